Background: an optimization exercise with open tools, aiming at small area. Do not read the settings as production practice.
Only simulation tests tie the RTL to the original design; equivalence was not proved.
Runs are listed by start time; runs that overlapped did not see each other's results, and the first one shown may already differ from the original design.
The series may have gaps, and a smaller design here may also do less where the tests do not look.
Power figures rest on the tool's default switching activity, not on a simulated workload.

### flow/config.mk
export PLATFORM = sky130hd
export DESIGN_NAME = vga_top
export DESIGN_NICKNAME = vga_top
export VERILOG_FILES = /design/flow/design.v
export SDC_FILE = /design/flow/constraint.sdc
export NUM_CORES = 4
export LEC_CHECK = 0
export CAP_MARGIN = 20
export CORE_MARGIN = 2
export CORE_UTILIZATION = 40
export SLEW_MARGIN = 20
### flow/constraint.sdc
create_clock -name core_clock -period 12.0 [get_ports {ClkPort}]
set_input_delay 2.4000 -clock core_clock [delete_from_list [all_inputs] [get_ports {ClkPort}]]
set_output_delay 2.4000 -clock core_clock [all_outputs]
set_load 0.01 [all_outputs]
### flow/design.v
`timescale 1ns / 1ps
module display_controller(
	input clk,
	input rst,
	output hSync, vSync,
	output reg bright,
	output reg[9:0] hCount, 
	output reg [9:0] vCount  
	);
	always @ (posedge clk)
		begin
		if (rst)
			begin
			hCount <= 0;
			vCount <= 0;
			end
		else if (hCount < 10'd799)  
			begin
			hCount <= hCount + 1;
			end
		else if (vCount < 10'd524)  
			begin
			hCount <= 0;
			vCount <= vCount + 1;
			end
		else
			begin
			hCount <= 0;
			vCount <= 0;
			end
		end
	assign hSync = (hCount < 96) ? 0:1;
	assign vSync = (vCount < 2) ? 0:1;
	always @(posedge clk)
		begin
		if (rst)
			bright <= 0;
		else if(hCount > 10'd143 && hCount < 10'd784 && vCount > 10'd34 && vCount < 10'd516)
			bright <= 1;
		else
			bright <= 0;
		end	
endmodule
`timescale 1ns / 1ps
module block_controller(
	input clk,   
	input tick,  
	input bright,
	input rst,
	input up, input down, input left, input right,
	input [9:0] hCount, vCount,
	output reg [11:0] rgb,
	output reg [11:0] background,
	output reg [11:0] health,
	output reg [15:0] score
   );
	reg [3:0] state; 
	localparam
    	START		    =   4'b0001,
	    GAME	        =   4'b0010,
	    WIN	            =   4'b0100,
	    LOSE 	        =   4'b1000;
	wire block_fill;
	wire pipe_fill;
	wire pipe_fill_long;
	wire pipe_fill_3;
	wire coin_fill;
	wire coin2_fill;
	wire coin3_fill;
	wire coin4_fill;
	wire coin5_fill;
	wire coin6_fill;
	wire coin7_fill;
	wire coin8_fill;
	wire coin9_fill;
	wire coin10_fill;
	wire coin11_fill;
	wire coin12_fill;
	wire coin13_fill;
	wire coin14_fill;
	wire coin15_fill;
	wire coin16_fill;
	wire coin17_fill;
	wire coin18_fill;
	wire coin19_fill;
	wire coin20_fill;
	wire coin21_fill;
	wire coin22_fill;
	wire coin23_fill;
	wire coin24_fill;
	wire coin25_fill;
	wire coin26_fill;
	wire coin27_fill;
	wire coin28_fill;
	wire ground_fill;
	wire floating_block_fill;
	wire cloud_fill2;
	wire cloud_fill3;
	wire cloud_fill4;
	wire brick_fill;
	wire brick2_fill;
	wire brick3_fill;
	wire brick4_fill;
	wire brick5_fill;
	wire brick6_fill;
	wire goomba_fill;
	wire flag_fill;
	wire goal_fill;
	reg jump_flag;
	reg [9:0] counter;
	reg [9:0] prevcounter;
    reg count;
	reg [6:0] coin_count;
	reg coin_flag;
	reg coin_flag2;
	reg coin_flag3;
	reg coin_flag4;
	reg coin_flag5;
	reg coin_flag6;
	reg coin_flag7;
	reg coin_flag8;
	reg coin_flag9;
	reg coin_flag10;
	reg score_flag;
	reg fall_flag;
	reg [9:0] xpos, ypos;
    reg [10:0] pipe_xpos, pipe_ypos;
	reg [9:0] cloud_xpos, cloud_ypos;
	reg [10:0] brick_xpos, brick_ypos;
	reg [10:0] coin_xpos, coin_ypos;
	reg [10:0] goomba_xpos, goomba_ypos;
	reg goomba_flag;
	reg [10:0] goal_xpos, goal_ypos; 
	reg [10:0] flag_xpos, flag_ypos;
    parameter SPRITE_WIDTH = 50;
    parameter SPRITE_HEIGHT = 100;
	parameter FLAG_WIDTH = 5;
	parameter FLAG_HEIGHT = 100;
    parameter GOAL_WIDTH = 80;
    parameter GOAL_HEIGHT = 60;
	parameter GROUND_WIDTH = 800;
	parameter GROUND_HEIGHT = 50;
	parameter BRICK_WIDTH = 50;
	parameter BRICK_HEIGHT = 20;
	parameter COIN_WIDTH = 6;
	parameter COIN_HEIGHT = 6;
	parameter GOOMBA_WIDTH = 10;
	parameter GOOMBA_HEIGHT = 10;
	parameter RED   = 12'b1111_0000_0000;
	parameter GREEN = 12'b0000_1111_0000;
	parameter WHITE = 12'b1111_1111_1111;
	parameter BROWN = 12'b1100_0010_0000;
	parameter YELLOW = 12'b1111_1111_0000;
	parameter SKYBLUE = 12'b0000_1111_1111;
	always@ (*) begin
    	if(~bright )	 
			rgb = 12'b0000_0000_0000;
		else if (block_fill) 
			rgb = RED;  
		else if (pipe_fill)
			rgb = 12'b0000_1111_0000;  
		else if (pipe_fill_long)
			rgb = GREEN;  
		else if (pipe_fill_3)
			rgb = GREEN;  
		else if (floating_block_fill)
			rgb = WHITE;
		else if (cloud_fill2)
			rgb = WHITE;
		else if (cloud_fill3)
			rgb = WHITE;
		else if (cloud_fill4)
			rgb = WHITE;
		else if (brick_fill)
			rgb = BROWN;
		else if (brick2_fill)
			rgb = BROWN;
		else if (brick3_fill)
			rgb = BROWN;
		else if (brick4_fill)
			rgb = BROWN;
		else if (brick5_fill)
			rgb = BROWN;
		else if (brick6_fill)
			rgb = BROWN;
		else if (goal_fill)
			rgb = BROWN;
		else if (flag_fill)
			rgb = WHITE;  
		else if (coin_fill)
			begin
				if(coin_flag == 1)
					rgb = 12'b0000_1111_1111;
				else  
					rgb = YELLOW;
			end
		else if (coin2_fill) 
			begin
				if(coin_flag == 1)
					rgb = 12'b0000_1111_1111;
				else  
					rgb = YELLOW;
			end
		else if (coin3_fill) 
			begin
				if(coin_flag == 1)
					rgb = 12'b0000_1111_1111;
				else  
					rgb = YELLOW;
			end
		else if (coin4_fill) 
			begin
				if(coin_flag2 == 1)
					rgb = 12'b0000_1111_1111;
				else  
					rgb = YELLOW;
			end
		else if (coin5_fill) 
			begin
				if(coin_flag2 == 1)
					rgb = 12'b0000_1111_1111;
				else  
					rgb = YELLOW;
			end
		else if (coin6_fill) 
			begin
				if(coin_flag2 == 1)
					rgb = 12'b0000_1111_1111;
				else  
					rgb = YELLOW;
			end
		else if (coin7_fill) 
			begin
				if(coin_flag3 == 1)
					rgb = 12'b0000_1111_1111;
				else  
					rgb = YELLOW;
			end
		else if (coin8_fill) 
			begin
				if(coin_flag3 == 1)
					rgb = 12'b0000_1111_1111;
				else  
					rgb = YELLOW;
			end
		else if (coin9_fill) 
			begin
				if(coin_flag3 == 1)
					rgb = 12'b0000_1111_1111;
				else  
					rgb = YELLOW;
			end
		else if (coin10_fill) 
			begin
				if(coin_flag4 == 1)
					rgb = 12'b0000_1111_1111;
				else  
					rgb = YELLOW;
			end
		else if (coin11_fill) 
			begin
				if(coin_flag4 == 1)
					rgb = 12'b0000_1111_1111;
				else  
					rgb = YELLOW;
			end
		else if (coin12_fill) 
			begin
				if(coin_flag4 == 1)
					rgb = 12'b0000_1111_1111;
				else  
					rgb = YELLOW;
			end
		else if (coin13_fill) 
			begin
				if(coin_flag5 == 1)
					rgb = 12'b0000_1111_1111;
				else  
					rgb = YELLOW;
			end
		else if (coin14_fill) 
			begin
				if(coin_flag5 == 1)
					rgb = 12'b0000_1111_1111;
				else  
					rgb = YELLOW;
			end
		else if (coin15_fill) 
			begin
				if(coin_flag5 == 1)
					rgb = 12'b0000_1111_1111;
				else  
					rgb = YELLOW;
			end
		else if (coin16_fill) 
			begin
				if(coin_flag6 == 1)
					rgb = 12'b0000_1111_1111;
				else  
					rgb = YELLOW;
			end
		else if (coin17_fill) 
			begin
				if(coin_flag6 == 1)
					rgb = 12'b0000_1111_1111;
				else  
					rgb = YELLOW;
			end
		else if (coin18_fill) 
			begin
				if(coin_flag6 == 1)
					rgb = 12'b0000_1111_1111;
				else  
					rgb = YELLOW;
			end
		else if (coin19_fill) 
			begin
				if(coin_flag7 == 1)
					rgb = 12'b0000_1111_1111;
				else  
					rgb = YELLOW;
			end
		else if (coin20_fill) 
			begin
				if(coin_flag7 == 1)
					rgb = 12'b0000_1111_1111;
				else  
					rgb = YELLOW;
			end
		else if (coin21_fill) 
			begin
				if(coin_flag8 == 1)
					rgb = 12'b0000_1111_1111;
				else  
					rgb = YELLOW;
			end
		else if (coin22_fill) 
			begin
				if(coin_flag8 == 1)
					rgb = 12'b0000_1111_1111;
				else  
					rgb = YELLOW;
			end
		else if (coin23_fill) 
			begin
				if(coin_flag9 == 1)
					rgb = 12'b0000_1111_1111;
				else  
					rgb = YELLOW;
			end
		else if (coin24_fill) 
			begin
				if(coin_flag9 == 1)
					rgb = 12'b0000_1111_1111;
				else  
					rgb = YELLOW;
			end
		else if (coin25_fill) 
			begin
				if(coin_flag9 == 1)
					rgb = 12'b0000_1111_1111;
				else  
					rgb = YELLOW;
			end
		else if (coin26_fill) 
			begin
				if(coin_flag10 == 1)
					rgb = 12'b0000_1111_1111;
				else  
					rgb = YELLOW;
			end
		else if (coin27_fill) 
			begin
				if(coin_flag10 == 1)
					rgb = 12'b0000_1111_1111;
				else  
					rgb = YELLOW;
			end
		else if (coin28_fill) 
			begin
				if(coin_flag10 == 1)
					rgb = 12'b0000_1111_1111;
				else  
					rgb = YELLOW;
			end
		else if (goomba_fill)
			rgb = BROWN;
		else if (vCount >= 450)
			rgb = BROWN;
		else	
			rgb=background;
	end
	assign block_fill = vCount>=(ypos-5) && vCount<=(ypos+5) && hCount>=(xpos-5) && hCount<=(xpos+5);
	assign coin_fill  = (vCount >= (coin_ypos + 60)) && (vCount <= (coin_ypos + 60) + COIN_HEIGHT) && (hCount >= (515 - coin_xpos)) && (hCount <= ((515 - coin_xpos) + COIN_WIDTH));
	assign coin2_fill = (vCount >= (coin_ypos + 60)) && (vCount <= ((coin_ypos + 60) + COIN_HEIGHT)) && (hCount >= (525 - coin_xpos)) && (hCount <= (525 - coin_xpos) + COIN_WIDTH);
	assign coin3_fill = (vCount >= (coin_ypos + 60)) && (vCount <= ((coin_ypos + 60) + COIN_HEIGHT)) && (hCount >= (535 - coin_xpos)) && (hCount <= (535 - coin_xpos) + COIN_WIDTH);
	assign coin4_fill = (vCount >= (coin_ypos + 50)) && (vCount <= ((coin_ypos + 50) + COIN_HEIGHT)) && (hCount >= (625 - coin_xpos)) && (hCount <= ((625 - coin_xpos) + COIN_WIDTH));
	assign coin5_fill = (vCount >= (coin_ypos + 50)) && (vCount <= ((coin_ypos + 50) + COIN_HEIGHT)) && (hCount >= (635 - coin_xpos)) && (hCount <= ((635 - coin_xpos) + COIN_WIDTH));
	assign coin6_fill = (vCount >= (coin_ypos + 50)) && (vCount <= ((coin_ypos + 50) + COIN_HEIGHT)) && (hCount >= (645 - coin_xpos)) && (hCount <= ((645 - coin_xpos) + COIN_WIDTH));
	assign coin7_fill = (vCount >= (coin_ypos + 130)) && (vCount <= ((coin_ypos + 130) + COIN_HEIGHT)) && (hCount >= (695 - coin_xpos)) && (hCount <= ((695 - coin_xpos) + COIN_WIDTH));
	assign coin8_fill = (vCount >= (coin_ypos + 130)) && (vCount <= ((coin_ypos + 130) + COIN_HEIGHT)) && (hCount >= (705 - coin_xpos)) && (hCount <= ((705 - coin_xpos) + COIN_WIDTH));
	assign coin9_fill = (vCount >= (coin_ypos + 130)) && (vCount <= ((coin_ypos + 130) + COIN_HEIGHT)) && (hCount >= (715 - coin_xpos)) && (hCount <= ((715 - coin_xpos) + COIN_WIDTH));
	assign coin10_fill = (vCount >= (coin_ypos + 50)) && (vCount <= ((coin_ypos + 50) + COIN_HEIGHT)) && (hCount >= (775 - coin_xpos)) && (hCount <= ((775 - coin_xpos) + COIN_WIDTH));
	assign coin11_fill = (vCount >= (coin_ypos + 50)) && (vCount <= ((coin_ypos + 50) + COIN_HEIGHT)) && (hCount >= (785 - coin_xpos)) && (hCount <= ((785 - coin_xpos) + COIN_WIDTH));
	assign coin12_fill = (vCount >= (coin_ypos + 50)) && (vCount <= ((coin_ypos + 50) + COIN_HEIGHT)) && (hCount >= (795 - coin_xpos)) && (hCount <= ((795 - coin_xpos) + COIN_WIDTH));
	assign coin13_fill = (vCount >= (coin_ypos - 50)) && (vCount <= ((coin_ypos - 50) + COIN_HEIGHT)) && (hCount >= (875 - coin_xpos)) && (hCount <= ((875 - coin_xpos) + COIN_WIDTH));
	assign coin14_fill = (vCount >= (coin_ypos - 50)) && (vCount <= ((coin_ypos - 50) + COIN_HEIGHT)) && (hCount >= (885 - coin_xpos)) && (hCount <= ((885 - coin_xpos) + COIN_WIDTH));
	assign coin15_fill = (vCount >= (coin_ypos - 50)) && (vCount <= ((coin_ypos - 50) + COIN_HEIGHT)) && (hCount >= (895 - coin_xpos)) && (hCount <= ((895 - coin_xpos) + COIN_WIDTH));
	assign coin16_fill = (vCount >= (coin_ypos + 110)) && (vCount <= ((coin_ypos + 110) + COIN_HEIGHT)) && (hCount >= (865 - coin_xpos)) && (hCount <= ((865 - coin_xpos) + COIN_WIDTH));
	assign coin17_fill = (vCount >= (coin_ypos + 110)) && (vCount <= ((coin_ypos + 110) + COIN_HEIGHT)) && (hCount >= (885 - coin_xpos)) && (hCount <= ((885 - coin_xpos) + COIN_WIDTH));
	assign coin18_fill = (vCount >= (coin_ypos + 110)) && (vCount <= ((coin_ypos + 110) + COIN_HEIGHT)) && (hCount >= (905 - coin_xpos)) && (hCount <= ((905 - coin_xpos) + COIN_WIDTH));
	assign coin19_fill = (vCount >= (coin_ypos - 10)) && (vCount <= ((coin_ypos - 10) + COIN_HEIGHT)) && (hCount >= (965 - coin_xpos)) && (hCount <= ((965 - coin_xpos) + COIN_WIDTH));
	assign coin20_fill = (vCount >= (coin_ypos - 10)) && (vCount <= ((coin_ypos - 10) + COIN_HEIGHT)) && (hCount >= (975 - coin_xpos)) && (hCount <= ((975 - coin_xpos) + COIN_WIDTH));
	assign coin21_fill = (vCount >= (coin_ypos - 60)) && (vCount <= ((coin_ypos - 60) + COIN_HEIGHT)) && (hCount >= (1035 - coin_xpos)) && (hCount <= ((1035 - coin_xpos) + COIN_WIDTH));
	assign coin22_fill = (vCount >= (coin_ypos - 60)) && (vCount <= ((coin_ypos - 60) + COIN_HEIGHT)) && (hCount >= (1045 - coin_xpos)) && (hCount <= ((1045 - coin_xpos) + COIN_WIDTH));
	assign coin23_fill = (vCount >= (coin_ypos - 10)) && (vCount <= ((coin_ypos - 10) + COIN_HEIGHT)) && (hCount >= (715 - coin_xpos)) && (hCount <= ((715 - coin_xpos) + COIN_WIDTH));
	assign coin24_fill = (vCount >= (coin_ypos - 10)) && (vCount <= ((coin_ypos - 10) + COIN_HEIGHT)) && (hCount >= (725 - coin_xpos)) && (hCount <= ((725 - coin_xpos) + COIN_WIDTH));
	assign coin25_fill = (vCount >= (coin_ypos - 10)) && (vCount <= ((coin_ypos - 10) + COIN_HEIGHT)) && (hCount >= (735 - coin_xpos)) && (hCount <= ((735 - coin_xpos) + COIN_WIDTH));
	assign coin26_fill = (vCount >= (coin_ypos + 40)) && (vCount <= ((coin_ypos + 40) + COIN_HEIGHT)) && (hCount >= (365 - coin_xpos)) && (hCount <= ((365 - coin_xpos) + COIN_WIDTH));
	assign coin27_fill = (vCount >= (coin_ypos + 40)) && (vCount <= ((coin_ypos + 40) + COIN_HEIGHT)) && (hCount >= (375 - coin_xpos)) && (hCount <= ((375 - coin_xpos) + COIN_WIDTH));
	assign coin28_fill = (vCount >= (coin_ypos + 40)) && (vCount <= ((coin_ypos + 40) + COIN_HEIGHT)) && (hCount >= (385 - coin_xpos)) && (hCount <= ((385 - coin_xpos) + COIN_WIDTH));
	assign pipe_fill = (vCount >= pipe_ypos) && (vCount <= (pipe_ypos + SPRITE_HEIGHT)) && (hCount >= (610 - pipe_xpos)) && (hCount <= ((610 - pipe_xpos) + SPRITE_WIDTH));
	assign pipe_fill_long = (vCount >= pipe_ypos) && (vCount <= (pipe_ypos + SPRITE_HEIGHT)) && (hCount >= (760 - pipe_xpos)) && (hCount <= ((760 - pipe_xpos) + SPRITE_WIDTH));
	assign pipe_fill_3 = (vCount >= pipe_ypos) && (vCount <= (pipe_ypos + SPRITE_HEIGHT)) && (hCount >= (960 - pipe_xpos)) && (hCount <= ((960 - pipe_xpos) + SPRITE_WIDTH));
	assign floating_block_fill = (vCount >= cloud_ypos-5) && (vCount <= cloud_ypos+5) && (hCount >= cloud_xpos - 20) && (hCount <= cloud_xpos + 20);
	assign cloud_fill2 = (vCount >= (cloud_ypos - 80)) && (vCount <= (cloud_ypos - 80) + 10) && (hCount >= (cloud_xpos + 120) - 25) && (hCount <= (cloud_xpos + 120) + 25);
	assign cloud_fill3 = (vCount >= (cloud_ypos - 5)) && (vCount <= (cloud_ypos - 5) + 10) && (hCount >= (cloud_xpos + 200) - 15) && (hCount <= (cloud_xpos + 200) + 15);
	assign cloud_fill4 = (vCount >= (cloud_ypos + 40)) && (vCount <= (cloud_ypos + 40) + 10) && (hCount >= (cloud_xpos + 100) - 15) && (hCount <= (cloud_xpos + 100) + 15);
	assign brick_fill  = (vCount >= (brick_ypos + 60)) && (vCount <= ((brick_ypos + 60) + BRICK_HEIGHT)) && (hCount >= (500 - brick_xpos)) && (hCount <= ((500 - brick_xpos) + BRICK_WIDTH));
	assign brick2_fill = (vCount >= (brick_ypos - 10)) && (vCount <= ((brick_ypos - 10) + BRICK_HEIGHT)) && (hCount >= (700 - brick_xpos)) && (hCount <= ((700 - brick_xpos) + BRICK_WIDTH));
	assign brick3_fill = (vCount >= (brick_ypos - 40)) && (vCount <= ((brick_ypos - 40) + BRICK_HEIGHT)) && (hCount >= (820 - brick_xpos)) && (hCount <= ((820 - brick_xpos) + (BRICK_WIDTH + 80)));
	assign brick4_fill = (vCount >= brick_ypos) && (vCount <= (brick_ypos + BRICK_HEIGHT)) && (hCount >= (950 - brick_xpos)) && (hCount <= ((950 - brick_xpos) + BRICK_WIDTH));
	assign brick5_fill = (vCount >= (brick_ypos - 50)) && (vCount <= ((brick_ypos - 50) + BRICK_HEIGHT)) && (hCount >= (1050 - brick_xpos)) && (hCount <= ((1050 - brick_xpos) + (BRICK_WIDTH - 20)));
	assign brick6_fill  = (vCount >= (brick_ypos + 40)) && (vCount <= ((brick_ypos + 40) + BRICK_HEIGHT)) && (hCount >= (350 - brick_xpos)) && (hCount <= ((350 - brick_xpos) + (BRICK_WIDTH + 60)));
	assign goomba_fill = (vCount >= (goomba_ypos-10)) && (vCount <= (goomba_ypos + 10)) && (hCount >= (780 - goomba_xpos) - 10) && (hCount <= ((780 - goomba_xpos) + 10));
	assign goal_fill = (vCount >= goal_ypos) && (vCount <= (goal_ypos + GOAL_HEIGHT)) && (hCount >= (1250 - goal_xpos)) && (hCount <= ((1250 - goal_xpos) + GOAL_WIDTH));
	assign flag_fill = (vCount >= flag_ypos) && (vCount <= (flag_ypos + FLAG_HEIGHT)) && (hCount >= (1290 - flag_xpos)) && (hCount <= ((1290 - flag_xpos) + FLAG_WIDTH));
	always@(posedge clk) 
	begin
		if(rst)
		begin 
			state <= START;
						xpos <= 400;  
						ypos <= 450;  
						cloud_xpos <= 450;
						cloud_ypos <= 150;
						brick_xpos <= 0;
						brick_ypos <= 300;
						pipe_xpos <= 0;
						pipe_ypos <= 350; 
						coin_xpos <= 0;
						coin_ypos <= 290; 
						coin_flag <= 0;
						coin_flag2 <= 0;
						coin_flag3 <= 0;
						coin_flag4 <= 0;
						coin_flag5 <= 0;
						coin_flag6 <= 0;
						coin_flag7 <= 0;
						coin_flag8 <= 0;
						coin_flag9 <= 0;
						coin_flag10 <= 0;
						score <= 0;
						goomba_xpos <= 820;
						goomba_ypos <= 440;
						goomba_flag <= 0;
						health <= 4'b0001;
						goal_xpos <= 0;
						goal_ypos <= 390;
						flag_xpos <= 0;
						flag_ypos <= 290;
						counter <= 0;
						jump_flag <= 0;
						prevcounter <= 0;
						score_flag <= 0;
						coin_count <= 0;
		end
		else if (tick) begin
			case (state)
				START:
					begin
						state <= GAME;
						xpos <= 400;  
						ypos <= 450;  
						cloud_xpos <= 450;
						cloud_ypos <= 150;
						brick_xpos <= 0;
						brick_ypos <= 300;
						pipe_xpos <= 0;
						pipe_ypos <= 350; 
						coin_xpos <= 0;
						coin_ypos <= 290; 
						coin_flag <= 0;
						coin_flag2 <= 0;
						coin_flag3 <= 0;
						coin_flag4 <= 0;
						coin_flag5 <= 0;
						coin_flag6 <= 0;
						coin_flag7 <= 0;
						coin_flag8 <= 0;
						coin_flag9 <= 0;
						coin_flag10 <= 0;
						score <= 0;
						goomba_xpos <= 820;
						goomba_ypos <= 440;
						goomba_flag <= 0;
						health <= 4'b0001;
						goal_xpos <= 0;
						goal_ypos <= 390;
						flag_xpos <= 0;
						flag_ypos <= 290;
						counter <= 0;
						jump_flag <= 0;
						prevcounter <= 0;
						score_flag <= 0;
						coin_count <= 0;
					end
				GAME:
					begin
						if(health == 0)
							state <= LOSE;
						if(xpos == (1290 - flag_xpos))
							state <= WIN;
						cloud_xpos <= cloud_xpos - 1;
						if(right) begin
							pipe_xpos <= pipe_xpos + 2;
							brick_xpos <= brick_xpos + 2; 
							coin_xpos <= coin_xpos + 2;
							goal_xpos <= goal_xpos + 2;
							flag_xpos <= flag_xpos + 2;
							goomba_xpos <= goomba_xpos + 2;
							if((xpos == (610 - pipe_xpos)) && (ypos > pipe_ypos))  
								begin
									pipe_xpos <= pipe_xpos;
									brick_xpos <= brick_xpos;
									coin_xpos <= coin_xpos;
									goal_xpos <= goal_xpos;
									flag_xpos <= flag_xpos;
								end 
							if((xpos == (760 - pipe_xpos)) && (ypos > pipe_ypos))
								begin
									pipe_xpos <= pipe_xpos;
									brick_xpos <= brick_xpos;
									coin_xpos <= coin_xpos;
									goal_xpos <= goal_xpos;
									flag_xpos <= flag_xpos;
								end 
							if((xpos == (960 - pipe_xpos)) && (ypos > pipe_ypos))
								begin
									pipe_xpos <= pipe_xpos;
									brick_xpos <= brick_xpos;
									coin_xpos <= coin_xpos;
									goal_xpos <= goal_xpos;
									flag_xpos <= flag_xpos;
								end 
							if((xpos == (1250 - goal_xpos)) && (ypos > goal_ypos))
								begin
									pipe_xpos <= pipe_xpos;
									brick_xpos <= brick_xpos;
									coin_xpos <= coin_xpos;
									goal_xpos <= goal_xpos;
									flag_xpos <= flag_xpos;
								end 
							if((xpos == (350 - brick_xpos)) && ((ypos >= (brick_ypos + 40)) && (ypos <= ((brick_ypos + 40) + BRICK_HEIGHT))))  
								begin
									pipe_xpos <= pipe_xpos;
									brick_xpos <= brick_xpos;
									coin_xpos <= coin_xpos;
									goal_xpos <= goal_xpos;
									flag_xpos <= flag_xpos;
								end
							if((xpos == (500 - brick_xpos)) && ((ypos >= (brick_ypos + 60)) && (ypos <= ((brick_ypos + 60) + BRICK_HEIGHT))))  
								begin
									pipe_xpos <= pipe_xpos;
									brick_xpos <= brick_xpos;
									coin_xpos <= coin_xpos;
									goal_xpos <= goal_xpos;
									flag_xpos <= flag_xpos;
								end 
							if((xpos == (700 - brick_xpos)) && ((ypos >= (brick_ypos - 10)) && (ypos <= ((brick_ypos - 10) + BRICK_HEIGHT))))  
								begin
									pipe_xpos <= pipe_xpos;
									brick_xpos <= brick_xpos;
									coin_xpos <= coin_xpos;
									goal_xpos <= goal_xpos;
									flag_xpos <= flag_xpos;
								end
							if((xpos == (820 - brick_xpos)) && ((ypos >= (brick_ypos - 40)) && (ypos <= ((brick_ypos - 40) + BRICK_HEIGHT))))  
								begin
									pipe_xpos <= pipe_xpos;
									brick_xpos <= brick_xpos;
									coin_xpos <= coin_xpos;
									goal_xpos <= goal_xpos;
									flag_xpos <= flag_xpos;
								end 
							if((xpos == (950 - brick_xpos)) && ((ypos >= (brick_ypos)) && (ypos <= ((brick_ypos) + BRICK_HEIGHT))))  
								begin
									pipe_xpos <= pipe_xpos;
									brick_xpos <= brick_xpos;
									coin_xpos <= coin_xpos;
									goal_xpos <= goal_xpos;
									flag_xpos <= flag_xpos;
								end 
							if((xpos == (1050 - brick_xpos)) && ((ypos >= (brick_ypos - 50)) && (ypos <= ((brick_ypos - 50) + BRICK_HEIGHT))))  
								begin
									pipe_xpos <= pipe_xpos;
									brick_xpos <= brick_xpos;
									coin_xpos <= coin_xpos;
									goal_xpos <= goal_xpos;
									flag_xpos <= flag_xpos;
								end				
						end
						else if(left) begin
						    if (pipe_xpos >= 2)
							    pipe_xpos <= pipe_xpos - 2;
							if (brick_xpos >= 2)
    							brick_xpos <= brick_xpos - 2; 
    						if (coin_xpos >= 2)
						        coin_xpos <= coin_xpos - 2;
							if (goal_xpos >= 2)
						        goal_xpos <= goal_xpos - 2;
							if (flag_xpos >= 2)
						        flag_xpos <= flag_xpos - 2;
							if(goomba_xpos >= 2)
								goomba_xpos <= goomba_xpos - 2;
							if((xpos == ((610 - pipe_xpos) + SPRITE_WIDTH)) && (ypos > pipe_ypos))
								begin
									pipe_xpos <= pipe_xpos;
									brick_xpos <= brick_xpos;
									coin_xpos <= coin_xpos;
									goal_xpos <= goal_xpos;
									flag_xpos <= flag_xpos;
								end 
							if((xpos == ((760 - pipe_xpos) + SPRITE_WIDTH)) && (ypos > pipe_ypos))
								begin
									pipe_xpos <= pipe_xpos;
									brick_xpos <= brick_xpos;
									coin_xpos <= coin_xpos;
									goal_xpos <= goal_xpos;
									flag_xpos <= flag_xpos;
								end 
							if((xpos == ((960 - pipe_xpos) + SPRITE_WIDTH)) && (ypos > pipe_ypos))
								begin
									pipe_xpos <= pipe_xpos;
									brick_xpos <= brick_xpos;
									coin_xpos <= coin_xpos;
									goal_xpos <= goal_xpos;
									flag_xpos <= flag_xpos;
								end 
							if((xpos == ((1250 - goal_xpos) + GOAL_WIDTH)) && (ypos > goal_ypos))
								begin
									pipe_xpos <= pipe_xpos;
									brick_xpos <= brick_xpos;
									coin_xpos <= coin_xpos;
									goal_xpos <= goal_xpos;
									flag_xpos <= flag_xpos;
								end 
							if((xpos == ((350 - brick_xpos)  + BRICK_WIDTH)) && ((ypos >= (brick_ypos + 40)) && (ypos <= ((brick_ypos + 40) + BRICK_HEIGHT))))  
								begin
									pipe_xpos <= pipe_xpos;
									brick_xpos <= brick_xpos;
									coin_xpos <= coin_xpos;
									goal_xpos <= goal_xpos;
									flag_xpos <= flag_xpos;
								end
							if((xpos == ((500 - brick_xpos) + BRICK_WIDTH)) && ((ypos >= (brick_ypos + 60)) && (ypos <= ((brick_ypos + 60) + BRICK_HEIGHT))))  
								begin
									pipe_xpos <= pipe_xpos;
									brick_xpos <= brick_xpos;
									coin_xpos <= coin_xpos;
									goal_xpos <= goal_xpos;
									flag_xpos <= flag_xpos;
								end 
							if((xpos == ((700 - brick_xpos) + BRICK_WIDTH)) && ((ypos >= (brick_ypos - 10)) && (ypos <= ((brick_ypos - 10) + BRICK_HEIGHT))))  
								begin
									pipe_xpos <= pipe_xpos;
									brick_xpos <= brick_xpos;
									coin_xpos <= coin_xpos;
									goal_xpos <= goal_xpos;
									flag_xpos <= flag_xpos;
								end
							if((xpos == ((820 - brick_xpos) + BRICK_WIDTH)) && ((ypos >= (brick_ypos - 40)) && (ypos <= ((brick_ypos - 40) + BRICK_HEIGHT))))  
								begin
									pipe_xpos <= pipe_xpos;
									brick_xpos <= brick_xpos;
									coin_xpos <= coin_xpos;
									goal_xpos <= goal_xpos;
									flag_xpos <= flag_xpos;
								end 
							if((xpos == ((950 - brick_xpos) + BRICK_WIDTH)) && ((ypos >= (brick_ypos)) && (ypos <= ((brick_ypos) + BRICK_HEIGHT))))  
								begin
									pipe_xpos <= pipe_xpos;
									brick_xpos <= brick_xpos;
									coin_xpos <= coin_xpos;
									goal_xpos <= goal_xpos;
									flag_xpos <= flag_xpos;
								end 
							if((xpos == ((1050 - brick_xpos) + BRICK_WIDTH)) && ((ypos >= (brick_ypos - 50)) && (ypos <= ((brick_ypos - 50) + (BRICK_HEIGHT - 20)))))  
								begin
									pipe_xpos <= pipe_xpos;
									brick_xpos <= brick_xpos;
									coin_xpos <= coin_xpos;
									goal_xpos <= goal_xpos;
									flag_xpos <= flag_xpos;
								end
						end
						else if(up) begin
							jump_flag = 1;
							if(ypos==34)
								ypos<=514;	
						end
						else if(down) begin
							ypos <= ypos + 2;
							jump_flag = 0;
							if(((xpos > (610 - pipe_xpos)) && (xpos < ((610 - pipe_xpos) + SPRITE_WIDTH))) && (ypos == pipe_ypos))
								ypos <= ypos;
							if(((xpos > (760 - pipe_xpos)) && (xpos < ((760 - pipe_xpos) + SPRITE_WIDTH))) && (ypos == pipe_ypos))
								ypos <= ypos;
							if(((xpos > (960 - pipe_xpos)) && (xpos < ((960 - pipe_xpos) + SPRITE_WIDTH))) && (ypos == pipe_ypos))
								ypos <= ypos;
							if(((xpos > (1250 - goal_xpos)) && (xpos < ((1250 - goal_xpos) + GOAL_WIDTH))) && (ypos == goal_ypos))
								ypos <= ypos;
							if(((xpos > (350 - brick_xpos)) && (xpos < ((350 - brick_xpos)  + (BRICK_WIDTH + 60)))) && (ypos == (brick_ypos + 40)))
								ypos <= ypos;
							if(((xpos > (500 - brick_xpos)) && (xpos < ((500 - brick_xpos) + BRICK_WIDTH))) && (ypos == (brick_ypos + 60)))
								ypos <= ypos;
							if(((xpos > (700 - brick_xpos)) && (xpos < ((700 - brick_xpos) + BRICK_WIDTH))) && (ypos == (brick_ypos - 10)))
								ypos <= ypos;
							if(((xpos > (820 - brick_xpos)) && (xpos < ((820 - brick_xpos)  + (BRICK_WIDTH + 80)))) && (ypos == (brick_ypos - 40)))
								ypos <= ypos;
							if(((xpos > (950 - brick_xpos)) && (xpos < ((950 - brick_xpos)  + BRICK_WIDTH))) && (ypos == brick_ypos))
								ypos <= ypos;
							if(((xpos > (1050 - brick_xpos)) && (xpos < ((1050 - brick_xpos) + BRICK_WIDTH))) && (ypos == (brick_ypos - 50)))
								ypos <= ypos;
							if(ypos > 450)
								ypos <= ypos;
							if(ypos==514)
								ypos<=34;		
						end
			if (jump_flag == 1 && counter < prevcounter + 128)
                begin 
                    ypos <= ypos - 1;
                    counter = counter + 1;
					if(((xpos > (350 - brick_xpos))  && (xpos < ((350 - brick_xpos)  + (BRICK_WIDTH + 60)))) && (ypos == ((brick_ypos + 40) + BRICK_HEIGHT)))
								ypos <= ypos;
                    if(((xpos > (500 - brick_xpos))  && (xpos < ((500 - brick_xpos)  + BRICK_WIDTH))) && (ypos == ((brick_ypos + 60) + BRICK_HEIGHT)))
								ypos <= ypos;
					if(((xpos > (700 - brick_xpos))  && (xpos < ((700 - brick_xpos)  + BRICK_WIDTH))) && (ypos == ((brick_ypos - 10) + BRICK_HEIGHT)))
								ypos <= ypos;
					if(((xpos > (820 - brick_xpos))  && (xpos < ((820 - brick_xpos)  + (BRICK_WIDTH + 80)))) && (ypos == ((brick_ypos - 40) + BRICK_HEIGHT)))
								ypos <= ypos;
					if(((xpos > (950 - brick_xpos))  && (xpos < ((950 - brick_xpos)  + BRICK_WIDTH))) && (ypos == (brick_ypos + BRICK_HEIGHT)))
								ypos <= ypos;
					if(((xpos > (1050 - brick_xpos)) && (xpos < ((1050 - brick_xpos) + BRICK_WIDTH))) && (ypos == ((brick_ypos - 50) + BRICK_HEIGHT)))
								ypos <= ypos;
                end
            if (counter == prevcounter + 127)
                begin 
                    jump_flag <= 0;
                end
            if (jump_flag == 0 && counter >= 1)
                begin 
                    ypos <= ypos + 1;
                    if(((xpos > (610 - pipe_xpos)) && (xpos < ((610 - pipe_xpos) + SPRITE_WIDTH))) && (ypos == pipe_ypos))
								begin
									ypos <= ypos;
									prevcounter<= counter;
								end
					else if(((xpos > (760 - pipe_xpos)) && (xpos < ((760 - pipe_xpos) + SPRITE_WIDTH))) && (ypos == pipe_ypos))
								begin
									ypos <= ypos;
									prevcounter<= counter;
								end
					else if(((xpos > (960 - pipe_xpos)) && (xpos < ((960 - pipe_xpos) + SPRITE_WIDTH))) && (ypos == pipe_ypos))
								begin
									ypos <= ypos;
									prevcounter<= counter;
								end
					else if(((xpos > (1250 - goal_xpos)) && (xpos < ((1250 - goal_xpos) + GOAL_WIDTH))) && (ypos <= (goal_ypos + GOAL_HEIGHT)))
								begin
									ypos <= ypos;
									prevcounter<= counter;
								end
					else if(((xpos > (350 - brick_xpos)) && (xpos < ((350 - brick_xpos)  + (BRICK_WIDTH + 60)))) && (ypos == (brick_ypos + 40)))
								begin
									ypos <= ypos;
									prevcounter<= counter;
								end		
					else if(((xpos > (500 - brick_xpos)) && (xpos < ((500 - brick_xpos) + BRICK_WIDTH))) && (ypos == (brick_ypos + 60)))
								begin
									ypos <= ypos;
									prevcounter<= counter;
								end
					else if(((xpos > (700 - brick_xpos)) && (xpos < ((700 - brick_xpos) + BRICK_WIDTH))) && (ypos == (brick_ypos - 10)))
								begin
									ypos <= ypos;
									prevcounter<= counter;
								end
					else if(((xpos > (820 - brick_xpos)) && (xpos < ((820 - brick_xpos)  + (BRICK_WIDTH + 80)))) && (ypos == (brick_ypos - 40)))
								begin
									ypos <= ypos;
									prevcounter<= counter;
								end
					else if(((xpos > (950 - brick_xpos))  && (xpos < ((950 - brick_xpos)  + BRICK_WIDTH))) && (ypos == brick_ypos))
								begin
									ypos <= ypos;
									prevcounter<= counter;
								end
					else if(((xpos > (1050 - brick_xpos)) && (xpos < ((1050 - brick_xpos) + BRICK_WIDTH))) && (ypos == (brick_ypos - 50)))
								begin
									ypos <= ypos;
									prevcounter <= counter;
								end
					else 
						counter = counter - 1;
						prevcounter <= counter;
					if(ypos > 450)
					begin 
						ypos <= ypos;
						prevcounter <= 0;
					end 
                end
						if(goomba_xpos == (960 - pipe_xpos))
							goomba_flag <= 1;
						if((xpos == goomba_xpos) && (ypos > goomba_ypos))
								health <= health - 1;
						if(goomba_flag == 0)
							goomba_xpos <= goomba_xpos + 1;
						else begin
							goomba_xpos <= goomba_xpos - 1;
							if(goomba_xpos == ((760 - pipe_xpos) + SPRITE_WIDTH))
								goomba_flag <= 0;
						end
						if(((xpos > (350 - brick_xpos)) && (xpos < ((350 - brick_xpos)  + (BRICK_WIDTH + 60)))) && (ypos == (brick_ypos + 40)))
							begin
								coin_flag10 <= 1;
								score_flag <= 1;
							end
						if(((xpos > (500 - brick_xpos)) && (xpos < ((500 - brick_xpos) + BRICK_WIDTH))) && (ypos == (brick_ypos + 60)))
							begin
								coin_flag <= 1;
								score_flag <= 1;
							end
						if(((xpos > (610 - pipe_xpos)) && (xpos < ((610 - pipe_xpos) + SPRITE_WIDTH))) && (ypos == pipe_ypos))
							begin
								coin_flag2 <= 1;
								score_flag <= 1;
							end
						if((xpos == (760 - pipe_xpos)) && (ypos > pipe_ypos))
							begin
								coin_flag3 <= 1;
								score_flag <= 1;
							end
						if(((xpos > (760 - pipe_xpos)) && (xpos < ((760 - pipe_xpos) + SPRITE_WIDTH))) && (ypos == pipe_ypos))
							begin
								coin_flag4 <= 1;
								score_flag <= 1;
							end
						if(((xpos > (820 - brick_xpos)) && (xpos < ((820 - brick_xpos)  + (BRICK_WIDTH + 80)))) && (ypos == (brick_ypos - 40)))
							begin
								coin_flag5 <= 1;
								score_flag <= 1;
							end
						if((xpos == (960 - pipe_xpos)) && (ypos > pipe_ypos))
							begin
								coin_flag6 <= 1;
								score_flag <= 1;
							end
						if(((xpos > (950 - brick_xpos))  && (xpos < ((950 - brick_xpos)  + BRICK_WIDTH))) && (ypos == brick_ypos))
							begin
								coin_flag7 <= 1;
								score_flag <= 1;
							end
						if(((xpos > (1050 - brick_xpos)) && (xpos < ((1050 - brick_xpos) + BRICK_WIDTH))) && (ypos == (brick_ypos - 50)))
							begin
								coin_flag8 <= 1;
								score_flag <= 1;
							end
						if(((xpos > (700 - brick_xpos)) && (xpos < ((700 - brick_xpos) + BRICK_WIDTH))) && (ypos == (brick_ypos - 10)))
							begin
								coin_flag9 <= 1;
								score_flag <= 1;
							end
						if(score_flag == 1)
							begin
								coin_count <= coin_count + 1;
								if(coin_count == 15)
									begin
										score <= score + 10;
										score_flag <= 0;
										coin_count <= 0;
									end
							end
					end
				LOSE:
					begin 
						state <= START;
					end
				WIN:
					begin 
						state <= START;
					end
			endcase
		end
	end
	always@(posedge clk) begin
		if(rst)
			background <= 12'b0000_1111_1111;
		else if (tick)
			if(right)
				background <= 12'b0000_1111_1111;
			else if(left)
				background <= 12'b0000_1111_1111;
			else if(down)
				background <= 12'b0000_1111_1111;
			else if(up)
				background <= 12'b0000_1111_1111;
	end
endmodule
`timescale 1ns / 1ps
module vga_top(
	input ClkPort,  
	input BtnC,     
	input BtnU,
	input BtnR,
	input BtnL,
	input BtnD,
	output hSync, vSync,
	output [3:0] vgaR, vgaG, vgaB,
	output An0, An1, An2, An3, An4, An5, An6, An7,
	output Ca, Cb, Cc, Cd, Ce, Cf, Cg, Dp,
	output MemOE, MemWR, RamCS, QuadSpiFlashCS
	);
	wire Reset;
	assign Reset=BtnC;
	wire bright;
	wire[9:0] hc, vc;
	wire[15:0] score;
	wire[11:0] health;
	wire up,down,left,right;
	wire [3:0] anode;
	wire [11:0] rgb;
	wire rst;
	reg [3:0]	SSD;
	wire [3:0] SSD7, SSD6, SSD5, SSD4, SSD3, SSD2, SSD1, SSD0;
	reg [7:0]  	SSD_CATHODES;
	wire [2:0] 	ssdscan_clk;
	reg [11:0]	DIV_CLK;
	always @ (posedge ClkPort)  
	begin : CLOCK_DIVIDER
      if (Reset)
			DIV_CLK <= 0;
	  else
			DIV_CLK <= DIV_CLK + 1'b1;
	end
	wire move_tick;
	assign move_tick = (DIV_CLK == 12'h7FF);  
	wire [11:0] background;
	display_controller dc(.clk(ClkPort), .rst(Reset), .hSync(hSync), .vSync(vSync), .bright(bright), .hCount(hc), .vCount(vc));
	block_controller sc(.clk(ClkPort), .tick(move_tick), .bright(bright), .rst(BtnC), .up(BtnU), .down(BtnD),.left(BtnL),.right(BtnR),.hCount(hc), .vCount(vc), .rgb(rgb), .background(background), .health(health), .score(score));
	assign vgaR = rgb[11 : 8];
	assign vgaG = rgb[7  : 4];
	assign vgaB = rgb[3  : 0];
	assign {MemOE, MemWR, RamCS, QuadSpiFlashCS} = 4'b1111;
	assign SSD0 = health[3:0];
	assign SSD1 = 4'b0000;
	assign SSD2 = 4'b0000;
	assign SSD3 = 4'b0000;
	assign SSD4 = score[3:0];
	assign SSD5 = score[7:4];
	assign SSD6 = score[11:8];
	assign SSD7 = score[15:12];
	assign ssdscan_clk = DIV_CLK[11:9];
	assign An0	= ~(~(ssdscan_clk[2]) && ~(ssdscan_clk[1]) && ~(ssdscan_clk[0]));   
	assign An1	= ~(~(ssdscan_clk[2]) && ~(ssdscan_clk[1]) &&  (ssdscan_clk[0]));   
	assign An2	= ~(~(ssdscan_clk[2]) &&  (ssdscan_clk[1]) && ~(ssdscan_clk[0]));   
	assign An3	= ~(~(ssdscan_clk[2]) &&  (ssdscan_clk[1]) &&  (ssdscan_clk[0]));
	assign An4	= ~( (ssdscan_clk[2]) && ~(ssdscan_clk[1]) && ~(ssdscan_clk[0]));   
	assign An5	= ~( (ssdscan_clk[2]) && ~(ssdscan_clk[1]) &&  (ssdscan_clk[0]));   
	assign An6	= ~( (ssdscan_clk[2]) &&  (ssdscan_clk[1]) && ~(ssdscan_clk[0]));   
	assign An7	= ~( (ssdscan_clk[2]) &&  (ssdscan_clk[1]) &&  (ssdscan_clk[0]));   
	always @ (ssdscan_clk, SSD0, SSD1, SSD2, SSD3, SSD4, SSD5, SSD6, SSD7)
	begin : SSD_SCAN_OUT
		case (ssdscan_clk) 
				  3'b000: SSD = SSD0;
				  3'b001: SSD = SSD1;
				  3'b010: SSD = SSD2;
				  3'b011: SSD = SSD3;
				  3'b100: SSD = SSD4;
				  3'b101: SSD = SSD5;
				  3'b110: SSD = SSD6;
				  3'b111: SSD = SSD7;
		endcase 
	end
	always @ (SSD) 
	begin : HEX_TO_SSD
		case (SSD)  
			4'b0000: SSD_CATHODES = 8'b00000011;  
			4'b0001: SSD_CATHODES = 8'b10011111;  
			4'b0010: SSD_CATHODES = 8'b00100101;  
			4'b0011: SSD_CATHODES = 8'b00001101;  
			4'b0100: SSD_CATHODES = 8'b10011001;  
			4'b0101: SSD_CATHODES = 8'b01001001;  
			4'b0110: SSD_CATHODES = 8'b01000001;  
			4'b0111: SSD_CATHODES = 8'b00011111;  
			4'b1000: SSD_CATHODES = 8'b00000001;  
			4'b1001: SSD_CATHODES = 8'b00001001;  
			4'b1010: SSD_CATHODES = 8'b00010001;  
			4'b1011: SSD_CATHODES = 8'b11000001;  
			4'b1100: SSD_CATHODES = 8'b01100011;  
			4'b1101: SSD_CATHODES = 8'b10000101;  
			4'b1110: SSD_CATHODES = 8'b01100001;  
			4'b1111: SSD_CATHODES = 8'b01110001;  
			default: SSD_CATHODES = 8'b11111111;  
		endcase
	end	
	assign {Ca, Cb, Cc, Cd, Ce, Cf, Cg, Dp} = {SSD_CATHODES};
endmodule
### flow/run.sh
#!/bin/bash
# synth_recipe.tcl (not shown) runs the flow's synth.tcl, then flattens the netlist and writes it again
# the make line also repeats each setting of config.mk as NAME=value (left out here)
make -C /OpenROAD-flow-scripts/flow DESIGN_CONFIG=/design/flow/config.mk WORK_HOME=/design/flow/orfs CLKGATE_MAP_FILE= SYNTH_SCRIPT=/design/flow/synth_recipe.tcl finish
==> summary.txt, run 1 <==
Status = finished clean
Worst endpoint required time = 9600 ps
Synth Area in Adders = 0.2447
DR DRC count = 0
Synthesized cell area = 46800 um2
DIE WIDTH = 346.1 um
Ranking of synthesized cells by area = ha_1, xnor2_1, dfxtp_1
Syn Inst Count = 6338
Commonest cells in the netlist = ha_1, nor2_1, nand2_1
DR WL/cell = 22.50 um
Worst-margin pin slew = 1290 ps
Worst Path Arrival = 9000 ps
Die area = 119800 um2
GRT overflow = 0
Clk sinks = 185
CTS Hold Buffers Added = 0
Post-CTS Resized = 0
Area growth syn-to-layout = 4.991%
Vias in the first global route = 45052
Ys Warns = 3
CTS tree = built
CTS Buffer Depth = 2
Row count = 125
Compound-Gate Fraction of Synth Area = 0.2239
Clock latency (worst-skew pair) = 530 ps
CP Capture Type = output port
Post-synth ARST share = 0
Post-synthesis register bit count = 185
Slew margin rel. = 0.1328
Final HPWL DP = 131600 um
Largest net degree at the start of global routing = 81
Layout Nets = 7089
Peak VDD IR = 0.09714 mV
Post-route clock period utilization = 0.9500
Count leader, synth = ha_1
RSZ-0062 raised after global routing = no
Routed via count = 48441
Mux contribution to synthesized area = 0.01436
Routed wire length = 173400 um
Setup Viol. Count Final = 0
Post-CTS setup repair buffer count = 0
Core Area = 116000 um2
Max_cap viols = 0
DRT iter0 DRCs = 4923
Initial antenna violation count = 3
Vias/cell = 6.285
GRT Util Overall = 0.2794
FF+latch area = 3740 um2
Post-synth EDFFs = 0
# IOs = 40
Synth Area in XOR/XNOR = 0.1186
Setup TNS = 0 ps
Hold slack final = 450.4 ps
Power Density = 28.29 nW/um2
Register area share after synthesis = 0.07914
Initial core utilization = 0.4033
First-pass GRT wire length = 266900 um
Skew final = 25.84 ps
Worst Hold Class = flop to flop
Clk Tree Root Cell = clkbuf_16
CP Max Fanout = 19
Maximum achievable frequency = 0.08772 GHz
Synth top area share = 0.2441
Antenna-violating nets left = 0
Synth Flop Type = dfxtp_1
Multi-input gate area = 40740 um2
Synth area leader = ha_1
Simple-Gate Fraction of Synth Area = 0.2677
CTS HTree Levels = 4
Main combinational cell family by area after synthesis = simple AND/OR/NAND/NOR gates
Final hold violations = 0
CTS clock-pin slew for the worst setup and hold paths = 90 ps
Input/output buffers = 34
Fin. max-slew vios = 0
Total power = 0.001390 W
Leakage power = 21.25 nW
RD Place Congestion = 1.006
Min cycle time layout = 11400 ps
Setup slack, reg-to-reg = 4000 ps
Initial DRT Pass Iterations = 6
FILL cells = 11973
Share of cells above drive strength 1 = 0.04756
Die Ht = 346.1 um
WS Path Type = flop to output port
CTS Buf Count = 17
Average cell area after synthesis = 7.384 um2
Unique cell type count in the Yosys netlist = 114
Setup crit start kind = flop
[per-layer routing]
layer	wire length [um]	vias to the layer above	GRT usage
met1	76600	22937	0.3780
met4	8377	0	0.1200
met2	74310	2000	0.4380
li1	-	23084	-
met3	14120	420	0.04329
met5	0	-	0
[worst paths after layout]
| kind | startpoint | endpoint | depth (start not counted) |
|---|---|---|---|
| worst min-delay path | sc.prevcounter[4] | sc.prevcounter[4] | 2 |
| worst min register to register | sc.prevcounter[4] | sc.prevcounter[4] | 2 |
| worst max register to register | sc.pipe_xpos[1] | sc.pipe_xpos[9] | 22 |
| worst max-delay path | sc.brick_xpos[1] | vgaB[0] | 19 |
[state kept, by name (all words and copies together) (netlist names), 11 cells and up]
signal,flops
sc.health,12
DIV_CLK,12
sc.score,15
sc.goomba_xpos,11
[metrics by stage]
step	setup slack [ps]	cells	instance area, um2	utilization
after detailed placement	1344	7674	48520	0.4181
final	600.0	7707	49140	0.4234
after floorplan	3521	6342	46810	-
after CTS	760.9	7706	49130	0.4234
after global routing	366.0	7707	49140	0.4234
after global placement	1478	7674	48520	0.4181
[power by group]
part | leakage (nW) | internal (W) | switching (W)
Combinational | 19.5 | 0.0000434 | 0.0000916
Sequential | 1.50 | 0.000613 | 0.00000391
Clock | 0.301 | 0.000311 | 0.000327
[cell usage in the layout, fill, tap and decap left out, types with 27 or more instances in the layout]
| cell | instances |
|---|---|
| o21ai_0 | 301 |
| or2_2 | 44 |
| nand3_1 | 274 |
| nand4_1 | 157 |
| xor2_1 | 178 |
| or3_1 | 105 |
| nand2b_1 | 100 |
| nor3b_1 | 27 |
| nand3b_1 | 45 |
| ha_1 | 913 |
| nor2_1 | 533 |
| clkdlybuf4s50_1 | 32 |
| nor4_1 | 86 |
| and3_1 | 45 |
| o21bai_1 | 27 |
| nand2_1 | 479 |
| dfxtp_1 | 170 |
| o21a_1 | 120 |
| a2111oi_0 | 29 |
| inv_1 | 257 |
| or4_1 | 32 |
| mux2i_1 | 39 |
| a21o_1 | 154 |
| o2111ai_1 | 37 |
| xnor2_1 | 450 |
| nor4b_1 | 30 |
| and2_1 | 56 |
| a21oi_1 | 315 |
| nand4b_1 | 27 |
| nor3_1 | 207 |
| o211ai_1 | 60 |
| a211oi_1 | 48 |
| buf_4 | 96 |
| o31ai_1 | 30 |
| a31oi_1 | 63 |
| nor2b_1 | 82 |
[critical path: stages, from the launching register on]
cell	delay [ps]
dfxtp_1	790
clkinv_1	660
ha_1	710
inv_1	210
ha_1	300
nand2_1	130
and2_1	240
a21oi_1	490
nand3_1	150
ha_1	310
or4b_2	570
or4_1	540
a311o_1	360
o2111ai_1	130
o221ai_1	170
nor4_1	930
and3b_1	350
nand3_1	80
o21ai_0	640
clkdlybuf4s50_1	680
[cells by family after synthesis]
logic type      Yosys count
simple gates           2415
compound gates         1532
fa+ha+maj               915
xor+xnor                631
buf+inv                 597
flops                   185
mux                      62
other cells               1
[cell type report]
class                   instances  area share
clock inverters                14    0.003361
well taps                    1524     0.03881
repair buffers                133     0.02261
diodes                          1  0.00005093
multi-input cells            5560      0.8291
clock buffers                  18    0.009167
flip-flops and latches        185     0.07611
inverters                     272     0.02078
==> run 2: changes to the inputs <==
==> flow/design.v (replaced) <==
`timescale 1ns / 1ps
module display_controller(
	input clk,
	input rst,
	output hSync, vSync,
	output bright,
	output reg [9:0] hCount,
	output reg [9:0] vCount
	);
	wire h_end = (hCount == 10'd799);
	wire v_end = (vCount == 10'd524);
	always @ (posedge clk)
		begin
		if (rst)
			begin
			hCount <= 0;
			vCount <= 0;
			end
		else if (!h_end)
			hCount <= hCount + 1'b1;
		else
			begin
			hCount <= 0;
			vCount <= v_end ? 10'd0 : vCount + 1'b1;
			end
		end
	assign hSync = (hCount >= 10'd96);
	assign vSync = (vCount >= 10'd2);
	assign bright = (hCount >= 10'd145) && (hCount <= 10'd784) &&
	                (vCount >= 10'd35) && (vCount <= 10'd515);
endmodule
`timescale 1ns / 1ps
module block_controller(
	input clk,   
	input tick,  
	input bright,
	input rst,
	input up, input down, input left, input right,
	input [9:0] hCount, vCount,
	output reg [11:0] rgb,
	output health0,
	output [15:0] score
   );
	reg        st_game, st_end;    
	reg [9:0]  ypos;
	reg [9:0]  cloud_xpos;
	reg [10:1] xs;                 
	reg [10:0] goomba_xpos;
	reg        goomba_flag;
	reg        health;
	reg [15:1] sc;
	reg [3:0]  coin_count;
	reg        score_flag;
	reg [10:1] coin_flag;          
	reg [9:0]  counter, prevcounter;
	reg        jump_flag;
	wire [10:0] X = {xs, 1'b0};
	assign score = {sc, 1'b0};
	assign health0 = health;
	wire y_gt350 = (ypos > 10'd350);
	wire y_gt390 = (ypos > 10'd390);
	wire y_gt440 = (ypos > 10'd440);
	wire y_gt450 = (ypos > 10'd450);
	wire xb6 = (X <= 11'd59);
	wire xb1 = (X >= 11'd101) && (X <= 11'd149);
	wire xp1 = (X >= 11'd211) && (X <= 11'd259);
	wire xb2 = (X >= 11'd301) && (X <= 11'd349);
	wire xp2 = (X >= 11'd361) && (X <= 11'd409);
	wire xb3 = (X >= 11'd421) && (X <= 11'd549);
	wire xb4 = (X >= 11'd551) && (X <= 11'd599);
	wire xp3 = (X >= 11'd561) && (X <= 11'd609);
	wire xb5 = (X >= 11'd651) && (X <= 11'd699);
	wire xgl = (X >= 11'd851) && (X <= 11'd929);
	wire on_b6 = xb6 && (ypos == 10'd340);
	wire on_b1 = xb1 && (ypos == 10'd360);
	wire on_p1 = xp1 && (ypos == 10'd350);
	wire on_b2 = xb2 && (ypos == 10'd290);
	wire on_p2 = xp2 && (ypos == 10'd350);
	wire on_b3 = xb3 && (ypos == 10'd260);
	wire on_b4 = xb4 && (ypos == 10'd300);
	wire on_p3 = xp3 && (ypos == 10'd350);
	wire on_b5 = xb5 && (ypos == 10'd250);
	wire on_bricks = on_b6 | on_b1 | on_b2 | on_b3 | on_b4 | on_b5;
	wire on_pipes  = on_p1 | on_p2 | on_p3;
	wire hit_below = (xb6 && (ypos == 10'd360)) | (xb1 && (ypos == 10'd380)) |
	                 (xb2 && (ypos == 10'd310)) | (xb3 && (ypos == 10'd280)) |
	                 (xb4 && (ypos == 10'd320)) | (xb5 && (ypos == 10'd270));
	wire col_down = on_pipes | on_bricks | (xgl && (ypos == 10'd390));
	wire col_fall = on_pipes | on_bricks | (xgl && !y_gt450);
	wire y_in_b1 = (ypos >= 10'd360) && (ypos <= 10'd380);
	wire y_in_b2 = (ypos >= 10'd290) && (ypos <= 10'd310);
	wire y_in_b3 = (ypos >= 10'd260) && (ypos <= 10'd280);
	wire y_in_b4 = (ypos >= 10'd300) && (ypos <= 10'd320);
	wire y_in_b5 = (ypos >= 10'd250) && (ypos <= 10'd270);
	wire x360 = (X == 11'd360);
	wire x560 = (X == 11'd560);
	wire col_right = ((X == 11'd210) | x360 | x560) & y_gt350 |
	                 (X == 11'd850) & y_gt390 |
	                 (X == 11'd100) & y_in_b1 |
	                 (X == 11'd300) & y_in_b2 |
	                 (X == 11'd420) & y_in_b3 |
	                 (X == 11'd550) & y_in_b4 |
	                 (X == 11'd650) & y_in_b5;
	wire col_left  = ((X == 11'd260) | (X == 11'd410) | (X == 11'd610)) & y_gt350 |
	                 (X == 11'd930) & y_gt390 |
	                 (X == 11'd150) & y_in_b1 |
	                 (X == 11'd350) & y_in_b2 |
	                 (X == 11'd470) & y_in_b3 |
	                 (X == 11'd600) & y_in_b4 |
	                 (X == 11'd700) & (ypos == 10'd250);
	wire [10:1] coin_hit;
	assign coin_hit[1]  = on_b1;
	assign coin_hit[2]  = on_p1;
	assign coin_hit[3]  = x360 & y_gt350;
	assign coin_hit[4]  = on_p2;
	assign coin_hit[5]  = on_b3;
	assign coin_hit[6]  = x560 & y_gt350;
	assign coin_hit[7]  = on_b4;
	assign coin_hit[8]  = on_b5;
	assign coin_hit[9]  = on_b2;
	assign coin_hit[10] = on_b6;
	wire [11:0] gx = {1'b0, goomba_xpos} + {1'b0, X};
	reg        jf;
	reg        rise, fall;
	reg [9:0]  cnt;
	reg [9:0]  ynext;
	always @(*) begin
		jf = jump_flag;
		ynext = ypos;
		if (right || left) begin
		end
		else if (up) begin
			jf = 1'b1;
			if (ypos == 10'd34)
				ynext = 10'd514;
		end
		else if (down) begin
			jf = 1'b0;
			if (!(col_down || y_gt450))
				ynext = ypos + 10'd2;
			if (ypos == 10'd514)
				ynext = 10'd34;
		end
		rise = jf && ({1'b0, counter} < ({1'b0, prevcounter} + 11'd128));
		cnt = counter;
		if (rise) begin
			cnt = counter + 1'b1;
			ynext = hit_below ? ypos : ypos - 1'b1;
		end
		fall = !jf && (cnt != 10'd0);
		if (fall) begin
			ynext = (col_fall || y_gt450) ? ypos : ypos + 1'b1;
			if (!col_fall)
				cnt = cnt - 1'b1;
		end
	end
	wire jf_clear = ({1'b0, cnt} == ({1'b0, prevcounter} + 11'd127));
	wire st_start = !st_game && !st_end;
	wire load = rst || (tick && st_start);
	always @(posedge clk) begin
		if (load) begin
			st_game <= !rst;
			st_end <= 1'b0;
			ypos <= 10'd450;
			cloud_xpos <= 10'd450;
			xs <= 0;
			goomba_xpos <= 11'd820;
			goomba_flag <= 1'b0;
			health <= 1'b1;
			sc <= 0;
			coin_count <= 0;
			score_flag <= 1'b0;
			coin_flag <= 0;
			counter <= 0;
			prevcounter <= 0;
			jump_flag <= 1'b0;
		end
		else if (tick) begin
			if (st_end)
				st_end <= 1'b0;
			if (st_game) begin
				if (!health || (X == 11'd890)) begin
					st_game <= 1'b0;
					st_end <= 1'b1;
				end
				cloud_xpos <= cloud_xpos - 1'b1;
				if (right) begin
					if (!col_right)
						xs <= xs + 1'b1;
				end
				else if (left) begin
					if (!col_left && (xs != 0))
						xs <= xs - 1'b1;
				end
				ypos <= ynext;
				counter <= cnt;
				jump_flag <= jf_clear ? 1'b0 : jf;
				if (fall)
					prevcounter <= y_gt450 ? 10'd0 : cnt;
				if (gx == 12'd960)
					goomba_flag <= 1'b1;
				else if (goomba_flag && (gx == 12'd810))
					goomba_flag <= 1'b0;
				goomba_xpos <= goomba_flag ? goomba_xpos - 1'b1 : goomba_xpos + 1'b1;
				if ((goomba_xpos == 11'd400) && y_gt440)
					health <= 1'b0;
				coin_flag <= coin_flag | coin_hit;
				if (score_flag)
					coin_count <= coin_count + 1'b1;
				if (score_flag && (coin_count == 4'd15)) begin
					sc <= sc + 15'd5;
					score_flag <= 1'b0;
				end
				else if (|coin_hit)
					score_flag <= 1'b1;
			end
		end
	end
	wire [11:0] S  = {2'b0, hCount} + {1'b0, X};            
	wire [11:0] SG = {2'b0, hCount} + {1'b0, goomba_xpos};  
	wire [10:0] DC = {1'b0, hCount} - {1'b0, cloud_xpos};   
	wire [10:0] DY = {1'b0, vCount} - {1'b0, ypos};         
	wire sDC = DC[10];
	wire sDY = DY[10];
	wire player = !sDY ? (DY <= 11'd5) : (DY >= 11'h7FB) ;
	wire player_fill = player && (hCount >= 10'd395) && (hCount <= 10'd405);
	wire pipe_fill = ((vCount >= 350) && (vCount <= 450)) && (((S >= 610) && (S <= 660)) || ((S >= 760) && (S <= 810)) || ((S >= 960) && (S <= 1010)));
	wire cloud_fill =
		(((vCount >= 145) && (vCount <= 155)) && ((!sDC && DC <= 11'd20) || (sDC && DC >= 11'h7EC))) ||
		(((vCount >= 70) && (vCount <= 80))   && !sDC && DC >= 11'd95  && DC <= 11'd145) ||
		(((vCount >= 145) && (vCount <= 155)) && !sDC && DC >= 11'd185 && DC <= 11'd215) ||
		(((vCount >= 190) && (vCount <= 200)) && !sDC && DC >= 11'd85  && DC <= 11'd115);
	wire brick_fill =
		(((vCount >= 360) && (vCount <= 380)) && ((S >= 500) && (S <= 550))) ||
		(((vCount >= 290) && (vCount <= 310)) && ((S >= 700) && (S <= 750))) ||
		(((vCount >= 260) && (vCount <= 280)) && ((S >= 820) && (S <= 950))) ||
		(((vCount >= 300) && (vCount <= 320)) && ((S >= 950) && (S <= 1000))) ||
		(((vCount >= 250) && (vCount <= 270)) && ((S >= 1050) && (S <= 1080))) ||
		(((vCount >= 340) && (vCount <= 360)) && ((S >= 350) && (S <= 460))) ||
		(((vCount >= 390) && (vCount <= 450)) && ((S >= 1250) && (S <= 1330)));
	wire flag_fill = ((vCount >= 290) && (vCount <= 390)) && ((S >= 1290) && (S <= 1295));
	wire coin_y =
		(((vCount >= 350) && (vCount <= 356)) && !coin_flag[1]  && (((S >= 515) && (S <= 521)) || ((S >= 525) && (S <= 531)) || ((S >= 535) && (S <= 541)))) ||
		(((vCount >= 340) && (vCount <= 346)) && !coin_flag[2]  && (((S >= 625) && (S <= 631)) || ((S >= 635) && (S <= 641)) || ((S >= 645) && (S <= 651)))) ||
		(((vCount >= 420) && (vCount <= 426)) && !coin_flag[3]  && (((S >= 695) && (S <= 701)) || ((S >= 705) && (S <= 711)) || ((S >= 715) && (S <= 721)))) ||
		(((vCount >= 340) && (vCount <= 346)) && !coin_flag[4]  && (((S >= 775) && (S <= 781)) || ((S >= 785) && (S <= 791)) || ((S >= 795) && (S <= 801)))) ||
		(((vCount >= 240) && (vCount <= 246)) && !coin_flag[5]  && (((S >= 875) && (S <= 881)) || ((S >= 885) && (S <= 891)) || ((S >= 895) && (S <= 901)))) ||
		(((vCount >= 400) && (vCount <= 406)) && !coin_flag[6]  && (((S >= 865) && (S <= 871)) || ((S >= 885) && (S <= 891)) || ((S >= 905) && (S <= 911)))) ||
		(((vCount >= 280) && (vCount <= 286)) && !coin_flag[7]  && (((S >= 965) && (S <= 971)) || ((S >= 975) && (S <= 981)))) ||
		(((vCount >= 230) && (vCount <= 236)) && !coin_flag[8]  && (((S >= 1035) && (S <= 1041)) || ((S >= 1045) && (S <= 1051)))) ||
		(((vCount >= 280) && (vCount <= 286)) && !coin_flag[9]  && (((S >= 715) && (S <= 721)) || ((S >= 725) && (S <= 731)) || ((S >= 735) && (S <= 741)))) ||
		(((vCount >= 330) && (vCount <= 336)) && !coin_flag[10] && (((S >= 365) && (S <= 371)) || ((S >= 375) && (S <= 381)) || ((S >= 385) && (S <= 391))));
	wire ground_fill = (((vCount >= 430) && (vCount <= 450)) && (SG >= 12'd770) && (SG <= 12'd790)) || (vCount >= 10'd450);
	localparam RED    = 12'hF00;
	localparam GREEN  = 12'h0F0;
	localparam WHITE  = 12'hFFF;
	localparam BROWN  = 12'hC20;
	localparam YELLOW = 12'hFF0;
	localparam SKY    = 12'h0FF;
	always @(*) begin
		if (!bright)           rgb = 12'h000;
		else if (player_fill)  rgb = RED;
		else if (pipe_fill)    rgb = GREEN;
		else if (cloud_fill)   rgb = WHITE;
		else if (brick_fill)   rgb = BROWN;
		else if (flag_fill)    rgb = WHITE;
		else if (coin_y)       rgb = YELLOW;
		else if (ground_fill)  rgb = BROWN;
		else                   rgb = SKY;
	end
endmodule
`timescale 1ns / 1ps
module vga_top(
	input ClkPort,  
	input BtnC,     
	input BtnU,
	input BtnR,
	input BtnL,
	input BtnD,
	output hSync, vSync,
	output [3:0] vgaR, vgaG, vgaB,
	output An0, An1, An2, An3, An4, An5, An6, An7,
	output Ca, Cb, Cc, Cd, Ce, Cf, Cg, Dp,
	output MemOE, MemWR, RamCS, QuadSpiFlashCS
	);
	wire Reset = BtnC;
	wire bright;
	wire [9:0] hc, vc;
	wire [15:0] score;
	wire health0;
	wire [11:0] rgb;
	reg [11:0] DIV_CLK;
	always @ (posedge ClkPort)
	begin : CLOCK_DIVIDER
		if (Reset)
			DIV_CLK <= 0;
		else
			DIV_CLK <= DIV_CLK + 1'b1;
	end
	wire move_tick = (DIV_CLK == 12'h7FF);
	display_controller dc(.clk(ClkPort), .rst(Reset), .hSync(hSync), .vSync(vSync), .bright(bright), .hCount(hc), .vCount(vc));
	block_controller sc(.clk(ClkPort), .tick(move_tick), .bright(bright), .rst(Reset), .up(BtnU), .down(BtnD), .left(BtnL), .right(BtnR),
		.hCount(hc), .vCount(vc), .rgb(rgb), .health0(health0), .score(score));
	assign vgaR = rgb[11 : 8];
	assign vgaG = rgb[7  : 4];
	assign vgaB = rgb[3  : 0];
	assign {MemOE, MemWR, RamCS, QuadSpiFlashCS} = 4'b1111;
	wire [2:0] ssdscan_clk = DIV_CLK[11:9];
	assign An0 = ~(ssdscan_clk == 3'd0);
	assign An1 = ~(ssdscan_clk == 3'd1);
	assign An2 = ~(ssdscan_clk == 3'd2);
	assign An3 = ~(ssdscan_clk == 3'd3);
	assign An4 = ~(ssdscan_clk == 3'd4);
	assign An5 = ~(ssdscan_clk == 3'd5);
	assign An6 = ~(ssdscan_clk == 3'd6);
	assign An7 = ~(ssdscan_clk == 3'd7);
	reg [3:0] SSD;
	always @(*) begin
		case (ssdscan_clk)
			3'd0: SSD = {3'b000, health0};
			3'd4: SSD = score[3:0];
			3'd5: SSD = score[7:4];
			3'd6: SSD = score[11:8];
			3'd7: SSD = score[15:12];
			default: SSD = 4'b0000;
		endcase
	end
	reg [7:0] SSD_CATHODES;
	always @(*) begin
		case (SSD)  
			4'b0000: SSD_CATHODES = 8'b00000011;
			4'b0001: SSD_CATHODES = 8'b10011111;
			4'b0010: SSD_CATHODES = 8'b00100101;
			4'b0011: SSD_CATHODES = 8'b00001101;
			4'b0100: SSD_CATHODES = 8'b10011001;
			4'b0101: SSD_CATHODES = 8'b01001001;
			4'b0110: SSD_CATHODES = 8'b01000001;
			4'b0111: SSD_CATHODES = 8'b00011111;
			4'b1000: SSD_CATHODES = 8'b00000001;
			4'b1001: SSD_CATHODES = 8'b00001001;
			4'b1010: SSD_CATHODES = 8'b00010001;
			4'b1011: SSD_CATHODES = 8'b11000001;
			4'b1100: SSD_CATHODES = 8'b01100011;
			4'b1101: SSD_CATHODES = 8'b10000101;
			4'b1110: SSD_CATHODES = 8'b01100001;
			default: SSD_CATHODES = 8'b01110001;
		endcase
	end
	assign {Ca, Cb, Cc, Cd, Ce, Cf, Cg, Dp} = SSD_CATHODES;
endmodule
==> summary.txt, run 2 <==
Status = finished clean
Max_cap viols = 0 (unchanged)
RD Place Congestion = 0.9953 (-1.1%)
Worst Hold Class = flop to flop
Most frequent cells in the layout = nor2_1, nand2_1, a21oi_1
Row count = 68 (-46%)
CTS Hold Buffers Added = 0 (unchanged)
Final HPWL DP = 35770 um (-73%)
Setup TNS = 0 ps (unchanged)
Area growth syn-to-layout = 8.541%
Place WS = 4020 ps (+2676 ps)
DIE WIDTH = 191.7 um (-45%)
CP Capture Type = output port
CTS HTree Levels = 4 (unchanged)
Fin. max-slew vios = 0 (unchanged)
Initial DRT Pass Iterations = 6 (unchanged)
Clk sinks = 128 (-31%)
Synthesized cell area = 14090 um2 (-70%)
Die Ht = 191.7 um (-45%)
Layout Nets = 2066 (-71%)
CP Max Fanout = 23 (+4)
Ranking of synthesized cells by area = dfxtp_1, ha_1, nor2_1
Synth area leader = dfxtp_1
Die area = 36750 um2 (-69%)
Count leader, synth = nor2_1
RSZ-0062 raised after global routing = no
Comb pwr share = 0.076 (-0.021)
Maximum achievable frequency = 0.1184 GHz (+35%)
Setup crit start kind = flop
Initial core utilization = 0.4070 (+0.003718)
CTS tree = built
Worst Path Arrival = 6040 ps (-2960 ps)
Final hold violations = 0 (unchanged)
Post-synthesis register bit count = 128 (-31%)
Switching power = 0.0002544 W (-40%)
Largest register by flop count = sc.sc
Slew margin rel. = 0.2421 (+0.1093)
Clock latency (worst-skew pair) = 450 ps (-80 ps)
Most common cell after layout, fill and taps aside = nor2_1
Register area share after synthesis = 0.1825 (+0.1034)
Syn Inst Count = 1986 (-69%)
Largest register FFs = 15 (unchanged)
DR WL/cell = 19.89 um (-12%)
Core Area = 34630 um2 (-70%)
Ys Warns = 3 (unchanged)
Average cell area after synthesis = 7.096 um2 (-3.9%)
Clock Power Share = 0.511 (+0.052)
Slowest Stage Delay on Critical Path = 810 ps (-120 ps)
Unique cell type count in the Yosys netlist = 95 (-17%)
Post-route clock period utilization = 0.7036 (-0.2464)
Ant diodes = 0 (-1)
Peak VDD IR = 0.09922 mV (+2.1%)
Setup Viol. Count Final = 0 (unchanged)
CP max stage cell = dfxtp_1
Sw Ratio = 0.2434 (-0.06050)
Cell mode on critical path = a211oi_1
Register share of total power = 0.413 (-0.031)
Total power = 0.001045 W (-25%)
Skew final = 13.78 ps (-12.06 ps)
CTS Buf Count = 17 (unchanged)
Worst path cell trace = inv_1 -> fa_1 -> nor2b_1 -> o21a_1 -> o21ai_1 -> a211oi_1 -> or2_2 -> nor3_1 -> nor4_1 -> o32ai_1 -> a221oi_1 -> nand3_1 -> a211oi_1 -> clkdlybuf4s50_1
First-pass GRT wire length = 75920 um (-72%)
Post-synth EDFFs = 1 (+1)
Clk Tree Root Cell = clkbuf_16
Routed wire length = 48020 um (-72%)
Initial antenna violation count = 0 (-3)
# IOs = 40 (unchanged)
Worst setup margin = 3556 ps (+2956 ps)
GRT overflow = 0 (unchanged)
Power Density = 68.32 nW/um2 (+140%)
DRT iter0 DRCs = 1735 (-65%)
Post-CTS Resized = 0 (unchanged)
Vias/cell = 6.195 (-1.4%)
Share of cells above drive strength 1 = 0.04798 (+0.0004262)
Worst endpoint required time = 9600 ps (about the same)
Commonest cells in the netlist = nor2_1, nand2_1, a21oi_1
Min cycle time layout = 8444 ps (-2956 ps)
Biggest regs = sc.sc: 15 flops, DIV_CLK: 12 flops, sc.goomba_xpos: 11 flops
Post-CTS setup repair buffer count = 0 (unchanged)
Routed via count = 14955 (-69%)
Synth top area share = 0.1804 (-0.06369)
Leakage power = 5.825 nW (-73%)
Hold slack final = 435.1 ps (-15.30 ps)
Pint = 0.0007907 W (-18%)
Post-synth ARST share = 0 (unchanged)
GRT Util Overall = 0.2609 (-0.01858)
Vias in the first global route = 13679 (-70%)
Input/output buffers = 34 (unchanged)
Worst-margin pin slew = 1129 ps (-161.4 ps)
CTS clock-pin slew for the worst setup and hold paths = 60 ps (-30 ps)
Setup slack, reg-to-reg = 6650 ps (+2650 ps)
Synth Flop Type = dfxtp_1
CTS Buffer Depth = 2 (unchanged)
Antenna-violating nets left = 0 (unchanged)
DR DRC count = 0 (unchanged)
Largest net degree at the start of global routing = 61 (-25%)
WS Path Type = flop to output port
run 2: changes by cell type in the layout (fill, tap and decap cells not counted), moves of 134 or more:
cell	previous run	this run
inv_1	257	104
a21oi_1	315	157
a21o_1	154	20
nor2_1	533	225
xnor2_1	450	75
ha_1	913	105
nand3_1	274	72
nand2_1	479	171
o21ai_0	301	102
run 2: worst paths after layout:
path,from,endpoint,cells past startpoint
setup / recovery,sc.xs[2],vgaG[0],14
hold / removal,DIV_CLK[0],DIV_CLK[0],1
setup reg to reg,sc.prevcounter[7],sc.ypos[6],15
hold reg to reg,DIV_CLK[0],DIV_CLK[0],1
run 2: cells by family after synthesis:
kind of cell,synth area share
simple gates,0.2908
compound gates,0.2591
buf+inv,0.06445
xor+xnor,0.08008
flops,0.1825
fa+ha+maj,0.1039
mux,0.01882
other cells,0.0002661
run 2: area by class of cell:
type / count / area, um2
multi-input cells: 1638 / 10650
repair buffers: 59 / 525.5
clock buffers: 26 / 519.2
inverters: 104 / 390.4
flip-flops and latches: 128 / 2572
fillers: 3525 / 19330
well taps: 455 / 569.3
clock inverters: 4 / 73.82
run 2: through the flow:
stage          utilization  area (um2)  instances
2_1_floorplan            -       14110       1990
3_3_place_gp        0.4240       14680       2383
3_5_place_dp        0.4240       14680       2383
4_1_cts             0.4411       15280       2413
5_1_grt             0.4418       15300       2414
6_report            0.4418       15300       2414
run 2: layer usage:
layer  vias up  wire length, um  part of all wire  global-route usage
li1       7184                -                 -                   -
met1      7022            21600              0.45              0.3594
met2       645            21420              0.45              0.4070
met3       104             3393             0.071             0.04221
met4         0             1600             0.033             0.09882
met5         -                0                 0                   0
run 2: worst max-delay path, delay by kind of cell, from the launching register on:
family                   cells  cell delay [ps]
adder cells (fa/ha/maj)      1              540
AND/OR/NAND/NOR              5             1600
flip-flops                   1              810
buffers and inverters        2              880
AO/OA/AOI/OAI                6             1760
run 2: power by group through the flow:
stage	registers, W	clock network [W]	logic (W)
final	0.000432	0.000534	0.0000790
after global routing	0.000432	0.000567	0.0000875
after CTS	0.000432	0.000546	0.0000776
after detailed placement	0.000441	0	0.0000772
after global placement	0.000441	0	0.0000771
after floorplan	0.000439	0	0.0000592
==> run 3: changes to the inputs <==
==> flow/design.v (replaced) <==
`timescale 1ns / 1ps
module display_controller(
	input clk,
	input rst,
	output hSync, vSync,
	output bright,
	output reg [9:0] hCount,
	output reg [9:0] vCount
	);
	function ge10;
		input [9:0] x; input [9:0] k;
		integer i; reg r;
		begin
			r = 1'b1;
			for (i = 0; i < 10; i = i + 1) r = k[i] ? (x[i] & r) : (x[i] | r);
			ge10 = r;
		end
	endfunction
	function le10;
		input [9:0] x; input [9:0] k;
		integer i; reg r;
		begin
			r = 1'b1;
			for (i = 0; i < 10; i = i + 1) r = k[i] ? (~x[i] | r) : (~x[i] & r);
			le10 = r;
		end
	endfunction
	wire h_end = hCount[9] & hCount[8] & (&hCount[4:0]);    
	wire v_end = vCount[9] & vCount[3] & vCount[2];           
	always @ (posedge clk)
		begin
		if (rst)
			begin
			hCount <= 0;
			vCount <= 0;
			end
		else if (!h_end)
			hCount <= hCount + 1'b1;
		else
			begin
			hCount <= 0;
			vCount <= v_end ? 10'd0 : vCount + 1'b1;
			end
		end
	assign hSync = ge10(hCount, 10'd96);
	assign vSync = |vCount[9:1];
	assign bright = ge10(hCount, 10'd145) && le10(hCount, 10'd784) &&
	                ge10(vCount, 10'd35) && le10(vCount, 10'd515);
endmodule
`timescale 1ns / 1ps
module block_controller(
	input clk,   
	input tick,  
	input bright,
	input rst,
	input up, input down, input left, input right,
	input [9:0] hCount, vCount,
	output reg [11:0] rgb,
	output health0,
	output [15:0] score
   );
	function ge;
		input [11:0] x; input [11:0] k;
		integer i; reg r;
		begin
			r = 1'b1;
			for (i = 0; i < 12; i = i + 1) r = k[i] ? (x[i] & r) : (x[i] | r);
			ge = r;
		end
	endfunction
	function le;
		input [11:0] x; input [11:0] k;
		integer i; reg r;
		begin
			r = 1'b1;
			for (i = 0; i < 12; i = i + 1) r = k[i] ? (~x[i] | r) : (~x[i] & r);
			le = r;
		end
	endfunction
	function inr;
		input [11:0] x; input [11:0] lo; input [11:0] hi;
		inr = ge(x, lo) & le(x, hi);
	endfunction
	reg        st_game, st_end;    
	reg [9:0]  ypos;
	reg [9:0]  cloud_xpos;
	reg [10:1] xs;                 
	reg [10:0] goomba_xpos;
	reg        goomba_flag;
	reg        health;
	reg [15:1] sc;
	reg [3:0]  coin_count;
	reg        score_flag;
	reg [10:1] coin_flag;          
	reg [9:0]  counter, prevcounter;
	reg        jump_flag;
	wire [11:0] X = {1'b0, xs, 1'b0};
	wire [11:0] Y = {2'b0, ypos};
	assign score = {sc, 1'b0};
	assign health0 = health;
	wire y_gt350 = ge(Y, 351);
	wire y_gt390 = ge(Y, 391);
	wire y_gt440 = ge(Y, 441);
	wire y_gt450 = ge(Y, 451);
	wire xb6 = le(X, 59);
	wire xb1 = inr(X, 101, 149);
	wire xp1 = inr(X, 211, 259);
	wire xb2 = inr(X, 301, 349);
	wire xp2 = inr(X, 361, 409);
	wire xb3 = inr(X, 421, 549);
	wire xb4 = inr(X, 551, 599);
	wire xp3 = inr(X, 561, 609);
	wire xb5 = inr(X, 651, 699);
	wire xgl = inr(X, 851, 929);
	wire on_b6 = xb6 && (ypos == 10'd340);
	wire on_b1 = xb1 && (ypos == 10'd360);
	wire on_p1 = xp1 && (ypos == 10'd350);
	wire on_b2 = xb2 && (ypos == 10'd290);
	wire on_p2 = xp2 && (ypos == 10'd350);
	wire on_b3 = xb3 && (ypos == 10'd260);
	wire on_b4 = xb4 && (ypos == 10'd300);
	wire on_p3 = xp3 && (ypos == 10'd350);
	wire on_b5 = xb5 && (ypos == 10'd250);
	wire on_bricks = on_b6 | on_b1 | on_b2 | on_b3 | on_b4 | on_b5;
	wire on_pipes  = on_p1 | on_p2 | on_p3;
	wire hit_below = (xb6 && (ypos == 10'd360)) | (xb1 && (ypos == 10'd380)) |
	                 (xb2 && (ypos == 10'd310)) | (xb3 && (ypos == 10'd280)) |
	                 (xb4 && (ypos == 10'd320)) | (xb5 && (ypos == 10'd270));
	wire col_down = on_pipes | on_bricks | (xgl && (ypos == 10'd390));
	wire col_fall = on_pipes | on_bricks | (xgl && !y_gt450);
	wire y_in_b1 = inr(Y, 360, 380);
	wire y_in_b2 = inr(Y, 290, 310);
	wire y_in_b3 = inr(Y, 260, 280);
	wire y_in_b4 = inr(Y, 300, 320);
	wire y_in_b5 = inr(Y, 250, 270);
	wire x360 = (xs == 10'd180);
	wire x560 = (xs == 10'd280);
	wire col_right = ((xs == 10'd105) | x360 | x560) & y_gt350 |
	                 (xs == 10'd425) & y_gt390 |
	                 (xs == 10'd50)  & y_in_b1 |
	                 (xs == 10'd150) & y_in_b2 |
	                 (xs == 10'd210) & y_in_b3 |
	                 (xs == 10'd275) & y_in_b4 |
	                 (xs == 10'd325) & y_in_b5;
	wire col_left  = ((xs == 10'd130) | (xs == 10'd205) | (xs == 10'd305)) & y_gt350 |
	                 (xs == 10'd465) & y_gt390 |
	                 (xs == 10'd75)  & y_in_b1 |
	                 (xs == 10'd175) & y_in_b2 |
	                 (xs == 10'd235) & y_in_b3 |
	                 (xs == 10'd300) & y_in_b4 |
	                 (xs == 10'd350) & (ypos == 10'd250);
	wire [10:1] coin_hit;
	assign coin_hit[1]  = on_b1;
	assign coin_hit[2]  = on_p1;
	assign coin_hit[3]  = x360 & y_gt350;
	assign coin_hit[4]  = on_p2;
	assign coin_hit[5]  = on_b3;
	assign coin_hit[6]  = x560 & y_gt350;
	assign coin_hit[7]  = on_b4;
	assign coin_hit[8]  = on_b5;
	assign coin_hit[9]  = on_b2;
	assign coin_hit[10] = on_b6;
	wire [11:0] gx = {1'b0, goomba_xpos} + X;
	wire [10:0] d = {1'b0, counter} - {1'b0, prevcounter};
	wire d_lt128 = d[10] | ~(|d[9:7]);
	wire d_is126 = (d == 11'd126);
	wire no_lr = !right && !left;
	wire jf = no_lr ? (up ? 1'b1 : (down ? 1'b0 : jump_flag)) : jump_flag;
	wire rise = jf && d_lt128;
	wire fall = !jf && (counter != 10'd0);
	wire cnt_dec = fall && !col_fall;
	wire [9:0] cnt = counter + {{9{cnt_dec}}, rise | cnt_dec};
	wire jf_clear = rise && d_is126 && !(&counter);
	wire y_is34  = (ypos == 10'd34);
	wire y_is514 = (ypos == 10'd514);
	reg  [1:0] ydel;    
	reg        yset;
	reg  [9:0] yval;
	always @(*) begin
		ydel = 2'b00;
		yset = 1'b0;
		yval = 10'd514;
		if (rise) begin
			if (!hit_below) ydel = 2'b11;
		end
		else if (fall) begin
			if (!(col_fall || y_gt450)) ydel = 2'b01;
		end
		else if (no_lr && up) begin
			yset = y_is34;
			yval = 10'd514;
		end
		else if (no_lr && down) begin
			if (!(col_down || y_gt450)) ydel = 2'b10;
			yset = y_is514;
			yval = 10'd34;
		end
	end
	wire [9:0] yadd  = ypos + {{8{ydel[0] & ydel[1]}}, ydel};
	wire [9:0] ynext = yset ? yval : yadd;
	wire xs_inc = right && !col_right;
	wire xs_dec = !right && left && !col_left && (xs != 10'd0);
	wire [9:0] xs_next = xs + {{9{xs_dec}}, xs_inc | xs_dec};
	wire st_start = !st_game && !st_end;
	wire load = rst || (tick && st_start);
	wire step = tick && st_game;
	always @(posedge clk) begin
		if (load) begin
			st_game <= !rst;
			st_end <= 1'b0;
			ypos <= 10'd450;
			cloud_xpos <= 10'd450;
			xs <= 0;
			goomba_xpos <= 11'd820;
			goomba_flag <= 1'b0;
			health <= 1'b1;
			sc <= 0;
			coin_count <= 0;
			score_flag <= 1'b0;
			coin_flag <= 0;
			counter <= 0;
			prevcounter <= 0;
			jump_flag <= 1'b0;
		end
		else begin
			if (tick && st_end)
				st_end <= 1'b0;
			if (step) begin
				if (!health || (xs == 10'd445)) begin
					st_game <= 1'b0;
					st_end <= 1'b1;
				end
				cloud_xpos <= cloud_xpos - 1'b1;
				xs <= xs_next;
				ypos <= ynext;
				counter <= cnt;
				jump_flag <= jf && !jf_clear;
				if (fall)
					prevcounter <= y_gt450 ? 10'd0 : cnt;
				if (gx == 12'd960)
					goomba_flag <= 1'b1;
				else if (goomba_flag && (gx == 12'd810))
					goomba_flag <= 1'b0;
				goomba_xpos <= goomba_xpos + {{10{goomba_flag}}, 1'b1};
				if ((goomba_xpos == 11'd400) && y_gt440)
					health <= 1'b0;
				coin_flag <= coin_flag | coin_hit;
				if (score_flag)
					coin_count <= coin_count + 1'b1;
				if (score_flag && (&coin_count)) begin
					sc <= sc + 15'd5;
					score_flag <= 1'b0;
				end
				else if (|coin_hit)
					score_flag <= 1'b1;
			end
		end
	end
	wire [11:0] H  = {2'b0, hCount};
	wire [11:0] V  = {2'b0, vCount};
	wire [11:0] S  = H + X;                                 
	wire [11:0] SG = H + {1'b0, goomba_xpos};               
	wire [10:0] DC = {1'b0, hCount} - {1'b0, cloud_xpos};   
	wire [10:0] DY = {1'b0, vCount} - {1'b0, ypos};         
	wire [11:0] DCu = {1'b0, DC};
	wire [11:0] DYu = {1'b0, DY};
	wire player = DY[10] ? ge(DYu, 12'h7FB) : le(DYu, 5);
	wire player_fill = player && inr(H, 395, 405);
	wire pipe_fill = inr(V, 350, 450) && (inr(S, 610, 660) || inr(S, 760, 810) || inr(S, 960, 1010));
	wire cloud_fill =
		(inr(V, 145, 155) && (DC[10] ? ge(DCu, 12'h7EC) : le(DCu, 20))) ||
		(inr(V, 70, 80)   && !DC[10] && inr(DCu, 95, 145)) ||
		(inr(V, 145, 155) && !DC[10] && inr(DCu, 185, 215)) ||
		(inr(V, 190, 200) && !DC[10] && inr(DCu, 85, 115));
	wire brick_fill =
		(inr(V, 360, 380) && inr(S, 500, 550)) ||
		(inr(V, 290, 310) && inr(S, 700, 750)) ||
		(inr(V, 260, 280) && inr(S, 820, 950)) ||
		(inr(V, 300, 320) && inr(S, 950, 1000)) ||
		(inr(V, 250, 270) && inr(S, 1050, 1080)) ||
		(inr(V, 340, 360) && inr(S, 350, 460)) ||
		(inr(V, 390, 450) && inr(S, 1250, 1330));
	wire flag_fill = inr(V, 290, 390) && inr(S, 1290, 1295);
	wire coin_y =
		(inr(V, 350, 356) && !coin_flag[1]  && (inr(S, 515, 521) || inr(S, 525, 531) || inr(S, 535, 541))) ||
		(inr(V, 340, 346) && !coin_flag[2]  && (inr(S, 625, 631) || inr(S, 635, 641) || inr(S, 645, 651))) ||
		(inr(V, 420, 426) && !coin_flag[3]  && (inr(S, 695, 701) || inr(S, 705, 711) || inr(S, 715, 721))) ||
		(inr(V, 340, 346) && !coin_flag[4]  && (inr(S, 775, 781) || inr(S, 785, 791) || inr(S, 795, 801))) ||
		(inr(V, 240, 246) && !coin_flag[5]  && (inr(S, 875, 881) || inr(S, 885, 891) || inr(S, 895, 901))) ||
		(inr(V, 400, 406) && !coin_flag[6]  && (inr(S, 865, 871) || inr(S, 885, 891) || inr(S, 905, 911))) ||
		(inr(V, 280, 286) && !coin_flag[7]  && (inr(S, 965, 971) || inr(S, 975, 981))) ||
		(inr(V, 230, 236) && !coin_flag[8]  && (inr(S, 1035, 1041) || inr(S, 1045, 1051))) ||
		(inr(V, 280, 286) && !coin_flag[9]  && (inr(S, 715, 721) || inr(S, 725, 731) || inr(S, 735, 741))) ||
		(inr(V, 330, 336) && !coin_flag[10] && (inr(S, 365, 371) || inr(S, 375, 381) || inr(S, 385, 391)));
	wire ground_fill = (inr(V, 430, 450) && inr(SG, 770, 790)) || ge(V, 450);
	localparam RED    = 12'hF00;
	localparam GREEN  = 12'h0F0;
	localparam WHITE  = 12'hFFF;
	localparam BROWN  = 12'hC20;
	localparam YELLOW = 12'hFF0;
	localparam SKY    = 12'h0FF;
	always @(*) begin
		if (!bright)           rgb = 12'h000;
		else if (player_fill)  rgb = RED;
		else if (pipe_fill)    rgb = GREEN;
		else if (cloud_fill)   rgb = WHITE;
		else if (brick_fill)   rgb = BROWN;
		else if (flag_fill)    rgb = WHITE;
		else if (coin_y)       rgb = YELLOW;
		else if (ground_fill)  rgb = BROWN;
		else                   rgb = SKY;
	end
endmodule
`timescale 1ns / 1ps
module vga_top(
	input ClkPort,  
	input BtnC,     
	input BtnU,
	input BtnR,
	input BtnL,
	input BtnD,
	output hSync, vSync,
	output [3:0] vgaR, vgaG, vgaB,
	output An0, An1, An2, An3, An4, An5, An6, An7,
	output Ca, Cb, Cc, Cd, Ce, Cf, Cg, Dp,
	output MemOE, MemWR, RamCS, QuadSpiFlashCS
	);
	wire Reset = BtnC;
	wire bright;
	wire [9:0] hc, vc;
	wire [15:0] score;
	wire health0;
	wire [11:0] rgb;
	reg [11:0] DIV_CLK;
	always @ (posedge ClkPort)
	begin : CLOCK_DIVIDER
		if (Reset)
			DIV_CLK <= 0;
		else
			DIV_CLK <= DIV_CLK + 1'b1;
	end
	wire move_tick = (DIV_CLK == 12'h7FF);
	display_controller dc(.clk(ClkPort), .rst(Reset), .hSync(hSync), .vSync(vSync), .bright(bright), .hCount(hc), .vCount(vc));
	block_controller sc(.clk(ClkPort), .tick(move_tick), .bright(bright), .rst(Reset), .up(BtnU), .down(BtnD), .left(BtnL), .right(BtnR),
		.hCount(hc), .vCount(vc), .rgb(rgb), .health0(health0), .score(score));
	assign vgaR = rgb[11 : 8];
	assign vgaG = rgb[7  : 4];
	assign vgaB = rgb[3  : 0];
	assign {MemOE, MemWR, RamCS, QuadSpiFlashCS} = 4'b1111;
	wire [2:0] ssdscan_clk = DIV_CLK[11:9];
	assign An0 = ~(ssdscan_clk == 3'd0);
	assign An1 = ~(ssdscan_clk == 3'd1);
	assign An2 = ~(ssdscan_clk == 3'd2);
	assign An3 = ~(ssdscan_clk == 3'd3);
	assign An4 = ~(ssdscan_clk == 3'd4);
	assign An5 = ~(ssdscan_clk == 3'd5);
	assign An6 = ~(ssdscan_clk == 3'd6);
	assign An7 = ~(ssdscan_clk == 3'd7);
	reg [3:0] SSD;
	always @(*) begin
		case (ssdscan_clk)
			3'd0: SSD = {3'b000, health0};
			3'd4: SSD = score[3:0];
			3'd5: SSD = score[7:4];
			3'd6: SSD = score[11:8];
			3'd7: SSD = score[15:12];
			default: SSD = 4'b0000;
		endcase
	end
	reg [7:0] SSD_CATHODES;
	always @(*) begin
		case (SSD)  
			4'b0000: SSD_CATHODES = 8'b00000011;
			4'b0001: SSD_CATHODES = 8'b10011111;
			4'b0010: SSD_CATHODES = 8'b00100101;
			4'b0011: SSD_CATHODES = 8'b00001101;
			4'b0100: SSD_CATHODES = 8'b10011001;
			4'b0101: SSD_CATHODES = 8'b01001001;
			4'b0110: SSD_CATHODES = 8'b01000001;
			4'b0111: SSD_CATHODES = 8'b00011111;
			4'b1000: SSD_CATHODES = 8'b00000001;
			4'b1001: SSD_CATHODES = 8'b00001001;
			4'b1010: SSD_CATHODES = 8'b00010001;
			4'b1011: SSD_CATHODES = 8'b11000001;
			4'b1100: SSD_CATHODES = 8'b01100011;
			4'b1101: SSD_CATHODES = 8'b10000101;
			4'b1110: SSD_CATHODES = 8'b01100001;
			default: SSD_CATHODES = 8'b01110001;
		endcase
	end
	assign {Ca, Cb, Cc, Cd, Ce, Cf, Cg, Dp} = SSD_CATHODES;
endmodule
--- a/flow/config.mk
+++ b/flow/config.mk
@@ -5,6 +5,7 @@
 export SDC_FILE = /design/flow/constraint.sdc
 export NUM_CORES = 4
 export LEC_CHECK = 0
+export ABC_AREA = 1
 export CAP_MARGIN = 20
 export CORE_MARGIN = 2
 export CORE_UTILIZATION = 40
==> summary.txt, run 3 <==
Routed wire length = 40230 um (-16%)
Die area = 33460 um2 (-9.0%)
Die Ht = 182.9 um (-4.6%)
CTS Buffer Depth = 2 (unchanged)
Share of cells above drive strength 1 = 0.03475 (-0.01324)
Skew final = 10.51 ps (-3.266 ps)
GRT Util Overall = 0.2438 (-0.01710)
Most common cell after layout, fill and taps aside = nand2_1
CP Capture Type = output port
Synth Flop Type = dfxtp_1
CTS Hold Buffers Added = 0 (unchanged)
Status = finished clean
Ranking of synthesized cells by area = dfxtp_1, nand2_1, ha_1
FILL cells = 3361 (-4.7%)
Area growth syn-to-layout = 9.371%
Syn Inst Count = 2082 (+4.8%)
Fin. max-slew vios = 0 (unchanged)
Post-layout util = 0.4438 (+0.002020)
Setup TNS = 0 ps (unchanged)
Post-synthesis register bit count = 128 (unchanged)
CTS tree = built
Worst Hold Class = flop to flop
CP Max Fanout = 12 (-48%)
CP max stage cell = clkdlybuf4s50_1
Post-CTS Resized = 0 (unchanged)
Register area share after synthesis = 0.2009 (+0.01839)
Antenna-violating nets left = 0 (unchanged)
DR WL/cell = 16.07 um (-19%)
Post-CTS setup repair buffer count = 0 (unchanged)
Input/output buffers = 34 (unchanged)
Setup crit start kind = flop
Max_cap viols = 0 (unchanged)
# IOs = 40 (unchanged)
Worst Path Arrival = 4460 ps (-1580 ps)
CTS clock-pin slew for the worst setup and hold paths = 60 ps (about the same)
Slew margin rel. = 0.4564 (+0.2143)
Min cycle time layout = 6863 ps (-1580 ps)
Total power = 0.001011 W (-3.3%)
Clock latency (worst-skew pair) = 440 ps (about the same)
Leakage power = 6.511 nW (+12%)
Ant diodes = 0 (unchanged)
Maximum achievable frequency = 0.1457 GHz (+23%)
GRT overflow = 0 (unchanged)
Peak VDD IR = 0.1002 mV (+0.99%)
Largest register by flop count = sc.sc
Core Area = 31560 um2 (-8.9%)
Multi-input gate area = 8911 um2 (-16%)
Initial DRT Pass Iterations = 7 (+1)
Place WS = 5534 ps (+1514 ps)
Row count = 65 (-4.4%)
Clk Tree Root Cell = clkbuf_16
Post-route clock period utilization = 0.5720 (-0.1317)
DRT iter0 DRCs = 979 (-44%)
Power Density = 72.17 nW/um2 (+5.6%)
Setup Viol. Count Final = 0 (unchanged)
CTS HTree Levels = 4 (unchanged)
Worst setup margin = 5137 ps (+1580 ps)
Largest register FFs = 15 (unchanged)
Final hold violations = 0 (unchanged)
DIE WIDTH = 182.9 um (-4.6%)
Initial antenna violation count = 0 (unchanged)
First-pass GRT wire length = 65810 um (-13%)
Synthesized cell area = 12800 um2 (-9.2%)
Largest net degree at the start of global routing = 59 (-3.3%)
Ys Warns = 3 (unchanged)
Post-synth EDFFs = 1 (unchanged)
FF+latch area = 2572 um2 (unchanged)
Most frequent cells in the layout = nand2_1, inv_1, nor2_1
RSZ-0062 raised after global routing = no
Slowest Stage Delay on Critical Path = 590 ps (-220 ps)
Layout Nets = 2217 (+7.3%)
Buffer and inverter count on the worst path = 2 (unchanged)
Post-route cell area = 14000 um2 (-8.5%)
DR DRC count = 0 (unchanged)
Vias/cell = 5.530 (-11%)
Worst path cell trace = ha_1 -> fa_1 -> inv_1 -> nand2_1 -> nand2_1 -> o21ai_0 -> nand3_1 -> nor2_1 -> nand3_1 -> nand3_1 -> nand3_1 -> nand2_1 -> nand2_1 -> nand2_1 -> nor2_1 -> nand4_1 -> or2_1 -> nor2_1 -> clkdlybuf4s50_1
Routed via count = 13841 (-7.4%)
Post-synth ARST share = 0 (unchanged)
Synth area leader = dfxtp_1
RD Place Congestion = 0.9806 (-1.5%)
Placed cell areas = 13430 um2 (-8.6%)
Count leader, synth = nand2_1
WS Path Type = flop to output port
Commonest cells in the netlist = nand2_1, inv_1, nor2_1
CTS Buf Count = 17 (unchanged)
Cell mode on critical path = nand2_1
Clk sinks = 128 (unchanged)
Synth top area share = 0.1986 (+0.01818)
Worst endpoint required time = 9600 ps (about the same)
Average cell area after synthesis = 6.150 um2 (-13%)
Worst-margin pin slew = 812.3 ps (-316.4 ps)
Initial core utilization = 0.4057 (-0.001246)
Unique cell type count in the Yosys netlist = 60 (-37%)
Biggest regs = sc.sc: 15 flops, DIV_CLK: 12 flops, sc.goomba_xpos: 11 flops
Final HPWL DP = 31300 um (-12%)
Largest delay share family, worst path = simple AND/OR/NAND/NOR gates
Vias in the first global route = 13062 (-4.5%)
[run 3: final cells by class]
cell class,count,area share
clock buffers,17,0.03038
clock inverters,15,0.01054
inverters,288,0.07720
multi-input cells,1616,0.6363
flip-flops and latches,128,0.1837
well taps,402,0.03592
repair buffers,37,0.02591
[run 3: routing by layer]
metal / vias up / global-route usage / wire length, um
li1: 6966 / - / -
met2: 449 / 0.4085 / 18040
met5: - / 0 / 0
met4: 0 / 0.09888 / 1493
met3: 80 / 0.03634 / 1957
met1: 6346 / 0.3145 / 18740
[run 3: kinds of logic after synthesis]
logic type / synth area share
compound gates: 0.1778
xor+xnor: 0.04036
fa+ha+maj: 0.1261
buf+inv: 0.1049
flops: 0.2009
other cells: 0.0002929
simple gates: 0.3498
[run 3: worst register-to-register path: stages (launching register included)]
cell	delay (ps)
dfxtp_1	720
inv_1	280
nor2_1	340
a21oi_1	120
nor3_1	310
nand3_1	170
nand3_1	160
nor3b_1	70
nand2_1	160
inv_1	220
ha_1	410
a21oi_1	160
nand2_1	90
a21o_1	170
a21oi_1	200
o21ai_0	100
a21oi_1	200
nor2_1	90
nor2_1	90
inv_1	60
a21oi_1	130
nand2_1	80
nand2_1	70
nand2_1	50
nand2_1	70
inv_1	30
[run 3: worst paths after layout]
| path | startpoint | cells past startpoint | to | slack (ps) |
|---|---|---|---|---|
| hold reg to reg | DIV_CLK[0] | 1 | DIV_CLK[0] | 450 |
| setup reg to reg | sc.xs[5] | 25 | sc.counter[9] | 7360 |
| setup / recovery | dc.hCount[1] | 19 | vgaB[3] | 5140 |
| hold / removal | DIV_CLK[0] | 1 | DIV_CLK[0] | 450 |
[run 3: power by group]
part	internal, W	total (W)	switching (W)
Sequential	0.000427	0.000431	0.00000354
Clock	0.000291	0.000521	0.000230
Combinational	0.0000188	0.0000590	0.0000402
Total	0.000737	0.00101	0.000273
[run 3: per-stage QoR]
step	instances	hold slack [ps]
after floorplan	2086	417.5
after global placement	2471	430.1
after detailed placement	2471	441.3
after CTS	2503	454.2
after global routing	2503	480.0
final	2503	453.9
==> run 4: changes to the inputs <==
==> flow/flow/run.sh (new file) <==
#!/bin/bash
# Own layout flow:
#  1. the standard synthesis (standard.sh, up to 1_2_yosys.v);
#  2. the combinational logic between the registers re-mapped for area by
#     ABC (flow/resynth.tcl); every register instance, its name and its cell
#     are kept exactly as the standard synthesis made them;
#  3. the standard layout steps from that netlist on (standard.sh finish).
# Each tool writes its full output to a log file of its own in this folder.
set -euo pipefail
W=$(pwd)
R=$W/orfs/results/$FLOW_PLATFORM/vga_top/base

bash standard.sh "$R/1_2_yosys.v" > 1_synth_standard.log 2>&1
cp "$R/1_2_yosys.v" "$W/1_2_yosys_standard.v"

RS_IN="$W/1_2_yosys_standard.v" RS_OUT="$W/1_2_yosys_resynth.v" \
  yosys -c flow/resynth.tcl > 1_resynth_yosys.log 2>&1
cp "$W/1_2_yosys_resynth.v" "$R/1_2_yosys.v"
touch "$R/1_2_yosys.v"

bash standard.sh finish > 2_layout_standard.log 2>&1
test -f out/final.def
==> flow/flow/resynth.tcl (new file) <==
# Re-map the combinational logic of the standard synthesis netlist for area.
# Flip-flop cells are kept as instances (same names, same cells); everything
# else is read as its liberty function, flattened and mapped again by ABC.
set lib $::env(FLOW_HOME)/platforms/$::env(FLOW_PLATFORM)/lib/sky130_fd_sc_hd__tt_025C_1v80.lib
set top $::env(FLOW_TOP)

yosys read_liberty -ignore_miss_func $lib
yosys read_verilog $::env(RS_IN)
yosys hierarchy -top $top
yosys setattr -mod -set keep_hierarchy 1 sky130_fd_sc_hd__*df* sky130_fd_sc_hd__*dl*
yosys flatten
yosys rename -hide w:_*
yosys opt -purge $top
yosys stat -liberty $lib

set dont_use {}
foreach c {probe_p_8 probec_p_8 lpflow_bleeder_1 lpflow_clkbufkapwr_1 lpflow_clkbufkapwr_16
  lpflow_clkbufkapwr_2 lpflow_clkbufkapwr_4 lpflow_clkbufkapwr_8 lpflow_clkinvkapwr_1
  lpflow_clkinvkapwr_16 lpflow_clkinvkapwr_2 lpflow_clkinvkapwr_4 lpflow_clkinvkapwr_8
  lpflow_decapkapwr_12 lpflow_decapkapwr_3 lpflow_decapkapwr_4 lpflow_decapkapwr_6
  lpflow_decapkapwr_8 lpflow_inputiso0n_1 lpflow_inputiso0p_1 lpflow_inputiso1n_1
  lpflow_inputiso1p_1 lpflow_inputisolatch_1 lpflow_isobufsrc_1 lpflow_isobufsrc_16
  lpflow_isobufsrc_2 lpflow_isobufsrc_4 lpflow_isobufsrc_8 lpflow_isobufsrckapwr_16
  lpflow_lsbuf_lh_hl_isowell_tap_1 lpflow_lsbuf_lh_hl_isowell_tap_2
  lpflow_lsbuf_lh_hl_isowell_tap_4 lpflow_lsbuf_lh_isowell_4 lpflow_lsbuf_lh_isowell_tap_1
  lpflow_lsbuf_lh_isowell_tap_2 lpflow_lsbuf_lh_isowell_tap_4} {
  lappend dont_use -dont_use sky130_fd_sc_hd__$c
}

# area-oriented AIG optimisation, then the area mapper
yosys abc -liberty $lib {*}$dont_use -script "+strash;&get,-n;&deepsyn,-T,60;&put;dch,-f;amap;topo" $top
yosys opt_clean -purge

yosys hilomap -singleton -hicell sky130_fd_sc_hd__conb_1 HI -locell sky130_fd_sc_hd__conb_1 LO $top
yosys insbuf -buf sky130_fd_sc_hd__buf_4 A X $top
yosys splitnets $top
yosys opt_clean -purge
yosys stat -liberty $lib
yosys check $top
yosys select $top
yosys write_verilog -noattr -nohex -nodec -selected $::env(RS_OUT)
==> flow/standard.sh (new file) <==
#!/bin/bash
# synth_recipe.tcl (not shown) runs the flow's synth.tcl, then flattens the netlist and writes it again
# the make line also repeats each setting of config.mk as NAME=value (left out here)
make -C /OpenROAD-flow-scripts/flow DESIGN_CONFIG=/design/flow/config.mk WORK_HOME=/design/flow/orfs CLKGATE_MAP_FILE= SYNTH_SCRIPT=/design/flow/synth_recipe.tcl "${@:-finish}"
--- a/flow/config.mk
+++ b/flow/config.mk
@@ -5,7 +5,6 @@
 export SDC_FILE = /design/flow/constraint.sdc
 export NUM_CORES = 4
 export LEC_CHECK = 0
-export ABC_AREA = 1
 export CAP_MARGIN = 20
 export CORE_MARGIN = 2
 export CORE_UTILIZATION = 40
removed: flow/run.sh
==> summary.txt, run 4 <==
Status = finished clean
CP Max Fanout = 12 (unchanged)
GRT overflow = 0 (unchanged)
Setup TNS = 0 ps (unchanged)
Skew final = 13.67 ps (+3.163 ps)
CTS clock-pin slew for the worst setup and hold paths = 70 ps (about the same)
Share of cells above drive strength 1 = 0.02977 (-0.004972)
FF+latch area = 2572 um2 (unchanged)
Input/output buffers = 34 (unchanged)
Row count = 55 (-15%)
R2R depth = 26 (+4.0%)
CTS HTree Levels = 4 (unchanged)
RD Place Congestion = 1.018 (+3.8%)
Routed wire length = 34030 um (-15%)
Layout Nets = 1538 (-31%)
Initial DRT Pass Iterations = 5 (-2)
Worst Hold Class = flop to flop
Setup slack, reg-to-reg = 6120 ps (-1240 ps)
Power Density = 101.3 nW/um2 (+40%)
CTS Buffer Depth = 2 (unchanged)
Ant diodes = 0 (unchanged)
Post-CTS setup repair buffer count = 0 (unchanged)
Area growth syn-to-layout = 14.41%
WS Path Type = flop to output port
DIE WIDTH = 156.2 um (-15%)
DR DRC count = 0 (unchanged)
Worst Path Arrival = 6240 ps (+1780 ps)
Crit Reg-Reg Startpoint = sc.xs[6]
GRT Util Overall = 0.2808 (+0.03704)
RSZ-0062 raised after global routing = no
Die area = 24400 um2 (-27%)
DR WL/cell = 18.60 um (+16%)
Final hold violations = 0 (unchanged)
Largest register by flop count = sc.sc
Hold path start = DIV_CLK[0]
Most common cell after layout, fill and taps aside = nor2_1
Average cell area after synthesis = 6.287 um2 (+2.2%)
Ys Warns = 3 (unchanged)
Worst endpoint required time = 9600 ps (about the same)
CTS Buf Count = 17 (unchanged)
Core Area = 22710 um2 (-28%)
Die Ht = 156.2 um (-15%)
CP Capture Type = output port
Vias in the first global route = 10078 (-23%)
Worst-margin pin slew = 963.8 ps (+151.5 ps)
Max_cap viols = 0 (unchanged)
Min cycle time layout = 8644 ps (+1780 ps)
Fin. max-slew vios = 0 (unchanged)
Clk sinks = 128 (unchanged)
Clock latency (worst-skew pair) = 430 ps (about the same)
Final HPWL DP = 26060 um (-17%)
Multi-input gate area = 5898 um2 (-34%)
First-pass GRT wire length = 54120 um (-18%)
Routed via count = 11010 (-20%)
FILL cells = 2421 (-28%)
Hold EP = DIV_CLK[0]
Initial antenna violation count = 0 (unchanged)
Worst R2R End = sc.prevcounter[7]
CTS Hold Buffers Added = 0 (unchanged)
Peak VDD IR = 0.07672 mV (-23%)
Post-CTS Resized = 0 (unchanged)
Post-route clock period utilization = 0.7203 (+0.1484)
Post-layout util = 0.4669 (+0.02311)
Biggest regs = sc.sc: 15 flops, DIV_CLK: 12 flops, sc.goomba_xpos: 11 flops
Synthesized cell area = 9268 um2 (-28%)
Hold-critical path depth = 1 (unchanged)
CTS tree = built
Setup Viol. Count Final = 0 (unchanged)
Most frequent cells in the layout = nor2_1, clkinv_1, dfxtp_1
Leakage power = 3.392 nW (-48%)
Vias/cell = 6.016 (+8.8%)
Maximum achievable frequency = 0.1157 GHz (-21%)
Slew margin rel. = 0.3507 (-0.1058)
Initial core utilization = 0.4081 (+0.002350)
Clk Tree Root Cell = clkbuf_16
Antenna-violating nets left = 0 (unchanged)
# IOs = 40 (unchanged)
Syn Inst Count = 1474 (-29%)
Setup crit start kind = flop
Largest register FFs = 15 (unchanged)
Largest net degree at the start of global routing = 43 (-27%)
DRT iter0 DRCs = 1032 (+5.4%)
-- run 4: cell count changes in the layout (fill, tap and decap cells not counted), sizes merged, moves of 22 or more --
cell / delta
nand2: -324
inv: -287
clkinv: +194
ha: -113
nand3: -113
a21oi: -107
nor2: +102
o22ai: +43
nand4: -42
xor2: -40
a211oi: +25
nor3: +22
o21ai: -22
-- run 4: per-layer routing --
layer / track usage / part of all wire / up-vias
li1: - / - / 5431
met1: 0.3639 / 0.43 / 4974
met2: 0.4547 / 0.45 / 495
met3: 0.03766 / 0.064 / 110
met4: 0.1503 / 0.053 / 0
met5: 0 / 0 / -
-- run 4: worst max-delay path by stage --
stage	start	endpoint	slack [ps]	depth (start not counted)
6_report	sc.xs[3]	vgaB[1]	3360	25
5_1_grt	sc.xs[1]	vgaB[1]	2730	27
4_1_cts	sc.xs[3]	vgaB[1]	3400	25
3_5_place_dp	sc.xs[3]	vgaB[1]	3860	25
3_3_place_gp	sc.xs[3]	vgaB[1]	4150	25
2_1_floorplan	sc.xs[1]	vgaB[1]	4920	27
-- run 4: power breakdown --
group | internal, W | switching, W | leakage [nW]
registers | 0.000429 | 0.00000801 | 1.04
logic | 0.0000269 | 0.0000656 | 2.05
clock network | 0.000301 | 0.000244 | 0.301
-- run 4: final cells by class --
type	count	area share
multi-input combinational	1145	0.5563
sequential	128	0.2426
inverter	193	0.06833
timing repair buffer	47	0.04130
clock buffer	17	0.04012
tap	285	0.03363
clock inverter	15	0.01770
-- run 4: critical path, stage by stage (launching register included) --
cell             delay, ps
dfxtp_1                620
clkinv_1               410
a22oi_1                290
nand2_1                 90
o21ai_0                100
nand2_1                100
o21ai_0                120
nand2_1                100
o21ai_0                110
nand2_1                100
o21ai_0                100
nand2_1                 90
o21ai_0                100
nand2_1                 90
o21ai_0                110
nor2_1                  60
a21oi_1                280
clkinv_1               140
or3_1                  400
or4_1                  400
nor3_1                 240
or2_0                  190
a31oi_1                 80
nor3_1                 360
nor3b_1                510
clkdlybuf4s50_1        640
-- run 4: per-stage QoR --
| step | total power [W] | worst slack, ps | cell area [um2] | hold slack, ps | cells |
|---|---|---|---|---|---|
| floorplan | 0.0005056 | 4916 | 9283 | 402.5 | 1478 |
| global placement | 0.0005379 | 4151 | 9990 | 421.5 | 1798 |
| detailed placement | 0.0005362 | 3859 | 9990 | 430.8 | 1798 |
| CTS | 0.001079 | 3400 | 10600 | 443.9 | 1830 |
| global route | 0.001109 | 2731 | 10600 | 467.1 | 1830 |
| finish | 0.001074 | 3356 | 10600 | 441.9 | 1830 |
==> run 5: changes to the inputs <==
--- a/flow/design.v
+++ b/flow/design.v
@@ -27,20 +27,12 @@
 	endfunction
 	wire h_end = hCount[9] & hCount[8] & (&hCount[4:0]);    
 	wire v_end = vCount[9] & vCount[3] & vCount[2];           
+	wire [9:0] h_inc = hCount + 1'b1;
+	wire [9:0] v_inc = vCount + {9'd0, h_end};
 	always @ (posedge clk)
 		begin
-		if (rst)
-			begin
-			hCount <= 0;
-			vCount <= 0;
-			end
-		else if (!h_end)
-			hCount <= hCount + 1'b1;
-		else
-			begin
-			hCount <= 0;
-			vCount <= v_end ? 10'd0 : vCount + 1'b1;
-			end
+		hCount <= (rst || h_end) ? 10'd0 : h_inc;
+		vCount <= (rst || (h_end && v_end)) ? 10'd0 : v_inc;
 		end
 	assign hSync = ge10(hCount, 10'd96);
 	assign vSync = |vCount[9:1];
@@ -92,7 +84,8 @@
 	reg [3:0]  coin_count;
 	reg        score_flag;
 	reg [10:1] coin_flag;          
-	reg [9:0]  counter, prevcounter;
+	reg [9:0]  counter;
+	reg [10:0] jd;                 
 	reg        jump_flag;
 	wire [11:0] X = {1'b0, xs, 1'b0};
 	wire [11:0] Y = {2'b0, ypos};
@@ -161,16 +154,23 @@
 	assign coin_hit[9]  = on_b2;
 	assign coin_hit[10] = on_b6;
 	wire [11:0] gx = {1'b0, goomba_xpos} + X;
-	wire [10:0] d = {1'b0, counter} - {1'b0, prevcounter};
-	wire d_lt128 = d[10] | ~(|d[9:7]);
-	wire d_is126 = (d == 11'd126);
+	wire st_start = !st_game && !st_end;
+	wire load = rst || (tick && st_start);
+	wire step = tick && st_game;
+	wire jd_lt128 = jd[10] | ~(|jd[9:7]);
+	wire jd_is126 = (jd == 11'd126);
+	wire cnt_max  = &counter;
 	wire no_lr = !right && !left;
 	wire jf = no_lr ? (up ? 1'b1 : (down ? 1'b0 : jump_flag)) : jump_flag;
-	wire rise = jf && d_lt128;
+	wire rise = jf && jd_lt128;
 	wire fall = !jf && (counter != 10'd0);
 	wire cnt_dec = fall && !col_fall;
-	wire [9:0] cnt = counter + {{9{cnt_dec}}, rise | cnt_dec};
-	wire jf_clear = rise && d_is126 && !(&counter);
+	wire s_inc = step && rise;
+	wire s_dec = step && cnt_dec;
+	wire [9:0] cnt = counter + {{9{s_dec}}, s_inc | s_dec};
+	wire jf_clear = rise && jd_is126 && !cnt_max;
+	wire [10:0] jd_inc = jd + {10'd0, s_inc};
+	wire [10:0] jd_rise = {jd_inc[10] ^ (s_inc & cnt_max), jd_inc[9:0]};
 	wire y_is34  = (ypos == 10'd34);
 	wire y_is514 = (ypos == 10'd514);
 	reg  [1:0] ydel;    
@@ -195,31 +195,37 @@
 			yset = y_is514;
 			yval = 10'd34;
 		end
+		if (!step) begin
+			ydel = 2'b00;
+			yset = 1'b0;
+		end
 	end
 	wire [9:0] yadd  = ypos + {{8{ydel[0] & ydel[1]}}, ydel};
-	wire [9:0] ynext = yset ? yval : yadd;
-	wire xs_inc = right && !col_right;
-	wire xs_dec = !right && left && !col_left && (xs != 10'd0);
-	wire [9:0] xs_next = xs + {{9{xs_dec}}, xs_inc | xs_dec};
-	wire st_start = !st_game && !st_end;
-	wire load = rst || (tick && st_start);
-	wire step = tick && st_game;
+	wire xs_inc = step && right && !col_right;
+	wire xs_dec = step && !right && left && !col_left && (xs != 10'd0);
+	wire [10:0] g_add = goomba_xpos + {{10{step & goomba_flag}}, step};
+	wire sc_add = step && score_flag && (&coin_count);
 	always @(posedge clk) begin
+		cloud_xpos  <= load ? 10'd450 : cloud_xpos - {9'd0, step};
+		xs          <= load ? 10'd0 : xs + {{9{xs_dec}}, xs_inc | xs_dec};
+		goomba_xpos <= load ? 11'd820 : g_add;
+		counter     <= load ? 10'd0 : cnt;
+		ypos        <= load ? 10'd450 : (yset ? yval : yadd);
+		sc          <= load ? 15'd0 : sc + {12'd0, sc_add, 1'b0, sc_add};
+		coin_count  <= load ? 4'd0 : coin_count + {3'd0, step & score_flag};
+		coin_flag   <= load ? 10'd0 : coin_flag | (coin_hit & {10{step}});
+		if (load)
+			jd <= 11'd0;
+		else if (step && fall)
+			jd <= y_gt450 ? {1'b0, cnt} : 11'd0;
+		else
+			jd <= jd_rise;
 		if (load) begin
 			st_game <= !rst;
 			st_end <= 1'b0;
-			ypos <= 10'd450;
-			cloud_xpos <= 10'd450;
-			xs <= 0;
-			goomba_xpos <= 11'd820;
 			goomba_flag <= 1'b0;
 			health <= 1'b1;
-			sc <= 0;
-			coin_count <= 0;
 			score_flag <= 1'b0;
-			coin_flag <= 0;
-			counter <= 0;
-			prevcounter <= 0;
 			jump_flag <= 1'b0;
 		end
 		else begin
@@ -230,27 +236,15 @@
 					st_game <= 1'b0;
 					st_end <= 1'b1;
 				end
-				cloud_xpos <= cloud_xpos - 1'b1;
-				xs <= xs_next;
-				ypos <= ynext;
-				counter <= cnt;
 				jump_flag <= jf && !jf_clear;
-				if (fall)
-					prevcounter <= y_gt450 ? 10'd0 : cnt;
 				if (gx == 12'd960)
 					goomba_flag <= 1'b1;
 				else if (goomba_flag && (gx == 12'd810))
 					goomba_flag <= 1'b0;
-				goomba_xpos <= goomba_xpos + {{10{goomba_flag}}, 1'b1};
 				if ((goomba_xpos == 11'd400) && y_gt440)
 					health <= 1'b0;
-				coin_flag <= coin_flag | coin_hit;
-				if (score_flag)
-					coin_count <= coin_count + 1'b1;
-				if (score_flag && (&coin_count)) begin
-					sc <= sc + 15'd5;
+				if (score_flag && (&coin_count))
 					score_flag <= 1'b0;
-				end
 				else if (|coin_hit)
 					score_flag <= 1'b1;
 			end
@@ -331,15 +325,17 @@
 	wire [15:0] score;
 	wire health0;
 	wire [11:0] rgb;
-	reg [11:0] DIV_CLK;
+	reg [6:0] DIV_HI;
+	wire div_lo_end = &hc[4:0];
 	always @ (posedge ClkPort)
 	begin : CLOCK_DIVIDER
 		if (Reset)
-			DIV_CLK <= 0;
+			DIV_HI <= 0;
 		else
-			DIV_CLK <= DIV_CLK + 1'b1;
+			DIV_HI <= DIV_HI + {6'd0, div_lo_end};
 	end
-	wire move_tick = (DIV_CLK == 12'h7FF);
+	wire [11:0] DIV_CLK = {DIV_HI, hc[4:0]};
+	wire move_tick = (DIV_HI == 7'h3F) && div_lo_end;    
 	display_controller dc(.clk(ClkPort), .rst(Reset), .hSync(hSync), .vSync(vSync), .bright(bright), .hCount(hc), .vCount(vc));
 	block_controller sc(.clk(ClkPort), .tick(move_tick), .bright(bright), .rst(Reset), .up(BtnU), .down(BtnD), .left(BtnL), .right(BtnR),
 		.hCount(hc), .vCount(vc), .rgb(rgb), .health0(health0), .score(score));
--- a/flow/config.mk
+++ b/flow/config.mk
@@ -7,5 +7,6 @@
 export LEC_CHECK = 0
 export CAP_MARGIN = 20
 export CORE_MARGIN = 2
-export CORE_UTILIZATION = 40
+export CORE_UTILIZATION = 70
+export PLACE_DENSITY = 0.8
 export SLEW_MARGIN = 20
==> summary.txt, run 5 <==
Status = finished clean
Stages on the worst setup path = 29 (+16%)
Place WS = 4184 ps (+325.2 ps)
Slowest Stage Delay on Critical Path = 620 ps (-20 ps)
R2R depth = 25 (-3.8%)
Ant diodes = 0 (unchanged)
# IOs = 40 (unchanged)
CTS Buf Count = 17 (unchanged)
CP Capture Type = output port
Syn Inst Count = 1420 (-3.7%)
Multi-input gate area = 5784 um2 (-1.9%)
Worst R2R End = sc.sc[15]
Worst-margin pin slew = 870.3 ps (-93.47 ps)
GRT overflow = 0 (unchanged)
Setup crit end = vgaB[3]
Ys Warns = 3 (unchanged)
Largest register by flop count = sc.sc
Synthesized cell area = 8999 um2 (-2.9%)
Initial core utilization = 0.7160 (+0.3079)
Setup TNS = 0 ps (unchanged)
Post-CTS setup repair buffer count = 0 (unchanged)
Routed via count = 11273 (+2.4%)
Peak VDD IR = 0.1530 mV (+99%)
Antenna-violating nets left = 0 (unchanged)
Final HPWL DP = 21690 um (-17%)
Setup slack, reg-to-reg = 6130 ps (about the same)
Initial DRT Pass Iterations = 10 (+5)
Post-route clock period utilization = 0.6983 (-0.02199)
Clk sinks = 124 (-3.1%)
Clock latency (worst-skew pair) = 430 ps (about the same)
Core Area = 12570 um2 (-45%)
Post-CTS Resized = 0 (unchanged)
Share of cells above drive strength 1 = 0.02626 (-0.003511)
Area growth syn-to-layout = 12.24%
Biggest regs = sc.sc: 15 flops, sc.goomba_xpos: 11 flops, sc.jd: 11 flops
FILL cells = 924 (-62%)
Row count = 41 (-25%)
Input/output buffers = 34 (unchanged)
Largest delay share family, worst path = compound AO/OA/AOI/OAI gates
Leakage power = 3.301 nW (-2.7%)
Most common cell after layout, fill and taps aside = nor2_1
Min cycle time layout = 8380 ps (-263.9 ps)
Max_cap viols = 0 (unchanged)
DRT iter0 DRCs = 1823 (+77%)
Crit. Startpoint = dc.hCount[2]
Layout Nets = 1478 (-3.9%)
Skew final = 11.35 ps (-2.324 ps)
Crit Reg-Reg Startpoint = dc.hCount[0]
Vias in the first global route = 10387 (+3.1%)
DR DRC count = 0 (unchanged)
Hold slack final = 460.7 ps (+18.82 ps)
Setup Viol. Count Final = 0 (unchanged)
Slew margin rel. = 0.4172 (+0.06655)
CTS clock-pin slew for the worst setup and hold paths = 50 ps (-20 ps)
Worst Path Arrival = 5980 ps (-260 ps)
Worst endpoint required time = 9600 ps (about the same)
Routed wire length = 30240 um (-11%)
CTS Buffer Depth = 2 (unchanged)
FF+latch area = 2492 um2 (-3.1%)
Maximum achievable frequency = 0.1193 GHz (+3.1%)
DR WL/cell = 18.25 um (-1.9%)
Die Ht = 117.4 um (-25%)
Die area = 13780 um2 (-44%)
RD Place Congestion = 1.118 (+9.8%)
First-pass GRT wire length = 48900 um (-9.7%)
CTS tree = built
Largest net degree at the start of global routing = 37 (-14%)
CP Max Fanout = 11 (-1)
Most frequent cells in the layout = nor2_1, clkinv_1, nand2_1
Worst setup margin = 3620 ps (+263.9 ps)
CTS HTree Levels = 4 (unchanged)
Buffer and inverter count on the worst path = 6 (+3)
Fin. max-slew vios = 0 (unchanged)
Largest register FFs = 15 (unchanged)
RSZ-0062 raised after global routing = no
WS Path Type = flop to output port
Final hold violations = 0 (unchanged)
DIE WIDTH = 117.4 um (-25%)
Setup crit start kind = flop
Average cell area after synthesis = 6.337 um2 (+0.79%)
CTS Hold Buffers Added = 0 (unchanged)
Clk Tree Root Cell = clkbuf_16
Worst Hold Class = flop to flop
Post-layout util = 0.8036 (+0.3367)
GRT Util Overall = 0.4285 (+0.1477)
Vias/cell = 6.803 (+13%)
Initial antenna violation count = 0 (unchanged)
Power Density = 94.17 nW/um2 (-7.0%)
CP max stage cell = clkdlybuf4s50_1
-- run 5: cell count changes in the layout (fill, tap and decap cells not counted), sizes merged, moves of 10 or more --
cell    previous run  this run
nand2            113       142
nor2             363       335
clkinv           198       176
o22ai             51        30
a211oi            31        48
nor3              93        76
a31oi             25        15
-- run 5: power by group --
| group | switching [W] | internal (W) | total, W | leakage (nW) |
|---|---|---|---|---|
| Sequential | 0.00000175 | 0.000413 | 0.000415 | 1.00 |
| Clock | 0.000193 | 0.000300 | 0.000493 | 0.264 |
| Combinational | 0.0000307 | 0.0000122 | 0.0000429 | 2.04 |
-- run 5: metrics by stage --
stage               power [W]  instance area, um2  cells
floorplan           0.0004530                9014   1424
global placement    0.0004640                9534   1625
global route        0.0009709               10100   1657
CTS                 0.0009444               10100   1657
finish              0.0009511               10100   1657
detailed placement  0.0004644                9534   1625
-- run 5: cell type report --
type | count | area share
flip-flops and latches | 124 | 0.2468
well taps | 172 | 0.02131
multi-input cells | 1115 | 0.5727
inverters | 173 | 0.06430
clock inverters | 10 | 0.009044
repair buffers | 41 | 0.03890
clock buffers | 22 | 0.04695
-- run 5: per-layer routing --
metal / part of all wire / wire length, um / track usage / up-vias
met5: 0 / 0 / 0 / -
met4: 0.054 / 1636 / 0.2357 / 0
met3: 0.12 / 3763 / 0.1196 / 221
met2: 0.44 / 13320 / 0.6714 / 799
met1: 0.38 / 11530 / 0.5331 / 5015
li1: - / - / - / 5238
-- run 5: how the worst min path moves through the flow --
| stage | start | endpoint | cells after the start |
|---|---|---|---|
| after detailed placement | sc.sc[2] | sc.sc[2] | 1 |
| after floorplan | sc.coin_flag[9] | sc.coin_flag[9] | 2 |
| after global routing | sc.sc[2] | sc.sc[2] | 1 |
| after global placement | sc.coin_flag[10] | sc.coin_flag[10] | 2 |
| after CTS | sc.health | sc.health | 2 |
| final | sc.sc[2] | sc.sc[2] | 1 |
-- run 5: worst register-to-register path, stage by stage (launching register included) --
cell and delay, ps:
dfxtp_1 480, clkinv_1 260, nor2_1 360, nand2_1 130, nor2_1 210, and3_1 240
and3_1 230, nand2_1 140, nor2_1 220, nand2_1 420, clkinv_1 470, and3_1 300
and3_1 220, nand2_1 120, clkinv_1 100, o21ai_0 100, nor2_1 200, and3_1 250
nand2_1 100, nor2_1 200, and3_1 270, nand2_1 90, nor2_1 210, and3_1 240
nor2_1 50, a211oi_1 190
==> run 6: changes to the inputs <==
--- a/flow/flow/run.sh
+++ b/flow/flow/run.sh
@@ -4,7 +4,8 @@
 #  2. the combinational logic between the registers re-mapped for area by
 #     ABC (flow/resynth.tcl); every register instance, its name and its cell
 #     are kept exactly as the standard synthesis made them;
-#  3. the standard layout steps from that netlist on (standard.sh finish).
+#  3. the standard layout steps from that netlist on (standard.sh finish),
+#     with the ports buffered by buf_1 cells.
 # Each tool writes its full output to a log file of its own in this folder.
 set -euo pipefail
 W=$(pwd)
@@ -18,5 +19,7 @@
 cp "$W/1_2_yosys_resynth.v" "$R/1_2_yosys.v"
 touch "$R/1_2_yosys.v"
 
-bash standard.sh finish > 2_layout_standard.log 2>&1
+# every port still gets its own buffer, but the smallest one (buf_1) rather
+# than the delay buffer the resizer picks by default
+bash standard.sh finish "BUFFER_PORTS_ARGS=-buffer_cell sky130_fd_sc_hd__buf_1" > 2_layout_standard.log 2>&1
 test -f out/final.def
--- a/flow/config.mk
+++ b/flow/config.mk
@@ -7,6 +7,7 @@
 export LEC_CHECK = 0
 export CAP_MARGIN = 20
 export CORE_MARGIN = 2
-export CORE_UTILIZATION = 70
-export PLACE_DENSITY = 0.8
+export CORE_UTILIZATION = 65
+export CTS_BUF_LIST = sky130_fd_sc_hd__clkbuf_8
+export PLACE_DENSITY = 0.75
 export SLEW_MARGIN = 20
==> summary.txt, run 6 <==
Worst-margin pin slew = 908.6 ps (+38.31 ps)
DIE WIDTH = 121.7 um (+3.6%)
R2R depth = 25 (unchanged)
Leakage power = 3.138 nW (-4.9%)
Peak VDD IR = 0.09394 mV (-39%)
CTS Buffer Depth = 2 (unchanged)
Detailed-routed wire length on met3 = 4062 um (+7.9%)
Power Density = 86.50 nW/um2 (-8.1%)
Share of cells above drive strength 1 = 0.02761 (+0.001347)
WS Path Type = flop to output port
Ys Warns = 3 (unchanged)
Setup slack, reg-to-reg = 6150 ps (+20 ps)
First-pass GRT wire length = 49760 um (+1.8%)
Top Metal Used = met4
Post-layout util = 0.7260 (-0.07763)
Die area = 14800 um2 (+7.4%)
Hold-critical path depth = 1 (unchanged)
Most frequent cells in the layout = nor2_1, clkinv_1, nand2_1
FILL cells = 1104 (+19%)
Post-Route M1 WL = 11700 um (+1.5%)
Largest register FFs = 15 (unchanged)
DR WL/cell = 18.56 um (+1.7%)
Die Ht = 121.7 um (+3.6%)
Ant diodes = 0 (unchanged)
Vias in the first global route = 10066 (-3.1%)
Post-CTS Resized = 0 (unchanged)
Clk Tree Root Cell = clkbuf_8
Routed via count = 11153 (-1.1%)
RSZ-0062 raised after global routing = no
Status = finished clean
# IOs = 40 (unchanged)
CTS Buf Count = 17 (unchanged)
Min cycle time layout = 8036 ps (-344.2 ps)
Crit Reg-Reg Startpoint = dc.hCount[0]
Initial antenna violation count = 0 (unchanged)
Largest register by flop count = sc.sc
Max_cap viols = 0 (unchanged)
Most common cell after layout, fill and taps aside = nor2_1
Slew margin rel. = 0.3916 (-0.02565)
Synthesized cell area = 8999 um2 (unchanged)
Initial core utilization = 0.6715 (-0.04446)
CP max stage cell = dfxtp_1
Initial DRT Pass Iterations = 8 (-2)
Antenna-violating nets left = 0 (unchanged)
Fin. max-slew vios = 0 (unchanged)
Largest delay share family, worst path = compound AO/OA/AOI/OAI gates
Clk sinks = 124 (unchanged)
CTS Hold Buffers Added = 0 (unchanged)
Skew final = 21.61 ps (+10.27 ps)
Worst Hold Class = flop to flop
Largest net degree at the start of global routing = 64 (+73%)
GRT overflow = 0 (unchanged)
Worst Path Arrival = 5640 ps (-340 ps)
Setup crit start kind = flop
Biggest regs = sc.sc: 15 flops, sc.goomba_xpos: 11 flops, sc.jd: 11 flops
Slowest Stage Delay on Critical Path = 540 ps (-80 ps)
Hold EP = sc.sc[15]
Average cell area after synthesis = 6.337 um2 (unchanged)
Buffer and inverter count on the worst path = 6 (unchanged)
Hold path start = sc.sc[15]
Post-CTS setup repair buffer count = 0 (unchanged)
Row count = 42 (+2.4%)
Clock latency (worst-skew pair) = 490 ps (+60 ps)
Length of routed met2 wiring = 13300 um (about the same)
DR DRC count = 0 (unchanged)
Vias/cell = 6.715 (-1.3%)
Area growth syn-to-layout = 8.106%
Worst endpoint required time = 9600 ps (about the same)
Maximum achievable frequency = 0.1244 GHz (+4.3%)
CP Max Fanout = 10 (-1)
CTS HTree Levels = 4 (unchanged)
Worst R2R End = sc.sc[15]
Post-route clock period utilization = 0.6696 (-0.02868)
Final HPWL DP = 22580 um (+4.1%)
Routed wire length = 30830 um (+1.9%)
Setup TNS = 0 ps (unchanged)
Final hold violations = 0 (unchanged)
Setup Viol. Count Final = 0 (unchanged)
Layout Nets = 1478 (unchanged)
CP Capture Type = output port
Input/output buffers = 34 (unchanged)
Syn Inst Count = 1420 (unchanged)
CTS tree = built
CTS clock-pin slew for the worst setup and hold paths = 80 ps (+30 ps)
Core Area = 13400 um2 (+6.6%)
DRT iter0 DRCs = 1591 (-13%)
RD Place Congestion = 1.077 (-3.6%)
GRT Util Overall = 0.4272 (-0.001298)
## run 6: changes by cell type in the layout (fill, tap and decap cells not counted), moves of 2 or more
cell,previous run,this run
clkdlybuf4s50_1,34,0
inv_6,0,2
clkbuf_1,2,0
clkbuf_16,17,0
clkbuf_8,3,19
buf_1,0,34
## run 6: per-stage QoR
| stage | std cells | instance area [um2] | setup WS (ps) | power [W] | hold slack [ps] |
|---|---|---|---|---|---|
| 3_5_place_dp | 1629 | 9326 | 4567 | 0.0004635 | 450.6 |
| 2_1_floorplan | 1424 | 9014 | 4800 | 0.0004530 | 418.5 |
| 4_1_cts | 1661 | 9728 | 4022 | 0.0008378 | 469.0 |
| 6_report | 1661 | 9728 | 3964 | 0.0008415 | 465.7 |
| 5_1_grt | 1661 | 9728 | 3210 | 0.0008596 | 483.7 |
| 3_3_place_gp | 1629 | 9326 | 4777 | 0.0004630 | 443.3 |
## run 6: how the worst max path moves through the flow
stage	end	depth (start not counted)	slack, ps	start
after floorplan	vgaB[1]	23	4800	sc.xs[2]
after global placement	vgaB[1]	27	4780	dc.hCount[2]
after detailed placement	vgaB[2]	29	4570	sc.xs[2]
after CTS	vgaB[2]	29	4020	sc.xs[2]
after global routing	vgaB[2]	29	3210	sc.xs[2]
final	vgaB[2]	29	3960	sc.xs[2]
## run 6: power breakdown
part           internal (W)   total, W  leakage [nW]  switching (W)
logic             0.0000111  0.0000418          1.94      0.0000307
registers          0.000412   0.000414          1.00     0.00000162
clock network      0.000196   0.000386         0.191       0.000190
## run 6: routing by layer
layer  global-route usage  up-vias
met4               0.2277        0
met5                    0        -
met2               0.6433      788
met3               0.1522      199
li1                     -     5228
met1               0.5359     4938
## run 6: cell type report
class | count | area (um2) | area share
tap | 176 | 220.2 | 0.02264
sequential | 124 | 2492 | 0.2562
clock buffer | 19 | 261.5 | 0.02688
timing repair buffer | 41 | 180.2 | 0.01852
inverter | 173 | 649.4 | 0.06675
multi-input combinational | 1115 | 5784 | 0.5946
clock inverter | 13 | 140.1 | 0.01441
==> run 7: changes to the inputs <==
--- a/flow/config.mk
+++ b/flow/config.mk
@@ -7,7 +7,8 @@
 export LEC_CHECK = 0
 export CAP_MARGIN = 20
 export CORE_MARGIN = 2
-export CORE_UTILIZATION = 65
-export CTS_BUF_LIST = sky130_fd_sc_hd__clkbuf_8
-export PLACE_DENSITY = 0.75
+export CORE_UTILIZATION = 50
+export CTS_BUF_LIST = sky130_fd_sc_hd__clkbuf_8 sky130_fd_sc_hd__clkbuf_16
+export CTS_CLUSTER_DIAMETER = 100
+export CTS_CLUSTER_SIZE = 30
 export SLEW_MARGIN = 20
==> summary.txt, run 7 <==
Post-CTS Resized = 0 (unchanged)
Power Density = 99.96 nW/um2 (+16%)
Worst Hold Class = flop to flop
Biggest regs = sc.sc: 15 flops, sc.goomba_xpos: 11 flops, sc.jd: 11 flops
Setup Viol. Count Final = 0 (unchanged)
Ys Warns = 3 (unchanged)
Worst endpoint required time = 9600 ps (about the same)
CTS clock-pin slew for the worst setup and hold paths = 60 ps (-20 ps)
Post-route cell area = 10020 um2 (+3.0%)
WS Path Type = flop to output port
Setup TNS = 0 ps (unchanged)
CP Capture Type = output port
# IOs = 40 (unchanged)
Skew final = 14.70 ps (-6.911 ps)
DIE WIDTH = 138.2 um (+14%)
Worst Path Arrival = 5670 ps (+30 ps)
Min cycle time layout = 8073 ps (+36.84 ps)
Ant diodes = 0 (unchanged)
Vias/cell = 6.248 (-7.0%)
GRT overflow = 0 (unchanged)
R2R depth = 25 (unchanged)
Row count = 49 (+17%)
Setup crit start kind = flop
Final HPWL DP = 23930 um (+6.0%)
Post-CTS setup repair buffer count = 0 (unchanged)
Antenna-violating nets left = 0 (unchanged)
Die area = 19090 um2 (+29%)
Peak VDD IR = 0.09708 mV (+3.3%)
Area growth syn-to-layout = 11.30%
CTS Buf Count = 17 (unchanged)
DR DRC count = 0 (unchanged)
Total power = 0.001001 W (+19%)
CTS Hold Buffers Added = 0 (unchanged)
Slew margin rel. = 0.4078 (+0.01623)
Clk Tree Root Cell = clkbuf_16
Initial core utilization = 0.5061 (-0.1654)
Most frequent cells in the layout = nor2_1, clkinv_1, nand2_1
Vias in the first global route = 9819 (-2.5%)
CTS HTree Levels = 4 (unchanged)
Status = finished clean
Post-Place Cells = 1682 (+3.3%)
Core Area = 17780 um2 (+33%)
Synthesized cell area = 8999 um2 (unchanged)
GRT Util Overall = 0.3287 (-0.09844)
Hold-critical path depth = 2 (+1)
Initial antenna violation count = 0 (unchanged)
CTS Buffer Depth = 2 (unchanged)
FILL cells = 1828 (+66%)
Clock latency (worst-skew pair) = 430 ps (-60 ps)
Largest net degree at the start of global routing = 53 (-17%)
DRT iter0 DRCs = 1070 (-33%)
Final hold violations = 0 (unchanged)
Die Ht = 138.2 um (+14%)
Share of cells above drive strength 1 = 0.02626 (-0.001347)
Input/output buffers = 34 (unchanged)
Maximum achievable frequency = 0.1239 GHz (-0.46%)
Worst-margin pin slew = 884.4 ps (-24.24 ps)
Routed wire length = 31580 um (+2.5%)
DR WL/cell = 18.43 um (-0.71%)
Max_cap viols = 0 (unchanged)
Syn Inst Count = 1420 (unchanged)
Placed cell areas = 9393 um2 (+0.71%)
Leakage power = 3.251 nW (+3.6%)
CTS tree = built
Largest register by flop count = sc.sc
RSZ-0062 raised after global routing = no
Average cell area after synthesis = 6.337 um2 (unchanged)
Largest register FFs = 15 (unchanged)
Hold slack final = 458.9 ps (-6.885 ps)
Clk sinks = 124 (unchanged)
Post-Layout Cell Count = 1714 (+3.2%)
Most common cell after layout, fill and taps aside = nor2_1
CP Max Fanout = 11 (+1)
Routed via count = 10709 (-4.0%)
Layout Nets = 1478 (unchanged)
RD Place Congestion = 1.009 (-6.3%)
Post-route clock period utilization = 0.6727 (+0.003070)
Initial DRT Pass Iterations = 8 (unchanged)
Fin. max-slew vios = 0 (unchanged)
First-pass GRT wire length = 51160 um (+2.8%)
==> run 7: cell count changes in the layout (fill, tap and decap cells not counted), sizes merged <==
| cell | previous run | this run |
|---|---|---|
| clkbuf | 19 | 21 |
| clkinvlp | 5 | 3 |
| bufinv | 2 | 3 |
| inv | 4 | 3 |
==> run 7: critical path: stages, from the launching register on <==
cell      delay [ps]
dfxtp_1          540
clkinv_1         230
o22ai_1          350
clkinv_1         170
nand2_1          110
o21a_1           150
nand2_1           70
o21ai_0          110
nand2_1          100
o21a_1           120
nand2_1           70
o21a_1           140
nand2_1           70
o21ai_0          130
nand2_1          110
o21ai_0          130
nand2_1          100
o21ai_0          110
nor2_1            70
a21oi_1          330
clkinv_1         180
nor3_1           470
o31ai_1          180
nor3_1           240
a31oi_1          100
nor3_1           280
nor3b_1          390
buf_1            200
==> run 7: final timing paths <==
kind,startpoint,endpoint,slack (ps)
max,dc.hCount[2],vgaB[1],3930
min,sc.coin_flag[10],sc.coin_flag[10],460
max reg2reg,dc.hCount[0],sc.sc[15],6270
min reg2reg,sc.coin_flag[10],sc.coin_flag[10],460
==> run 7: where the power goes <==
group	total, W	internal (W)	switching (W)
logic	0.0000421	0.0000111	0.0000310
clock network	0.000544	0.000347	0.000197
registers	0.000415	0.000413	0.00000165
==> run 7: final cells by class <==
type	count	area, um2	share of cell area
multi-input combinational	1115	5784	0.5775
tap	229	286.5	0.02861
clock inverter	11	142.6	0.01424
clock buffer	21	480.5	0.04797
sequential	124	2492	0.2488
timing repair buffer	41	180.2	0.01799
inverter	173	649.4	0.06483
==> run 7: per-stage QoR <==
stage / utilization / setup slack, ps
2_1_floorplan: - / 4800
3_3_place_gp: 0.5283 / 4715
3_5_place_dp: 0.5283 / 4530
4_1_cts: 0.5633 / 4074
5_1_grt: 0.5633 / 3377
6_report: 0.5633 / 3928
==> run 7: metal layers <==
layer / vias up / share of wire / wire length (um) / track usage
met1: 4815 / 0.44 / 13870 / 0.4510
li1: 5253 / - / - / -
met4: 0 / 0.040 / 1276 / 0.1525
met3: 107 / 0.084 / 2658 / 0.05473
met5: - / 0 / 0 / 0
met2: 534 / 0.44 / 13780 / 0.5073
==> run 8: changes to the inputs <==
--- a/flow/flow/run.sh
+++ b/flow/flow/run.sh
@@ -5,7 +5,8 @@
 #     ABC (flow/resynth.tcl); every register instance, its name and its cell
 #     are kept exactly as the standard synthesis made them;
 #  3. the standard layout steps from that netlist on (standard.sh finish),
-#     with the ports buffered by buf_1 cells.
+#     with the ports buffered by buf_1 cells and a clock tree without
+#     dummy loads.
 # Each tool writes its full output to a log file of its own in this folder.
 set -euo pipefail
 W=$(pwd)
@@ -19,7 +20,12 @@
 cp "$W/1_2_yosys_resynth.v" "$R/1_2_yosys.v"
 touch "$R/1_2_yosys.v"
 
-# every port still gets its own buffer, but the smallest one (buf_1) rather
-# than the delay buffer the resizer picks by default
-bash standard.sh finish "BUFFER_PORTS_ARGS=-buffer_cell sky130_fd_sc_hd__buf_1" > 2_layout_standard.log 2>&1
+# Every port still gets its own buffer, but the smallest one (buf_1) rather
+# than the delay buffer the resizer picks by default. The clock tree is built
+# from clkbuf_8 cells and without the dummy loads CTS adds to even out the
+# load of its leaf nets.
+bash standard.sh finish \
+  "BUFFER_PORTS_ARGS=-buffer_cell sky130_fd_sc_hd__buf_1" \
+  "CTS_ARGS=-sink_clustering_enable -repair_clock_nets -dont_use_dummy_load -buf_list sky130_fd_sc_hd__clkbuf_8" \
+  > 2_layout_standard.log 2>&1
 test -f out/final.def
==> flow/config.mk (replaced) <==
export PLATFORM = sky130hd
export DESIGN_NAME = vga_top
export DESIGN_NICKNAME = vga_top
export VERILOG_FILES = /design/flow/design.v
export SDC_FILE = /design/flow/constraint.sdc
export NUM_CORES = 4
export LEC_CHECK = 0
export CAP_MARGIN = 20
export CORE_MARGIN = 2
export CORE_UTILIZATION = 55
export CTS_BUF_LIST = sky130_fd_sc_hd__clkbuf_8
export SLEW_MARGIN = 20
==> summary.txt, run 8 <==
Clk sinks = 124 (unchanged)
CP Capture Type = output port
Biggest regs = sc.sc: 15 flops, sc.goomba_xpos: 11 flops, sc.jd: 11 flops
Post-layout util = 0.6009 (+0.03753)
Average cell area after synthesis = 6.406 um2 (+1.1%)
Worst Hold Class = flop to flop
Post-CTS setup repair buffer count = 0 (unchanged)
Final hold violations = 0 (unchanged)
Leakage power = 2.907 nW (-11%)
CTS clock-pin slew for the worst setup and hold paths = 70 ps (about the same)
# IOs = 40 (unchanged)
RD Place Congestion = 1.064 (+5.5%)
Setup slack, reg-to-reg = 6120 ps (-150 ps)
Routed via count = 10686 (-0.21%)
Largest register by flop count = sc.sc
Die area = 17200 um2 (-9.9%)
Met1 Use GR = 0.4902 (+0.03917)
Register share of total power = 0.564 (+0.150)
Synthesized cell area = 8891 um2 (-1.2%)
Post-CTS Resized = 0 (unchanged)
Hold slack final = 461.1 ps (+2.252 ps)
Worst Path Arrival = 5700 ps (+30 ps)
Most common cell after layout, fill and taps aside = nor2_1
Switching power = 0.0001875 W (-18%)
CTS HTree Levels = 4 (unchanged)
Initial antenna violation count = 0 (unchanged)
Ant diodes = 0 (unchanged)
DIE WIDTH = 131.1 um (-5.1%)
Post-Place Cells = 1638 (-2.6%)
Global route hottest layer = met2
Post-Layout Cell Count = 1655 (-3.4%)
Clock latency (worst-skew pair) = 460 ps (+30 ps)
Row count = 46 (-6.1%)
CP Max Fanout = 14 (+3)
CTS Hold Buffers Added = 0 (unchanged)
DR WL/cell = 18.48 um (+0.31%)
Fin. max-slew vios = 0 (unchanged)
WS Path Type = flop to output port
Skew final = 20.87 ps (+6.162 ps)
Maximum achievable frequency = 0.1235 GHz (-0.34%)
Clk Tree Root Cell = clkbuf_8
Min cycle time layout = 8100 ps (+27.85 ps)
Final HPWL DP = 22900 um (-4.3%)
Antenna-violating nets left = 0 (unchanged)
Worst endpoint required time = 9600 ps (about the same)
Initial core utilization = 0.5617 (+0.05562)
Layout Nets = 1447 (-2.1%)
CTS tree = built
Clock Power Share = 0.377 (-0.167)
Syn Inst Count = 1388 (-2.3%)
Peak VDD IR = 0.07834 mV (-19%)
CTS Buffer Depth = 2 (unchanged)
Area growth syn-to-layout = 6.966%
CTS Buf Count = 17 (unchanged)
Vias/cell = 6.457 (+3.3%)
Met3 Usage GRT = 0.07523 (+0.02050)
GRT Util Overall = 0.3509 (+0.02221)
Status = finished clean
M2 GR Usage = 0.5187 (+0.01142)
Power Density = 77.42 nW/um2 (-23%)
Routed wire length = 30590 um (-3.1%)
Largest net degree at the start of global routing = 62 (+17%)
Placed cell areas = 9276 um2 (-1.2%)
Post-route cell area = 9510 um2 (-5.0%)
Setup Viol. Count Final = 0 (unchanged)
GRT overflow = 0 (unchanged)
Post-route clock period utilization = 0.6750 (+0.002321)
Max_cap viols = 0 (unchanged)
Sw Ratio = 0.2547 (+0.02535)
Pint = 0.0005487 W (-29%)
Share of cells above drive strength 1 = 0.01876 (-0.007500)
Worst-margin pin slew = 1001 ps (+116.3 ps)
Setup TNS = 0 ps (unchanged)
Vias in the first global route = 9503 (-3.2%)
Setup crit start kind = flop
Die Ht = 131.1 um (-5.1%)
RSZ-0062 raised after global routing = no
Core Area = 15830 um2 (-11%)
First-pass GRT wire length = 49220 um (-3.8%)
Slew margin rel. = 0.3156 (-0.09221)
Ys Warns = 3 (unchanged)
Most frequent cells in the layout = nor2_1, clkinv_1, nand2_1
Initial DRT Pass Iterations = 6 (-2)
Input/output buffers = 34 (unchanged)
DR DRC count = 0 (unchanged)
DRT iter0 DRCs = 1413 (+32%)
Comb pwr share = 0.059 (+0.017)
Largest register FFs = 15 (unchanged)
==> run 8: through the flow <==
stage          power [W]  setup WS (ps)
5_1_grt        0.0007590           3412
6_report       0.0007362           3900
3_3_place_gp   0.0004664           4790
2_1_floorplan  0.0004539           5454
3_5_place_dp   0.0004660           4617
4_1_cts        0.0007376           4107
==> run 8: worst paths after layout <==
kind | from | endpoint | depth (start not counted)
worst max-delay path | sc.xs[3] | vgaR[3] | 20
worst min-delay path | sc.sc[2] | sc.sc[2] | 1
worst max register to register | dc.hCount[1] | sc.sc[15] | 29
worst min register to register | sc.sc[2] | sc.sc[2] | 1
==> run 8: power by group through the flow <==
stage                     Sequential (W)  Clock [W]  Combinational, W
after floorplan                 0.000423          0         0.0000305
after global placement          0.000424          0         0.0000423
after detailed placement        0.000424          0         0.0000419
after CTS                       0.000415   0.000281         0.0000422
after global routing            0.000415   0.000296         0.0000480
final                           0.000415   0.000278         0.0000435
==> run 8: cell type report <==
| cell class | instances | area [um2] |
|---|---|---|
| clock buffer | 17 | 234.0 |
| fill | 1597 | 6317 |
| inverter | 162 | 608.1 |
| multi-input combinational | 1094 | 5718 |
| sequential | 124 | 2492 |
| tap | 216 | 270.3 |
| timing repair buffer | 42 | 187.7 |
==> run 8: per-layer routing <==
| layer | part of all wire | wire [um] |
|---|---|---|
| met5 | 0 | 0 |
| met4 | 0.045 | 1367 |
| met3 | 0.11 | 3236 |
| met2 | 0.41 | 12620 |
| met1 | 0.44 | 13360 |
==> run 8: critical path, stage by stage (launching register included) <==
cell and delay [ps]:
dfxtp_1 630, clkinv_1 460, o22ai_1 440, clkinv_1 140, o21ai_0 570, clkinv_1 490
nor2_1 260, nor2_1 70, a21oi_1 270, clkinv_1 90, o21ai_0 350, o32ai_1 140
a32oi_1 220, o211ai_1 130, o22ai_1 190, o22a_1 180, a31oi_1 60, nor2_1 100
nor3_1 60, a21oi_1 200, buf_1 170
==> run 9: changes to the inputs <==
--- a/flow/design.v
+++ b/flow/design.v
@@ -252,9 +252,11 @@
 	end
 	wire [11:0] H  = {2'b0, hCount};
 	wire [11:0] V  = {2'b0, vCount};
-	wire [11:0] S  = H + X;                                 
+	wire c_rows = ~(vCount[9] | vCount[8]) & ~(&vCount[7:5]);   
+	wire [11:0] SA = H + (c_rows ? ~{2'b0, cloud_xpos} : X) + {11'd0, c_rows};
+	wire [11:0] S  = SA;                                     
 	wire [11:0] SG = H + {1'b0, goomba_xpos};               
-	wire [10:0] DC = {1'b0, hCount} - {1'b0, cloud_xpos};   
+	wire [10:0] DC = SA[10:0];                               
 	wire [10:0] DY = {1'b0, vCount} - {1'b0, ypos};         
 	wire [11:0] DCu = {1'b0, DC};
 	wire [11:0] DYu = {1'b0, DY};
==> summary.txt, run 9 <==
GRT overflow = 0 (unchanged)
CTS clock-pin slew for the worst setup and hold paths = 60 ps (about the same)
CTS Buf Count = 17 (unchanged)
Post-route clock period utilization = 0.8666 (+0.1916)
# IOs = 40 (unchanged)
CP max stage cell = nor2_1
Initial DRT Pass Iterations = 6 (unchanged)
Row count = 46 (unchanged)
DR DRC count = 0 (unchanged)
Placed cell areas = 9166 um2 (-1.2%)
Clock latency (worst-skew pair) = 450 ps (about the same)
Worst Path Arrival = 8000 ps (+2300 ps)
Setup Viol. Count Final = 0 (unchanged)
CP Capture Type = output port
Worst Hold Class = flop to flop
First-pass GRT wire length = 47630 um (-3.2%)
Clk Tree Root Cell = clkbuf_8
Largest net degree at the start of global routing = 55 (-11%)
RD Place Congestion = 1.031 (-3.1%)
Max_cap viols = 0 (unchanged)
Average cell area after synthesis = 6.390 um2 (-0.25%)
Post-route cell area = 9400 um2 (-1.2%)
Antenna-violating nets left = 0 (unchanged)
Initial core utilization = 0.5567 (-0.005011)
Area growth syn-to-layout = 7.069% (about the same)
Met1 Use GR = 0.4498 (-0.04040)
Status = finished clean
Largest register by flop count = sc.sc
Setup TNS = 0 ps (unchanged)
Routed wire length = 30050 um (-1.8%)
GRT Util Overall = 0.3591 (+0.008200)
Met3 Usage GRT = 0.06478 (-0.01045)
Syn Inst Count = 1374 (-1.0%)
Largest register FFs = 15 (unchanged)
Peak VDD IR = 0.09806 mV (+25%)
Total power = 0.0007637 W (+3.7%)
FILL cells = 1545 (-3.3%)
Worst-margin pin slew = 1108 ps (+106.9 ps)
Die area = 16990 um2 (-1.2%)
WS Path Type = flop to output port
CP Max Fanout = 12 (-2)
Leakage power = 2.879 nW (-0.96%)
Ys Warns = 3 (unchanged)
Final hold violations = 0 (unchanged)
CTS Buffer Depth = 2 (unchanged)
R2R depth = 28 (-3.4%)
Skew final = 35.69 ps (+14.82 ps)
Post-CTS setup repair buffer count = 0 (unchanged)
Post-CTS Resized = 0 (unchanged)
DRT iter0 DRCs = 1375 (-2.7%)
Core Area = 15770 um2 (-0.36%)
Setup crit start kind = flop
CTS Hold Buffers Added = 0 (unchanged)
Synthesized cell area = 8780 um2 (-1.3%)
Vias in the first global route = 9419 (-0.88%)
Routed via count = 10479 (-1.9%)
RSZ-0062 raised after global routing = no
Fin. max-slew vios = 0 (unchanged)
Biggest regs = sc.sc: 15 flops, sc.goomba_xpos: 11 flops, sc.jd: 11 flops
M2 GR Usage = 0.5852 (+0.06644)
DIE WIDTH = 130.3 um (-0.61%)
Hold-critical path depth = 2 (+1)
Global route hottest layer = met2
Clk sinks = 124 (unchanged)
Initial antenna violation count = 0 (unchanged)
CTS tree = built
Final HPWL DP = 22970 um (+0.29%)
Worst endpoint required time = 9600 ps (about the same)
Share of cells above drive strength 1 = 0.01825 (-0.0005174)
Most common cell after layout, fill and taps aside = nor2_1
Maximum achievable frequency = 0.09616 GHz (-22%)
Most frequent cells in the layout = nor2_1, clkinv_1, nand2_1
DR WL/cell = 18.31 um (-0.93%)
Slowest Stage Delay on Critical Path = 600 ps (-30 ps)
Ant diodes = 0 (unchanged)
Layout Nets = 1433 (-0.97%)
Slew margin rel. = 0.2597 (-0.05586)
Min cycle time layout = 10400 ps (+2299 ps)
CTS HTree Levels = 4 (unchanged)
Input/output buffers = 34 (unchanged)
Vias/cell = 6.386 (-1.1%)
Die Ht = 130.3 um (-0.61%)
Power Density = 81.25 nW/um2 (+5.0%)
==> run 9: cell type report <==
type / count / area, um2 / share of cell area
inverters: 182 / 683.2 / 0.07267
repair buffers: 42 / 187.7 / 0.01997
clock buffers: 17 / 234.0 / 0.02489
well taps: 216 / 270.3 / 0.02875
flip-flops and latches: 124 / 2492 / 0.2651
multi-input cells: 1060 / 5533 / 0.5886
==> run 9: per-stage QoR <==
step,hold slack [ps],util,instances,worst slack [ps]
2_1_floorplan,425.4,-,1378,3305
3_3_place_gp,442.1,0.5812,1624,2406
3_5_place_dp,451.3,0.5812,1624,2117
4_1_cts,458.4,0.5961,1641,1636
5_1_grt,469.7,0.5961,1641,575.5
6_report,458.6,0.5961,1641,1601
==> run 9: path summary, 6_finish.rpt <==
| path | from | end | slack, ps |
|---|---|---|---|
| max | dc.vCount[7] | vgaR[2] | 1600 |
| min | sc.st_end | sc.st_end | 460 |
| max reg2reg | dc.hCount[1] | sc.sc[15] | 6330 |
| min reg2reg | sc.st_end | sc.st_end | 460 |
==> run 9: critical path, delay by kind of cell (launching register included) <==
family          cells  cell delay (ps)
buf+inv             7             1570
compound gates     14             3030
flops               1              410
simple gates       11             2560
==> run 9: layer usage <==
layer	up-vias	wire, um	part of all wire
met4	0	1602	0.053
li1	5061	-	-
met5	-	0	0
met3	138	2724	0.091
met2	651	13630	0.45
met1	4629	12100	0.40
==> run 9: where the power goes <==
group | internal, W | leakage [nW] | switching [W]
clock network | 0.000124 | 0.122 | 0.000146
logic | 0.0000191 | 1.76 | 0.0000603
registers | 0.000413 | 1.00 | 0.00000156
total | 0.000556 | 2.88 | 0.000207
==> run 10: changes to the inputs <==
--- a/flow/flow/run.sh
+++ b/flow/flow/run.sh
@@ -22,10 +22,10 @@
 
 # Every port still gets its own buffer, but the smallest one (buf_1) rather
 # than the delay buffer the resizer picks by default. The clock tree is built
-# from clkbuf_8 cells and without the dummy loads CTS adds to even out the
+# from clkbuf_4 cells below a clkbuf_8 root and without the dummy loads CTS adds to even out the
 # load of its leaf nets.
 bash standard.sh finish \
   "BUFFER_PORTS_ARGS=-buffer_cell sky130_fd_sc_hd__buf_1" \
-  "CTS_ARGS=-sink_clustering_enable -repair_clock_nets -dont_use_dummy_load -buf_list sky130_fd_sc_hd__clkbuf_8" \
+  "CTS_ARGS=-sink_clustering_enable -repair_clock_nets -dont_use_dummy_load -buf_list sky130_fd_sc_hd__clkbuf_4 -root_buf sky130_fd_sc_hd__clkbuf_8" \
   > 2_layout_standard.log 2>&1
 test -f out/final.def
==> flow/config.mk (replaced) <==
export PLATFORM = sky130hd
export DESIGN_NAME = vga_top
export DESIGN_NICKNAME = vga_top
export VERILOG_FILES = /design/flow/design.v
export SDC_FILE = /design/flow/constraint.sdc
export NUM_CORES = 4
export LEC_CHECK = 0
export CAP_MARGIN = 0
export CORE_MARGIN = 2
export CORE_UTILIZATION = 55
export SLEW_MARGIN = 0
==> summary.txt, run 10 <==
Crit Reg-Reg Startpoint = dc.hCount[1]
Post-CTS setup repair buffer count = 0 (unchanged)
Slowest Stage Delay on Critical Path = 610 ps (about the same)
Initial DRT Pass Iterations = 6 (unchanged)
Status = finished clean
CTS HTree Levels = 4 (unchanged)
Ys Warns = 3 (unchanged)
Post-route clock period utilization = 0.8641 (-0.002492)
Routed via count = 10425 (-0.52%)
Post-CTS Resized = 0 (unchanged)
Synthesized cell area = 8780 um2 (unchanged)
Routed wire length = 29920 um (-0.44%)
Clk sinks = 124 (unchanged)
CP max stage cell = nor2_1
CTS Buf Count = 17 (unchanged)
Area growth syn-to-layout = 5.928%
Fin. max-slew vios = 0 (unchanged)
Leakage power = 2.838 nW (-1.4%)
FF+latch area = 2492 um2 (unchanged)
RSZ-0062 raised after global routing = no
CP Max Fanout = 12 (unchanged)
Power Density = 75.09 nW/um2 (-7.6%)
Ant diodes = 0 (unchanged)
DR WL/cell = 18.23 um (-0.44%)
Crit. Startpoint = dc.vCount[7]
RD Place Congestion = 1.031 (unchanged)
CTS Hold Buffers Added = 0 (unchanged)
Largest register FFs = 15 (unchanged)
DR DRC count = 0 (unchanged)
Die Ht = 130.3 um (unchanged)
Skew final = 43.06 ps (+7.377 ps)
Syn Inst Count = 1374 (unchanged)
CTS tree = built
Hold path start = sc.st_end
Worst Hold Class = flop to flop
Largest register by flop count = sc.sc
Post-Place Cells = 1624 (unchanged)
GRT Util Overall = 0.3577 (-0.001469)
Post-route cell area = 9300 um2 (-1.1%)
# IOs = 40 (unchanged)
Final hold violations = 0 (unchanged)
Largest net degree at the start of global routing = 55 (unchanged)
Biggest regs = sc.sc: 15 flops, sc.goomba_xpos: 11 flops, sc.jd: 11 flops
Initial core utilization = 0.5567 (unchanged)
Die area = 16990 um2 (unchanged)
Initial antenna violation count = 0 (unchanged)
Average cell area after synthesis = 6.390 um2 (unchanged)
CTS clock-pin slew for the worst setup and hold paths = 80 ps (+20 ps)
Most frequent cells in the layout = nor2_1, clkinv_1, nand2_1
Slew margin rel. = 0.2607 (+0.0009720)
Clock latency (worst-skew pair) = 440 ps (about the same)
CTS Buffer Depth = 2 (unchanged)
Most common cell after layout, fill and taps aside = nor2_1
CP Capture Type = output port
Final HPWL DP = 22970 um (unchanged)
Clk Tree Root Cell = clkbuf_8
Multi-input gate area = 5533 um2 (unchanged)
Maximum achievable frequency = 0.09644 GHz (+0.29%)
DIE WIDTH = 130.3 um (unchanged)
Peak VDD IR = 0.06132 mV (-37%)
Worst endpoint required time = 9600 ps (about the same)
DRT iter0 DRCs = 1400 (+1.8%)
Setup crit start kind = flop
Worst Path Arrival = 7970 ps (-30 ps)
Worst-margin pin slew = 1106 ps (-1.454 ps)
First-pass GRT wire length = 47450 um (-0.38%)
Vias/cell = 6.353 (-0.52%)
Layout Nets = 1433 (unchanged)
Placed cell areas = 9166 um2 (unchanged)
WS Path Type = flop to output port
GRT overflow = 0 (unchanged)
Setup Viol. Count Final = 0 (unchanged)
Max_cap viols = 0 (unchanged)
Post-Layout Cell Count = 1641 (unchanged)
Core Area = 15770 um2 (unchanged)
Setup TNS = 0 ps (unchanged)
Min cycle time layout = 10370 ps (-29.90 ps)
Input/output buffers = 34 (unchanged)
FILL cells = 1565 (+1.3%)
Antenna-violating nets left = 0 (unchanged)
Row count = 46 (unchanged)
Vias in the first global route = 9404 (-0.16%)
Share of cells above drive strength 1 = 0.01825 (unchanged)
-- run 10: report_power, final --
part           switching [W]  leakage, nW  internal (W)
Clock               0.000135       0.0808     0.0000693
Combinational      0.0000605         1.76     0.0000191
Sequential        0.00000155         1.00      0.000413
Total               0.000197         2.84      0.000501
-- run 10: critical path, delay by kind of cell, from the launching register on --
kind / cells / cell delay [ps]
AO/OA/AOI/OAI: 14 / 3010
buffers and inverters: 7 / 1580
flip-flops: 1 / 420
AND/OR/NAND/NOR: 11 / 2570
-- run 10: routing by layer --
metal	GRT usage	up-vias	part of all wire
li1	-	5069	-
met1	0.4500	4623	0.41
met2	0.5818	601	0.45
met3	0.06642	132	0.086
met4	0.1946	0	0.052
met5	0	-	0
-- run 10: layout make-up --
type	instances	area share
Inverter	182	0.07346
Multi-Input combinational cell	1060	0.5949
Timing Repair Buffer	42	0.02018
Tap cell	216	0.02906
Sequential cell	124	0.2680
Clock buffer	17	0.01440
-- run 10: final timing paths --
kind,cells past startpoint,end,slack (ps)
worst max-delay path,32,vgaR[2],1630
worst min-delay path,2,sc.st_end,460
worst max register to register,28,sc.sc[15],6320
worst min register to register,2,sc.st_end,460
-- run 10: stage by stage --
step / total power, W / worst slack [ps] / hold WS (ps) / utilization
after global routing: 0.0007255 / 585.6 / 473.3 / 0.5897
after global placement: 0.0005025 / 2406 / 442.1 / 0.5812
after floorplan: 0.0004748 / 3305 / 425.4 / -
final: 0.0006983 / 1631 / 461.6 / 0.5897
after CTS: 0.0006997 / 1651 / 461.8 / 0.5897
after detailed placement: 0.0004997 / 2117 / 451.3 / 0.5812

[afterwards: timing with drivers on the ports]
The flow's constraints put no driver on any port. The routed layouts listed below were extracted and timed again, unchanged, in two steps.
Step 1 (the two cells are an assumption about what drives the block):
set clk [get_ports {ClkPort}]
set_driving_cell -lib_cell sky130_fd_sc_hd__clkbuf_16 $clk
set_driving_cell -lib_cell sky130_fd_sc_hd__buf_2 [delete_from_list [all_inputs] $clk]
Step 2 also shifts input and output timing later by t, the mid clock arrival at the registers, as if the neighbouring blocks saw the same clock.
Slacks: ideal / step 1 / step 2; pairs: ideal / step 1.
run	t (ns)	setup WS [ns]	clock arrival spread, ns	worst data-port slew with drivers (ns)
run 1	0.586	0.600 / 0.532 / 1.118	0.026 / 0.026	0.26
run 2	0.495	3.556 / 3.500 / 3.995	0.014 / 0.014	0.03
run 3	0.492	5.137 / 5.082 / 5.496	0.011 / 0.011	0.03
run 4	0.474	3.356 / 3.308 / 3.782	0.014 / 0.014	0.04
run 5	0.465	3.620 / 3.574 / 4.039	0.012 / 0.012	0.03
run 6	0.517	3.964 / 3.926 / 4.443	0.022 / 0.022	0.03
run 7	0.469	3.928 / 3.880 / 4.349	0.016 / 0.016	0.03
run 8	0.494	3.900 / 3.858 / 4.352	0.021 / 0.021	0.04
run 9	0.473	1.601 / 1.558 / 2.030	0.039 / 0.039	0.03
run 10	0.457	1.631 / 1.588 / 2.045	0.053 / 0.053	0.03
After both steps setup and hold are still met in every run listed.
